Source: an optimization exercise on an open RTL-to-GDS flow (aim: small area and few clock cycles per item). Production flows keep margins and buffers that such runs may drop. At most, simulation tests tie the RTL to the original design; equivalence was not proved. Order is by start time. A run may have started before the one above it ended, and the first run may already hold edits. Not every run is shown, and edits may drop behaviour that the tests do not exercise. Only the layout flow was run in runs 3, 6 to 8, 10 to 12 and 16; the RTL was not checked for function there.

===== design/flow/config.mk =====
export PLATFORM = sky130hd
export DESIGN_NAME = top
export DESIGN_NICKNAME = top
export VERILOG_FILES = /design/flow/design.v
export SDC_FILE = /design/flow/constraint.sdc
export NUM_CORES = 4
export LEC_CHECK = 0
export CAP_MARGIN = 20
export CORE_MARGIN = 2
export CORE_UTILIZATION = 40
export SLEW_MARGIN = 20

===== design/flow/design.v =====
module top (clock, start, BestDist, motionX, motionY, AddressR, AddressS1, AddressS2, R, S1, S2, completed);
	input clock;
	input start;
	output [7:0] BestDist;
	output [3:0] motionX, motionY;
	output completed;
	wire clock;
	wire start;
	wire [7:0] BestDist;
	wire [3:0] motionX, motionY;
	input [7:0] R, S1, S2;
	output [7:0] AddressR;
	output [9:0] AddressS1, AddressS2;
	wire [15:0] S1S2mux, newDist, PEready;
	wire CompStart;
	wire [3:0] VectorX, VectorY;
	wire [127:0] Accumulate;
	wire [7:0] Rpipe;
	control ctl_u(clock, start, S1S2mux, newDist, CompStart, PEready, VectorX, VectorY, AddressR, AddressS1, AddressS2, completed);
	PEtotal pe_u(clock, R, S1, S2, S1S2mux, newDist, Accumulate);
	Comparator comp_u(clock, CompStart, Accumulate, PEready, VectorX, VectorY, BestDist, motionX, motionY);
endmodule
module PE (clock, R, S1, S2, S1S2mux, newDist, Accumulate, Rpipe);
	input clock;
	input [7:0] R, S1, S2;  
	input S1S2mux, newDist;  
	output [7:0] Accumulate, Rpipe;
	reg [7:0] Accumulate, AccumulateIn, difference, difference_temp, Rpipe;
	reg Carry;
	always @(posedge clock) Rpipe <= R;
	always @(posedge clock) Accumulate <= AccumulateIn;
	always @(R or S1 or S2 or S1S2mux or newDist or Accumulate)
	    begin 
		difference = R -(S1S2mux? S1:S2);
		difference_temp = - difference;
		if (R < (S1S2mux? S1:S2)) 
		 begin
			 difference = difference_temp;  
		 end
		{Carry,AccumulateIn} = Accumulate + difference;
		if (Carry == 1) AccumulateIn = 8'hFF;  
		if (newDist == 1) AccumulateIn = difference;
	    end
endmodule
module PEend (clock, R, S1, S2, S1S2mux, newDist, Accumulate);
	input clock;
	input [7:0] R, S1, S2;  
	input S1S2mux, newDist;  
	output [7:0] Accumulate;
	reg [7:0] Accumulate, AccumulateIn, difference, difference_temp;
	reg Carry;
	always @(posedge clock) Accumulate <= AccumulateIn;
	always @(R or S1 or S2 or S1S2mux or newDist or Accumulate)
	    begin 
		difference = R -(S1S2mux? S1:S2);
		difference_temp = - difference;
		if (R < (S1S2mux? S1:S2)) 
		 begin
			 difference = difference_temp;  
		 end
		{Carry,AccumulateIn} = Accumulate + difference;
		if (Carry == 1) AccumulateIn = 8'hFF;  
		if (newDist == 1) AccumulateIn = difference;
	    end
endmodule
module control (clock, start, S1S2mux, newDist, CompStart, PEready, VectorX, VectorY, AddressR, AddressS1, AddressS2, completed);
	input clock;
	input start;  
	output [15:0] S1S2mux, newDist, PEready;
	output CompStart;
	output [3:0] VectorX, VectorY;
	output [7:0] AddressR;
	output [9:0] AddressS1, AddressS2;
	output reg completed;
	parameter count_complete = 16*(16*16) + 16;  
	reg [15:0] S1S2mux, newDist, PEready;
	reg CompStart;
	reg [3:0] VectorX, VectorY;
	reg [7:0] AddressR;
	reg [9:0] AddressS1, AddressS2;
	reg  [12:0] count, count_temp;
	integer i;
	reg [11:0]  temp;
	always @ (posedge clock)
	  begin
		  if (start == 0) count <= 12'b0;
		  else if (completed == 0) count <= count_temp;
	  end
	always @ (count)
	    begin
	      count_temp = count + 1'b1;
	      for (i=0; i<16; i= i+1)
		begin
		   newDist[i] = (count[7:0] == i);	
		   PEready[i] = (newDist[i] && !(count < 256));	
		   S1S2mux[i] = (count[3:0] >= i);
		   CompStart  = (!(count < 256));
		end
		AddressR = count[7:0];
		AddressS1 = (count[11:8] + count[7:4])*32 + count[3:0];
		temp = count[11:0]-16;
		AddressS2 = (temp[11:8] + temp[7:4])*32 + temp[3:0] + 16;
		VectorX = count[3:0] - 8; 
		VectorY = count[11:8] - 9;
		completed = (count[12:0] == count_complete);  
	    end
endmodule
module Comparator (clock, CompStart, PEout, PEready, vectorX, vectorY, BestDist, motionX, motionY);
	input clock;
	input CompStart;  
	input [8*16-1:0] PEout;  
	input [15:0] PEready;  
	input [3:0] vectorX, vectorY;  
	output [7:0] BestDist;  
	output [3:0] motionX, motionY;  
	reg [7:0] BestDist, newDist;
	reg [3:0] motionX, motionY;
	reg newBest;
	integer n;
	always @ (posedge clock)
	  if (CompStart == 0) BestDist <= 8'hFF;  
	  else if (newBest == 1)
	    begin
	      BestDist <= newDist;
	      motionX <= vectorX;
	      motionY <= vectorY;
	    end
	always @ (BestDist or PEout or PEready or CompStart)
	  begin
	    newDist = 8'hFF;
	    for (n = 0; n <= 15; n = n+1)
		begin
		      if (PEready[n] == 1) 
			case (n) 
			  4'b0000: newDist = PEout[7:0];
			  4'b0001: newDist = PEout[15:8]; 
			  4'b0010: newDist = PEout[23:16]; 
			  4'b0011: newDist = PEout[31:24];
			  4'b0100: newDist = PEout[39:32]; 
			  4'b0101: newDist = PEout[47:40]; 
			  4'b0110: newDist = PEout[55:48]; 
			  4'b0111: newDist = PEout[63:56]; 
			  4'b1000: newDist = PEout[71:64]; 
			  4'b1001: newDist = PEout[79:72]; 
			  4'b1010: newDist = PEout[87:80]; 
			  4'b1011: newDist = PEout[95:88]; 
			  4'b1100: newDist = PEout[103:96]; 
			  4'b1101: newDist = PEout[111:104]; 
			  4'b1110: newDist = PEout[119:112]; 
			  4'b1111: newDist = PEout[127:120];
			  default: newDist = 8'hFF;  
			endcase
	     end
	    if ((|PEready == 0) || (CompStart == 0)) newBest = 0;  
	    else if (newDist < BestDist) newBest = 1;
	    else newBest = 0;
	  end
endmodule
module PEtotal (clock, R, S1, S2, S1S2mux, newDist, Accumulate);
	input clock;
	input [7:0] R, S1, S2;  
	input [15:0] S1S2mux, newDist;  
	output [127:0] Accumulate;
	wire [7:0] Rpipe0, Rpipe1, Rpipe2, Rpipe3, Rpipe4, Rpipe5, Rpipe6, Rpipe7, Rpipe8, Rpipe9, Rpipe10, Rpipe11, Rpipe12, Rpipe13, Rpipe14;
	PE pe0 (clock, R, S1, S2, S1S2mux[0], newDist[0], Accumulate[7:0], Rpipe0);
	PE pe1 (clock, Rpipe0, S1, S2, S1S2mux[1], newDist[1], Accumulate[15:8], Rpipe1);
	PE pe2 (clock, Rpipe1, S1, S2, S1S2mux[2], newDist[2], Accumulate[23:16], Rpipe2);
	PE pe3 (clock, Rpipe2, S1, S2, S1S2mux[3], newDist[3], Accumulate[31:24], Rpipe3);
	PE pe4 (clock, Rpipe3, S1, S2, S1S2mux[4], newDist[4], Accumulate[39:32], Rpipe4);
	PE pe5 (clock, Rpipe4, S1, S2, S1S2mux[5], newDist[5], Accumulate[47:40], Rpipe5);
	PE pe6 (clock, Rpipe5, S1, S2, S1S2mux[6], newDist[6], Accumulate[55:48], Rpipe6);
	PE pe7 (clock, Rpipe6, S1, S2, S1S2mux[7], newDist[7], Accumulate[63:56], Rpipe7);
	PE pe8 (clock, Rpipe7, S1, S2, S1S2mux[8], newDist[8], Accumulate[71:64], Rpipe8);
	PE pe9 (clock, Rpipe8, S1, S2, S1S2mux[9], newDist[9], Accumulate[79:72], Rpipe9);
	PE pe10 (clock, Rpipe9, S1, S2, S1S2mux[10], newDist[10], Accumulate[87:80], Rpipe10);
	PE pe11 (clock, Rpipe10, S1, S2, S1S2mux[11], newDist[11], Accumulate[95:88], Rpipe11);
	PE pe12 (clock, Rpipe11, S1, S2, S1S2mux[12], newDist[12], Accumulate[103:96], Rpipe12);
	PE pe13 (clock, Rpipe12, S1, S2, S1S2mux[13], newDist[13], Accumulate[111:104], Rpipe13);
	PE pe14 (clock, Rpipe13, S1, S2, S1S2mux[14], newDist[14], Accumulate[119:112], Rpipe14);
	PEend pe15 (clock, Rpipe14, S1, S2, S1S2mux[15], newDist[15], Accumulate[127:120]);
endmodule

===== design/flow/constraint.sdc =====
create_clock -name core_clock -period 5.5 [get_ports {clock}]
set_input_delay 1.1000 -clock core_clock [delete_from_list [all_inputs] [get_ports {clock}]]
set_output_delay 1.1000 -clock core_clock [all_outputs]
set_load 0.01 [all_outputs]

===== design/flow/run.sh =====
#!/bin/bash
# synth_recipe.tcl (not shown) runs the flow's synth.tcl, then flattens the netlist and writes it again
# the make line also repeats each setting of config.mk as NAME=value (left out here)
make -C /OpenROAD-flow-scripts/flow DESIGN_CONFIG=/design/flow/config.mk WORK_HOME=/design/flow/orfs CLKGATE_MAP_FILE= SYNTH_SCRIPT=/design/flow/synth_recipe.tcl finish

==> results of run 1 <==
## worst register-to-register path, cell delays in order (launching register included)
cell       delay, ns
dfxtp_1         0.31
inv_1           0.16
ha_1            0.44
nor4bb_4        0.47
buf_4           0.22
nand2_1         0.30
o211a_1         0.34
o221ai_1        0.33
a2bb2oi_1       0.12
a311o_1         0.43
ha_1            0.30
o21a_1          0.10
o211ai_1        0.20
o21ai_0         0.14
a211oi_1        0.25
o21ai_1         0.18
o21ai_4         0.39
buf_4           0.27
## timing repair
action,CTS,global route
hold buffers,0,0
endpoints found under the setup margin,11,47
gates resized for setup,1,9
hold endpoints to repair,0,0
## cells in the final DEF (no fill, tap or decap), drive strengths merged, types with 29 or more instances in the layout
cell | netlist | routed
a211oi | 35 | 35
a21o | 48 | 48
a21oi | 199 | 199
buf | 43 | 266
clkbuf | 51 | 51
clkdlybuf4s50 | 0 | 68
dfxtp | 269 | 269
fa | 34 | 34
ha | 311 | 311
inv | 170 | 171
mux2i | 40 | 40
nand2 | 95 | 95
nand2b | 44 | 44
nand3 | 75 | 75
nor2 | 271 | 271
nor2b | 49 | 49
nor3 | 45 | 45
o211ai | 29 | 29
o21a | 56 | 56
o21ai | 124 | 124
o22a | 113 | 113
o31a | 39 | 39
xnor2 | 167 | 167
xor2 | 72 | 72
## metrics by stage
stage,std cells,setup slack (ns),hold WS (ns),setup TNS (ns)
2_1_floorplan,2733,0.01535,0.3308,0
3_3_place_gp,3738,-0.2077,0.3368,-3.231
3_5_place_dp,3738,-0.3013,0.3391,-10.60
4_1_cts,3805,0.05693,0.3499,0
5_1_grt,3805,0.001720,0.3600,0
6_report,3805,0.2271,0.3525,0
## cell families (layout without fill, tap and decap cells)
group / Yosys count / after routing
fa+ha+maj: 345 / 345
simple gates: 697 / 697
compound gates: 848 / 848
mux: 61 / 61
xor+xnor: 239 / 239
buf+inv: 264 / 571
other cells: 2 / 2
flops: 277 / 277
## final timing paths
kind / to
worst max-delay path: pe_u.pe9.Accumulate[1]
worst min-delay path: pe_u.pe8.Rpipe[3]
worst max register to register: comp_u.motionY[0]
worst min register to register: pe_u.pe8.Rpipe[3]
## layer usage
metal | global-route usage | vias up | part of all wire
li1 | - | 10563 | -
met1 | 0.3299 | 10338 | 0.44
met2 | 0.4327 | 634 | 0.46
met3 | 0.03769 | 148 | 0.059
met4 | 0.1025 | 0 | 0.038
met5 | 0 | - | 0
## cell type report
cell class,count,area share
inverter,170,0.02266
clock inverter,16,0.01026
sequential,277,0.1997
multi-input combinational,2192,0.5946
tap,765,0.03399
clock buffer,51,0.03883
timing repair buffer,334,0.09996
==> impl_metrics.ini, run 1 <==
[outcome]
outcome = no timing/DRC/antenna violations

[global_routing]
grt_pass1_wl_mm = 120.6
antenna_found_initial = 0
grt_max_degree = 26
grt-ovfl-total = 0
grt_pass1_vias = 21286
grt_usage = 0.2574

[synth]
synth_top_family_by_area = compound AO/OA/AOI/OAI gates
synth_common_cells = 311 x ha_1, 270 x nor2_1, 269 x dfxtp_1
synth-compound-area-share = 0.2544
synth_flop_cell = dfxtp_1
syn_area_um2 = 23430
synth_edf_count = 8
synth_adder_area_share = 0.1952
yosys.area.top_type = dfxtp_1
synth.avg_cell_area_um2 = 8.572
synthCells = 2733
yosys.area_share.simple = 0.1455
synth_fp_nets = 3104
synth_mux_area_frac = 0.02799
yosysMostFrequentCell = ha_1
yosysSeqAreaShare = 0.2401
synth_warnings = 4
ys_seq_elements = 277
synthArstFlopShare = 0
yosysTopAreaCellShare = 0.2299
synth_xor_area_frac = 0.08936
synth_cell_types = 90
synthTopCellsByArea = dfxtp_1 23%, ha_1 17%, xnor2_1 6.2%

[sta]
slew-limit-headroom = 0.3390
fmax_mhz = 189.6
tightestPinTransition_ns = 0.9825
slew_viol_final = 0
period_minus_slack_ns = 5.273
clock_skew_ns = 0.03361
setup_viol = 0
final_hold_viol_count = 0
rsz0062_at_grt = false
fin_crit_sh = 0.9587

[setup_path]
end_kind = flop
critical_path_arrival_ns = 5.73
critPathMaxStageDelay_ns = 0.55
r2r-start = ctl_u.count[5]
path_buf_inv = 4
critPathTopFamily = compound AO/OA/AOI/OAI gates
setup.worst_path.start_class = input port
cp.required_ns = 5.95
crit_chain = clkdlybuf4s50_1 > inv_1 > buf_12 > buf_4 > nor2_1 > a21oi_1 > ha_1 > nor2b_1 > o31a_1 > o31a_1 > o21ai_1 > a21oi_1 > a31o_2 > fa_1 > a21o_1 > a21oi_1 > o21bai_1 > a21oi_1 > o21ai_1 > o22a_1
cp_max_fo = 8
cp-startpoint = S1[2]
ff2ff_path_depth = 17
r2r_setup_slack_ns = 0.25
path_class = input port to flop
worst-path-stages = 20
crit_top_cell = a21oi_1
cp_slowest_cell = clkdlybuf4s50_1

[floorplan]
start_util = 0.4053
die_w_um = 246.0
die_y_um = 246.0
ioPinCount = 71
die-area_um2 = 60520
rows = 88
coreArea_um2 = 57810

[layout]
syn2layout_area_growth_pct = 20.22
largest_register = ctl_u.count
final_util = 0.4872
drive_gt1_frac = 0.1355
regArea_um2 = 5625
multi_input_area_um2 = 16740
n_fill_cell = 5512
diodes = 0
stdcell_area_um2 = 28160
largest_reg_flops = 13
finalNetCount = 3383

[routing]
vias = 21683
drc = 0
dr.first_iter.drc_count = 1666
wl_per_cell_um = 20.80
avgViaCountPerCell = 5.699
drt_first_pass_iters = 5
ant_nets = 0
wl_mm = 79.14

[cts]
clk_path_buf_depth = 3
root_buffer = clkbuf_16
numCtsBuffers = 37
cts.reportedPaths.clkPinSlew_ns = 0.06
cts.sinks = 277
cts_tree = done
worstSkewPairLatency_ns = 0.58
cts_max_level = 2
post-cts-setup-buffer-count = 0

[placed_design]
numPortBuffers = 68
gp_routability_congestion = 0.9595
placed_area_um2 = 26740
hpwl_mm = 62.78

[flow_run]
max_cap_violations = 0

[hold_path]
hold_path_depth = 0
worstHoldStart = pe_u.pe7.Rpipe[3]
min_path_type = flop to flop
Testbench counts, summed over its fixed seeds: cycles 197,416, searches 48.
Power of run 1 is not shown: the default activity estimate is doubtful for this run.
==> run 2, diff against run 1 <==
==> design/flow/design.v (replaced) <==
module top (clock, start, BestDist, motionX, motionY, AddressR, AddressS1, AddressS2, R, S1, S2, completed);
	input clock;
	input start;
	output [7:0] BestDist;
	output [3:0] motionX, motionY;
	output completed;
	input [7:0] R, S1, S2;
	output [7:0] AddressR;
	output [9:0] AddressS1, AddressS2;
	localparam IDLE = 3'd0, FILL = 3'd1, RUN = 3'd2, SEL = 3'd3, DONE = 3'd4;
	reg [2:0] st;
	reg [7:0] p;           
	reg [4:0] r1, r2;      
	reg [3:0] K;           
	reg [7:0] n;           
	reg [7:0] best;
	reg [3:0] mvx, mvy;
	reg completed;
	assign AddressR  = p;
	assign AddressS1 = {r1, 1'b0, p[3:0]};
	assign AddressS2 = {r2, 1'b1, p[3:0]};
	assign BestDist  = best;
	assign motionX   = mvx;
	assign motionY   = mvy;
	reg  [7:0] rpipe [0:14];
	reg  [7:0] acc [0:15];
	wire [15:0] alive;
	wire load = (st == RUN) && (n == 8'd0);
	wire hold = (st != RUN);
	genvar j;
	generate
		for (j = 0; j < 16; j = j + 1) begin : pe
			wire [7:0] r = (j == 0) ? R : rpipe[j-1];
			wire [7:0] s = (p[3:0] >= j) ? S1 : S2;
			wire [8:0] t = {1'b0, r} + {1'b0, ~s};
			wire c = t[8];
			wire [7:0] x = load ? 8'd0 : acc[j];
			wire [7:0] y = hold ? 8'd0 : (t[7:0] ^ {8{~c}});
			wire ci = c & ~hold;
			wire [8:0] sum = {1'b0, x} + {1'b0, y} + {8'd0, ci};
			always @(posedge clock) begin
				acc[j] <= sum[8] ? 8'hFF : sum[7:0];
				if (j < 15) rpipe[j] <= r;
			end
			assign alive[j] = acc[j] < best;
		end
	endgenerate
	reg [7:0] selv;
	reg [3:0] seli;
	integer q;
	always @* begin
		selv = 8'd0;
		seli = 4'd0;
		for (q = 15; q >= 0; q = q - 1)
			if (alive[q]) begin
				selv = acc[q];
				seli = q;
			end
	end
	wire any_alive = |alive;
	wire last_row = (K == 4'd15);
	reg [2:0] st_n;
	reg [3:0] K_n;
	reg [7:0] n_n;
	always @* begin
		st_n = st;
		K_n = K;
		n_n = n + 8'd1;
		case (st)
			IDLE: begin st_n = FILL; K_n = 4'd0; n_n = 8'd0; end
			FILL: if (n == 8'd13) begin st_n = RUN; n_n = 8'd0; end
			RUN: begin
				if (n != 8'd0 && !any_alive) begin
					if (last_row) st_n = DONE;
					else begin K_n = K + 4'd1; n_n = 8'd0; end
				end else if (n == 8'd255)
					st_n = SEL;
			end
			SEL: if (!any_alive) begin
				n_n = 8'd0;
				if (last_row) st_n = DONE;
				else begin st_n = RUN; K_n = K + 4'd1; end
			end
			default: st_n = DONE;
		endcase
		if (!start) st_n = IDLE;
	end
	wire [7:0] p_n = start ? p + 8'd1 : 8'd0;
	wire [3:0] am1 = p_n[7:4] - 4'd1;
	always @(posedge clock) begin
		st <= st_n;
		K <= K_n;
		n <= n_n;
		p <= p_n;
		r1 <= {1'b0, K_n} + {1'b0, p_n[7:4]};
		r2 <= {1'b0, K_n} + {1'b0, am1};
		completed <= start && (st_n == DONE);
		if (st == IDLE)
			best <= 8'hFF;
		else if (st == SEL && any_alive) begin
			best <= selv;
			mvx <= {~seli[3], seli[2:0]};
			mvy <= {~K[3], K[2:0]};
		end
	end
endmodule
==> run 2 against run 1 <==
Against the previous run: area after synthesis grew 4.0%; clock skew grew 0.0064 ns; first-iteration DRC count shrank 15%; clock-buffer cell count grew 4; critical path depth grew 4; highest routed layer unchanged; critical path type unchanged; die area grew 3.9%; still clean; register-to-register slack gained 0.08 ns; maximum frequency is essentially flat; routed wire length shrank 3.6%.
==> impl_metrics.ini, run 2 <==
[outcome]
outcome = no timing/DRC/antenna violations

[setup_path]
cp_slowest_cell = clkdlybuf4s50_1
r2r_setup_slack_ns = 0.33
path_buf_inv = 4
ff2ff_path_depth = 29
crit_chain = clkdlybuf4s50_1 > buf_6 > buf_4 > a21oi_1 > ha_1 > fa_1 > a21o_1 > a21oi_2 > o21bai_1 > a21oi_1 > o21bai_1 > a21oi_4 > xnor2_1 > nor2_1 > fa_1 > fa_1 > a21o_1 > a21oi_2 > o21bai_1 > a21oi_2 > o21bai_1 > a21oi_2 > buf_4 > nand2b_1
r2r_end = acc[13][0]
cp-startpoint = S2[0]
end_kind = flop
cp_max_fo = 8
critPathTopFamily = compound AO/OA/AOI/OAI gates
critPathMaxStageDelay_ns = 0.47
cp.required_ns = 5.95
r2r-start = p[1]
path_class = input port to flop
setup.worst_path.start_class = input port
critical_path_arrival_ns = 5.73

[synth]
synth_flop_cell = dfxtp_1
yosysTopAreaCellShare = 0.2384
synth_fp_nets = 3315
synthTopCellsByArea = dfxtp_1 24%, ha_1 19%, xnor2_1 8.6%
synth_edf_count = 8
synthArstFlopShare = 0
yosysMostFrequentCell = ha_1
syn_area_um2 = 24360
synth_common_cells = 369 x ha_1, 290 x dfxtp_1, 290 x nor2_1
synthCells = 2870
yosys.area.top_type = dfxtp_1
synth_cell_types = 72
synth.avg_cell_area_um2 = 8.486
yosysSeqAreaShare = 0.2482
ys_seq_elements = 298
synth_warnings = 3

[global_routing]
grt-ovfl-total = 0
antenna_found_initial = 1
grt_max_degree = 51
grt_usage = 0.2385
grt_pass1_wl_mm = 117.4
grt_pass1_vias = 20759

[routing]
avgViaCountPerCell = 5.306
wl_per_cell_um = 18.99
drc = 0
drt_first_pass_iters = 7
vias = 21304
dr.first_iter.drc_count = 1414
wl_mm = 76.26
ant_nets = 0

[floorplan]
start_util = 0.4043
die_y_um = 250.8
rows = 90
die_w_um = 250.8
die-area_um2 = 62880
coreArea_um2 = 60250
ioPinCount = 71

[layout]
multi_input_area_um2 = 17640
n_fill_cell = 5582
finalNetCount = 3650
layout_commonest_cell = ha_1
drive_gt1_frac = 0.1504
regArea_um2 = 6048
syn2layout_area_growth_pct = 22.39
top_regs = acc: 128 flops, rpipe: 120 flops
largest_reg_flops = 128
largest_register = acc
stdcell_area_um2 = 29810
final_cell_mix = 368 x ha_1, 315 x buf_4, 289 x nor2_1
fin_cells = 4015

[sta]
clock_skew_ns = 0.04006
tightestPinTransition_ns = 0.9920
finalSetupTns_ns = 0
slew_viol_final = 0
fin_crit_sh = 0.9585
final_hold_viol_count = 0
setup_viol = 0
period_minus_slack_ns = 5.272
fmax_mhz = 189.7
slew-limit-headroom = 0.3380
worst_slack_ns = 0.2283

[hold_path]
worstHoldStart = rpipe[4][4]
hold_path_depth = 0
min_path_type = flop to flop
hold_end = rpipe[5][4]

[cts]
worstSkewPairLatency_ns = 0.57
numCtsBuffers = 38
cts.reportedPaths.clkPinSlew_ns = 0.06
cts_tree = done
root_buffer = clkbuf_16
clk_path_buf_depth = 3
cts.sinks = 298
cts_hold_buffers = 0
cts_max_level = 2

[placed_design]
numPlacedInstances = 3942
numPortBuffers = 68
pre_cts_ws_ns = -0.5104
hpwl_mm = 61.72
placed_area_um2 = 28270
gp_routability_congestion = 0.9955

[flow_run]
max_cap_violations = 0
==> run 2: logic make-up (layout without fill, tap and decap cells) <==
group / after synthesis / in the layout / share of synthesized area
AND/OR/NAND/NOR: 824 / 824 / 0.1598
XOR/XNOR: 310 / 310 / 0.1115
buffers and inverters: 266 / 628 / 0.04295
flip-flops: 298 / 298 / 0.2482
multiplexers: 71 / 71 / 0.02959
other: 2 / 3 / 0.0003083
AO/OA/AOI/OAI: 680 / 680 / 0.1770
adder cells (fa/ha/maj): 419 / 419 / 0.2307
==> run 2: cell type report <==
cell class	count	area share
repair buffers	398	0.1109
diodes	1	0.00008395
multi-input cells	2306	0.5919
inverters	163	0.02078
well taps	782	0.03282
clock inverters	12	0.003861
clock buffers	55	0.03673
flip-flops and latches	298	0.2029
==> run 2: worst max path at each step <==
stage / endpoint / slack (ns) / depth (start not counted)
floorplan: acc[4][0] / -0.00001 / 27
global placement: acc[3][1] / -0.43 / 26
detailed placement: acc[9][2] / -0.51 / 23
CTS: acc[9][2] / 0.01 / 23
global route: acc[13][0] / -0.006 / 29
finish: acc[5][1] / 0.23 / 24
==> run 2: routing by layer <==
layer / vias up / global-route usage / routed length (um)
li1: 10511 / - / -
met1: 10026 / 0.3424 / 36740
met2: 630 / 0.3717 / 32610
met3: 137 / 0.03034 / 4510
met4: 0 / 0.07220 / 2404
met5: - / 0 / 0
==> run 2: repair_timing <==
item,4_1_cts,5_1_grt
buffers inserted,0,5
endpoints found under the setup margin,0,128
gates resized for setup,0,73
==> run 2: worst register-to-register path: cells and delay by family, from the launching register on <==
family	cells	cell delay, ns
buf+inv	6	0.75
compound gates	11	1.73
simple gates	6	0.66
fa+ha+maj	5	1.38
mux	1	0.12
flops	1	0.38
==> run 2: per-stage QoR <==
| step | hold slack [ns] | util |
|---|---|---|
| after detailed placement | 0.3424 | 0.4693 |
| after floorplan | 0.3368 | - |
| after CTS | 0.3575 | 0.4894 |
| after global placement | 0.3415 | 0.4693 |
| final | 0.3562 | 0.4948 |
| after global routing | 0.3630 | 0.4948 |
Testbench counts for the RTL of run 2, summed over its fixed seeds: cycles 45,315, searches 48.
Power of run 2 is not shown: the default activity estimate is doubtful for this run.
==> run 3, diff against run 2 <==
--- a/design/flow/design.v
+++ b/design/flow/design.v
@@ -22,27 +22,23 @@
 	assign BestDist  = best;
 	assign motionX   = mvx;
 	assign motionY   = mvy;
-	reg  [7:0] rpipe [0:14];
-	reg  [7:0] acc [0:15];
+	wire [8*16-1:0] rin;    
+	wire [8*16-1:0] accs;
 	wire [15:0] alive;
 	wire load = (st == RUN) && (n == 8'd0);
 	wire hold = (st != RUN);
+	assign rin[7:0] = R;
 	genvar j;
 	generate
 		for (j = 0; j < 16; j = j + 1) begin : pe
-			wire [7:0] r = (j == 0) ? R : rpipe[j-1];
-			wire [7:0] s = (p[3:0] >= j) ? S1 : S2;
-			wire [8:0] t = {1'b0, r} + {1'b0, ~s};
-			wire c = t[8];
-			wire [7:0] x = load ? 8'd0 : acc[j];
-			wire [7:0] y = hold ? 8'd0 : (t[7:0] ^ {8{~c}});
-			wire ci = c & ~hold;
-			wire [8:0] sum = {1'b0, x} + {1'b0, y} + {8'd0, ci};
-			always @(posedge clock) begin
-				acc[j] <= sum[8] ? 8'hFF : sum[7:0];
-				if (j < 15) rpipe[j] <= r;
+			PE u (.clock(clock), .r(rin[8*j+7:8*j]), .s1(S1), .s2(S2), .use_s1(p[3:0] >= j),
+			      .load(load), .hold(hold), .best(best),
+			      .acc(accs[8*j+7:8*j]), .alive(alive[j]));
+			if (j < 15) begin : rp
+				reg [7:0] rpipe;
+				always @(posedge clock) rpipe <= rin[8*j+7:8*j];
+				assign rin[8*j+15:8*j+8] = rpipe;
 			end
-			assign alive[j] = acc[j] < best;
 		end
 	endgenerate
 	reg [7:0] selv;
@@ -53,7 +49,7 @@
 		seli = 4'd0;
 		for (q = 15; q >= 0; q = q - 1)
 			if (alive[q]) begin
-				selv = acc[q];
+				selv = accs[8*q +: 8];
 				seli = q;
 			end
 	end
@@ -104,3 +100,32 @@
 		end
 	end
 endmodule
+module PE (clock, r, s1, s2, use_s1, load, hold, best, acc, alive);
+	input clock;
+	input [7:0] r, s1, s2;
+	input use_s1, load, hold;
+	input [7:0] best;
+	output reg [7:0] acc;
+	output alive;
+	wire [7:0] ns = use_s1 ? ~s1 : ~s2;
+	wire [8:0] cy, cz, lt;
+	wire [7:0] t, x, y, z;
+	wire c = cy[8];
+	assign cy[0] = 1'b0;
+	assign x = acc & {8{~load}};
+	assign y = (t ^ {8{~c}}) & {8{~hold}};
+	assign cz[0] = c & ~hold;
+	assign lt[0] = 1'b0;
+	genvar i;
+	generate
+		for (i = 0; i < 8; i = i + 1) begin : bt
+			assign t[i] = r[i] ^ ns[i] ^ cy[i];
+			assign cy[i+1] = (r[i] & ns[i]) | (r[i] & cy[i]) | (ns[i] & cy[i]);
+			assign z[i] = x[i] ^ y[i] ^ cz[i];
+			assign cz[i+1] = (x[i] & y[i]) | (x[i] & cz[i]) | (y[i] & cz[i]);
+			assign lt[i+1] = (~acc[i] & best[i]) | (~acc[i] & lt[i]) | (best[i] & lt[i]);
+		end
+	endgenerate
+	assign alive = lt[8];
+	always @(posedge clock) acc <= z | {8{cz[8]}};
+endmodule
==> run 3 against run 2 <==
Against the previous run: now fails the layout checks on negative setup slack; first-iteration DRC count down 0.42%; setup slack got worse by 2.1 ns; global-route usage rose by 0.68 points; worst hold slack got worse by 0.0018 ns; largest cell class unchanged.
==> impl_metrics.ini, run 3 <==
[global_routing]
grt_max_degree = 86
grt-ovfl-total = 0
grt_pass1_vias = 17358
grt_pass1_wl_mm = 105.1
grt_usage = 0.2453
antenna_found_initial = 0

[flow_run]
max_cap_violations = 0

[routing]
wl_per_cell_um = 21.55
drt_first_pass_iters = 7
avgViaCountPerCell = 5.418
dr.first_iter.drc_count = 1408
drc = 0
wl_mm = 68.60
vias = 17245
ant_nets = 0

[layout]
final_util = 0.4976
largest_reg_flops = 128
layout_commonest_cell = dfxtp_1
regArea_um2 = 6053
fin_cells = 3183
finalNetCount = 2763
syn2layout_area_growth_pct = 23.28
final_cell_mix = 288 x dfxtp_1, 234 x fa_2, 221 x nor2_1
diodes = 0
largest_register = pe.u.acc
stdcell_area_um2 = 26730
multi_input_area_um2 = 15430
drive_gt1_frac = 0.2726
n_fill_cell = 4834
top_regs = pe.u.acc: 128 flops, pe.rp.rpipe: 120 flops

[floorplan]
die_w_um = 236.8
coreArea_um2 = 53710
rows = 85
die-area_um2 = 56070
start_util = 0.4036
ioPinCount = 71
die_y_um = 236.8

[setup_path]
setup.worst_path.start_class = flop
cp.required_ns = 5.99
path_class = flop to flop
cp_max_fo = 3
ff2ff_path_depth = 31
cp_slowest_cell = fa_2
crit_top_cell = fa_2
end_kind = flop
critical_path_arrival_ns = 7.86
critPathMaxStageDelay_ns = 0.42

[sta]
final_hold_viol_count = 0
tightestPinTransition_ns = 1.068
period_minus_slack_ns = 7.365
slew-limit-headroom = 0.2878
setup_viol = 128
fin_crit_sh = 1.339
fmax_mhz = 135.8
worst_slack_ns = -1.865
slew_viol_final = 0
rsz0062_at_grt = true
clock_skew_ns = 0.02603

[cts]
cts.reportedPaths.clkPinSlew_ns = 0.06
root_buffer = clkbuf_16
numCtsBuffers = 36
cts.sinks = 298
worstSkewPairLatency_ns = 0.56
cts_tree = done
clk_path_buf_depth = 3
cts_max_level = 2

[outcome]
check.faults = negative setup slack
outcome = failed layout checks

[synth]
synth.avg_cell_area_um2 = 9.479
yosysSeqAreaShare = 0.2789
yosysTopAreaCellShare = 0.2678
syn_area_um2 = 21680
synth_common_cells = 290 x dfxtp_1, 242 x fa_1, 229 x nor2_1
synthCells = 2287
yosysMostFrequentCell = dfxtp_1
yosys.area.top_type = dfxtp_1
synth_cell_types = 99
synth_warnings = 2
synthArstFlopShare = 0
ys_seq_elements = 298
synthTopCellsByArea = dfxtp_1 27%, fa_1 22%, nand2b_1 4.6%
synth_flop_cell = dfxtp_1
synth_fp_nets = 2589
synth_edf_count = 8

[placed_design]
placed_area_um2 = 24790
pre_cts_ws_ns = -2.866
gp_routability_congestion = 1.000
numPortBuffers = 68
hpwl_mm = 55.02
numPlacedInstances = 3076

[hold_path]
hold_path_depth = 0
min_path_type = flop to flop
==> run 3: cell count changes in the layout (fill, tap and decap cells not counted), sizes merged, moves of 105 or more <==
cell	delta
a21o	-108
buf	-129
fa	+192
ha	-335
nand2b	+105
xnor2	-203
==> run 3: kinds of logic after synthesis <==
| logic type | after synthesis | synth area share |
|---|---|---|
| mux | 78 | 0.03752 |
| compound gates | 421 | 0.1372 |
| simple gates | 765 | 0.1813 |
| buf+inv | 283 | 0.05402 |
| fa+ha+maj | 294 | 0.2517 |
| other cells | 2 | 0.0003464 |
| flops | 298 | 0.2789 |
| xor+xnor | 146 | 0.05899 |
==> run 3: what timing repair did <==
action / in CTS / in global routing
setup buffers: 30 / 18
resized for setup: 83 / 51
pin swaps: 139 / 72
hold buffers: 0 / 0
setup endpoints to repair: 128 / 128
==> run 3: area by class of cell <==
type | instances | area share
multi-input cells | 1706 | 0.5774
flip-flops and latches | 298 | 0.2265
repair buffers | 267 | 0.09490
clock buffers | 56 | 0.04265
well taps | 696 | 0.03258
inverters | 152 | 0.02205
clock inverters | 8 | 0.003933
==> run 3: worst paths after layout <==
check / startpoint / slack [ns] / end
hold / removal: pe[10].rp.rpipe[1] / 0.35 / pe[11].rp.rpipe[1]
setup / recovery: p[1] / -1.87 / pe[13].u.acc[7]
setup reg to reg: p[1] / -1.87 / pe[13].u.acc[7]
hold reg to reg: pe[10].rp.rpipe[1] / 0.35 / pe[11].rp.rpipe[1]
==> run 3: worst max-delay path: cells and delay by family, from the launching register on <==
kind / cells / cell delay [ns]
muxes: 1 / 0.12
xor gates and xnor gates: 1 / 0.18
adders and majority gates: 17 / 5.63
and+or+nand+nor: 4 / 0.43
buffers and inverters: 8 / 0.57
DFF: 1 / 0.36
==> run 3: layer usage <==
metal / vias up / wire, um / track usage
li1: 7999 / - / -
met3: 124 / 3912 / 0.03462
met4: 0 / 2522 / 0.08727
met5: - / 0 / 0
met1: 8532 / 32530 / 0.3556
met2: 590 / 29640 / 0.3733
==> run 3: stage by stage <==
| step | setup TNS, ns | hold slack (ns) |
|---|---|---|
| 6_report | -214.05 | 0.3543 |
| 3_3_place_gp | -330.07 | 0.3433 |
| 3_5_place_dp | -339.21 | 0.3446 |
| 5_1_grt | -242.99 | 0.3629 |
| 2_1_floorplan | -239.16 | 0.3308 |
| 4_1_cts | -229.27 | 0.3555 |
Power of run 3 is not shown: the default activity estimate is doubtful for this run.
==> run 4, diff against run 3 <==
--- a/design/flow/design.v
+++ b/design/flow/design.v
@@ -10,6 +10,8 @@
 	localparam IDLE = 3'd0, FILL = 3'd1, RUN = 3'd2, SEL = 3'd3, DONE = 3'd4;
 	reg [2:0] st;
 	reg [7:0] p;           
+	reg [3:0] phi;         
+	reg pass2;
 	reg [4:0] r1, r2;      
 	reg [3:0] K;           
 	reg [7:0] n;           
@@ -55,30 +57,45 @@
 	end
 	wire any_alive = |alive;
 	wire last_row = (K == 4'd15);
+	localparam [7:0] T1 = 8'd32;
+	wire found = ~best[5];                  
+	wire give_up = !pass2 && !found && (phi == 4'd14);
+	reg new_pass;
 	reg [2:0] st_n;
 	reg [3:0] K_n;
 	reg [7:0] n_n;
+	reg next_row;
 	always @* begin
 		st_n = st;
 		K_n = K;
 		n_n = n + 8'd1;
+		next_row = 1'b0;
+		new_pass = 1'b0;
 		case (st)
 			IDLE: begin st_n = FILL; K_n = 4'd0; n_n = 8'd0; end
 			FILL: if (n == 8'd13) begin st_n = RUN; n_n = 8'd0; end
 			RUN: begin
-				if (n != 8'd0 && !any_alive) begin
-					if (last_row) st_n = DONE;
-					else begin K_n = K + 4'd1; n_n = 8'd0; end
-				end else if (n == 8'd255)
-					st_n = SEL;
+				if (n != 8'd0 && !any_alive) next_row = 1'b1;
+				else if (n == 8'd255) st_n = SEL;
 			end
-			SEL: if (!any_alive) begin
-				n_n = 8'd0;
-				if (last_row) st_n = DONE;
-				else begin st_n = RUN; K_n = K + 4'd1; end
-			end
+			SEL: if (!any_alive) next_row = 1'b1;
 			default: st_n = DONE;
 		endcase
+		if (next_row) begin
+			n_n = 8'd0;
+			st_n = RUN;
+			K_n = K + 4'd1;
+			if (last_row) begin
+				if (pass2 || found) st_n = DONE;
+				else new_pass = 1'b1;
+			end
+		end
+		if (give_up && (st == RUN || st == SEL)) begin
+			new_pass = 1'b1;
+			n_n = 8'd0;
+			st_n = RUN;
+		end
+		if (new_pass) K_n = 4'd0;
 		if (!start) st_n = IDLE;
 	end
 	wire [7:0] p_n = start ? p + 8'd1 : 8'd0;
@@ -88,10 +105,16 @@
 		K <= K_n;
 		n <= n_n;
 		p <= p_n;
+		if (st == IDLE) phi <= 4'd0;
+		else if (p == 8'hFF) phi <= phi + 4'd1;
+		if (st == IDLE) pass2 <= 1'b0;
+		else if (new_pass) pass2 <= 1'b1;
 		r1 <= {1'b0, K_n} + {1'b0, p_n[7:4]};
 		r2 <= {1'b0, K_n} + {1'b0, am1};
 		completed <= start && (st_n == DONE);
 		if (st == IDLE)
+			best <= T1;
+		else if (new_pass)
 			best <= 8'hFF;
 		else if (st == SEL && any_alive) begin
 			best <= selv;
@@ -107,25 +130,13 @@
 	input [7:0] best;
 	output reg [7:0] acc;
 	output alive;
-	wire [7:0] ns = use_s1 ? ~s1 : ~s2;
-	wire [8:0] cy, cz, lt;
-	wire [7:0] t, x, y, z;
-	wire c = cy[8];
-	assign cy[0] = 1'b0;
-	assign x = acc & {8{~load}};
-	assign y = (t ^ {8{~c}}) & {8{~hold}};
-	assign cz[0] = c & ~hold;
-	assign lt[0] = 1'b0;
-	genvar i;
-	generate
-		for (i = 0; i < 8; i = i + 1) begin : bt
-			assign t[i] = r[i] ^ ns[i] ^ cy[i];
-			assign cy[i+1] = (r[i] & ns[i]) | (r[i] & cy[i]) | (ns[i] & cy[i]);
-			assign z[i] = x[i] ^ y[i] ^ cz[i];
-			assign cz[i+1] = (x[i] & y[i]) | (x[i] & cz[i]) | (y[i] & cz[i]);
-			assign lt[i+1] = (~acc[i] & best[i]) | (~acc[i] & lt[i]) | (best[i] & lt[i]);
-		end
-	endgenerate
-	assign alive = lt[8];
-	always @(posedge clock) acc <= z | {8{cz[8]}};
+	wire [7:0] s = use_s1 ? s1 : s2;
+	wire [8:0] t = {1'b0, r} + {1'b0, ~s};
+	wire c = t[8];
+	wire [7:0] x = load ? 8'd0 : acc;
+	wire [7:0] y = hold ? 8'd0 : (t[7:0] ^ {8{~c}});
+	wire ci = c & ~hold;
+	wire [8:0] sum = {1'b0, x} + {1'b0, y} + {8'd0, ci};
+	assign alive = acc < best;
+	always @(posedge clock) acc <= sum[8] ? 8'hFF : sum[7:0];
 endmodule
==> run 4 against run 3 <==
Against the previous run: now clean on timing, DRC and antenna; critical path depth down 2; worst hold slack better by 0.0016 ns; via count up 27%; setup slack better by 2.1 ns; clock-buffer cell count unchanged; die area up 14%; non-clock buffer count up 138; area after synthesis up 14%; register-to-register slack better by 2.1 ns; clock skew down 0.0061 ns; sequential share of layout area down 2.3 points.
==> impl_metrics.ini, run 4 <==
[sta]
finalSetupTns_ns = 0
hold-worst-slack_ns = 0.3559
slew_viol_final = 0
period_minus_slack_ns = 5.240
tightestPinTransition_ns = 0.9491
setup_viol = 0
fin_crit_sh = 0.9527
fmax_mhz = 190.9
final_hold_viol_count = 0
slew-limit-headroom = 0.3672
clock_skew_ns = 0.01990

[synth]
syn_area_um2 = 24720
yosysTopAreaCellShare = 0.2389
synth_flop_cell = dfxtp_1
synthCells = 2942
synth_edf_count = 8
synthTopCellsByArea = dfxtp_1 24%, ha_1 19%, xnor2_1 8.0%
yosysSeqAreaShare = 0.2486
yosys.area.top_type = dfxtp_1
synth_warnings = 2
ys_seq_elements = 303
synth_common_cells = 372 x ha_1, 295 x dfxtp_1, 270 x nor2_1
yosysMostFrequentCell = ha_1
synth.avg_cell_area_um2 = 8.403
synth_fp_nets = 3390
synth_cell_types = 77
synthArstFlopShare = 0

[setup_path]
ff2ff_path_depth = 29
setup.worst_path.start_class = flop
critical_path_arrival_ns = 5.75
cp.required_ns = 6.01
path_class = flop to flop
cp-startpoint = p[0]
end_kind = flop
r2r-start = p[0]
cp_slowest_cell = dfxtp_4
cp_max_fo = 5
critPathMaxStageDelay_ns = 0.44

[floorplan]
start_util = 0.4028
rows = 91
die-area_um2 = 63810
die_w_um = 252.6
die_y_um = 252.6
coreArea_um2 = 61370
ioPinCount = 71

[layout]
largest_register = pe.u.acc
stdcell_area_um2 = 30270
top_regs = pe.u.acc: 128 flops, pe.rp.rpipe: 120 flops
drive_gt1_frac = 0.1518
finalNetCount = 3727
largest_reg_flops = 128
layout_commonest_cell = ha_1
syn2layout_area_growth_pct = 22.43
final_cell_mix = 366 x ha_1, 319 x buf_4, 294 x dfxtp_1
diodes = 0

[hold_path]
worstHoldStart = pe[3].rp.rpipe[4]
min_path_type = flop to flop
hold_path_depth = 0

[cts]
worstSkewPairLatency_ns = 0.58
cts.sinks = 303
cts_tree = done
cts_hold_buffers = 0
root_buffer = clkbuf_16
numCtsBuffers = 40
clk_path_buf_depth = 3
cts.reportedPaths.clkPinSlew_ns = 0.06
cts_max_level = 2

[placed_design]
numPortBuffers = 68
placed_area_um2 = 28630
hpwl_mm = 64.38
gp_routability_congestion = 0.9395

[global_routing]
grt_pass1_wl_mm = 124.1
grt_max_degree = 64
grt_pass1_vias = 21479
grt_usage = 0.2520
grt-ovfl-total = 0
antenna_found_initial = 0

[routing]
drc = 0
wl_per_cell_um = 19.83
vias = 21964
dr.first_iter.drc_count = 1637
wl_mm = 81.26
ant_nets = 0
avgViaCountPerCell = 5.361
drt_first_pass_iters = 5

[outcome]
outcome = no timing/DRC/antenna violations

[flow_run]
max_cap_violations = 0
[run 4: path summary, 6_finish.rpt]
| check | endpoint | slack [ns] |
|---|---|---|
| max | pe[2].u.acc[4] | 0.26 |
| min | pe[4].rp.rpipe[4] | 0.36 |
| max reg2reg | pe[2].u.acc[4] | 0.26 |
| min reg2reg | pe[4].rp.rpipe[4] | 0.36 |
[run 4: cell type report]
type | count | area [um2]
Clock inverter | 14 | 136.4
Clock buffer | 56 | 1154
Sequential cell | 303 | 6150
Fill cell | 5788 | 31100
Tap cell | 790 | 988.4
Multi-Input combinational cell | 2353 | 17790
Inverter | 176 | 663.1
Timing Repair Buffer | 405 | 3386
[run 4: worst max-delay path: cells and delay by family, from the launching register on]
| family | cells | cell delay [ns] |
|---|---|---|
| DFF | 1 | 0.44 |
| buffers and inverters | 5 | 0.73 |
| and+or+nand+nor | 8 | 1.06 |
| AOI/OAI and AO/OA | 10 | 1.40 |
| muxes | 1 | 0.17 |
| adders and majority gates | 4 | 1.20 |
| xor gates and xnor gates | 1 | 0.15 |
[run 4: logic make-up (layout without fill, tap and decap cells)]
logic type | after synthesis | count (layout) | share of synthesized area
adder cells (fa/ha/maj) | 422 | 422 | 0.2288
flip-flops | 303 | 303 | 0.2486
buffers and inverters | 286 | 651 | 0.04540
multiplexers | 56 | 56 | 0.02283
other | 2 | 2 | 0.0003038
XOR/XNOR | 305 | 305 | 0.1081
AND/OR/NAND/NOR | 885 | 885 | 0.1716
AO/OA/AOI/OAI | 683 | 683 | 0.1745
[run 4: repair_timing]
item	4_1_cts	5_1_grt
pin swaps	0	36
buffers inserted	0	8
gates resized for setup	4	114
endpoints found under the setup margin	45	128
[run 4: stage by stage]
stage	util	std cells	worst slack, ns
finish	0.4932	4097	0.2604
floorplan	-	2942	-0.05412
global route	0.4932	4097	-0.09458
CTS	0.4877	4089	0.03380
global placement	0.4665	4019	-0.5559
detailed placement	0.4665	4019	-0.6143
[run 4: per-layer routing]
metal	GRT usage	vias to the layer above	wire [um]
li1	-	10752	-
met1	0.3547	10399	38060
met2	0.3953	677	35540
met3	0.03708	136	5122
met4	0.07946	0	2534
met5	0	-	0
Testbench counts for the RTL of run 4, summed over its fixed seeds: cycles 27,633, searches 48.
Power of run 4 is not shown: the default activity estimate is doubtful for this run.
==> run 5, diff against run 4 <==
--- a/design/flow/config.mk
+++ b/design/flow/config.mk
@@ -8,4 +8,5 @@
 export CAP_MARGIN = 20
 export CORE_MARGIN = 2
 export CORE_UTILIZATION = 40
+export GPL_TIMING_DRIVEN = 0
 export SLEW_MARGIN = 20
==> run 5 against run 4 <==
Against the previous run: area after synthesis did not move; design area fell by 4.0%; still clean on timing, DRC and antenna; register-to-register slack got worse by 0.04 ns; global-route usage barely moved; first-iteration DRC count fell by 9.8%; clock skew rose by 0.0020 ns; via count fell by 2.3%; clock-buffer cell count did not move; die area did not move; setup slack got worse by 0.040 ns; non-clock buffer count fell by 160; cell count fell by 3.9%; largest cell class unchanged.
==> impl_metrics.ini, run 5 <==
[layout]
largest_reg_flops = 128
largest_register = pe.u.acc
top_regs = pe.u.acc: 128 flops, pe.rp.rpipe: 120 flops
diodes = 0
finalNetCount = 3566
final_util = 0.4733
multi_input_area_um2 = 18070
syn2layout_area_growth_pct = 17.51
final_cell_mix = 365 x ha_1, 291 x dfxtp_1, 265 x nor2_1
drive_gt1_frac = 0.1043
layout_commonest_cell = ha_1
regArea_um2 = 6161
n_fill_cell = 5870

[synth]
yosys.area.top_type = dfxtp_1
yosysMostFrequentCell = ha_1
synth_edf_count = 8
ys_seq_elements = 303
synth_common_cells = 372 x ha_1, 295 x dfxtp_1, 270 x nor2_1
synthTopCellsByArea = dfxtp_1 24%, ha_1 19%, xnor2_1 8.0%
synth_warnings = 2
synthArstFlopShare = 0
synth.avg_cell_area_um2 = 8.403
yosysSeqAreaShare = 0.2486
syn_area_um2 = 24720
synthCells = 2942
synth_flop_cell = dfxtp_1
yosysTopAreaCellShare = 0.2389
synth_cell_types = 77
synth_fp_nets = 3390

[global_routing]
met3_usage = 0.03079
grt.busiest_layer = met2
grt_pass1_wl_mm = 123.4
grt_max_degree = 20
antenna_found_initial = 0
use_met1 = 0.3570
grt-ovfl-total = 0
grt_usage = 0.2521
grt_pass1_vias = 21069
use_met2 = 0.3889

[setup_path]
cp_slowest_cell = fa_2
crit_top_cell = a21o_1
path_class = flop to flop
critPathMaxStageDelay_ns = 0.43
ff2ff_path_depth = 28
critPathTopFamily = compound AO/OA/AOI/OAI gates
critical_path_arrival_ns = 5.77
path_buf_inv = 3
cp.required_ns = 5.99
r2r_setup_slack_ns = 0.22
r2r-start = p[0]
cp_max_fo = 9
r2r_end = pe[1].u.acc[2]
setup.worst_path.start_class = flop
end_kind = flop

[placed_design]
gp_routability_congestion = 0.9832
numPortBuffers = 61
hpwl_mm = 64.64

[hold_path]
hold_path_depth = 0
worstHoldStart = pe[11].rp.rpipe[3]
hold_end = pe[12].rp.rpipe[3]
min_path_type = flop to flop

[sta]
period_minus_slack_ns = 5.280
slew_viol_final = 0
slew-limit-headroom = 0.3301
final_hold_viol_count = 0
fin_crit_sh = 0.9599
setup_viol = 0
fmax_mhz = 189.4
rsz0062_at_grt = true
clock_skew_ns = 0.02191
tightestPinTransition_ns = 1.004

[cts]
cts.sinks = 303
cts_tree = done
root_buffer = clkbuf_16
clk_path_buf_depth = 3
numCtsBuffers = 39
cts.reportedPaths.clkPinSlew_ns = 0.06
cts_hold_buffers = 0
cts_max_level = 2
worstSkewPairLatency_ns = 0.58

[routing]
wl_per_cell_um = 20.76
wl_mm = 81.72
drt_first_pass_iters = 6
avgViaCountPerCell = 5.449
ant_nets = 0
drc = 0
vias = 21448
dr.first_iter.drc_count = 1476

[floorplan]
coreArea_um2 = 61370
die_w_um = 252.6
start_util = 0.4028
die-area_um2 = 63810
rows = 91
ioPinCount = 71
die_y_um = 252.6

[outcome]
outcome = no timing/DRC/antenna violations

[flow_run]
max_cap_violations = 0
[run 5: worst max path at each step]
stage / startpoint / end / slack, ns / cells after the start
2_1_floorplan: p[3] / pe[4].u.acc[2] / -0.05 / 27
3_3_place_gp: S1[1] / pe[3].u.acc[2] / -1.85 / 27
3_5_place_dp: S1[1] / pe[3].u.acc[4] / -1.93 / 27
4_1_cts: p[1] / pe[9].u.acc[4] / 0.004 / 32
5_1_grt: p[2] / pe[10].u.acc[3] / -0.06 / 29
6_report: p[0] / pe[1].u.acc[2] / 0.22 / 28
[run 5: metrics by stage]
stage	cell area, um2	worst slack, ns	TNS [ns]	cells	hold slack, ns
floorplan	24790	-0.05412	-0.3860	2942	0.3368
global placement	26390	-1.852	-170.43	3793	0.3435
detailed placement	26400	-1.929	-186.04	3793	0.3470
CTS	28280	0.003943	0	3886	0.3563
global route	29050	-0.06427	-0.6453	3936	0.3603
finish	29050	0.2204	0	3936	0.3547
[run 5: cell type report]
type	instances	area share
Timing Repair Buffer	146	0.04389
Clock inverter	13	0.003790
Tap cell	790	0.03403
Clock buffer	56	0.03958
Multi-Input combinational cell	2353	0.6222
Sequential cell	303	0.2121
Inverter	176	0.02356
Buffer	99	0.02085
[run 5: logic make-up (layout without fill, tap and decap cells)]
logic type,Yosys count,after routing,synth area share
and+or+nand+nor,885,885,0.1716
other,2,2,0.0003038
buffers and inverters,286,490,0.04540
DFF,303,303,0.2486
xor gates and xnor gates,305,305,0.1081
AOI/OAI and AO/OA,683,683,0.1745
muxes,56,56,0.02283
adders and majority gates,422,422,0.2288
[run 5: what timing repair did]
item / 4_1_cts / 5_1_grt
resized for setup: 120 / 158
gates cloned: 0 / 1
endpoints found under the setup margin: 128 / 129
pin swaps: 13 / 39
endpoints found under the hold margin: 0 / 0
setup buffers: 35 / 49
[run 5: layer usage]
metal,routed length [um],part of all wire
met3,4526,0.055
met5,0,0
met1,38640,0.47
met2,35480,0.43
met4,3066,0.038
Power of run 5 is not shown: the default activity estimate is doubtful for this run.
==> run 6, diff against run 5 <==
--- a/design/flow/design.v
+++ b/design/flow/design.v
@@ -10,6 +10,7 @@
 	localparam IDLE = 3'd0, FILL = 3'd1, RUN = 3'd2, SEL = 3'd3, DONE = 3'd4;
 	reg [2:0] st;
 	reg [7:0] p;           
+	reg [15:1] th;         
 	reg [3:0] phi;         
 	reg pass2;
 	reg [4:0] r1, r2;      
@@ -25,6 +26,7 @@
 	assign motionX   = mvx;
 	assign motionY   = mvy;
 	wire [8*16-1:0] rin;    
+	wire [15:0] th_all = {th, 1'b1};
 	wire [8*16-1:0] accs;
 	wire [15:0] alive;
 	wire load = (st == RUN) && (n == 8'd0);
@@ -33,7 +35,7 @@
 	genvar j;
 	generate
 		for (j = 0; j < 16; j = j + 1) begin : pe
-			PE u (.clock(clock), .r(rin[8*j+7:8*j]), .s1(S1), .s2(S2), .use_s1(p[3:0] >= j),
+			PE u (.clock(clock), .r(rin[8*j+7:8*j]), .s1(S1), .s2(S2), .use_s1(th_all[j]),
 			      .load(load), .hold(hold), .best(best),
 			      .acc(accs[8*j+7:8*j]), .alive(alive[j]));
 			if (j < 15) begin : rp
@@ -105,6 +107,8 @@
 		K <= K_n;
 		n <= n_n;
 		p <= p_n;
+		if (p_n[3:0] == 4'd0) th <= 15'd0;
+		else th <= {th[14:1], 1'b1};
 		if (st == IDLE) phi <= 4'd0;
 		else if (p == 8'hFF) phi <= phi + 4'd1;
 		if (st == IDLE) pass2 <= 1'b0;
@@ -137,6 +141,14 @@
 	wire [7:0] y = hold ? 8'd0 : (t[7:0] ^ {8{~c}});
 	wire ci = c & ~hold;
 	wire [8:0] sum = {1'b0, x} + {1'b0, y} + {8'd0, ci};
-	assign alive = acc < best;
+	wire [8:0] lt;
+	assign lt[0] = 1'b0;
+	genvar i;
+	generate
+		for (i = 0; i < 8; i = i + 1) begin : cmp
+			assign lt[i+1] = (~acc[i] & best[i]) | (~acc[i] & lt[i]) | (best[i] & lt[i]);
+		end
+	endgenerate
+	assign alive = lt[8];
 	always @(posedge clock) acc <= sum[8] ? 8'hFF : sum[7:0];
 endmodule
--- a/design/flow/config.mk
+++ b/design/flow/config.mk
@@ -5,6 +5,7 @@
 export SDC_FILE = /design/flow/constraint.sdc
 export NUM_CORES = 4
 export LEC_CHECK = 0
+export ABC_AREA = 1
 export CAP_MARGIN = 20
 export CORE_MARGIN = 2
 export CORE_UTILIZATION = 40
==> run 6 against run 5 <==
Against the previous run: clock skew grew 0.0094 ns; design area decreased by 3.4%; non-clock buffer count decreased by 44; critical path type is now input port to flop; highest routed layer unchanged.
==> impl_metrics.ini, run 6 <==
[synth]
yosysMostFrequentCell = nand2_1
yosysSeqAreaShare = 0.2601
synth.avg_cell_area_um2 = 7.068
synth_flop_cell = dfxtp_1
yosysTopAreaCellShare = 0.2504
ys_seq_elements = 318
yosys.area.top_type = dfxtp_1
synth_fp_nets = 3839
synthArstFlopShare = 0
synth_edf_count = 8
synthTopCellsByArea = dfxtp_1 25%, ha_1 13%, nand2_1 8.5%
syn_area_um2 = 24790
synth_cell_types = 52
synth_common_cells = 564 x nand2_1, 538 x inv_1, 382 x a21oi_1
synthCells = 3507
synth_warnings = 2

[floorplan]
die_w_um = 252.9
start_util = 0.4032
coreArea_um2 = 61480
die_y_um = 252.9
ioPinCount = 71
rows = 91
die-area_um2 = 63980

[routing]
drt_first_pass_iters = 6
wl_per_cell_um = 18.61
avgViaCountPerCell = 5.208
drc = 0
vias = 23108
wl_mm = 82.57
ant_nets = 0
dr.first_iter.drc_count = 2044

[placed_design]
gp_routability_congestion = 0.9639
hpwl_mm = 63.46
numPortBuffers = 68
placed_area_um2 = 26460
numPlacedInstances = 4365

[sta]
fmax_mhz = 190.1
slew-limit-headroom = 0.2774
slew_viol_final = 0
period_minus_slack_ns = 5.260
tightestPinTransition_ns = 1.084
final_hold_viol_count = 0
hold-worst-slack_ns = 0.3558
rsz0062_at_grt = false
setup_viol = 0
clock_skew_ns = 0.03128
fin_crit_sh = 0.9563

[cts]
cts_max_level = 2
worstSkewPairLatency_ns = 0.59
cts_hold_buffers = 0
numCtsBuffers = 39
root_buffer = clkbuf_16
clk_path_buf_depth = 3
cts.sinks = 318
cts.reportedPaths.clkPinSlew_ns = 0.06
cts_tree = done

[layout]
stdcell_area_um2 = 28070
top_regs = pe.u.acc: 128 flops, pe.rp.rpipe: 120 flops, th: 15 flops
fin_cells = 4437
largest_reg_flops = 128
layout_commonest_cell = nand2_1
largest_register = pe.u.acc
drive_gt1_frac = 0.07049
syn2layout_area_growth_pct = 13.24
finalNetCount = 3947
n_fill_cell = 6323
final_cell_mix = 564 x nand2_1, 535 x inv_1, 366 x a21oi_1

[flow_run]
max_cap_violations = 0

[outcome]
outcome = no timing/DRC/antenna violations

[setup_path]
r2r_setup_slack_ns = 0.47
end_kind = flop
cp_max_fo = 10
path_class = input port to flop
cp.required_ns = 5.92
r2r-start = st[2]
ff2ff_path_depth = 15
critical_path_arrival_ns = 5.68
setup.worst_path.start_class = input port
r2r_end = pe[5].u.acc[5]

[global_routing]
grt-ovfl-total = 0
grt_max_degree = 20
grt_pass1_vias = 21219
grt_pass1_wl_mm = 124.4
antenna_found_initial = 2
grt_usage = 0.2562

[hold_path]
min_path_type = flop to flop
hold_end = pe[10].rp.rpipe[6]
worstHoldStart = pe[9].rp.rpipe[6]
hold_path_depth = 0
==> run 6: cell types whose count changed in the layout (fill, tap and decap cells not counted), moves of 52 or more <==
cell      change
inv_1       +370
nand2_1     +325
a21oi_1     +186
o21ai_0     +176
xnor2_1     -168
and2_1      -147
a21o_1      -113
ha_1        -109
nor2_1       +94
buf_4        -75
xor2_1       +72
nand2b_1     -64
nor2b_1      -55
mux2i_1      -52
==> run 6: worst max-delay path by stage <==
stage,endpoint,startpoint
6_report,pe[8].u.acc[5],S2[0]
5_1_grt,pe[11].u.acc[5],S2[5]
4_1_cts,pe[1].u.acc[5],S1[1]
3_5_place_dp,pe[14].u.acc[5],S1[1]
3_3_place_gp,pe[14].u.acc[5],S1[1]
2_1_floorplan,pe[2].u.acc[5],S1[0]
==> run 6: kinds of logic (layout without fill, tap and decap cells) <==
family / after synthesis / after routing / synth area share
AO/OA/AOI/OAI: 894 / 894 / 0.2096
XOR/XNOR: 201 / 201 / 0.07102
adder cells (fa/ha/maj): 306 / 306 / 0.1696
buffers and inverters: 688 / 827 / 0.1092
flip-flops: 318 / 318 / 0.2601
other: 2 / 3 / 0.0003030
AND/OR/NAND/NOR: 1098 / 1098 / 0.1802
==> run 6: layout make-up <==
| class | count | area [um2] | area share |
|---|---|---|---|
| Buffer | 130 | 665.6 | 0.02371 |
| Clock buffer | 56 | 1194 | 0.04252 |
| Clock inverter | 16 | 180.2 | 0.006419 |
| Antenna cell | 1 | 2.502 | 0.00008915 |
| Timing Repair Buffer | 71 | 730.7 | 0.02603 |
| Multi-Input combinational cell | 2501 | 15770 | 0.5619 |
| Tap cell | 790 | 988.4 | 0.03521 |
| Sequential cell | 318 | 6446 | 0.2297 |
| Inverter | 554 | 2091 | 0.07449 |
==> run 6: critical path, stage by stage <==
cell and delay, ns:
clkdlybuf4s50_1 0.57, o21ai_0 0.26, ha_1 0.21, inv_1 0.06, fa_1 0.40, o21ai_0 0.39, nand2_1 0.10, nand2_1 0.11
clkbuf_1 0.31, xor2_1 0.19, nor2_1 0.08, fa_1 0.48, inv_1 0.09, fa_1 0.23, inv_1 0.05, a31oi_1 0.24
o31ai_1 0.15, nand2_1 0.08, nand2_1 0.07, a21oi_2 0.34, o21ai_0 0.17
==> run 6: per-layer routing <==
layer	vias to the layer above	GRT usage	share of wire
met5	-	0	0
met4	0	0.08876	0.034
met3	144	0.03927	0.075
met2	766	0.3991	0.43
met1	10493	0.3589	0.46
li1	11705	-	-
==> run 6: repair_timing <==
action | CTS | global route
gates resized for setup | 39 | 59
setup buffers | 0 | 3
endpoints found under the setup margin | 99 | 128
==> run 6: metrics by stage <==
step	setup slack [ns]	setup TNS, ns	utilization
finish	0.2401	0	0.4565
global route	0.005039	0	0.4565
CTS	0.007506	0	0.4539
detailed placement	-1.633	-133.54	0.4304
global placement	-1.579	-132.23	0.4303
floorplan	0.4862	0	-
Power of run 6 is not shown: the default activity estimate is doubtful for this run.
==> run 7, diff against run 6 <==
--- a/design/flow/config.mk
+++ b/design/flow/config.mk
@@ -9,5 +9,6 @@
 export CAP_MARGIN = 20
 export CORE_MARGIN = 2
 export CORE_UTILIZATION = 40
+export CTS_BUF_LIST = sky130_fd_sc_hd__clkbuf_4
 export GPL_TIMING_DRIVEN = 0
 export SLEW_MARGIN = 20
==> run 7 against run 6 <==
Against the previous run: still clean on timing, DRC and antenna; die area did not move; cell count is 2.1% higher; global-route usage grew 0.18 points; synthesized cell count unchanged; area after synthesis is the same; clock-buffer cell count is 77 higher; first-iteration DRC count is 4.2% lower; sequential cell count unchanged; largest cell class unchanged.
==> impl_metrics.ini, run 7 <==
[flow_run]
max_cap_violations = 0

[synth]
synthTopCellsByArea = dfxtp_1 25%, ha_1 13%, nand2_1 8.5%
yosysTopAreaCellShare = 0.2504
synth_fp_nets = 3839
synthCells = 3507
synth_cell_types = 52
yosysMostFrequentCell = nand2_1
synth_edf_count = 8
yosysSeqAreaShare = 0.2601
ys_seq_elements = 318
synth.avg_cell_area_um2 = 7.068
synth_common_cells = 564 x nand2_1, 538 x inv_1, 382 x a21oi_1
yosys.area.top_type = dfxtp_1
synth_warnings = 2
syn_area_um2 = 24790
synthArstFlopShare = 0
synth_flop_cell = dfxtp_1

[placed_design]
hpwl_mm = 63.46
numPortBuffers = 68
numPlacedInstances = 4365
gp_routability_congestion = 0.9639

[layout]
drive_gt1_frac = 0.08463
layout_commonest_cell = nand2_1
largest_reg_flops = 128
finalNetCount = 3997
top_regs = pe.u.acc: 128 flops, pe.rp.rpipe: 120 flops, th: 15 flops
final_util = 0.4511
fin_cells = 4532
final_cell_mix = 564 x nand2_1, 536 x inv_1, 366 x a21oi_1
syn2layout_area_growth_pct = 11.90
largest_register = pe.u.acc

[routing]
wl_per_cell_um = 18.26
drc = 0
drt_first_pass_iters = 6
wl_mm = 82.75
dr.first_iter.drc_count = 1958
avgViaCountPerCell = 5.172
vias = 23439
ant_nets = 0

[setup_path]
setup.worst_path.start_class = input port
critPathMaxStageDelay_ns = 0.57
cp_max_fo = 10
crit_chain = clkdlybuf4s50_1 > clkbuf_2 > o21ai_0 > ha_1 > inv_1 > fa_1 > o21ai_1 > nand2_1 > nand2_1 > xor2_1 > nor2_1 > fa_1 > fa_1 > a21oi_1 > o21bai_1 > a21oi_1 > o21bai_1 > nand2_1 > nand2_1 > a21oi_2 > o21ai_0
path_buf_inv = 3
critical_path_arrival_ns = 5.93
crit_top_cell = nand2_1
path_class = input port to flop
critPathTopFamily = adder cells
cp_slowest_cell = clkdlybuf4s50_1
worst-path-stages = 21
cp.required_ns = 6.23
end_kind = flop
ff2ff_path_depth = 15

[sta]
period_minus_slack_ns = 5.199
setup_viol = 0
clock_skew_ns = 0.04598
final_hold_viol_count = 0
finalSetupTns_ns = 0
fin_crit_sh = 0.9453
fmax_mhz = 192.3
tightestPinTransition_ns = 1.025
rsz0062_at_grt = false
slew-limit-headroom = 0.3170
slew_viol_final = 0

[global_routing]
grt_usage = 0.2580
grt_pass1_wl_mm = 124.9
grt_pass1_vias = 21607
grt-ovfl-total = 0
antenna_found_initial = 4
grt_max_degree = 20

[cts]
cts_tree = done
root_buffer = clkbuf_4
worstSkewPairLatency_ns = 0.88
cts.reportedPaths.clkPinSlew_ns = 0.07
clk_path_buf_depth = 3
cts.sinks = 318
cts_max_level = 3
cts_hold_buffers = 0
numCtsBuffers = 93

[floorplan]
die_y_um = 252.9
start_util = 0.4032
die_w_um = 252.9
die-area_um2 = 63980
ioPinCount = 71
coreArea_um2 = 61480
rows = 91

[hold_path]
hold_path_depth = 0
min_path_type = flop to flop

[outcome]
outcome = no timing/DRC/antenna violations
-- run 7: through the flow --
| stage | area (um2) | hold WS [ns] | setup slack, ns |
|---|---|---|---|
| after floorplan | 24790 | 0.3345 | 0.4862 |
| after global placement | 26460 | 0.3450 | -1.579 |
| after detailed placement | 26460 | 0.3462 | -1.633 |
| after CTS | 27660 | 0.3290 | 0.01901 |
| after global routing | 27730 | 0.3619 | 0.03401 |
| final | 27740 | 0.3380 | 0.3008 |
-- run 7: cells by family (layout without fill, tap and decap cells) --
family          after synthesis  in the layout  synth area share
flops                       318            318            0.2601
xor+xnor                    201            201           0.07102
fa+ha+maj                   306            306            0.1696
buf+inv                     688            915            0.1092
other cells                   2             10         0.0003030
simple gates               1098           1098            0.1802
compound gates              894            894            0.2096
-- run 7: what timing repair did --
action / in CTS / in global routing
pin swaps: 0 / 0
buffers inserted: 0 / 3
endpoints found under the setup margin: 88 / 125
resized for setup: 17 / 42
-- run 7: worst paths after layout --
path	from	endpoint	slack (ns)
min reg2reg	pe[4].rp.rpipe[7]	pe[5].rp.rpipe[7]	0.34
max	S2[0]	pe[2].u.acc[5]	0.30
max reg2reg	st[2]	pe[13].u.acc[5]	0.48
min	pe[4].rp.rpipe[7]	pe[5].rp.rpipe[7]	0.34
-- run 7: routing by layer --
metal | wire length [um] | track usage | vias up
li1 | - | - | 11857
met1 | 37970 | 0.3571 | 10630
met2 | 35470 | 0.3987 | 798
met3 | 6594 | 0.05088 | 154
met4 | 2713 | 0.08893 | 0
met5 | 0 | 0 | -
-- run 7: area by class of cell --
cell class	count	area, um2
tap	790	988.4
sequential	318	6446
clock inverter	31	171.4
timing repair buffer	71	703.2
clock buffer	133	998.5
inverter	554	2088
buffer	126	620.6
multi-input combinational	2501	15700
fill	6426	33750
antenna	8	20.02
Power of run 7 is not shown: the default activity estimate is doubtful for this run.
==> run 8, diff against run 7 <==
--- a/design/flow/config.mk
+++ b/design/flow/config.mk
@@ -8,7 +8,7 @@
 export ABC_AREA = 1
 export CAP_MARGIN = 20
 export CORE_MARGIN = 2
-export CORE_UTILIZATION = 40
+export CORE_UTILIZATION = 65
 export CTS_BUF_LIST = sky130_fd_sc_hd__clkbuf_4
 export GPL_TIMING_DRIVEN = 0
 export SLEW_MARGIN = 20
==> run 8 against run 7 <==
Against the previous run: core utilization grew 27 points; area after synthesis is the same; via count grew 4.6%; worst hold slack gained 0.0091 ns; sequential share of layout area grew 0.39 points; routed wire length shrank 6.5%; synthesized cell count is the same.
==> impl_metrics.ini, run 8 <==
[outcome]
outcome = no timing/DRC/antenna violations

[global_routing]
grt_pass1_vias = 22514
use_met2 = 0.5836
grt_pass1_wl_mm = 118.5
met3_usage = 0.07004
antenna_found_initial = 2
grt.busiest_layer = met2
grt_usage = 0.3877
grt_max_degree = 13
use_met1 = 0.5382
grt-ovfl-total = 0

[setup_path]
cp_max_fo = 10
end_kind = flop
r2r-start = st[1]
path_class = input port to flop
setup.worst_path.start_class = input port
cp.required_ns = 6.20
cp-startpoint = S1[1]
critical_path_arrival_ns = 5.98

[synth]
syn_area_um2 = 24790
synth_cell_types = 52
ys_seq_elements = 318
synth_fp_nets = 3839
yosysMostFrequentCell = nand2_1
synth.avg_cell_area_um2 = 7.068
synth_warnings = 2
synth_common_cells = 564 x nand2_1, 538 x inv_1, 382 x a21oi_1
yosys.area.top_type = dfxtp_1
synthCells = 3507
synthTopCellsByArea = dfxtp_1 25%, ha_1 13%, nand2_1 8.5%
yosysSeqAreaShare = 0.2601
synth_flop_cell = dfxtp_1
synth_edf_count = 8
yosysTopAreaCellShare = 0.2504
synthArstFlopShare = 0

[routing]
drt_first_pass_iters = 6
avgViaCountPerCell = 5.786
drc = 0
dr.first_iter.drc_count = 2785
wl_per_cell_um = 18.25
wl_mm = 77.34
ant_nets = 0
vias = 24517

[cts]
ctsResizeCount = 8
cts_tree = done
cts.sinks = 318
root_buffer = clkbuf_4
worstSkewPairLatency_ns = 0.85
cts_hold_buffers = 0
cts_max_level = 3
clk_path_buf_depth = 3
cts.reportedPaths.clkPinSlew_ns = 0.07
post-cts-setup-buffer-count = 0
numCtsBuffers = 90

[floorplan]
ioPinCount = 71
die_w_um = 199.3
die-area_um2 = 39710
start_util = 0.6596
coreArea_um2 = 37580
die_y_um = 199.3
rows = 71

[placed_design]
gp_routability_congestion = 1.011
hpwl_mm = 62.17
numPortBuffers = 68

[layout]
layout_commonest_cell = nand2_1
largest_reg_flops = 128
finalNetCount = 3995
largest_register = pe.u.acc
top_regs = pe.u.acc: 128 flops, pe.rp.rpipe: 120 flops, th: 15 flops
final_cell_mix = 564 x nand2_1, 538 x inv_1, 366 x a21oi_1
n_fill_cell = 3155
final_util = 0.7259
syn2layout_area_growth_pct = 10.04
drive_gt1_frac = 0.08004

[sta]
setup_viol = 0
tightestPinTransition_ns = 0.8451
fin_crit_sh = 0.9602
rsz0062_at_grt = false
final_hold_viol_count = 0
clock_skew_ns = 0.04443
fmax_mhz = 189.3
finalSetupTns_ns = 0
slew-limit-headroom = 0.4366
period_minus_slack_ns = 5.281
slew_viol_final = 0

[hold_path]
worstHoldStart = pe[9].rp.rpipe[7]
min_path_type = flop to flop

[flow_run]
max_cap_violations = 0
[run 8: cell count changes in the layout (fill, tap and decap cells not counted), sizes merged]
cell / previous run / this run
buf: 45 / 44
bufinv: 2 / 1
clkbuf: 217 / 211
clkinv: 29 / 23
diode: 8 / 3
inv: 553 / 556
[run 8: worst max-delay path: stages]
cell and delay, ns:
clkdlybuf4s50_1 0.45, inv_1 0.28, buf_2 0.35, nand2_1 0.09, o21ai_0 0.13, inv_1 0.10, fa_1 0.42, o21ai_0 0.41
nand2_1 0.11, nand2_1 0.18, xor2_1 0.19, nor2_1 0.09, fa_1 0.45, fa_1 0.49, a31oi_1 0.29, o31ai_1 0.15
nand2_1 0.09, nand2_1 0.06, a21oi_2 0.32, o21ai_0 0.21
[run 8: cells by family (layout without fill, tap and decap cells)]
logic type | count (synthesis) | count (layout) | share of synthesized area
AND/OR/NAND/NOR | 1098 | 1098 | 0.1802
AO/OA/AOI/OAI | 894 | 894 | 0.2096
buffers and inverters | 688 | 904 | 0.1092
flip-flops | 318 | 318 | 0.2601
adder cells (fa/ha/maj) | 306 | 306 | 0.1696
XOR/XNOR | 201 | 201 | 0.07102
other | 2 | 5 | 0.0003030
[run 8: worst paths after layout]
kind / to / slack, ns / cells past startpoint
setup / recovery: pe[5].u.acc[5] / 0.22 / 20
hold reg to reg: pe[10].rp.rpipe[7] / 0.35 / 0
setup reg to reg: pe[5].u.acc[5] / 0.30 / 17
hold / removal: pe[10].rp.rpipe[7] / 0.35 / 0
[run 8: final cells by class]
type	instances	area [um2]	area share
antenna	3	7.507	0.0002752
buffer	130	619.3	0.02271
clock buffer	125	938.4	0.03440
clock inverter	27	132.6	0.004862
inverter	554	2085	0.07642
multi-input combinational	2501	15730	0.5766
sequential	318	6446	0.2363
tap	511	639.4	0.02344
timing repair buffer	68	680.7	0.02495
[run 8: routing by layer]
layer / part of all wire / wire, um
met1: 0.44 / 33990
met2: 0.42 / 32390
met3: 0.095 / 7354
met4: 0.047 / 3612
met5: 0 / 0
[run 8: metrics by stage]
step           instance area (um2)  hold slack (ns)  setup slack, ns  instances
6_report                     27280           0.3470           0.2186       4237
5_1_grt                      27280           0.3525          0.02070       4237
4_1_cts                      27200           0.3468         0.008150       4238
3_5_place_dp                 26110           0.3449           -1.184       4086
3_3_place_gp                 26110           0.3418          -0.9910       4086
2_1_floorplan                24790           0.3345           0.4862       3507
Power of run 8 is not shown: the default activity estimate is doubtful for this run.
==> run 9, diff against run 8 <==
--- a/design/flow/design.v
+++ b/design/flow/design.v
@@ -13,13 +13,15 @@
 	reg [15:1] th;         
 	reg [3:0] phi;         
 	reg pass2;
-	reg [4:0] r1, r2;      
 	reg [3:0] K;           
 	reg [7:0] n;           
 	reg [7:0] best;
 	reg [3:0] mvx, mvy;
 	reg completed;
 	assign AddressR  = p;
+	wire [3:0] am1 = p[7:4] - 4'd1;
+	wire [4:0] r1 = {1'b0, K} + {1'b0, p[7:4]};
+	wire [4:0] r2 = {1'b0, K} + {1'b0, am1};
 	assign AddressS1 = {r1, 1'b0, p[3:0]};
 	assign AddressS2 = {r2, 1'b1, p[3:0]};
 	assign BestDist  = best;
@@ -101,7 +103,6 @@
 		if (!start) st_n = IDLE;
 	end
 	wire [7:0] p_n = start ? p + 8'd1 : 8'd0;
-	wire [3:0] am1 = p_n[7:4] - 4'd1;
 	always @(posedge clock) begin
 		st <= st_n;
 		K <= K_n;
@@ -113,8 +114,6 @@
 		else if (p == 8'hFF) phi <= phi + 4'd1;
 		if (st == IDLE) pass2 <= 1'b0;
 		else if (new_pass) pass2 <= 1'b1;
-		r1 <= {1'b0, K_n} + {1'b0, p_n[7:4]};
-		r2 <= {1'b0, K_n} + {1'b0, am1};
 		completed <= start && (st_n == DONE);
 		if (st == IDLE)
 			best <= T1;
--- a/design/flow/config.mk
+++ b/design/flow/config.mk
@@ -9,6 +9,8 @@
 export CAP_MARGIN = 20
 export CORE_MARGIN = 2
 export CORE_UTILIZATION = 65
-export CTS_BUF_LIST = sky130_fd_sc_hd__clkbuf_4
+export CTS_BUF_LIST = sky130_fd_sc_hd__clkbuf_8
+export CTS_CLUSTER_DIAMETER = 60
+export CTS_CLUSTER_SIZE = 30
 export GPL_TIMING_DRIVEN = 0
 export SLEW_MARGIN = 20
==> run 9 against run 8 <==
Against the previous run: sequential share of layout area shrank 0.15 points; first-iteration DRC count shrank 5.0%; synthesized cell count shrank 0.17%; setup slack lost 0.095 ns; critical path depth shrank 3; design area shrank 2.5%; via count shrank 1.1%; largest cell class unchanged.
==> impl_metrics.ini, run 9 <==
[outcome]
outcome = no timing/DRC/antenna violations

[synth]
synth_warnings = 2
yosysMostFrequentCell = nand2_1
synthArstFlopShare = 0
synth_flop_cell = dfxtp_1
yosysTopAreaCellShare = 0.2459
syn_area_um2 = 24430
synthCells = 3501
yosys.area.top_type = dfxtp_1
synth_fp_nets = 3834
yosysSeqAreaShare = 0.2557
synthTopCellsByArea = dfxtp_1 25%, ha_1 13%, nand2_1 8.8%
synth_edf_count = 8
ys_seq_elements = 308
synth_common_cells = 572 x nand2_1, 545 x inv_1, 373 x a21oi_1
synth.avg_cell_area_um2 = 6.977
synth_cell_types = 53

[layout]
finalNetCount = 3935
regArea_um2 = 6246
multi_input_area_um2 = 15580
top_regs = pe.u.acc: 128 flops, pe.rp.rpipe: 120 flops, th: 15 flops
drive_gt1_frac = 0.05569
largest_reg_flops = 128
diodes = 0
syn2layout_area_growth_pct = 8.897
fin_cells = 4101
layout_commonest_cell = nand2_1
largest_register = pe.u.acc
final_cell_mix = 571 x nand2_1, 543 x inv_1, 357 x a21oi_1
final_util = 0.7129
n_fill_cell = 3168

[placed_design]
gp_routability_congestion = 1.018
hpwl_mm = 62.86
numPlacedInstances = 4043
numPortBuffers = 68

[cts]
numCtsBuffers = 34
root_buffer = clkbuf_8
cts_max_level = 2
cts.reportedPaths.clkPinSlew_ns = 0.11
cts_tree = done
clk_path_buf_depth = 3
worstSkewPairLatency_ns = 0.65
cts_hold_buffers = 0
cts.sinks = 308

[setup_path]
crit_top_cell = nand2_1
crit_chain = inv_1 > nor3_2 > nand2_1 > inv_2 > clkbuf_1 > buf_1 > nor2_1 > fa_1 > inv_1 > fa_1 > o21ai_1 > a21oi_1 > o21bai_1 > nand2_1 > nand2_1 > a21oi_2 > o21ai_0
path_class = flop to flop
end_kind = flop
setup.worst_path.start_class = flop
critical_path_arrival_ns = 5.87
critPathMaxStageDelay_ns = 0.76
cp_slowest_cell = buf_1
cp_max_fo = 10
cp.required_ns = 5.99

[routing]
ant_nets = 0
avgViaCountPerCell = 5.912
drt_first_pass_iters = 7
dr.first_iter.drc_count = 2645
wl_mm = 78.39
wl_per_cell_um = 19.11
drc = 0
vias = 24246

[global_routing]
grt_pass1_wl_mm = 119.8
use_met1 = 0.5477
use_met2 = 0.6035
grt.busiest_layer = met2
grt_pass1_vias = 22149
grt_max_degree = 18
grt-ovfl-total = 0
antenna_found_initial = 1
grt_usage = 0.3965
met3_usage = 0.07154

[sta]
period_minus_slack_ns = 5.376
setup_viol = 0
tightestPinTransition_ns = 0.9801
fmax_mhz = 186.0
slew_viol_final = 0
slew-limit-headroom = 0.3466
clock_skew_ns = 0.02855
finalSetupTns_ns = 0
fin_crit_sh = 0.9775
final_hold_viol_count = 0

[floorplan]
die_y_um = 197.9
coreArea_um2 = 37310
die_w_um = 197.9
start_util = 0.6547
rows = 71
ioPinCount = 71
die-area_um2 = 39150

[flow_run]
max_cap_violations = 0

[hold_path]
min_path_type = flop to flop
run 9: final timing paths:
kind	depth (start not counted)	end	from	slack, ns
hold / removal	0	pe[9].rp.rpipe[4]	pe[8].rp.rpipe[4]	0.36
hold reg to reg	0	pe[9].rp.rpipe[4]	pe[8].rp.rpipe[4]	0.36
setup / recovery	17	pe[15].u.acc[5]	st[1]	0.12
setup reg to reg	17	pe[15].u.acc[5]	st[1]	0.12
run 9: per-stage QoR:
step                      hold WS (ns)  cell area (um2)  setup WS, ns
after floorplan                 0.3345            24430        0.4876
after global placement          0.3443            25700        -1.089
after detailed placement        0.3431            25700        -1.236
after CTS                       0.3567            26510      0.006454
after global routing            0.3630            26600     -0.003273
final                           0.3555            26600        0.1240
run 9: kinds of logic after synthesis:
kind of cell,synth area share
flops,0.2557
buf+inv,0.1110
xor+xnor,0.07207
simple gates,0.1814
fa+ha+maj,0.1726
compound gates,0.2069
other cells,0.0003074
run 9: worst max-delay path: cells and delay by family (launching register included):
kind | cells | cell delay (ns)
compound gates | 5 | 0.95
fa+ha+maj | 2 | 0.66
buf+inv | 5 | 1.93
flops | 1 | 0.38
simple gates | 5 | 1.30
run 9: metal layers:
| metal | share of wire | vias to the layer above |
|---|---|---|
| met2 | 0.42 | 1227 |
| met1 | 0.44 | 11141 |
| met4 | 0.046 | 2 |
| met3 | 0.097 | 230 |
| met5 | 0.00011 | - |
| li1 | - | 11646 |
run 9: area by class of cell:
| type | instances | share of cell area |
|---|---|---|
| multi-input cells | 2501 | 0.5858 |
| repair buffers | 68 | 0.02568 |
| plain buffers | 132 | 0.02371 |
| clock inverters | 26 | 0.01077 |
| well taps | 474 | 0.02230 |
| clock buffers | 35 | 0.01811 |
| inverters | 557 | 0.07879 |
| flip-flops and latches | 308 | 0.2348 |
run 9: repair_timing:
action,CTS,global route
gates cloned,0,0
setup endpoints to repair,97,128
resized for setup,20,52
setup buffers,0,0
Testbench counts for the RTL of run 9, summed over its fixed seeds: cycles 27,633, searches 48.
Power of run 9 is not shown: the default activity estimate is doubtful for this run.
==> run 10, diff against run 9 <==
--- a/design/flow/design.v
+++ b/design/flow/design.v
@@ -10,25 +10,28 @@
 	localparam IDLE = 3'd0, FILL = 3'd1, RUN = 3'd2, SEL = 3'd3, DONE = 3'd4;
 	reg [2:0] st;
 	reg [7:0] p;           
-	reg [15:1] th;         
 	reg [3:0] phi;         
 	reg pass2;
 	reg [3:0] K;           
 	reg [7:0] n;           
 	reg [7:0] best;
 	reg [3:0] mvx, mvy;
-	reg completed;
 	assign AddressR  = p;
 	wire [3:0] am1 = p[7:4] - 4'd1;
 	wire [4:0] r1 = {1'b0, K} + {1'b0, p[7:4]};
 	wire [4:0] r2 = {1'b0, K} + {1'b0, am1};
 	assign AddressS1 = {r1, 1'b0, p[3:0]};
 	assign AddressS2 = {r2, 1'b1, p[3:0]};
+	assign completed = (st == DONE);
 	assign BestDist  = best;
 	assign motionX   = mvx;
 	assign motionY   = mvy;
 	wire [8*16-1:0] rin;    
-	wire [15:0] th_all = {th, 1'b1};
+	wire [15:0] th_all;
+	genvar g;
+	generate for (g = 0; g < 16; g = g + 1) begin : thd
+		assign th_all[g] = (p[3:0] >= g);
+	end endgenerate
 	wire [8*16-1:0] accs;
 	wire [15:0] alive;
 	wire load = (st == RUN) && (n == 8'd0);
@@ -108,13 +111,10 @@
 		K <= K_n;
 		n <= n_n;
 		p <= p_n;
-		if (p_n[3:0] == 4'd0) th <= 15'd0;
-		else th <= {th[14:1], 1'b1};
 		if (st == IDLE) phi <= 4'd0;
 		else if (p == 8'hFF) phi <= phi + 4'd1;
 		if (st == IDLE) pass2 <= 1'b0;
 		else if (new_pass) pass2 <= 1'b1;
-		completed <= start && (st_n == DONE);
 		if (st == IDLE)
 			best <= T1;
 		else if (new_pass)
==> run 10 against run 9 <==
Against the previous run: clock skew shrank 0.0042 ns; worst hold slack lost 0.0032 ns; critical path depth grew 4; sequential share of layout area shrank 1.0 points; first-iteration DRC count shrank 6.6%; still clean on timing, DRC and antenna; register-to-register slack gained 0.18 ns; maximum frequency grew 1.5%; non-clock buffer count shrank 21; critical path type is now input port to flop; die area shrank 2.2%; core utilization grew 1.3 points; synthesized cell count shrank 3.1%; critical endpoint is now pe[7].u.acc[5].
==> impl_metrics.ini, run 10 <==
[cts]
numCtsBuffers = 35
cts_max_level = 2
cts.sinks = 292
root_buffer = clkbuf_8
cts_tree = done
cts.reportedPaths.clkPinSlew_ns = 0.09
worstSkewPairLatency_ns = 0.63
clk_path_buf_depth = 3
cts_hold_buffers = 0

[synth]
synth_warnings = 2
synth_flop_cell = dfxtp_1
synthCells = 3392
yosysSeqAreaShare = 0.2482
synth.avg_cell_area_um2 = 7.038
synth_cell_types = 53
yosys.area.top_type = dfxtp_1
synth_edf_count = 8
synthTopCellsByArea = dfxtp_1 24%, ha_1 14%, nand2_1 9.0%
ys_seq_elements = 292
synth_common_cells = 570 x nand2_1, 486 x inv_1, 374 x a21oi_1
yosysMostFrequentCell = nand2_1
syn_area_um2 = 23870
synthArstFlopShare = 0
yosysTopAreaCellShare = 0.2382
synth_fp_nets = 3728

[floorplan]
coreArea_um2 = 36350
rows = 70
ioPinCount = 71
start_util = 0.6568
die-area_um2 = 38280
die_w_um = 195.6
die_y_um = 195.6

[routing]
ant_nets = 0
drt_first_pass_iters = 6
drc = 0
avgViaCountPerCell = 5.987
wl_mm = 77.75
vias = 23938
wl_per_cell_um = 19.45
dr.first_iter.drc_count = 2471

[sta]
tightestPinTransition_ns = 1.110
fmax_mhz = 188.8
period_minus_slack_ns = 5.298
slew_viol_final = 0
worst_slack_ns = 0.2020
slew-limit-headroom = 0.2541
setup_viol = 0
final_hold_viol_count = 0
fin_crit_sh = 0.9633
clock_skew_ns = 0.02432

[layout]
stdcell_area_um2 = 26380
finalNetCount = 3841
fin_cells = 3998
final_cell_mix = 563 x nand2_1, 483 x inv_1, 358 x a21oi_1
diodes = 0
multi_input_area_um2 = 15750
top_regs = pe.u.acc: 128 flops, pe.rp.rpipe: 120 flops
regArea_um2 = 5929
layout_commonest_cell = nand2_1
largest_register = pe.u.acc
drive_gt1_frac = 0.07394
final_util = 0.7258
n_fill_cell = 3008
largest_reg_flops = 128
syn2layout_area_growth_pct = 10.51

[setup_path]
critPathMaxStageDelay_ns = 0.54
critical_path_arrival_ns = 5.79
cp_slowest_cell = clkdlybuf4s50_1
cp-startpoint = S2[1]
r2r-start = p[0]
ff2ff_path_depth = 23
crit_top_cell = nand2_1
critPathTopFamily = adder cells
r2r_setup_slack_ns = 0.30
r2r_end = pe[3].u.acc[5]
setup.worst_path.start_class = input port
cp.required_ns = 5.99
cp_max_fo = 10
path_buf_inv = 3
end_kind = flop
crit_chain = clkdlybuf4s50_1 > buf_1 > o21ai_0 > fa_1 > nand3_1 > nand2_1 > nand2_1 > nand2_1 > clkbuf_2 > xor2_1 > nor2_1 > fa_1 > fa_1 > a21oi_1 > o21bai_1 > a21oi_1 > o21bai_1 > nand2_1 > nand2_1 > a21oi_4 > o21ai_0
path_class = input port to flop

[placed_design]
numPlacedInstances = 3928
hpwl_mm = 62.18
pre_cts_ws_ns = -0.9878
gp_routability_congestion = 0.9756
numPortBuffers = 68
placed_area_um2 = 25140

[hold_path]
min_path_type = flop to flop
hold_end = pe[8].rp.rpipe[0]
worstHoldStart = pe[7].rp.rpipe[0]
hold_path_depth = 0

[global_routing]
grt-ovfl-total = 0
grt_usage = 0.3986
antenna_found_initial = 0
grt_max_degree = 18
grt_pass1_wl_mm = 118.1
grt_pass1_vias = 22105

[flow_run]
max_cap_violations = 0

[outcome]
outcome = no timing/DRC/antenna violations
==> run 10: per-stage QoR <==
stage,TNS (ns),hold slack (ns)
detailed placement,-74.98,0.3458
floorplan,0,0.3368
finish,0,0.3523
CTS,0,0.3517
global route,-0.04187,0.3643
global placement,-56.74,0.3418
==> run 10: cells by family (layout without fill, tap and decap cells) <==
| family | after synthesis | after routing | share of synthesized area |
|---|---|---|---|
| AND/OR/NAND/NOR | 1070 | 1070 | 0.1823 |
| AO/OA/AOI/OAI | 905 | 905 | 0.2157 |
| buffers and inverters | 613 | 751 | 0.1018 |
| adder cells (fa/ha/maj) | 310 | 310 | 0.1782 |
| flip-flops | 292 | 292 | 0.2482 |
| XOR/XNOR | 200 | 200 | 0.07338 |
| other | 2 | 2 | 0.0003146 |
==> run 10: layout make-up <==
cell class,instances,area share
clock inverter,24,0.01300
sequential,292,0.2248
multi-input combinational,2487,0.5972
clock buffer,38,0.01983
timing repair buffer,76,0.02851
tap,468,0.02220
buffer,103,0.02073
inverter,510,0.07380
==> run 10: how the worst max path moves through the flow <==
| stage | depth (start not counted) | slack [ns] | end |
|---|---|---|---|
| after floorplan | 27 | 0.60 | pe[9].u.acc[5] |
| after global placement | 21 | -0.80 | pe[3].u.acc[5] |
| after detailed placement | 22 | -0.99 | pe[7].u.acc[5] |
| after CTS | 26 | 0.01 | pe[5].u.acc[5] |
| after global routing | 22 | -0.03 | pe[7].u.acc[5] |
| final | 21 | 0.20 | pe[7].u.acc[5] |
==> run 10: repair_timing <==
action                                 CTS  global route
pin swaps                                1             2
setup buffers                            1             7
resized for setup                       22            98
setup endpoints to repair               96           128
endpoints found under the hold margin    0             0
==> run 10: layer usage <==
layer,vias up,routed length (um),GRT usage
li1,11424,-,-
met1,11028,33310,0.5491
met2,1291,32800,0.6108
met3,195,8066,0.06978
met4,0,3571,0.1812
met5,-,0,0
Power of run 10 is not shown: the default activity estimate is doubtful for this run.
==> run 11, diff against run 10 <==
--- a/design/flow/design.v
+++ b/design/flow/design.v
@@ -18,8 +18,9 @@
 	reg [3:0] mvx, mvy;
 	assign AddressR  = p;
 	wire [3:0] am1 = p[7:4] - 4'd1;
-	wire [4:0] r1 = {1'b0, K} + {1'b0, p[7:4]};
-	wire [4:0] r2 = {1'b0, K} + {1'b0, am1};
+	wire [3:0] Kc;         
+	wire [4:0] r1 = {1'b0, Kc} + {1'b0, p[7:4]};
+	wire [4:0] r2 = {1'b0, Kc} + {1'b0, am1};
 	assign AddressS1 = {r1, 1'b0, p[3:0]};
 	assign AddressS2 = {r2, 1'b1, p[3:0]};
 	assign completed = (st == DONE);
@@ -34,8 +35,9 @@
 	end endgenerate
 	wire [8*16-1:0] accs;
 	wire [15:0] alive;
-	wire load = (st == RUN) && (n == 8'd0);
-	wire hold = (st != RUN);
+	wire sw;                
+	wire load = ((st == RUN) && (n == 8'd0)) || sw;
+	wire hold = (st != RUN) && !sw;
 	assign rin[7:0] = R;
 	genvar j;
 	generate
@@ -67,42 +69,35 @@
 	localparam [7:0] T1 = 8'd32;
 	wire found = ~best[5];                  
 	wire give_up = !pass2 && !found && (phi == 4'd14);
-	reg new_pass;
+	wire row_out = ((st == RUN) && (n != 8'd0) || (st == SEL)) && !any_alive;
+	wire pass_end = row_out && last_row;
+	wire to_done = pass_end && (pass2 || found);
+	wire new_pass = (pass_end && !to_done) || (give_up && (st == RUN || st == SEL));
+	assign sw = row_out && !to_done && !new_pass;
+	assign Kc = sw ? K + 4'd1 : K;
 	reg [2:0] st_n;
 	reg [3:0] K_n;
 	reg [7:0] n_n;
-	reg next_row;
 	always @* begin
 		st_n = st;
-		K_n = K;
+		K_n = Kc;
 		n_n = n + 8'd1;
-		next_row = 1'b0;
-		new_pass = 1'b0;
 		case (st)
 			IDLE: begin st_n = FILL; K_n = 4'd0; n_n = 8'd0; end
 			FILL: if (n == 8'd13) begin st_n = RUN; n_n = 8'd0; end
-			RUN: begin
-				if (n != 8'd0 && !any_alive) next_row = 1'b1;
-				else if (n == 8'd255) st_n = SEL;
-			end
-			SEL: if (!any_alive) next_row = 1'b1;
-			default: st_n = DONE;
+			RUN: if (!sw && n == 8'd255) st_n = SEL;
+			default: ;
 		endcase
-		if (next_row) begin
+		if (sw) begin
+			st_n = RUN;
+			n_n = 8'd1;
+		end
+		if (to_done) st_n = DONE;
+		if (new_pass) begin
+			st_n = RUN;
 			n_n = 8'd0;
-			st_n = RUN;
-			K_n = K + 4'd1;
-			if (last_row) begin
-				if (pass2 || found) st_n = DONE;
-				else new_pass = 1'b1;
-			end
+			K_n = 4'd0;
 		end
-		if (give_up && (st == RUN || st == SEL)) begin
-			new_pass = 1'b1;
-			n_n = 8'd0;
-			st_n = RUN;
-		end
-		if (new_pass) K_n = 4'd0;
 		if (!start) st_n = IDLE;
 	end
 	wire [7:0] p_n = start ? p + 8'd1 : 8'd0;
==> run 11 against run 10 <==
Against the previous run: now fails the layout checks on negative setup slack; cell count is 2.9% lower; setup slack worse by 0.26 ns; synthesized cell count is 5.4% lower; first-iteration DRC count is 4.8% higher.
==> impl_metrics.ini, run 11 <==
[routing]
drt_first_pass_iters = 6
dr.first_iter.drc_count = 2590
vias = 23869
wl_per_cell_um = 21.20
avgViaCountPerCell = 6.145
ant_nets = 0
wl_mm = 82.32
drc = 0

[floorplan]
ioPinCount = 71
coreArea_um2 = 35400
die-area_um2 = 37350
start_util = 0.6577
die_w_um = 193.3
rows = 69
die_y_um = 193.3

[synth]
yosysMostFrequentCell = nand2_1
ys_seq_elements = 292
synth_xor_area_frac = 0.1129
synth_mux_area_frac = 0
synth_flop_cell = dfxtp_1
yosysSeqAreaShare = 0.2545
synth_edf_count = 8
yosysTopAreaCellShare = 0.2442
synth-compound-area-share = 0.1774
synth_fp_nets = 3544
synthTopCellsByArea = dfxtp_1 24%, ha_1 14%, nand2_1 8.5%
synth_adder_area_share = 0.1827
synth_top_family_by_area = simple AND/OR/NAND/NOR gates
synthCells = 3208
synth_cell_types = 50
syn_area_um2 = 23280
yosys.area_share.simple = 0.1832
synthArstFlopShare = 0
synth.avg_cell_area_um2 = 7.257
yosys.area.top_type = dfxtp_1
synth_warnings = 2
synth_common_cells = 528 x nand2_1, 399 x inv_1, 374 x nor2_1

[cts]
cts.reportedPaths.clkPinSlew_ns = 0.11
cts.sinks = 292
worstSkewPairLatency_ns = 0.68
root_buffer = clkbuf_8
cts_hold_buffers = 0
clk_path_buf_depth = 3
numCtsBuffers = 30
cts_max_level = 1
cts_tree = done

[placed_design]
numPortBuffers = 67
gp_routability_congestion = 1.020
hpwl_mm = 60.77

[layout]
largest_register = pe.u.acc
largest_reg_flops = 128
drive_gt1_frac = 0.1253
syn2layout_area_growth_pct = 17.33
finalNetCount = 3736
layout_commonest_cell = nand2_1
final_cell_mix = 511 x nand2_1, 391 x inv_1, 359 x nor2_1
diodes = 0
top_regs = pe.u.acc: 128 flops, pe.rp.rpipe: 120 flops

[setup_path]
crit_chain = inv_1 > clkbuf_4 > o221ai_1 > o221ai_1 > o21ai_1 > buf_4 > nand2_1 > nand2_2 > nor2_4 > nand2_2 > nor2_4 > nand2_4 > nor2_8 > o211ai_4 > nor2_4 > xor2_2 > inv_2 > ha_4 > nand3_1 > nand2_2 > xor2_1 > buf_2
cp_max_fo = 10
end_kind = output port
cp_slowest_cell = clkbuf_4
critPathMaxStageDelay_ns = 0.36
path_class = flop to output port
cp.required_ns = 4.40
critical_path_arrival_ns = 4.46
setup.worst_path.start_class = flop

[sta]
fin_crit_sh = 1.010
slew-limit-headroom = 0.3076
clock_skew_ns = 0.05902
tightestPinTransition_ns = 1.039
rsz0062_at_grt = true
period_minus_slack_ns = 5.556
setup_viol = 3
final_hold_viol_count = 0
slew_viol_final = 0
fmax_mhz = 180.0
finalSetupTns_ns = -0.1520
worst_slack_ns = -0.05558

[global_routing]
grt_max_degree = 19
antenna_found_initial = 1
grt-ovfl-total = 0
grt_pass1_vias = 22513
grt_usage = 0.4111
grt_pass1_wl_mm = 121.4

[outcome]
outcome = failed layout checks
check.faults = negative setup slack

[hold_path]
min_path_type = flop to flop

[flow_run]
max_cap_violations = 0
-- run 11: final timing paths --
| check | cells past startpoint | slack (ns) | end | from |
|---|---|---|---|---|
| setup / recovery | 22 | -0.06 | AddressS2[8] | best[5] |
| hold / removal | 0 | 0.36 | pe[6].rp.rpipe[7] | pe[5].rp.rpipe[7] |
| setup reg to reg | 28 | 0.13 | pe[4].u.acc[5] | best[5] |
| hold reg to reg | 0 | 0.36 | pe[6].rp.rpipe[7] | pe[5].rp.rpipe[7] |
-- run 11: metrics by stage --
step                        util  setup slack (ns)  hold WS, ns  cell area, um2  instances
after floorplan                -          0.005504       0.3368           23290       3208
after global placement    0.6932            -1.751       0.3405           24540       3736
after detailed placement  0.6933            -1.922       0.3448           24540       3736
after CTS                 0.7400          -0.01006       0.3598           26190       3825
after global routing      0.7717           -0.3141       0.3649           27320       3884
final                     0.7717          -0.05558       0.3636           27320       3884
-- run 11: repair_timing --
action / 4_1_cts / 5_1_grt
gates resized for setup: 196 / 207
setup buffers: 35 / 59
pin swaps: 38 / 60
setup endpoints to repair: 138 / 138
gates cloned: 1 / 1
-- run 11: layout make-up --
type                            count  area [um2]
Sequential cell                   292        5949
Multi-Input combinational cell   2398       16280
Inverter                          421        1637
Tap cell                          461       576.8
Clock buffer                       32       440.4
Fill cell                        2587        8080
Timing Repair Buffer              163        1423
Buffer                             94       699.4
Clock inverter                     23       311.5
-- run 11: metal layers --
layer	GRT usage	share of wire
met1	0.5525	0.40
met2	0.6444	0.43
met3	0.07340	0.11
met4	0.1897	0.058
met5	0	0
-- run 11: cells by family after synthesis --
| group | Yosys count |
|---|---|
| DFF | 292 |
| adders and majority gates | 310 |
| and+or+nand+nor | 1055 |
| other | 2 |
| AOI/OAI and AO/OA | 731 |
| xor gates and xnor gates | 300 |
| buffers and inverters | 518 |
-- run 11: critical path, delay by kind of cell, from the launching register on --
kind | cells | cell delay (ns)
xor gates and xnor gates | 2 | 0.39
AOI/OAI and AO/OA | 4 | 0.54
and+or+nand+nor | 10 | 1.14
adders and majority gates | 1 | 0.31
buffers and inverters | 5 | 1.03
DFF | 1 | 0.35
Power of run 11 is not shown: the default activity estimate is doubtful for this run.
==> run 12, diff against run 11 <==
--- a/design/flow/design.v
+++ b/design/flow/design.v
@@ -19,8 +19,11 @@
 	assign AddressR  = p;
 	wire [3:0] am1 = p[7:4] - 4'd1;
 	wire [3:0] Kc;         
-	wire [4:0] r1 = {1'b0, Kc} + {1'b0, p[7:4]};
-	wire [4:0] r2 = {1'b0, Kc} + {1'b0, am1};
+	wire sw;               
+	wire [4:0] r1k = {1'b0, K} + {1'b0, p[7:4]};
+	wire [4:0] r2k = {1'b0, K} + {1'b0, am1};
+	wire [4:0] r1 = sw ? r1k + 5'd1 : r1k;
+	wire [4:0] r2 = sw ? r2k + 5'd1 : r2k;
 	assign AddressS1 = {r1, 1'b0, p[3:0]};
 	assign AddressS2 = {r2, 1'b1, p[3:0]};
 	assign completed = (st == DONE);
@@ -35,7 +38,6 @@
 	end endgenerate
 	wire [8*16-1:0] accs;
 	wire [15:0] alive;
-	wire sw;                
 	wire load = ((st == RUN) && (n == 8'd0)) || sw;
 	wire hold = (st != RUN) && !sw;
 	assign rin[7:0] = R;
==> run 12 against run 11 <==
Against the previous run: the run now finishes clean; design area decreased by 1.7%; clock-buffer cell count unchanged; critical path depth fell by 1; core utilization down 2.1 points; critical path type unchanged.
==> impl_metrics.ini, run 12 <==
[layout]
largest_register = pe.u.acc
largest_reg_flops = 128
regArea_um2 = 5938
finalNetCount = 3733
top_regs = pe.u.acc: 128 flops, pe.rp.rpipe: 120 flops
multi_input_area_um2 = 16190
drive_gt1_frac = 0.1091
syn2layout_area_growth_pct = 13.10
layout_commonest_cell = nand2_1
diodes = 0
final_cell_mix = 535 x nand2_1, 409 x inv_1, 296 x nor2_1
n_fill_cell = 2834

[setup_path]
path_class = flop to output port
setup.worst_path.start_class = flop
end_kind = output port
critPathMaxStageDelay_ns = 0.52
cp_slowest_cell = clkdlybuf4s50_1
path_buf_inv = 6
crit_chain = buf_4 > inv_2 > buf_6 > o221ai_1 > o221ai_1 > o221ai_1 > o221ai_1 > o21ai_1 > o21ai_1 > nand2_2 > nor2_4 > nand2_2 > nor2_4 > nand2_4 > nor2_4 > o211ai_4 > buf_6 > inv_4 > nand2_1 > nand2_1 > clkdlybuf4s50_1
crit_top_cell = o221ai_1
critical_path_arrival_ns = 4.26
cp_max_fo = 10
cp.required_ns = 4.40
critPathTopFamily = buffers and inverters

[sta]
finalSetupTns_ns = 0
clock_skew_ns = 0.02693
slew-limit-headroom = 0.1597
period_minus_slack_ns = 5.362
fin_crit_sh = 0.9750
tightestPinTransition_ns = 1.251
worst_slack_ns = 0.1376
final_hold_viol_count = 0
rsz0062_at_grt = true
fmax_mhz = 186.5
setup_viol = 0
slew_viol_final = 0

[synth]
synth_fp_nets = 3586
synthCells = 3247
yosysTopAreaCellShare = 0.2396
synth_edf_count = 8
synthTopCellsByArea = dfxtp_1 24%, ha_1 14%, nand2_1 8.6%
synth_warnings = 2
synth_common_cells = 543 x nand2_1, 410 x inv_1, 305 x nor2_1
yosys.area.top_type = dfxtp_1
ys_seq_elements = 292
synth.avg_cell_area_um2 = 7.308
synthArstFlopShare = 0
yosysMostFrequentCell = nand2_1
synth_flop_cell = dfxtp_1
synth_cell_types = 52
syn_area_um2 = 23730
yosysSeqAreaShare = 0.2497

[global_routing]
grt-ovfl-total = 0
grt_pass1_wl_mm = 119.9
grt_usage = 0.4016
antenna_found_initial = 1
grt_max_degree = 20
grt_pass1_vias = 22053

[routing]
wl_met1_mm = 32.82
drc = 0
wl_per_cell_um = 20.18
wl_mm = 78.29
top_layer_used = met4
dr.first_iter.drc_count = 2618
drt_first_pass_iters = 6
met3_length_mm = 7.723
vias = 23274
ant_nets = 0
avgViaCountPerCell = 5.998
dr_wl_met2_mm = 34.01

[cts]
cts_hold_buffers = 0
cts_max_level = 1
cts.sinks = 292
worstSkewPairLatency_ns = 0.70
numCtsBuffers = 31
root_buffer = clkbuf_8
clk_path_buf_depth = 3
cts.reportedPaths.clkPinSlew_ns = 0.11
cts_tree = done

[floorplan]
ioPinCount = 71
start_util = 0.6639
coreArea_um2 = 35740
die-area_um2 = 38050
rows = 69
die_y_um = 195.1
die_w_um = 195.1

[outcome]
outcome = no timing/DRC/antenna violations

[placed_design]
pre_cts_ws_ns = -1.864
gp_routability_congestion = 1.019
hpwl_mm = 60.64
numPortBuffers = 68

[flow_run]
max_cap_violations = 0

[hold_path]
min_path_type = flop to flop
==> run 12: cell types whose count changed after synthesis, moves of 11 or more <==
cell,previous run,this run
nor2_2,6,67
nor2_1,374,305
buf_4,12,28
buf_2,36,16
nand2_1,528,543
inv_1,399,410
==> run 12: final timing paths <==
| path | from | end | slack, ns | cells past startpoint |
|---|---|---|---|---|
| worst max register to register | best[3] | pe[3].u.acc[5] | 0.20 | 28 |
| worst min register to register | pe[3].rp.rpipe[0] | pe[4].rp.rpipe[0] | 0.36 | 0 |
| worst max-delay path | best[3] | AddressS1[6] | 0.14 | 21 |
| worst min-delay path | pe[3].rp.rpipe[0] | pe[4].rp.rpipe[0] | 0.36 | 0 |
==> run 12: kinds of logic after synthesis <==
family,synth area share
and+or+nand+nor,0.1894
AOI/OAI and AO/OA,0.1745
buffers and inverters,0.09269
adders and majority gates,0.1809
xor gates and xnor gates,0.1126
DFF,0.2497
other,0.0003165
==> run 12: layout make-up <==
type,count,area share
plain buffers,106,0.02732
well taps,461,0.02149
repair buffers,116,0.04009
inverters,421,0.05963
flip-flops and latches,292,0.2213
clock buffers,32,0.01641
multi-input cells,2426,0.6033
clock inverters,26,0.01054
==> run 12: worst register-to-register path: cells and delay by family, from the launching register on <==
kind,cells,cell delay [ns]
AOI/OAI and AO/OA,12,1.93
buffers and inverters,5,1.00
and+or+nand+nor,9,0.99
adders and majority gates,2,0.89
DFF,1,0.39
==> run 12: per-layer routing <==
layer / track usage / up-vias
li1: - / 10943
met1: 0.5467 / 10723
met2: 0.6295 / 1346
met3: 0.06321 / 262
met4: 0.1809 / 0
met5: 0 / -
==> run 12: per-stage QoR <==
step	util	std cells	hold WS [ns]	instance area (um2)
detailed placement	0.6995	3776	0.3446	25000
CTS	0.7332	3850	0.3593	26210
global route	0.7509	3880	0.3604	26840
global placement	0.6995	3776	0.3424	25000
finish	0.7509	3880	0.3593	26840
floorplan	-	3247	0.3368	23750
==> run 12: timing repair <==
action                                 in CTS  in global routing
resized for setup                         103                128
setup endpoints to repair                 138                138
pin swaps                                  12                 14
endpoints found under the hold margin       0                  0
setup buffers                              17                 31
Power of run 12 is not shown: the default activity estimate is doubtful for this run.
==> run 13, diff against run 12 <==
--- a/design/flow/design.v
+++ b/design/flow/design.v
@@ -39,13 +39,14 @@
 	wire [8*16-1:0] accs;
 	wire [15:0] alive;
 	wire load = ((st == RUN) && (n == 8'd0)) || sw;
-	wire hold = (st != RUN) && !sw;
+	wire rebias = (st == SEL) && any_alive;
+	wire [7:0] dlt;         
 	assign rin[7:0] = R;
 	genvar j;
 	generate
 		for (j = 0; j < 16; j = j + 1) begin : pe
 			PE u (.clock(clock), .r(rin[8*j+7:8*j]), .s1(S1), .s2(S2), .use_s1(th_all[j]),
-			      .load(load), .hold(hold), .best(best),
+			      .load(load), .rebias(rebias), .nb(~best), .dlt(dlt),
 			      .acc(accs[8*j+7:8*j]), .alive(alive[j]));
 			if (j < 15) begin : rp
 				reg [7:0] rpipe;
@@ -66,6 +67,7 @@
 				seli = q;
 			end
 	end
+	assign dlt = ~selv;
 	wire any_alive = |alive;
 	wire last_row = (K == 4'd15);
 	localparam [7:0] T1 = 8'd32;
@@ -116,35 +118,28 @@
 			best <= T1;
 		else if (new_pass)
 			best <= 8'hFF;
-		else if (st == SEL && any_alive) begin
-			best <= selv;
+		else if (rebias) begin
+			best <= selv + best + 8'd1;
 			mvx <= {~seli[3], seli[2:0]};
 			mvy <= {~K[3], K[2:0]};
 		end
 	end
 endmodule
-module PE (clock, r, s1, s2, use_s1, load, hold, best, acc, alive);
+module PE (clock, r, s1, s2, use_s1, load, rebias, nb, dlt, acc, alive);
 	input clock;
 	input [7:0] r, s1, s2;
-	input use_s1, load, hold;
-	input [7:0] best;
+	input use_s1, load, rebias;
+	input [7:0] nb;         
+	input [7:0] dlt;        
 	output reg [7:0] acc;
 	output alive;
 	wire [7:0] s = use_s1 ? s1 : s2;
 	wire [8:0] t = {1'b0, r} + {1'b0, ~s};
 	wire c = t[8];
-	wire [7:0] x = load ? 8'd0 : acc;
-	wire [7:0] y = hold ? 8'd0 : (t[7:0] ^ {8{~c}});
-	wire ci = c & ~hold;
+	wire [7:0] x = load ? nb : acc;
+	wire [7:0] y = rebias ? dlt : (t[7:0] ^ {8{~c}});
+	wire ci = c & ~rebias;
 	wire [8:0] sum = {1'b0, x} + {1'b0, y} + {8'd0, ci};
-	wire [8:0] lt;
-	assign lt[0] = 1'b0;
-	genvar i;
-	generate
-		for (i = 0; i < 8; i = i + 1) begin : cmp
-			assign lt[i+1] = (~acc[i] & best[i]) | (~acc[i] & lt[i]) | (best[i] & lt[i]);
-		end
-	endgenerate
-	assign alive = lt[8];
+	assign alive = ~&acc;
 	always @(posedge clock) acc <= sum[8] ? 8'hFF : sum[7:0];
 endmodule
--- a/design/flow/config.mk
+++ b/design/flow/config.mk
@@ -13,4 +13,5 @@
 export CTS_CLUSTER_DIAMETER = 60
 export CTS_CLUSTER_SIZE = 30
 export GPL_TIMING_DRIVEN = 0
+export SETUP_SLACK_MARGIN = 0.15
 export SLEW_MARGIN = 20
==> run 13 against run 12 <==
Against the previous run: still clean on timing, DRC and antenna; synthesized cell count grew 3.6%; setup slack gained 0.16 ns; via count grew 0.91%; area after synthesis shrank 1.4%; design area shrank 2.3%; clock skew grew 0.0051 ns; first-iteration DRC count grew 9.3%; core utilization shrank 1.2 points; worst hold slack lost 0.016 ns; cell count grew 2.4%; global-route usage grew 0.30 points; register-to-register slack gained 0.096 ns; critical endpoint is now pe[12].u.acc[5].
==> impl_metrics.ini, run 13 <==
[floorplan]
die-area_um2 = 37530
die_y_um = 193.7
coreArea_um2 = 35480
die_w_um = 193.7
rows = 69
ioPinCount = 71
start_util = 0.6594

[sta]
rsz0062_at_grt = true
final_hold_viol_count = 0
fmax_mhz = 192.2
period_minus_slack_ns = 5.204
clock_skew_ns = 0.03200
slew-limit-headroom = 0.3909
slew_viol_final = 0
tightestPinTransition_ns = 0.9137
setup_viol = 0
fin_crit_sh = 0.9461
hold-worst-slack_ns = 0.3433

[layout]
layout_commonest_cell = nand2_1
drive_gt1_frac = 0.08027
largest_reg_flops = 128
final_util = 0.7390
syn2layout_area_growth_pct = 12.06
largest_register = pe.u.acc
final_cell_mix = 838 x nand2_1, 431 x inv_1, 403 x o21ai_0
top_regs = pe.u.acc: 128 flops, pe.rp.rpipe: 120 flops
finalNetCount = 3834
stdcell_area_um2 = 26220

[cts]
cts_tree = done
worstSkewPairLatency_ns = 0.68
cts_hold_buffers = 0
cts.sinks = 292
cts.reportedPaths.clkPinSlew_ns = 0.12
cts_max_level = 1
clk_path_buf_depth = 3
root_buffer = clkbuf_8
numCtsBuffers = 31

[setup_path]
ff2ff_path_depth = 28
r2r-start = p[3]
cp_max_fo = 11
r2r_end = pe[12].u.acc[5]
path_class = flop to flop
r2r_setup_slack_ns = 0.30
critical_path_arrival_ns = 5.75
setup.worst_path.start_class = flop
cp.required_ns = 6.05
critPathMaxStageDelay_ns = 0.48
cp_slowest_cell = fa_1
end_kind = flop

[routing]
avgViaCountPerCell = 5.908
vias = 23486
drc = 0
dr.first_iter.drc_count = 2862
wl_mm = 79.20
ant_nets = 0
drt_first_pass_iters = 6
wl_per_cell_um = 19.92

[global_routing]
use_met2 = 0.6089
antenna_found_initial = 3
grt_max_degree = 19
grt_pass1_wl_mm = 119.0
use_met1 = 0.5492
met3_usage = 0.08314
grt-ovfl-total = 0
grt_pass1_vias = 21946
grt.busiest_layer = met2
grt_usage = 0.4047

[synth]
synth.avg_cell_area_um2 = 6.957
synthTopCellsByArea = dfxtp_1 24%, ha_1 14%, nand2_1 14%
yosys.area.top_type = dfxtp_1
synth_edf_count = 8
yosysTopAreaCellShare = 0.2430
syn_area_um2 = 23400
synthArstFlopShare = 0
synthCells = 3363
synth_fp_nets = 3709
ys_seq_elements = 292
synth_flop_cell = dfxtp_1
synth_cell_types = 43
yosysSeqAreaShare = 0.2533
synth_common_cells = 854 x nand2_1, 434 x inv_1, 420 x o21ai_0
yosysMostFrequentCell = nand2_1
synth_warnings = 2

[hold_path]
worstHoldStart = pe[0].rp.rpipe[3]
hold_end = pe[1].rp.rpipe[3]
min_path_type = flop to flop
hold_path_depth = 0

[flow_run]
max_cap_violations = 0

[placed_design]
gp_routability_congestion = 1.033
numPortBuffers = 60
hpwl_mm = 62.42
placed_area_um2 = 24590

[outcome]
outcome = no timing/DRC/antenna violations
## run 13: area by class of cell
cell class,instances,area [um2]
antenna,1,2.502
buffer,104,626.9
clock buffer,35,481.7
clock inverter,23,254.0
fill,2918,9263
inverter,444,1704
multi-input combinational,2524,15820
sequential,292,5938
tap,461,576.8
timing repair buffer,91,820.8
## run 13: how the worst max path moves through the flow
stage | to | slack (ns) | from
6_report | pe[12].u.acc[5] | 0.30 | p[3]
5_1_grt | pe[12].u.acc[5] | 0.04 | p[3]
4_1_cts | pe[15].u.acc[5] | 0.15 | p[1]
3_5_place_dp | pe[2].u.acc[5] | -1.42 | S1[1]
3_3_place_gp | pe[2].u.acc[5] | -1.27 | S1[1]
2_1_floorplan | pe[13].u.acc[7] | 0.20 | p[2]
## run 13: cells by family (layout without fill, tap and decap cells)
group                      Yosys count  after routing  synth area share
other                                2              3         0.0003210
AOI/OAI and AO/OA                  765            765            0.1727
xor gates and xnor gates           241            241           0.09021
adders and majority gates          320            320            0.1875
and+or+nand+nor                   1195           1196            0.2050
buffers and inverters              548            697           0.09102
DFF                                292            292            0.2533
## run 13: what timing repair did
item / 4_1_cts / 5_1_grt
resized for setup: 103 / 165
pin swaps: 2 / 26
buffers inserted: 5 / 26
gates cloned: 0 / 1
setup endpoints to repair: 128 / 133
## run 13: worst max-delay path, delay by kind of cell (launching register included)
family,cells,cell delay [ns]
AOI/OAI and AO/OA,13,1.95
buffers and inverters,6,0.88
and+or+nand+nor,5,0.52
DFF,1,0.38
adders and majority gates,4,1.30
## run 13: metal layers
layer | up-vias | part of all wire
met5 | - | 0
met4 | 0 | 0.061
met3 | 311 | 0.12
met2 | 1385 | 0.41
met1 | 10655 | 0.40
li1 | 11135 | -
## run 13: through the flow
| step | cells | TNS [ns] | worst slack (ns) |
|---|---|---|---|
| floorplan | 3363 | 0 | 0.2024 |
| global placement | 3884 | -123.65 | -1.272 |
| detailed placement | 3884 | -142.68 | -1.423 |
| global route | 3974 | 0 | 0.04313 |
| CTS | 3947 | 0 | 0.1453 |
| finish | 3975 | 0 | 0.2963 |
Testbench counts for the RTL of run 13, summed over its fixed seeds: cycles 26,779, searches 48.
Power of run 13 is not shown: the default activity estimate is doubtful for this run.
==> run 14, diff against run 13 <==
--- a/design/flow/config.mk
+++ b/design/flow/config.mk
@@ -13,5 +13,5 @@
 export CTS_CLUSTER_DIAMETER = 60
 export CTS_CLUSTER_SIZE = 30
 export GPL_TIMING_DRIVEN = 0
-export SETUP_SLACK_MARGIN = 0.15
+export SETUP_SLACK_MARGIN = 0.05
 export SLEW_MARGIN = 20
==> run 14 against run 13 <==
Against the previous run: first-iteration DRC count shrank 8.0%; setup slack worse by 0.17 ns; clock-buffer cell count fell by 4.
==> impl_metrics.ini, run 14 <==
[sta]
fmax_mhz = 186.2
tightestPinTransition_ns = 0.8804
setup_viol = 0
worst_slack_ns = 0.1291
slew_viol_final = 0
rsz0062_at_grt = true
finalSetupTns_ns = 0
period_minus_slack_ns = 5.371
fin_crit_sh = 0.9765
final_hold_viol_count = 0
slew-limit-headroom = 0.4131
clock_skew_ns = 0.03052

[setup_path]
cp_slowest_cell = clkbuf_1
cp.required_ns = 6.04
critical_path_arrival_ns = 5.91
critPathTopFamily = compound AO/OA/AOI/OAI gates
setup.worst_path.start_class = input port
path_class = input port to flop
crit_chain = clkbuf_1 > inv_1 > nand2_1 > o21ai_0 > ha_1 > inv_1 > o21ai_0 > a211o_1 > o21ai_0 > xor2_1 > nor2_1 > a21oi_1 > fa_1 > fa_1 > nand3_1 > nand2_1 > a21oi_1 > o21bai_1 > nand2_1 > nand2_1 > a21oi_4 > o21ai_0
critPathMaxStageDelay_ns = 0.64
cp_max_fo = 10
r2r_setup_slack_ns = 0.17
ff2ff_path_depth = 23
worst-path-stages = 22
end_kind = flop
path_buf_inv = 3

[synth]
synth.avg_cell_area_um2 = 6.957
yosys.area.top_type = dfxtp_1
synth_edf_count = 8
synthCells = 3363
syn_area_um2 = 23400
yosysMostFrequentCell = nand2_1
yosysTopAreaCellShare = 0.2430
synthArstFlopShare = 0
synthTopCellsByArea = dfxtp_1 24%, ha_1 14%, nand2_1 14%
ys_seq_elements = 292
synth_cell_types = 43
synth_fp_nets = 3709
yosysSeqAreaShare = 0.2533
synth_flop_cell = dfxtp_1
synth_warnings = 2
synth_common_cells = 854 x nand2_1, 434 x inv_1, 420 x o21ai_0

[routing]
drt_first_pass_iters = 7
dr.first_iter.drc_count = 2633
ant_nets = 0
vias = 23365
wl_per_cell_um = 19.84
avgViaCountPerCell = 5.902
drc = 0
wl_mm = 78.56

[placed_design]
pre_cts_ws_ns = -1.427
numPlacedInstances = 3884
gp_routability_congestion = 1.032
numPortBuffers = 60
hpwl_mm = 62.53

[global_routing]
grt.busiest_layer = met2
antenna_found_initial = 1
grt-ovfl-total = 0
grt_pass1_wl_mm = 119.6
grt_max_degree = 20
grt_pass1_vias = 21628
grt_usage = 0.4073
use_met1 = 0.5612
met3_usage = 0.06645
use_met2 = 0.6229

[flow_run]
max_cap_violations = 0

[floorplan]
die_y_um = 193.7
start_util = 0.6594
rows = 69
ioPinCount = 71
die_w_um = 193.7
die-area_um2 = 37530
coreArea_um2 = 35480

[cts]
root_buffer = clkbuf_8
cts_max_level = 1
cts.reportedPaths.clkPinSlew_ns = 0.12
cts.sinks = 292
worstSkewPairLatency_ns = 0.68
numCtsBuffers = 31
clk_path_buf_depth = 3
cts_tree = done
cts_hold_buffers = 0

[hold_path]
min_path_type = flop to flop
hold_path_depth = 0

[layout]
top_regs = pe.u.acc: 128 flops, pe.rp.rpipe: 120 flops
finalNetCount = 3820
syn2layout_area_growth_pct = 11.01
layout_commonest_cell = nand2_1
largest_register = pe.u.acc
fin_cells = 3959
drive_gt1_frac = 0.07318
n_fill_cell = 2946
final_cell_mix = 841 x nand2_1, 430 x inv_1, 406 x o21ai_0
largest_reg_flops = 128
final_util = 0.7320
diodes = 0

[outcome]
outcome = no timing/DRC/antenna violations
==> run 14: layer usage <==
metal  routed length, um  vias to the layer above
li1                    -                    11111
met4                4369                        2
met5                  12                        -
met3                8635                      259
met1               32780                    10689
met2               32760                     1304
==> run 14: timing repair <==
action	in CTS	in global routing
setup endpoints to repair	128	128
pin swaps	3	13
setup buffers	5	18
resized for setup	84	129
==> run 14: through the flow <==
stage	cell area [um2]	hold slack, ns
CTS	25540	0.3392
detailed placement	24580	0.3430
global route	25970	0.3423
global placement	24580	0.3391
floorplan	23400	0.3368
finish	25970	0.3341
==> run 14: worst paths after layout <==
check | startpoint | end
min | pe[12].rp.rpipe[0] | pe[13].rp.rpipe[0]
max reg2reg | pe[7].u.acc[6] | pe[10].u.acc[5]
max | S2[5] | pe[10].u.acc[5]
min reg2reg | pe[12].rp.rpipe[0] | pe[13].rp.rpipe[0]
==> run 14: cells by family after synthesis <==
logic type      share of synthesized area
fa+ha+maj                          0.1875
simple gates                       0.2050
compound gates                     0.1727
buf+inv                           0.09102
xor+xnor                          0.09021
other cells                     0.0003210
flops                              0.2533
==> run 14: layout make-up <==
cell class / count / area [um2] / share of cell area
tap: 461 / 576.8 / 0.02221
multi-input combinational: 2523 / 15750 / 0.6063
timing repair buffer: 83 / 760.7 / 0.02929
sequential: 292 / 5936 / 0.2285
clock inverter: 26 / 282.8 / 0.01089
clock buffer: 31 / 426.7 / 0.01643
buffer: 99 / 546.8 / 0.02105
inverter: 444 / 1697 / 0.06532
Power of run 14 is not shown: the default activity estimate is doubtful for this run.
==> run 15, diff against run 14 <==
--- a/design/flow/config.mk
+++ b/design/flow/config.mk
@@ -6,12 +6,12 @@
 export NUM_CORES = 4
 export LEC_CHECK = 0
 export ABC_AREA = 1
-export CAP_MARGIN = 20
+export CAP_MARGIN = 5
 export CORE_MARGIN = 2
 export CORE_UTILIZATION = 65
 export CTS_BUF_LIST = sky130_fd_sc_hd__clkbuf_8
 export CTS_CLUSTER_DIAMETER = 60
 export CTS_CLUSTER_SIZE = 30
 export GPL_TIMING_DRIVEN = 0
-export SETUP_SLACK_MARGIN = 0.05
-export SLEW_MARGIN = 20
+export SETUP_SLACK_MARGIN = 0.1
+export SLEW_MARGIN = 5
==> run 15 against run 14 <==
Against the previous run: non-clock buffer count up 11; setup slack better by 0.16 ns; maximum frequency grew 3.0%; clock skew grew 0.011 ns; design area rose by 0.68%; global-route usage is 0.26 points higher; via count increased by 0.62%; clock-buffer cell count grew 7; routed wire length increased by 0.91%; critical path depth rose by 4; area after synthesis stayed put.
==> impl_metrics.ini, run 15 <==
[routing]
dr.first_iter.drc_count = 2383
wl_mm = 79.27
wl_per_cell_um = 19.95
avgViaCountPerCell = 5.916
vias = 23510
drc = 0
ant_nets = 0
drt_first_pass_iters = 6

[synth]
ys_seq_elements = 292
synthArstFlopShare = 0
syn_area_um2 = 23400
synthTopCellsByArea = dfxtp_1 24%, ha_1 14%, nand2_1 14%
yosysTopAreaCellShare = 0.2430
synth_flop_cell = dfxtp_1
synth_edf_count = 8
yosysMostFrequentCell = nand2_1
yosys.area.top_type = dfxtp_1
synth_fp_nets = 3709
synth_cell_types = 43
synth.avg_cell_area_um2 = 6.957
synth_common_cells = 854 x nand2_1, 434 x inv_1, 420 x o21ai_0
synthCells = 3363
yosysSeqAreaShare = 0.2533
synth_warnings = 2

[floorplan]
start_util = 0.6594
die_w_um = 193.7
coreArea_um2 = 35480
die_y_um = 193.7
die-area_um2 = 37530
ioPinCount = 71
rows = 69

[sta]
slew_viol_final = 0
setup_viol = 0
fmax_mhz = 191.9
worst_slack_ns = 0.2876
rsz0062_at_grt = true
fin_crit_sh = 0.9477
final_hold_viol_count = 0
slew-limit-headroom = 0.1694
tightestPinTransition_ns = 1.241
period_minus_slack_ns = 5.212
clock_skew_ns = 0.04125

[setup_path]
cp_max_fo = 10
r2r-start = p[1]
setup.worst_path.start_class = flop
end_kind = flop
cp.required_ns = 5.99
r2r_end = pe[13].u.acc[6]
ff2ff_path_depth = 26
path_class = flop to flop
critical_path_arrival_ns = 5.70
r2r_setup_slack_ns = 0.29

[cts]
cts_hold_buffers = 0
cts_max_level = 2
cts.reportedPaths.clkPinSlew_ns = 0.09
cts.sinks = 292
clk_path_buf_depth = 3
root_buffer = clkbuf_8
numCtsBuffers = 34
worstSkewPairLatency_ns = 0.60
cts_tree = done

[layout]
final_util = 0.7370
top_regs = pe.u.acc: 128 flops, pe.rp.rpipe: 120 flops
diodes = 0
finalNetCount = 3834
layout_commonest_cell = nand2_1
drive_gt1_frac = 0.08027
stdcell_area_um2 = 26150
largest_register = pe.u.acc
largest_reg_flops = 128
final_cell_mix = 837 x nand2_1, 432 x inv_1, 397 x o21ai_0
syn2layout_area_growth_pct = 11.76

[placed_design]
placed_area_um2 = 24580
numPortBuffers = 60
gp_routability_congestion = 1.061
pre_cts_ws_ns = -1.425
hpwl_mm = 62.63

[global_routing]
grt-ovfl-total = 0
grt_max_degree = 19
grt_pass1_wl_mm = 120.1
antenna_found_initial = 1
grt_pass1_vias = 22074
grt_usage = 0.4099

[hold_path]
hold_end = pe[8].rp.rpipe[2]
worstHoldStart = pe[7].rp.rpipe[2]
min_path_type = flop to flop
hold_path_depth = 0

[outcome]
outcome = no timing/DRC/antenna violations

[flow_run]
max_cap_violations = 0
==> run 15: cell counts after synthesis <==
No cell type changed its count.
==> run 15: final cells by class <==
| type | instances | area [um2] |
|---|---|---|
| clock inverters | 23 | 249.0 |
| well taps | 461 | 576.8 |
| flip-flops and latches | 292 | 5936 |
| plain buffers | 104 | 596.8 |
| fillers | 2905 | 9333 |
| clock buffers | 38 | 523.0 |
| repair buffers | 89 | 798.3 |
| multi-input cells | 2523 | 15770 |
| inverters | 444 | 1702 |
==> run 15: how the worst max path moves through the flow <==
stage | start | end | slack [ns]
4_1_cts | p[0] | pe[11].u.acc[5] | 0.09
5_1_grt | p[1] | pe[13].u.acc[6] | 0.03
3_3_place_gp | S1[1] | pe[2].u.acc[5] | -1.29
2_1_floorplan | p[1] | pe[9].u.acc[5] | 0.13
6_report | p[1] | pe[13].u.acc[6] | 0.29
3_5_place_dp | S1[0] | pe[2].u.acc[5] | -1.42
==> run 15: repair_timing <==
action,in CTS,in global routing
setup endpoints to repair,128,128
pin swaps,5,23
hold endpoints to repair,0,0
gates resized for setup,96,167
buffers inserted,3,26
==> run 15: kinds of logic (layout without fill, tap and decap cells) <==
| kind of cell | Yosys count | in the layout | share of synthesized area |
|---|---|---|---|
| AND/OR/NAND/NOR | 1195 | 1195 | 0.2050 |
| XOR/XNOR | 241 | 241 | 0.09021 |
| AO/OA/AOI/OAI | 765 | 765 | 0.1727 |
| flip-flops | 292 | 292 | 0.2533 |
| other | 2 | 2 | 0.0003210 |
| adder cells (fa/ha/maj) | 320 | 320 | 0.1875 |
| buffers and inverters | 548 | 698 | 0.09102 |
==> run 15: worst max-delay path, cell delays in order, from the launching register on <==
cell	delay, ns
dfxtp_4	0.42
clkinvlp_4	0.14
buf_4	0.16
ha_4	0.20
a21oi_4	0.19
clkbuf_4	0.21
o21ai_0	0.09
ha_1	0.23
fa_1	0.41
nand3_1	0.09
nand2_1	0.08
a21oi_1	0.14
o21ai_0	0.14
a211o_1	0.31
nand2_2	0.12
buf_6	0.16
xnor2_1	0.08
nand2_1	0.09
nand2_1	0.10
fa_1	0.47
fa_1	0.41
inv_1	0.10
a31oi_2	0.15
o31ai_2	0.28
buf_4	0.16
xor2_1	0.14
nand2_1	0.06
==> run 15: metal layers <==
layer / routed length, um / global-route usage / vias to the layer above
met4: 4582 / 0.1985 / 2
li1: - / - / 11131
met3: 9406 / 0.08854 / 290
met2: 33090 / 0.6251 / 1436
met1: 32180 / 0.5515 / 10651
met5: 13 / 0 / -
==> run 15: per-stage QoR <==
stage	hold WS (ns)	setup TNS, ns	std cells
2_1_floorplan	0.3368	0	3363
3_3_place_gp	0.3408	-124.25	3884
3_5_place_dp	0.3438	-138.36	3884
4_1_cts	0.3337	0	3948
6_report	0.3360	0	3974
5_1_grt	0.3250	0	3974
Power of run 15 is not shown: the default activity estimate is doubtful for this run.
==> run 16, diff against run 15 <==
--- a/design/flow/design.v
+++ b/design/flow/design.v
@@ -20,10 +20,8 @@
 	wire [3:0] am1 = p[7:4] - 4'd1;
 	wire [3:0] Kc;         
 	wire sw;               
-	wire [4:0] r1k = {1'b0, K} + {1'b0, p[7:4]};
-	wire [4:0] r2k = {1'b0, K} + {1'b0, am1};
-	wire [4:0] r1 = sw ? r1k + 5'd1 : r1k;
-	wire [4:0] r2 = sw ? r2k + 5'd1 : r2k;
+	wire [4:0] r1 = {1'b0, K} + {1'b0, p[7:4]} + {4'd0, sw};
+	wire [4:0] r2 = {1'b0, K} + {1'b0, am1} + {4'd0, sw};
 	assign AddressS1 = {r1, 1'b0, p[3:0]};
 	assign AddressS2 = {r2, 1'b1, p[3:0]};
 	assign completed = (st == DONE);
--- a/design/flow/config.mk
+++ b/design/flow/config.mk
@@ -6,7 +6,7 @@
 export NUM_CORES = 4
 export LEC_CHECK = 0
 export ABC_AREA = 1
-export CAP_MARGIN = 5
+export CAP_MARGIN = 20
 export CORE_MARGIN = 2
 export CORE_UTILIZATION = 65
 export CTS_BUF_LIST = sky130_fd_sc_hd__clkbuf_8
@@ -14,4 +14,4 @@
 export CTS_CLUSTER_SIZE = 30
 export GPL_TIMING_DRIVEN = 0
 export SETUP_SLACK_MARGIN = 0.1
-export SLEW_MARGIN = 5
+export SLEW_MARGIN = 20
==> run 16 against run 15 <==
Against the previous run: still clean; sequential cell count stayed put; core utilization grew 1.7 points; clock-buffer cell count fell by 5; first-iteration DRC count decreased by 5.5%; area after synthesis shrank 1.8%; critical path depth shrank 11; critical path type is now flop to output port; critical endpoint is now AddressS2[6].
==> impl_metrics.ini, run 16 <==
[outcome]
outcome = no timing/DRC/antenna violations

[routing]
ant_nets = 0
wl_per_cell_um = 20.28
vias = 22994
avgViaCountPerCell = 5.966
wl_mm = 78.15
dr.first_iter.drc_count = 2252
drt_first_pass_iters = 6
drc = 0

[setup_path]
setup.worst_path.start_class = flop
end_kind = output port
critical_path_arrival_ns = 4.18
cp_max_fo = 10
cp.required_ns = 4.40
ff2ff_path_depth = 26
path_class = flop to output port

[hold_path]
hold_path_depth = 0
min_path_type = flop to flop

[placed_design]
numPortBuffers = 68
gp_routability_congestion = 1.033
hpwl_mm = 61.04
pre_cts_ws_ns = -1.601

[floorplan]
ioPinCount = 71
die_y_um = 192.0
die-area_um2 = 36870
start_util = 0.6619
die_w_um = 192.0
coreArea_um2 = 34710
rows = 68

[layout]
syn2layout_area_growth_pct = 13.85
drive_gt1_frac = 0.09682
finalNetCount = 3718
layout_commonest_cell = nand2_1
largest_register = pe.u.acc
final_cell_mix = 727 x nand2_1, 404 x inv_1, 276 x o21ai_0
top_regs = pe.u.acc: 128 flops, pe.rp.rpipe: 120 flops
largest_reg_flops = 128

[cts]
worstSkewPairLatency_ns = 0.68
root_buffer = clkbuf_8
cts_tree = done
cts.sinks = 292
clk_path_buf_depth = 3
numCtsBuffers = 31
cts_max_level = 1
cts.reportedPaths.clkPinSlew_ns = 0.11

[sta]
final_hold_viol_count = 0
worst_slack_ns = 0.2210
fin_crit_sh = 0.9598
period_minus_slack_ns = 5.279
setup_viol = 0
tightestPinTransition_ns = 1.109
rsz0062_at_grt = true
clock_skew_ns = 0.03301
slew_viol_final = 0
fmax_mhz = 189.4
hold-worst-slack_ns = 0.3539
slew-limit-headroom = 0.2576

[synth]
syn_area_um2 = 22980
synthArstFlopShare = 0
synth_fp_nets = 3561
yosys.area.top_type = dfxtp_1
yosysMostFrequentCell = nand2_1
synth_common_cells = 752 x nand2_1, 412 x inv_1, 301 x o21ai_0
synth_flop_cell = dfxtp_1
synth_warnings = 2
synthCells = 3217
synthTopCellsByArea = dfxtp_1 25%, ha_1 14%, nand2_1 12%
yosysTopAreaCellShare = 0.2474
synth_cell_types = 47
ys_seq_elements = 292
yosysSeqAreaShare = 0.2579
synth.avg_cell_area_um2 = 7.142
synth_edf_count = 8

[global_routing]
grt-ovfl-total = 0
grt.busiest_layer = met2
use_met1 = 0.5580
met3_usage = 0.08113
grt_pass1_wl_mm = 116.6
antenna_found_initial = 1
grt_max_degree = 20
grt_usage = 0.4137
use_met2 = 0.6319
grt_pass1_vias = 21387

[flow_run]
max_cap_violations = 0
==> run 16: cell count changes in the layout (fill, tap and decap cells not counted), moves of 8 or more <==
cell / delta
a21oi_1: -12
buf_4: +24
clkbuf_2: -10
dfxtp_1: -8
inv_1: -28
nand2_1: -110
nand2_4: +10
nor2_1: -31
o21ai_0: -121
o21ai_1: +120
o22ai_1: -8
xor2_1: +11
==> run 16: final cells by class <==
class | count | area, um2
Multi-Input combinational cell | 2415 | 15670
Fill cell | 2731 | 8554
Tap cell | 455 | 569.3
Buffer | 96 | 535.5
Clock inverter | 24 | 300.3
Clock buffer | 33 | 454.2
Antenna cell | 1 | 2.502
Sequential cell | 292 | 5948
Inverter | 414 | 1572
Timing Repair Buffer | 124 | 1109
==> run 16: cell families (layout without fill, tap and decap cells) <==
group                    count (synthesis)  after routing  synth area share
AND/OR/NAND/NOR                       1081           1081            0.1927
AO/OA/AOI/OAI                          764            764            0.1769
buffers and inverters                  510            691           0.08642
adder cells (fa/ha/maj)                318            318            0.1905
flip-flops                             292            292            0.2579
XOR/XNOR                               250            250           0.09530
other                                    2              3         0.0003268
==> run 16: path summary, 6_finish.rpt <==
kind	start	end	slack (ns)
setup / recovery	pe[8].u.acc[5]	AddressS2[6]	0.22
hold / removal	pe[7].rp.rpipe[5]	pe[8].rp.rpipe[5]	0.35
setup reg to reg	p[2]	pe[14].u.acc[5]	0.28
hold reg to reg	pe[7].rp.rpipe[5]	pe[8].rp.rpipe[5]	0.35
==> run 16: worst max-delay path, cell delays in order, from the launching register on <==
cell             delay, ns
dfxtp_1               0.43
nand4_1               0.11
or2_1                 0.22
buf_2                 0.18
nor2_4                0.14
nand2_2               0.11
nor2_1                0.13
nand2_2               0.17
nor2_4                0.15
inv_1                 0.10
nor2_4                0.17
nand2_4               0.11
fa_1                  0.42
fa_1                  0.46
inv_1                 0.08
clkdlybuf4s50_1       0.53
==> run 16: through the flow <==
stage	std cells	util	area (um2)	TNS (ns)
final	3854	0.7536	26160	0
after global routing	3853	0.7535	26160	-0.2706
after CTS	3806	0.7327	25440	0
after detailed placement	3740	0.6982	24240	-135.87
after global placement	3740	0.6982	24240	-118.63
after floorplan	3217	-	22990	0
==> run 16: timing repair <==
| item | CTS | global route |
|---|---|---|
| endpoints found under the setup margin | 137 | 137 |
| pin swaps | 14 | 41 |
| hold buffers | 0 | 0 |
| resized for setup | 126 | 153 |
| setup buffers | 9 | 47 |
==> run 16: per-layer routing <==
layer  vias to the layer above  share of wire
met1                     10534           0.41
met4                         2          0.060
met3                       301           0.11
li1                      10843              -
met5                         -        0.00015
met2                      1314           0.42
Power of run 16 is not shown: the default activity estimate is doubtful for this run.
==> run 17, diff against run 16 <==
--- a/design/flow/design.v
+++ b/design/flow/design.v
@@ -24,7 +24,6 @@
 	wire [4:0] r2 = {1'b0, K} + {1'b0, am1} + {4'd0, sw};
 	assign AddressS1 = {r1, 1'b0, p[3:0]};
 	assign AddressS2 = {r2, 1'b1, p[3:0]};
-	assign completed = (st == DONE);
 	assign BestDist  = best;
 	assign motionX   = mvx;
 	assign motionY   = mvy;
@@ -76,6 +75,7 @@
 	wire to_done = pass_end && (pass2 || found);
 	wire new_pass = (pass_end && !to_done) || (give_up && (st == RUN || st == SEL));
 	assign sw = row_out && !to_done && !new_pass;
+	assign completed = (st == DONE) || to_done;
 	assign Kc = sw ? K + 4'd1 : K;
 	reg [2:0] st_n;
 	reg [3:0] K_n;
--- a/design/flow/config.mk
+++ b/design/flow/config.mk
@@ -8,7 +8,7 @@
 export ABC_AREA = 1
 export CAP_MARGIN = 20
 export CORE_MARGIN = 2
-export CORE_UTILIZATION = 65
+export CORE_UTILIZATION = 55
 export CTS_BUF_LIST = sky130_fd_sc_hd__clkbuf_8
 export CTS_CLUSTER_DIAMETER = 60
 export CTS_CLUSTER_SIZE = 30
==> run 17 against run 16 <==
Against the previous run: still clean; core utilization shrank 12 points; cell count grew 3.7%; worst hold slack better by 0.0053 ns; critical path depth is 17 higher; first-iteration DRC count is 4.7% higher; clock-buffer cell count increased by 6; area after synthesis rose by 0.65%; routed wire length increased by 4.5%; sequential cell count did not move.
==> impl_metrics.ini, run 17 <==
[routing]
wl_mm = 81.70
drt_first_pass_iters = 6
vias = 22801
dr.first_iter.drc_count = 2358
ant_nets = 0
avgViaCountPerCell = 5.706
drc = 0
wl_per_cell_um = 20.45

[floorplan]
die_y_um = 209.1
coreArea_um2 = 41760
rows = 75
die_w_um = 209.1
ioPinCount = 71
die-area_um2 = 43710
start_util = 0.5538

[cts]
cts.sinks = 292
clk_path_buf_depth = 3
root_buffer = clkbuf_8
worstSkewPairLatency_ns = 0.62
cts_tree = done
numCtsBuffers = 36
cts.reportedPaths.clkPinSlew_ns = 0.09
cts_max_level = 2
cts_hold_buffers = 0

[sta]
slew-limit-headroom = 0.3054
slew_viol_final = 0
final_hold_viol_count = 0
setup_viol = 0
fmax_mhz = 191.9
worst_slack_ns = 0.2896
period_minus_slack_ns = 5.210
rsz0062_at_grt = true
clock_skew_ns = 0.02440
fin_crit_sh = 0.9473
tightestPinTransition_ns = 1.042

[synth]
synthTopCellsByArea = dfxtp_1 25%, ha_1 14%, nand2_1 13%
synth_warnings = 2
ys_seq_elements = 292
synth_cell_types = 41
synth_edf_count = 8
synth.avg_cell_area_um2 = 7.042
syn_area_um2 = 23130
yosysSeqAreaShare = 0.2562
synth_fp_nets = 3628
yosysMostFrequentCell = nand2_1
synth_flop_cell = dfxtp_1
yosysTopAreaCellShare = 0.2458
yosys.area.top_type = dfxtp_1
synth_common_cells = 777 x nand2_1, 440 x o21ai_0, 418 x inv_1
synthCells = 3284
synthArstFlopShare = 0

[setup_path]
end_kind = flop
setup.worst_path.start_class = flop
worst-path-stages = 32
setup.worst_path.end = pe[5].u.acc[7]
r2r_setup_slack_ns = 0.29
ff2ff_path_depth = 32
critical_path_arrival_ns = 5.72
r2r_end = pe[5].u.acc[7]
cp_slowest_cell = fa_1
path_class = flop to flop
crit_top_cell = nand2_1
cp.required_ns = 6.01
cp_max_fo = 10
r2r-start = p[1]
cp-startpoint = p[1]
critPathTopFamily = compound AO/OA/AOI/OAI gates
path_buf_inv = 7
critPathMaxStageDelay_ns = 0.42

[layout]
finalNetCount = 3775
syn2layout_area_growth_pct = 13.80
diodes = 0
largest_register = pe.u.acc
drive_gt1_frac = 0.09025
largest_reg_flops = 128
final_cell_mix = 761 x nand2_1, 414 x o21ai_0, 411 x inv_1
n_fill_cell = 3873
top_regs = pe.u.acc: 128 flops, pe.rp.rpipe: 120 flops
layout_commonest_cell = nand2_1

[placed_design]
numPortBuffers = 68
pre_cts_ws_ns = -1.534
gp_routability_congestion = 0.9823
hpwl_mm = 65.72

[outcome]
outcome = no timing/DRC/antenna violations

[global_routing]
grt_max_degree = 18
grt_pass1_vias = 21903
grt-ovfl-total = 0
grt_pass1_wl_mm = 124.1
antenna_found_initial = 0
grt_usage = 0.3701

[flow_run]
max_cap_violations = 0

[hold_path]
min_path_type = flop to flop
-- run 17: worst min-delay path by stage --
stage,start,to,slack (ns),depth (start not counted)
2_1_floorplan,pe[9].rp.rpipe[0],pe[10].rp.rpipe[0],0.33,0
3_3_place_gp,pe[12].rp.rpipe[7],pe[13].rp.rpipe[7],0.34,0
3_5_place_dp,pe[4].rp.rpipe[6],pe[5].rp.rpipe[6],0.35,0
4_1_cts,pe[3].rp.rpipe[6],pe[4].rp.rpipe[6],0.36,0
5_1_grt,pe[11].rp.rpipe[6],pe[12].rp.rpipe[6],0.36,0
6_report,pe[3].rp.rpipe[6],pe[4].rp.rpipe[6],0.36,0
-- run 17: what timing repair did --
action / CTS / global route
resized for setup: 112 / 172
pin swaps: 12 / 37
setup endpoints to repair: 136 / 136
gates cloned: 0 / 2
setup buffers: 9 / 31
-- run 17: through the flow --
step	setup TNS, ns	std cells	utilization	hold slack (ns)	instance area, um2
after floorplan	0	3284	-	0.3345	23130
after global placement	-117.44	3891	0.5863	0.3408	24480
after detailed placement	-133.73	3891	0.5864	0.3456	24490
after CTS	0	3963	0.6144	0.3577	25660
after global routing	0	3996	0.6303	0.3604	26320
final	0	3996	0.6303	0.3593	26320
-- run 17: kinds of logic (layout without fill, tap and decap cells) --
| group | Yosys count | in the layout | share of synthesized area |
|---|---|---|---|
| AOI/OAI and AO/OA | 823 | 823 | 0.1876 |
| xor gates and xnor gates | 219 | 219 | 0.08294 |
| adders and majority gates | 318 | 318 | 0.1892 |
| buffers and inverters | 519 | 691 | 0.08721 |
| DFF | 292 | 292 | 0.2562 |
| other | 2 | 2 | 0.0003247 |
| and+or+nand+nor | 1111 | 1112 | 0.1965 |
-- run 17: per-layer routing --
metal | GRT usage | vias up | wire length, um
li1 | - | 11049 | -
met5 | 0 | - | 0
met1 | 0.5087 | 10574 | 36160
met2 | 0.5733 | 955 | 35000
met3 | 0.05951 | 223 | 6509
met4 | 0.1643 | 0 | 4039
-- run 17: area by class of cell --
cell class / count / area, um2 / area share
buffer: 100 / 570.5 / 0.02168
clock buffer: 39 / 536.8 / 0.02039
clock inverter: 25 / 252.7 / 0.009603
inverter: 418 / 1588 / 0.06033
multi-input combinational: 2474 / 15760 / 0.5987
sequential: 292 / 5943 / 0.2258
tap: 539 / 674.4 / 0.02562
timing repair buffer: 109 / 997.2 / 0.03789
Testbench counts for the RTL of run 17, summed over its fixed seeds: cycles 26,731, searches 48.
Power of run 17 is not shown: the default activity estimate is doubtful for this run.
==> run 18, diff against run 17 <==
--- a/design/flow/config.mk
+++ b/design/flow/config.mk
@@ -8,7 +8,7 @@
 export ABC_AREA = 1
 export CAP_MARGIN = 20
 export CORE_MARGIN = 2
-export CORE_UTILIZATION = 55
+export CORE_UTILIZATION = 65
 export CTS_BUF_LIST = sky130_fd_sc_hd__clkbuf_8
 export CTS_CLUSTER_DIAMETER = 60
 export CTS_CLUSTER_SIZE = 30
==> run 18 against run 17 <==
Against the previous run: still clean; design area fell by 0.68%; critical path depth shrank 4; global-route usage grew 5.5 points; first-iteration DRC count is 9.8% higher; clock-buffer cell count fell by 1; critical endpoint is now pe[9].u.acc[5]; highest routed layer is now met5.
==> impl_metrics.ini, run 18 <==
[layout]
diodes = 0
top_regs = pe.u.acc: 128 flops, pe.rp.rpipe: 120 flops
regArea_um2 = 5943
finalNetCount = 3771
final_cell_mix = 766 x nand2_1, 418 x o21ai_0, 416 x inv_1
drive_gt1_frac = 0.08546
n_fill_cell = 2845
largest_reg_flops = 128
layout_commonest_cell = nand2_1
stdcell_area_um2 = 26140
syn2layout_area_growth_pct = 13.03
multi_input_area_um2 = 15720
largest_register = pe.u.acc

[setup_path]
r2r_setup_slack_ns = 0.16
ff2ff_path_depth = 28
cp.required_ns = 6.04
critical_path_arrival_ns = 5.87
r2r_end = pe[9].u.acc[5]
setup.worst_path.start_class = flop
cp_max_fo = 10
end_kind = flop
critPathTopFamily = compound AO/OA/AOI/OAI gates
cp_slowest_cell = fa_1
path_class = flop to flop
crit_top_cell = nand2_1
path_buf_inv = 5
r2r-start = p[0]
cp-startpoint = p[0]
critPathMaxStageDelay_ns = 0.43

[cts]
cts_hold_buffers = 0
cts.sinks = 292
worstSkewPairLatency_ns = 0.65
clk_path_buf_depth = 3
numCtsBuffers = 34
root_buffer = clkbuf_8
cts.reportedPaths.clkPinSlew_ns = 0.11
cts_max_level = 2
cts_tree = done

[routing]
drt_first_pass_iters = 7
vias = 23491
ant_nets = 0
avgViaCountPerCell = 6.003
wl_per_cell_um = 20.57
dr.first_iter.drc_count = 2590
drc = 0
wl_mm = 80.48

[sta]
slew-limit-headroom = 0.3193
fin_crit_sh = 0.9702
slew_viol_final = 0
rsz0062_at_grt = true
fmax_mhz = 187.4
clock_skew_ns = 0.04560
setup_viol = 0
tightestPinTransition_ns = 1.021
period_minus_slack_ns = 5.336
final_hold_viol_count = 0

[synth]
synth_warnings = 2
synth_flop_cell = dfxtp_1
ys_seq_elements = 292
synthArstFlopShare = 0
synth_common_cells = 777 x nand2_1, 440 x o21ai_0, 418 x inv_1
yosysTopAreaCellShare = 0.2458
synth_cell_types = 41
yosysSeqAreaShare = 0.2562
synthCells = 3284
synthTopCellsByArea = dfxtp_1 25%, ha_1 14%, nand2_1 13%
synth_fp_nets = 3628
synth_edf_count = 8
yosys.area.top_type = dfxtp_1
yosysMostFrequentCell = nand2_1
synth.avg_cell_area_um2 = 7.042
syn_area_um2 = 23130

[floorplan]
die_w_um = 192.6
die_y_um = 192.6
die-area_um2 = 37100
rows = 69
coreArea_um2 = 35310
start_util = 0.6550
ioPinCount = 71

[outcome]
outcome = no timing/DRC/antenna violations

[hold_path]
hold_path_depth = 0
hold_end = pe[4].rp.rpipe[7]
worstHoldStart = pe[3].rp.rpipe[7]
min_path_type = flop to flop

[placed_design]
gp_routability_congestion = 1.026
placed_area_um2 = 24390
hpwl_mm = 62.75
numPortBuffers = 68

[global_routing]
grt_max_degree = 22
grt_pass1_wl_mm = 119.1
antenna_found_initial = 3
grt_usage = 0.4252
grt_pass1_vias = 21871
grt-ovfl-total = 0

[flow_run]
max_cap_violations = 0
[run 18: changes by cell type in the layout (fill, tap and decap cells not counted), sizes merged]
cell / delta
clkdlybuf4s50: +2
clkinv: +4
clkdlybuf4s15: +1
dlymetal6s2s: -2
dlygate4sd2: +1
inv: +1
buf: -4
clkinvlp: -5
bufinv: -2
nor2: -1
[run 18: logic make-up after synthesis]
group,synth area share
xor+xnor,0.08294
fa+ha+maj,0.1892
buf+inv,0.08721
compound gates,0.1876
other cells,0.0003247
simple gates,0.1965
flops,0.2562
[run 18: timing repair]
item	4_1_cts	5_1_grt
setup endpoints to repair	135	136
resized for setup	110	153
setup buffers	11	28
pin swaps	13	37
[run 18: worst max path at each step]
stage,end,cells after the start,slack (ns)
floorplan,pe[13].u.acc[5],28,0.15
global placement,pe[10].u.acc[7],24,-1.31
detailed placement,pe[10].u.acc[7],25,-1.37
CTS,pe[1].u.acc[7],27,0.04
global route,pe[9].u.acc[5],29,-0.09
finish,pe[9].u.acc[5],28,0.16
[run 18: cell type report]
class,instances,share of cell area
Buffer,101,0.02192
Clock buffer,38,0.02001
Clock inverter,23,0.009334
Inverter,418,0.06036
Multi-Input combinational cell,2473,0.6015
Sequential cell,292,0.2274
Tap cell,461,0.02207
Timing Repair Buffer,107,0.03748
[run 18: layer usage]
layer / GRT usage / routed length [um]
met1: 0.5602 / 32650
met2: 0.6434 / 34000
met3: 0.1098 / 9323
met4: 0.2140 / 4484
met5: 0 / 19
[run 18: through the flow]
stage	util	std cells	setup WS (ns)	setup TNS (ns)	hold WS, ns
6_report	0.7403	3913	0.1641	0	0.3497
3_5_place_dp	0.6907	3813	-1.374	-124.90	0.3452
5_1_grt	0.7403	3913	-0.08876	-0.6646	0.3559
4_1_cts	0.7233	3885	0.03722	0	0.3517
3_3_place_gp	0.6906	3813	-1.312	-111.12	0.3387
2_1_floorplan	-	3284	0.1492	0	0.3345
Power of run 18 is not shown: the default activity estimate is doubtful for this run.
==> run 19, diff against run 18 <==
--- a/design/flow/config.mk
+++ b/design/flow/config.mk
@@ -8,7 +8,7 @@
 export ABC_AREA = 1
 export CAP_MARGIN = 20
 export CORE_MARGIN = 2
-export CORE_UTILIZATION = 65
+export CORE_UTILIZATION = 70
 export CTS_BUF_LIST = sky130_fd_sc_hd__clkbuf_8
 export CTS_CLUSTER_DIAMETER = 60
 export CTS_CLUSTER_SIZE = 30
==> run 19 against run 18 <==
Against the previous run: design area rose by 0.36%; non-clock buffer count rose by 15; still clean; first-iteration DRC count rose by 22%; maximum frequency fell by 0.74%; cell count fell by 0.23%; sequential cell count did not move; routed wire length rose by 5.2%; core utilization rose by 6.6 points; highest routed layer unchanged; worst hold slack improved by 0.0086 ns; via count rose by 3.4%; critical path depth rose by 1; area after synthesis did not move.
==> impl_metrics.ini, run 19 <==
[layout]
syn2layout_area_growth_pct = 13.44
finalNetCount = 3782
layout_commonest_cell = nand2_1
final_cell_mix = 765 x nand2_1, 416 x o21ai_0, 412 x inv_1
largest_register = pe.u.acc
n_fill_cell = 2256
drive_gt1_frac = 0.08986
final_util = 0.8063
top_regs = pe.u.acc: 128 flops, pe.rp.rpipe: 120 flops
multi_input_area_um2 = 15760
largest_reg_flops = 128
regArea_um2 = 5946

[setup_path]
cp.required_ns = 6.02
end_kind = flop
cp_slowest_cell = fa_1
path_class = flop to flop
r2r-start = p[1]
r2r_end = pe[9].u.acc[5]
setup.worst_path.start_class = flop
critical_path_arrival_ns = 5.89
setup.worst_path.end = pe[9].u.acc[5]
r2r_setup_slack_ns = 0.12
crit_top_cell = nand2_1
cp-startpoint = p[1]
cp_max_fo = 10
critPathMaxStageDelay_ns = 0.47
ff2ff_path_depth = 29

[synth]
synth_warnings = 2
synth_common_cells = 777 x nand2_1, 440 x o21ai_0, 418 x inv_1
synth_edf_count = 8
synth_flop_cell = dfxtp_1
syn_area_um2 = 23130
yosysTopAreaCellShare = 0.2458
synth.avg_cell_area_um2 = 7.042
synthCells = 3284
synthTopCellsByArea = dfxtp_1 25%, ha_1 14%, nand2_1 13%
synth_fp_nets = 3628
synth_cell_types = 41
yosysMostFrequentCell = nand2_1
yosysSeqAreaShare = 0.2562
yosys.area.top_type = dfxtp_1
synthArstFlopShare = 0
ys_seq_elements = 292

[global_routing]
grt_usage = 0.4641
grt_pass1_wl_mm = 122.2
grt-ovfl-total = 0
antenna_found_initial = 3
grt_max_degree = 22
grt_pass1_vias = 22755

[placed_design]
numPortBuffers = 68
hpwl_mm = 63.34
gp_routability_congestion = 1.054

[routing]
ant_nets = 0
drc = 0
wl_mm = 84.68
vias = 24300
avgViaCountPerCell = 6.224
wl_per_cell_um = 21.69
dr.first_iter.drc_count = 3162
drt_first_pass_iters = 9

[cts]
cts_hold_buffers = 0
cts_max_level = 1
cts.reportedPaths.clkPinSlew_ns = 0.12
numCtsBuffers = 29
root_buffer = clkbuf_8
worstSkewPairLatency_ns = 0.67
cts_tree = done
cts.sinks = 292
clk_path_buf_depth = 3

[outcome]
outcome = no timing/DRC/antenna violations

[floorplan]
ioPinCount = 71
die_w_um = 185.8
die-area_um2 = 34510
die_y_um = 185.8
rows = 66
coreArea_um2 = 32540
start_util = 0.7108

[sta]
hold-worst-slack_ns = 0.3583
fin_crit_sh = 0.9774
tightestPinTransition_ns = 1.225
final_hold_viol_count = 0
period_minus_slack_ns = 5.376
slew_viol_final = 0
finalSetupTns_ns = 0
clock_skew_ns = 0.05147
rsz0062_at_grt = true
fmax_mhz = 186.0
slew-limit-headroom = 0.1806
setup_viol = 0

[hold_path]
worstHoldStart = pe[0].rp.rpipe[2]
min_path_type = flop to flop

[flow_run]
max_cap_violations = 0
run 19: worst max-delay path: cells and delay by family, from the launching register on:
family,cells,cell delay (ns)
adders and majority gates,5,1.68
AOI/OAI and AO/OA,11,1.65
and+or+nand+nor,8,0.99
DFF,1,0.41
buffers and inverters,4,0.39
xor gates and xnor gates,1,0.09
run 19: kinds of logic (layout without fill, tap and decap cells):
logic type      Yosys count  count (layout)  synth area share
buf+inv                 519             695           0.08721
fa+ha+maj               318             318            0.1892
xor+xnor                219             219           0.08294
compound gates          823             823            0.1876
simple gates           1111            1112            0.1965
flops                   292             292            0.2562
other cells               2               3         0.0003247
run 19: worst min path at each step:
stage                              end  slack (ns)  cells after the start
finish               pe[1].rp.rpipe[2]        0.36                      0
global route         pe[7].rp.rpipe[4]        0.36                      0
CTS                  pe[1].rp.rpipe[2]        0.36                      0
detailed placement  pe[13].rp.rpipe[3]        0.34                      0
global placement    pe[13].rp.rpipe[7]        0.34                      0
floorplan           pe[10].rp.rpipe[0]        0.33                      0
run 19: layout make-up:
type                    instances  area share
multi-input cells            2474      0.6008
flip-flops and latches        292      0.2266
inverters                     418     0.06043
repair buffers                122     0.04144
plain buffers                 101     0.02184
well taps                     442     0.02108
clock buffers                  31     0.01626
clock inverters                23     0.01140
diodes                          1  0.00009538
run 19: what timing repair did:
action,CTS,global route
pin swaps,9,46
setup endpoints to repair,134,136
cloned,0,2
buffers inserted,6,47
resized for setup,118,167
run 19: per-stage QoR:
stage	cells	setup slack [ns]	area (um2)
floorplan	3284	0.1492	23130
global placement	3794	-1.200	24360
detailed placement	3794	-1.384	24360
CTS	3854	0.04957	25500
global route	3903	-0.04095	26230
finish	3904	0.1243	26240
run 19: layer usage:
layer / track usage / vias up / routed length, um
met1: 0.5868 / 10984 / 31800
li1: - / 11074 / -
met3: 0.1186 / 485 / 10860
met5: 0 / - / 25
met2: 0.7135 / 1753 / 35750
met4: 0.2772 / 4 / 6234
Power of run 19 is not shown: the default activity estimate is doubtful for this run.
==> run 20, diff against run 19 <==
--- a/design/flow/config.mk
+++ b/design/flow/config.mk
@@ -8,10 +8,10 @@
 export ABC_AREA = 1
 export CAP_MARGIN = 20
 export CORE_MARGIN = 2
-export CORE_UTILIZATION = 70
+export CORE_UTILIZATION = 60
 export CTS_BUF_LIST = sky130_fd_sc_hd__clkbuf_8
 export CTS_CLUSTER_DIAMETER = 60
 export CTS_CLUSTER_SIZE = 30
 export GPL_TIMING_DRIVEN = 0
-export SETUP_SLACK_MARGIN = 0.1
+export SETUP_SLACK_MARGIN = 0.05
 export SLEW_MARGIN = 20
==> run 20 against run 19 <==
Against the previous run: still clean; via count shrank 5.2%; register-to-register slack gained 0.06 ns; sequential share of layout area grew 0.10 points; maximum frequency grew 1.1%; core utilization shrank 12 points; cell count grew 1.4%; area after synthesis is the same; critical path type is now flop to output port; critical endpoint is now AddressS2[6].
==> impl_metrics.ini, run 20 <==
[outcome]
outcome = no timing/DRC/antenna violations

[sta]
setup_viol = 0
final_hold_viol_count = 0
slew_viol_final = 0
slew-limit-headroom = 0.3194
fin_crit_sh = 0.9664
tightestPinTransition_ns = 1.021
fmax_mhz = 188.1
worst_slack_ns = 0.1850
rsz0062_at_grt = true
clock_skew_ns = 0.02526
period_minus_slack_ns = 5.315
hold-worst-slack_ns = 0.3489

[synth]
synth_fp_nets = 3628
yosysTopAreaCellShare = 0.2458
synthArstFlopShare = 0
synth_edf_count = 8
synth.avg_cell_area_um2 = 7.042
synth_warnings = 2
yosysMostFrequentCell = nand2_1
ys_seq_elements = 292
yosys.area.top_type = dfxtp_1
synthTopCellsByArea = dfxtp_1 25%, ha_1 14%, nand2_1 13%
yosysSeqAreaShare = 0.2562
synth_flop_cell = dfxtp_1
synthCells = 3284
synth_cell_types = 41
syn_area_um2 = 23130
synth_common_cells = 777 x nand2_1, 440 x o21ai_0, 418 x inv_1

[routing]
ant_nets = 0
wl_mm = 79.83
wl_per_cell_um = 20.17
drc = 0
dr.first_iter.drc_count = 2591
vias = 23045
avgViaCountPerCell = 5.822
drt_first_pass_iters = 6

[layout]
final_cell_mix = 764 x nand2_1, 420 x o21ai_0, 412 x inv_1
drive_gt1_frac = 0.08212
n_fill_cell = 3401
layout_commonest_cell = nand2_1
largest_register = pe.u.acc
fin_cells = 3958
largest_reg_flops = 128
finalNetCount = 3766
syn2layout_area_growth_pct = 12.84
top_regs = pe.u.acc: 128 flops, pe.rp.rpipe: 120 flops
final_util = 0.6896

[placed_design]
numPlacedInstances = 3863
numPortBuffers = 68
gp_routability_congestion = 1.020
pre_cts_ws_ns = -1.471
hpwl_mm = 63.39

[cts]
root_buffer = clkbuf_8
cts.reportedPaths.clkPinSlew_ns = 0.12
numCtsBuffers = 30
cts.sinks = 292
cts_hold_buffers = 0
cts_max_level = 1
cts_tree = done
worstSkewPairLatency_ns = 0.68
clk_path_buf_depth = 3

[global_routing]
grt_pass1_wl_mm = 120.1
grt_usage = 0.3839
grt_max_degree = 21
grt-ovfl-total = 0
grt_pass1_vias = 21503
antenna_found_initial = 2

[floorplan]
start_util = 0.6111
die_w_um = 200.3
die-area_um2 = 40130
die_y_um = 200.3
ioPinCount = 71
coreArea_um2 = 37840
rows = 71

[setup_path]
end_kind = output port
cp_max_fo = 9
path_class = flop to output port
cp.required_ns = 4.40
critical_path_arrival_ns = 4.21
setup.worst_path.start_class = flop

[flow_run]
max_cap_violations = 0

[hold_path]
min_path_type = flop to flop
-- run 20: cell counts after synthesis --
Identical to the previous run, type by type.
-- run 20: cells by family after synthesis --
group	after synthesis	share of synthesized area
xor gates and xnor gates	219	0.08294
DFF	292	0.2562
and+or+nand+nor	1111	0.1965
buffers and inverters	519	0.08721
AOI/OAI and AO/OA	823	0.1876
adders and majority gates	318	0.1892
other	2	0.0003247
-- run 20: what timing repair did --
item,in CTS,in global routing
pin swaps,14,28
buffers inserted,12,28
resized for setup,106,130
setup endpoints to repair,136,130
-- run 20: worst max-delay path, cell delays in order, from the launching register on --
cell	delay, ns
dfxtp_1	0.40
nand2_1	0.07
nor2_1	0.12
nand2_2	0.13
nor2_2	0.17
nand2_2	0.14
nor4_4	0.41
nand2_2	0.23
nor2_4	0.20
o211ai_4	0.15
fa_1	0.44
fa_1	0.45
inv_1	0.07
clkdlybuf4s50_1	0.55
-- run 20: path summary, 6_finish.rpt --
check	depth (start not counted)	slack (ns)	from	endpoint
worst max-delay path	13	0.19	pe[14].u.acc[1]	AddressS2[6]
worst min-delay path	0	0.35	pe[4].rp.rpipe[6]	pe[5].rp.rpipe[6]
worst max register to register	28	0.19	p[1]	pe[9].u.acc[5]
worst min register to register	0	0.35	pe[4].rp.rpipe[6]	pe[5].rp.rpipe[6]
-- run 20: per-layer routing --
| metal | track usage | routed length [um] | share of wire | vias to the layer above |
|---|---|---|---|---|
| met3 | 0.06281 | 8465 | 0.11 | 223 |
| li1 | - | - | - | 11019 |
| met1 | 0.5356 | 33850 | 0.42 | 10613 |
| met4 | 0.1550 | 3951 | 0.049 | 4 |
| met2 | 0.5921 | 33540 | 0.42 | 1186 |
| met5 | 0 | 26 | 0.00033 | - |
-- run 20: area by class of cell --
cell class	count	area, um2	area share
Antenna cell	1	2.502	0.00009589
Inverter	418	1580	0.06055
Buffer	99	550.5	0.02110
Timing Repair Buffer	108	987.2	0.03783
Multi-Input combinational cell	2473	15680	0.6008
Clock buffer	35	481.7	0.01846
Tap cell	511	639.4	0.02450
Sequential cell	292	5941	0.2276
Clock inverter	21	236.5	0.009061
-- run 20: through the flow --
step / cell area (um2) / setup TNS (ns)
3_3_place_gp: 24450 / -114.95
5_1_grt: 26100 / -0.01350
3_5_place_dp: 24450 / -129.92
4_1_cts: 25560 / 0
2_1_floorplan: 23130 / 0
6_report: 26100 / 0
Power of run 20 is not shown: the default activity estimate is doubtful for this run.
==> run 21, diff against run 20 <==
--- a/design/flow/config.mk
+++ b/design/flow/config.mk
@@ -13,5 +13,6 @@
 export CTS_CLUSTER_DIAMETER = 60
 export CTS_CLUSTER_SIZE = 30
 export GPL_TIMING_DRIVEN = 0
+export PLACE_DENSITY = 0.8
 export SETUP_SLACK_MARGIN = 0.05
 export SLEW_MARGIN = 20
==> run 21 against run 20 <==
Against the previous run: non-clock buffer count up 4; first-iteration DRC count rose by 0.39%; global-route usage hardly changed; die area is the same; maximum frequency rose by 0.25%.
==> impl_metrics.ini, run 21 <==
[global_routing]
grt_pass1_vias = 21891
antenna_found_initial = 3
met3_usage = 0.06476
grt.busiest_layer = met2
grt-ovfl-total = 0
grt_pass1_wl_mm = 120.1
grt_max_degree = 19
grt_usage = 0.3837
use_met2 = 0.6029
use_met1 = 0.5146

[setup_path]
crit_chain = nand2_1 > nor2_1 > nand2_1 > nor2_4 > nand2_2 > nor4_4 > nand2_2 > nor2_4 > o211ai_4 > fa_1 > fa_1 > inv_1 > clkdlybuf4s50_1
cp_slowest_cell = clkdlybuf4s50_1
r2r-start = p[1]
path_class = flop to output port
cp_max_fo = 6
ff2ff_path_depth = 28
end_kind = output port
path_buf_inv = 2
setup.worst_path.start_class = flop
cp.required_ns = 4.40
critical_path_arrival_ns = 4.20
critPathTopFamily = simple AND/OR/NAND/NOR gates
r2r_setup_slack_ns = 0.26
critPathMaxStageDelay_ns = 0.53
r2r_end = pe[13].u.acc[7]

[sta]
setup_viol = 0
fin_crit_sh = 0.9640
rsz0062_at_grt = true
fmax_mhz = 188.6
slew_viol_final = 0
clock_skew_ns = 0.03321
tightestPinTransition_ns = 1.222
period_minus_slack_ns = 5.302
worst_slack_ns = 0.1980
slew-limit-headroom = 0.1824
final_hold_viol_count = 0

[cts]
cts_tree = done
root_buffer = clkbuf_8
cts.sinks = 292
numCtsBuffers = 31
cts_hold_buffers = 0
cts_max_level = 1
worstSkewPairLatency_ns = 0.68
clk_path_buf_depth = 3
cts.reportedPaths.clkPinSlew_ns = 0.11

[flow_run]
max_cap_violations = 0

[layout]
finalNetCount = 3771
final_cell_mix = 765 x nand2_1, 417 x o21ai_0, 411 x inv_1
syn2layout_area_growth_pct = 13.44
largest_register = pe.u.acc
drive_gt1_frac = 0.08522
layout_commonest_cell = nand2_1
top_regs = pe.u.acc: 128 flops, pe.rp.rpipe: 120 flops
largest_reg_flops = 128

[synth]
synth_common_cells = 777 x nand2_1, 440 x o21ai_0, 418 x inv_1
yosys.area.top_type = dfxtp_1
synth_edf_count = 8
synthArstFlopShare = 0
synth.avg_cell_area_um2 = 7.042
synthTopCellsByArea = dfxtp_1 25%, ha_1 14%, nand2_1 13%
yosysMostFrequentCell = nand2_1
synthCells = 3284
synth_warnings = 2
ys_seq_elements = 292
syn_area_um2 = 23130
synth_flop_cell = dfxtp_1
synth_fp_nets = 3628
yosysTopAreaCellShare = 0.2458
yosysSeqAreaShare = 0.2562
synth_cell_types = 41

[floorplan]
rows = 71
start_util = 0.6111
coreArea_um2 = 37840
ioPinCount = 71
die_w_um = 200.3
die-area_um2 = 40130
die_y_um = 200.3

[outcome]
outcome = no timing/DRC/antenna violations

[routing]
drt_first_pass_iters = 7
wl_per_cell_um = 20.25
wl_mm = 80.26
dr.first_iter.drc_count = 2601
ant_nets = 0
drc = 0
vias = 23113
avgViaCountPerCell = 5.832

[hold_path]
worstHoldStart = pe[10].rp.rpipe[4]
hold_path_depth = 0
hold_end = pe[11].rp.rpipe[4]
min_path_type = flop to flop

[placed_design]
pre_cts_ws_ns = -1.470
gp_routability_congestion = 1.011
hpwl_mm = 63.55
numPortBuffers = 68
-- run 21: cell counts after synthesis --
Identical to the previous run, type by type.
-- run 21: how the worst max path moves through the flow --
| stage | start | end | slack [ns] | cells past startpoint |
|---|---|---|---|---|
| final | pe[13].u.acc[5] | AddressS2[6] | 0.20 | 13 |
| after global routing | p[1] | pe[13].u.acc[7] | -0.05 | 31 |
| after CTS | p[0] | pe[9].u.acc[5] | 0.05 | 29 |
| after detailed placement | S1[0] | pe[7].u.acc[5] | -1.47 | 27 |
| after global placement | S1[0] | pe[7].u.acc[5] | -1.37 | 27 |
| after floorplan | S1[0] | pe[7].u.acc[5] | 0.07 | 26 |
-- run 21: cells by family after synthesis --
group / count (synthesis) / share of synthesized area
AOI/OAI and AO/OA: 823 / 0.1876
xor gates and xnor gates: 219 / 0.08294
and+or+nand+nor: 1111 / 0.1965
adders and majority gates: 318 / 0.1892
buffers and inverters: 519 / 0.08721
other: 2 / 0.0003247
DFF: 292 / 0.2562
-- run 21: routing by layer --
layer,part of all wire,vias to the layer above
li1,-,11039
met1,0.41,10607
met2,0.43,1203
met3,0.10,262
met4,0.053,2
met5,0.00011,-
-- run 21: repair_timing --
item / 4_1_cts / 5_1_grt
gates resized for setup: 105 / 148
setup buffers: 18 / 28
pin swaps: 12 / 33
setup endpoints to repair: 136 / 136
-- run 21: cell type report --
class,instances,area [um2]
antenna,2,5.005
sequential,292,5941
clock inverter,24,320.3
clock buffer,32,440.4
buffer,97,533.0
timing repair buffer,114,1032
inverter,418,1593
fill,3263,11610
multi-input combinational,2473,15730
tap,511,639.4
-- run 21: per-stage QoR --
step                      std cells  utilization  instance area (um2)  setup TNS [ns]  hold WS, ns
after floorplan                3284            -                23130               0       0.3345
after global placement         3863       0.6460                24450         -113.21       0.3383
after detailed placement       3863       0.6460                24450         -132.33       0.3445
after CTS                      3934       0.6773                25630               0       0.3519
after global routing           3961       0.6931                26230         -0.1126       0.3480
final                          3963       0.6932                26240               0       0.3522
Power of run 21 is not shown: the default activity estimate is doubtful for this run.
==> run 22, diff against run 21 <==
--- a/design/flow/config.mk
+++ b/design/flow/config.mk
@@ -12,7 +12,7 @@
 export CTS_BUF_LIST = sky130_fd_sc_hd__clkbuf_8
 export CTS_CLUSTER_DIAMETER = 60
 export CTS_CLUSTER_SIZE = 30
+export GPL_ROUTABILITY_DRIVEN = 0
 export GPL_TIMING_DRIVEN = 0
-export PLACE_DENSITY = 0.8
 export SETUP_SLACK_MARGIN = 0.05
 export SLEW_MARGIN = 20
==> run 22 against run 21 <==
Against the previous run: cell count shrank 0.15%; non-clock buffer count shrank 6; global-route usage shrank 0.10 points; synthesized cell count is the same; worst hold slack gained 0.0021 ns; via count shrank 0.37%; register-to-register slack lost 0.05 ns; first-iteration DRC count shrank 5.3%; critical endpoint is now AddressS2[7]; highest routed layer unchanged.
==> impl_metrics.ini, run 22 <==
[synth]
yosysMostFrequentCell = nand2_1
synth_edf_count = 8
yosysSeqAreaShare = 0.2562
synth_top_family_by_area = simple AND/OR/NAND/NOR gates
synthCells = 3284
synth_xor_area_frac = 0.08294
synth.avg_cell_area_um2 = 7.042
synth_flop_cell = dfxtp_1
yosysTopAreaCellShare = 0.2458
synthTopCellsByArea = dfxtp_1 25%, ha_1 14%, nand2_1 13%
ys_seq_elements = 292
synth-compound-area-share = 0.1876
synth_mux_area_frac = 0
synth_fp_nets = 3628
synth_cell_types = 41
synth_adder_area_share = 0.1892
yosys.area.top_type = dfxtp_1
yosys.area_share.simple = 0.1965
synth_common_cells = 777 x nand2_1, 440 x o21ai_0, 418 x inv_1
syn_area_um2 = 23130
synthArstFlopShare = 0
synth_warnings = 2

[sta]
tightestPinTransition_ns = 0.9175
final_hold_viol_count = 0
setup_viol = 0
slew-limit-headroom = 0.3883
slew_viol_final = 0
period_minus_slack_ns = 5.322
clock_skew_ns = 0.02097
rsz0062_at_grt = true
fin_crit_sh = 0.9677
worst_slack_ns = 0.1779
fmax_mhz = 187.9
hold-worst-slack_ns = 0.3543

[global_routing]
antenna_found_initial = 1
grt-ovfl-total = 0
grt_pass1_vias = 21606
grt_pass1_wl_mm = 120.0
grt_usage = 0.3827
grt_max_degree = 20

[cts]
numCtsBuffers = 31
cts_tree = done
clk_path_buf_depth = 3
cts_max_level = 1
cts.sinks = 292
root_buffer = clkbuf_8
cts.reportedPaths.clkPinSlew_ns = 0.10
worstSkewPairLatency_ns = 0.69

[layout]
largest_register = pe.u.acc
syn2layout_area_growth_pct = 12.92
top_regs = pe.u.acc: 128 flops, pe.rp.rpipe: 120 flops
final_cell_mix = 765 x nand2_1, 420 x o21ai_0, 413 x inv_1
largest_reg_flops = 128
layout_commonest_cell = nand2_1
drive_gt1_frac = 0.08358
finalNetCount = 3765
diodes = 0

[setup_path]
r2r_setup_slack_ns = 0.21
path_class = flop to output port
cp_max_fo = 7
setup.worst_path.start_class = flop
cp.required_ns = 4.40
end_kind = output port
critical_path_arrival_ns = 4.22

[hold_path]
min_path_type = flop to flop

[floorplan]
coreArea_um2 = 37840
die-area_um2 = 40130
rows = 71
die_w_um = 200.3
ioPinCount = 71
die_y_um = 200.3
start_util = 0.6111

[routing]
wl_per_cell_um = 19.91
avgViaCountPerCell = 5.819
dr.first_iter.drc_count = 2463
wl_mm = 78.79
drc = 0
ant_nets = 0
vias = 23027
drt_first_pass_iters = 6

[outcome]
outcome = no timing/DRC/antenna violations

[placed_design]
hpwl_mm = 62.86
numPortBuffers = 68
pre_cts_ws_ns = -1.481

[flow_run]
max_cap_violations = 0
## run 22: cell counts after synthesis
Identical to the previous run, type by type.
## run 22: metrics by stage
step / util / setup TNS (ns) / instance area, um2 / cells
finish: 0.6901 / 0 / 26120 / 3957
detailed placement: 0.6461 / -129.50 / 24450 / 3863
floorplan: - / 0 / 23130 / 3284
CTS: 0.6746 / 0 / 25530 / 3930
global route: 0.6901 / -0.06378 / 26120 / 3957
global placement: 0.6460 / -112.35 / 24450 / 3863
## run 22: cell type report
class / instances / area, um2
multi-input combinational: 2473 / 15720
fill: 3361 / 11730
sequential: 292 / 5939
inverter: 418 / 1584
timing repair buffer: 107 / 977.2
tap: 511 / 639.4
buffer: 98 / 554.3
clock buffer: 33 / 454.2
clock inverter: 25 / 247.7
## run 22: what timing repair did
action | 4_1_cts | 5_1_grt
hold buffers | 0 | 0
setup endpoints to repair | 134 | 136
cloned | 0 | 0
pin swaps | 12 | 29
endpoints found under the hold margin | 0 | 0
buffers inserted | 11 | 28
gates resized for setup | 104 | 143
## run 22: layer usage
layer  GRT usage  share of wire  up-vias
met3     0.05955          0.098      218
met4      0.1606          0.047        2
met1      0.5369           0.43    10631
met2      0.5862           0.42     1149
met5           0        0.00014        -
li1            -              -    11027
## run 22: cell families (layout without fill, tap and decap cells)
family / Yosys count / after routing
and+or+nand+nor: 1111 / 1111
AOI/OAI and AO/OA: 823 / 823
buffers and inverters: 519 / 681
adders and majority gates: 318 / 318
DFF: 292 / 292
xor gates and xnor gates: 219 / 219
other: 2 / 2
## run 22: worst max-delay path: stages (launching register included)
cell and delay (ns):
dfxtp_1 0.40, nand4_1 0.13, or3_1 0.47, nor4_4 0.40, nand2_2 0.20, nor2_4 0.19, o211ai_4 0.16, fa_1 0.44
fa_1 0.41, xnor2_1 0.17, clkdlybuf4s50_1 0.57
## run 22: final timing paths
| kind | startpoint | endpoint | cells past startpoint |
|---|---|---|---|
| max | pe[9].u.acc[4] | AddressS2[7] | 10 |
| min | pe[12].rp.rpipe[7] | pe[13].rp.rpipe[7] | 0 |
| max reg2reg | p[1] | pe[13].u.acc[5] | 28 |
| min reg2reg | pe[12].rp.rpipe[7] | pe[13].rp.rpipe[7] | 0 |
Power of run 22 is not shown: the default activity estimate is doubtful for this run.
==> run 23, diff against run 22 <==
--- a/design/flow/design.v
+++ b/design/flow/design.v
@@ -67,8 +67,8 @@
 	assign dlt = ~selv;
 	wire any_alive = |alive;
 	wire last_row = (K == 4'd15);
-	localparam [7:0] T1 = 8'd32;
-	wire found = ~best[5];                  
+	localparam [7:0] T1 = 8'd24;
+	wire found = (best < T1);               
 	wire give_up = !pass2 && !found && (phi == 4'd14);
 	wire row_out = ((st == RUN) && (n != 8'd0) || (st == SEL)) && !any_alive;
 	wire pass_end = row_out && last_row;
--- a/design/flow/config.mk
+++ b/design/flow/config.mk
@@ -12,7 +12,6 @@
 export CTS_BUF_LIST = sky130_fd_sc_hd__clkbuf_8
 export CTS_CLUSTER_DIAMETER = 60
 export CTS_CLUSTER_SIZE = 30
-export GPL_ROUTABILITY_DRIVEN = 0
 export GPL_TIMING_DRIVEN = 0
 export SETUP_SLACK_MARGIN = 0.05
 export SLEW_MARGIN = 20
==> run 23 against run 22 <==
Against the previous run: routed wire length shrank 0.36%; global-route usage up 0.78 points; synthesized cell count down 2.1%; cell count fell by 1.8%; critical endpoint is now pe[15].u.acc[5]; clock skew is 0.019 ns higher; non-clock buffer count down 8; design area is 1.1% lower.
==> impl_metrics.ini, run 23 <==
[outcome]
outcome = no timing/DRC/antenna violations

[sta]
tightestPinTransition_ns = 0.8933
fmax_mhz = 188.9
rsz0062_at_grt = true
slew-limit-headroom = 0.3981
worst_slack_ns = 0.2064
clock_skew_ns = 0.04008
period_minus_slack_ns = 5.294
fin_crit_sh = 0.9625
hold-worst-slack_ns = 0.3539
slew_viol_final = 0
final_hold_viol_count = 0
finalSetupTns_ns = 0
setup_viol = 0

[hold_path]
hold_end = pe[11].rp.rpipe[6]
hold_path_depth = 0
min_path_type = flop to flop
worstHoldStart = pe[10].rp.rpipe[6]

[placed_design]
hpwl_mm = 62.40
numPortBuffers = 68
pre_cts_ws_ns = -1.580
numPlacedInstances = 3795
gp_routability_congestion = 1.016

[synth]
synth.avg_cell_area_um2 = 7.148
synth_warnings = 2
yosysTopAreaCellShare = 0.2473
synth_edf_count = 8
synthTopCellsByArea = dfxtp_1 25%, ha_1 14%, nand2_1 13%
yosysSeqAreaShare = 0.2578
synthArstFlopShare = 0
syn_area_um2 = 22990
synth_cell_types = 45
synth_fp_nets = 3560
ys_seq_elements = 292
synthCells = 3216
yosys.area.top_type = dfxtp_1
yosysMostFrequentCell = nand2_1
synth_common_cells = 782 x nand2_1, 401 x inv_1, 399 x o21ai_0
synth_flop_cell = dfxtp_1

[layout]
diodes = 0
drive_gt1_frac = 0.08267
largest_reg_flops = 128
finalNetCount = 3695
top_regs = pe.u.acc: 128 flops, pe.rp.rpipe: 120 flops
layout_commonest_cell = nand2_1
syn2layout_area_growth_pct = 12.40
fin_cells = 3886
largest_register = pe.u.acc
final_cell_mix = 762 x nand2_1, 396 x inv_1, 386 x o21ai_0

[cts]
cts_hold_buffers = 0
cts_tree = done
numCtsBuffers = 30
cts.sinks = 292
cts.reportedPaths.clkPinSlew_ns = 0.11
root_buffer = clkbuf_8
worstSkewPairLatency_ns = 0.69
cts_max_level = 1
clk_path_buf_depth = 3

[flow_run]
max_cap_violations = 0

[floorplan]
coreArea_um2 = 37670
die_w_um = 199.7
start_util = 0.6103
ioPinCount = 71
rows = 71
die-area_um2 = 39890
die_y_um = 199.7

[routing]
dr.first_iter.drc_count = 2360
ant_nets = 0
avgViaCountPerCell = 5.781
drt_first_pass_iters = 6
wl_mm = 78.51
vias = 22465
wl_per_cell_um = 20.20
drc = 0

[setup_path]
critPathTopFamily = buffers and inverters
path_class = input port to flop
r2r-start = p[1]
cp_max_fo = 10
r2r_setup_slack_ns = 0.28
r2r_end = pe[9].u.acc[5]
critPathMaxStageDelay_ns = 0.61
crit_top_cell = nand2_1
setup.worst_path.start_class = input port
path_buf_inv = 4
crit_chain = clkdlybuf4s50_1 > inv_1 > clkbuf_1 > nand2_1 > o21ai_0 > ha_1 > a211o_1 > o21ai_4 > xnor2_1 > nand2_1 > nand2_1 > inv_1 > fa_1 > fa_1 > nand3_1 > nand2_1 > a21oi_1 > o21bai_1 > nand2_1 > nand2_1 > a21oi_4 > o21ai_0
cp.required_ns = 6.06
end_kind = flop
ff2ff_path_depth = 29
cp_slowest_cell = clkdlybuf4s50_1
critical_path_arrival_ns = 5.85

[global_routing]
antenna_found_initial = 1
grt_max_degree = 19
grt_usage = 0.3905
grt-ovfl-total = 0
grt_pass1_wl_mm = 118.1
grt_pass1_vias = 21273
## run 23: routing by layer
| layer | GRT usage | wire [um] | share of wire | up-vias |
|---|---|---|---|---|
| met5 | 0 | 13 | 0.00017 | - |
| li1 | - | - | - | 10764 |
| met1 | 0.5282 | 33640 | 0.43 | 10292 |
| met2 | 0.6021 | 32750 | 0.42 | 1123 |
| met3 | 0.07056 | 7533 | 0.096 | 284 |
| met4 | 0.1909 | 4570 | 0.058 | 2 |
## run 23: cell families after synthesis
logic type	Yosys count	share of synthesized area
AOI/OAI and AO/OA	742	0.1726
xor gates and xnor gates	255	0.09716
adders and majority gates	318	0.1904
buffers and inverters	499	0.08448
DFF	292	0.2578
other	2	0.0003267
and+or+nand+nor	1108	0.1973
## run 23: worst max-delay path by stage
stage                      from               to  slack [ns]  cells after the start
final                     S1[6]  pe[15].u.acc[5]        0.21                     22
after detailed placement  S1[1]  pe[15].u.acc[5]       -1.58                     26
after global placement    S1[1]  pe[15].u.acc[5]       -1.47                     26
after CTS                 S2[3]  pe[15].u.acc[5]        0.04                     24
after global routing       p[2]  pe[10].u.acc[4]       0.005                     29
after floorplan            p[1]  pe[13].u.acc[5]         0.1                     29
## run 23: metrics by stage
step / instance area (um2) / utilization
after floorplan: 22990 / -
after global placement: 24310 / 0.6454
after detailed placement: 24310 / 0.6455
after CTS: 25260 / 0.6706
after global routing: 25840 / 0.6860
final: 25840 / 0.6860
## run 23: final cells by class
| cell class | count | area (um2) |
|---|---|---|
| tap | 511 | 639.4 |
| buffer | 93 | 504.2 |
| fill | 3344 | 11830 |
| clock buffer | 32 | 440.4 |
| inverter | 405 | 1533 |
| clock inverter | 24 | 226.5 |
| sequential | 292 | 5941 |
| multi-input combinational | 2425 | 15600 |
| timing repair buffer | 104 | 958.4 |
## run 23: timing repair
item / in CTS / in global routing
gates resized for setup: 82 / 151
setup buffers: 5 / 31
hold endpoints to repair: 0 / 0
gates cloned: 0 / 0
endpoints found under the setup margin: 136 / 135
pin swaps: 7 / 26
Testbench counts for the RTL of run 23, summed over its fixed seeds: cycles 25,910, searches 48.
Power of run 23 is not shown: the default activity estimate is doubtful for this run.
==> run 24, diff against run 23 <==
--- a/design/flow/config.mk
+++ b/design/flow/config.mk
@@ -8,7 +8,7 @@
 export ABC_AREA = 1
 export CAP_MARGIN = 20
 export CORE_MARGIN = 2
-export CORE_UTILIZATION = 60
+export CORE_UTILIZATION = 55
 export CTS_BUF_LIST = sky130_fd_sc_hd__clkbuf_8
 export CTS_CLUSTER_DIAMETER = 60
 export CTS_CLUSTER_SIZE = 30
==> run 24 against run 23 <==
Against the previous run: critical path type is now flop to output port; die area is 8.9% higher; global-route usage is 3.0 points lower; still clean; critical path depth is 9 lower; clock skew is 0.010 ns lower; clock-buffer cell count is 6 higher; non-clock buffer count is 14 higher; highest routed layer is now met4; largest cell class unchanged.
==> impl_metrics.ini, run 24 <==
[outcome]
outcome = no timing/DRC/antenna violations

[synth]
yosysMostFrequentCell = nand2_1
synth.avg_cell_area_um2 = 7.148
synth_warnings = 2
synth_cell_types = 45
yosysTopAreaCellShare = 0.2473
syn_area_um2 = 22990
synth_fp_nets = 3560
yosys.area.top_type = dfxtp_1
synth_edf_count = 8
yosysSeqAreaShare = 0.2578
synthTopCellsByArea = dfxtp_1 25%, ha_1 14%, nand2_1 13%
ys_seq_elements = 292
synthArstFlopShare = 0
synth_common_cells = 782 x nand2_1, 401 x inv_1, 399 x o21ai_0
synth_flop_cell = dfxtp_1
synthCells = 3216

[floorplan]
rows = 74
ioPinCount = 71
die-area_um2 = 43450
die_y_um = 208.4
coreArea_um2 = 41020
die_w_um = 208.4
start_util = 0.5604

[cts]
root_buffer = clkbuf_8
cts_tree = done
numCtsBuffers = 35
clk_path_buf_depth = 3
worstSkewPairLatency_ns = 0.63
cts.sinks = 292
cts.reportedPaths.clkPinSlew_ns = 0.10
cts_hold_buffers = 0
cts_max_level = 2

[global_routing]
grt_pass1_vias = 20636
grt-ovfl-total = 0
grt_pass1_wl_mm = 119.0
antenna_found_initial = 1
grt_max_degree = 18
grt_usage = 0.3607

[layout]
largest_register = pe.u.acc
layout_commonest_cell = nand2_1
diodes = 0
largest_reg_flops = 128
fin_cells = 3928
syn2layout_area_growth_pct = 13.47
final_util = 0.6359
finalNetCount = 3714
final_cell_mix = 760 x nand2_1, 393 x inv_1, 384 x o21ai_0
drive_gt1_frac = 0.08952
top_regs = pe.u.acc: 128 flops, pe.rp.rpipe: 120 flops

[placed_design]
gp_routability_congestion = 1.008
hpwl_mm = 63.88
pre_cts_ws_ns = -1.504
numPlacedInstances = 3816
numPortBuffers = 68

[sta]
finalSetupTns_ns = 0
period_minus_slack_ns = 5.240
slew-limit-headroom = 0.3130
clock_skew_ns = 0.02996
worst_slack_ns = 0.2603
fmax_mhz = 190.9
tightestPinTransition_ns = 1.030
setup_viol = 0
final_hold_viol_count = 0
fin_crit_sh = 0.9527
slew_viol_final = 0
rsz0062_at_grt = true

[setup_path]
critical_path_arrival_ns = 4.14
r2r_end = pe[9].u.acc[5]
r2r-start = p[0]
end_kind = output port
cp.required_ns = 4.40
ff2ff_path_depth = 30
r2r_setup_slack_ns = 0.26
cp_max_fo = 10
setup.worst_path.start_class = flop
path_class = flop to output port

[flow_run]
max_cap_violations = 0

[hold_path]
worstHoldStart = pe[10].rp.rpipe[0]
hold_end = pe[11].rp.rpipe[0]
hold_path_depth = 0
min_path_type = flop to flop

[routing]
drt_first_pass_iters = 6
dr.first_iter.drc_count = 2224
wl_mm = 80.13
wl_per_cell_um = 20.40
drc = 0
ant_nets = 0
vias = 22146
avgViaCountPerCell = 5.638
-- run 24: changes by cell type in the layout (fill, tap and decap cells not counted), sizes merged --
cell,change
buf,+14
clkdlybuf4s15,-2
clkbuf,+7
inv,-2
clkinvlp,+2
clkdlybuf4s50,-1
dlymetal6s2s,+2
bufinv,+1
-- run 24: timing repair --
action | CTS | global route
buffers inserted | 4 | 48
gates cloned | 0 | 1
pin swaps | 8 | 25
resized for setup | 100 | 131
setup endpoints to repair | 135 | 134
-- run 24: routing by layer --
layer  global-route usage  part of all wire  vias to the layer above
met5                    0                 0                        -
met4               0.1816             0.056                        0
met3              0.05902             0.085                      224
met2               0.5509              0.42                      977
met1               0.4928              0.43                    10138
li1                     -                 -                    10807
-- run 24: worst max-delay path: stages, from the launching register on --
cell,delay (ns)
dfxtp_1,0.39
nand4_1,0.10
or2_1,0.24
buf_2,0.20
nor2_8,0.20
nand2_2,0.11
nor2_2,0.18
nand4_4,0.22
nor2_4,0.20
o211ai_4,0.17
fa_2,0.39
fa_1,0.40
xnor2_1,0.16
clkdlybuf4s50_1,0.56
-- run 24: worst max path at each step --
stage          slack (ns)      startpoint  cells after the start         endpoint
2_1_floorplan         0.1            p[1]                     29  pe[13].u.acc[5]
3_3_place_gp        -1.46           S1[0]                     27   pe[7].u.acc[5]
3_5_place_dp        -1.50           S1[0]                     27  pe[15].u.acc[5]
4_1_cts              0.03            p[2]                     27  pe[15].u.acc[5]
5_1_grt             -0.03            p[1]                     28  pe[11].u.acc[5]
6_report             0.26  pe[0].u.acc[4]                     13     AddressS2[7]
-- run 24: layout make-up --
class / count / area, um2
Multi-Input combinational cell: 2425 / 15600
Timing Repair Buffer: 121 / 1072
Clock inverter: 25 / 242.7
Fill cell: 3725 / 14930
Inverter: 405 / 1538
Sequential cell: 292 / 5937
Tap cell: 532 / 665.6
Clock buffer: 38 / 523.0
Buffer: 90 / 504.2
-- run 24: logic make-up (layout without fill, tap and decap cells) --
family	count (synthesis)	after routing	synth area share
fa+ha+maj	318	318	0.1904
simple gates	1108	1108	0.1973
xor+xnor	255	255	0.09716
buf+inv	499	679	0.08448
compound gates	742	742	0.1726
flops	292	292	0.2578
other cells	2	2	0.0003267
-- run 24: per-stage QoR --
step	hold WS [ns]	area, um2
floorplan	0.3345	22990
detailed placement	0.3432	24340
global route	0.3512	26080
CTS	0.3475	25440
global placement	0.3413	24340
finish	0.3480	26080
Power of run 24 is not shown: the default activity estimate is doubtful for this run.

==> re-timing with driven ports <==
How much do the figures lean on ideal ports? The routed layouts below were timed once more, with nothing changed but the port constraints.
Step 1 sets driving cells, clkbuf_16 on the clock port and buf_2 on the other inputs (assumed; they add their load-dependent delay and slew).
Step 2, shift: input delay + t, output delay - t, t = (earliest + latest rising clock arrival at the registers) / 2. This alone moves slack from input paths to output paths.
a / b / c = no drivers / after step 1 / after step 2; a / b = the first two.
run | shift t [ns] | setup slack, ns | hold WS [ns] | worst data-port slew with drivers (ns)
run 1 | 0.627 | 0.227 / 0.250 / -0.364 | 0.353 / 0.353 / 0.353 | 0.04
run 2 | 0.612 | 0.228 / 0.266 / -0.346 | 0.356 / 0.356 / 0.356 | 0.04
run 3 | 0.599 | -1.865 / -1.865 / -2.366 | 0.354 / 0.354 / 0.354 | 0.06
run 4 | 0.633 | 0.260 / 0.260 / -0.317 | 0.356 / 0.356 / 0.356 | 0.06
run 5 | 0.635 | 0.220 / 0.220 / -0.359 | 0.355 / 0.355 / 0.355 | 0.05
run 6 | 0.637 | 0.240 / 0.278 / -0.359 | 0.356 / 0.356 / 0.356 | 0.04
run 7 | 0.911 | 0.301 / 0.334 / -0.577 | 0.338 / 0.338 / 0.338 | 0.04
run 8 | 0.883 | 0.219 / 0.246 / -0.637 | 0.347 / 0.347 / 0.347 | 0.04
run 9 | 0.689 | 0.124 / 0.124 / -0.465 | 0.355 / 0.355 / 0.355 | 0.04
run 10 | 0.665 | 0.202 / 0.227 / -0.439 | 0.352 / 0.352 / 0.352 | 0.04
run 11 | 0.704 | -0.056 / -0.111 / -0.669 | 0.364 / 0.364 / 0.364 | 0.04
run 12 | 0.738 | 0.138 / 0.081 / -0.488 | 0.359 / 0.359 / 0.359 | 0.04
run 13 | 0.716 | 0.296 / 0.296 / -0.364 | 0.343 / 0.343 / 0.343 | 0.05
run 14 | 0.720 | 0.129 / 0.158 / -0.563 | 0.334 / 0.334 / 0.334 | 0.05
run 15 | 0.641 | 0.288 / 0.288 / -0.319 | 0.336 / 0.336 / 0.336 | 0.06
run 16 | 0.718 | 0.221 / 0.167 / -0.418 | 0.354 / 0.354 / 0.354 | 0.07
run 17 | 0.665 | 0.290 / 0.236 / -0.329 | 0.359 / 0.359 / 0.359 | 0.04
run 18 | 0.676 | 0.164 / 0.164 / -0.301 | 0.350 / 0.350 / 0.350 | 0.04
run 19 | 0.698 | 0.124 / 0.124 / -0.525 | 0.358 / 0.358 / 0.358 | 0.06
run 20 | 0.722 | 0.185 / 0.126 / -0.416 | 0.349 / 0.349 / 0.349 | 0.04
run 21 | 0.713 | 0.198 / 0.143 / -0.427 | 0.352 / 0.352 / 0.352 | 0.04
run 22 | 0.727 | 0.178 / 0.126 / -0.395 | 0.354 / 0.354 / 0.354 | 0.06
run 23 | 0.724 | 0.206 / 0.155 / -0.487 | 0.354 / 0.354 / 0.354 | 0.05
run 24 | 0.666 | 0.260 / 0.206 / -0.357 | 0.348 / 0.348 / 0.348 | 0.05
With both steps, setup timing fails in 22 of these runs, where it was met with ideal ports. The setup slack of run 7, which loses most, moves by +0.033 ns with the drivers and by -0.878 ns with both steps.
